From an optimization exercise on the open Yosys and OpenROAD flow, aimed at a short achievable clock period and few clock cycles; shortcuts taken in it are not production practice.
Where RTL was checked, it was by simulation tests only, not by an equivalence proof against the original.
Order is by start time. A run may have started before the one above it ended, and the first run may already hold edits.
Not every run is shown, and edits may drop behaviour that the tests do not exercise.
No functional check of the RTL was part of run 2.
No activity file was given, so power comes from the tool's default toggle rates.

### config.mk
export PLATFORM = sky130hd
export DESIGN_NAME = PCPU
export DESIGN_NICKNAME = PCPU
export VERILOG_FILES = /design/flow/design.v
export SDC_FILE = /design/flow/constraint.sdc
export NUM_CORES = 4
export LEC_CHECK = 0
export CAP_MARGIN = 20
export CORE_MARGIN = 2
export CORE_UTILIZATION = 40
export SLEW_MARGIN = 20
### run.sh
#!/bin/bash
# synth_recipe.tcl (not shown) runs the flow's synth.tcl, then flattens the netlist and writes it again
# the make line also repeats each setting of config.mk as NAME=value (left out here)
make -C /OpenROAD-flow-scripts/flow DESIGN_CONFIG=/design/flow/config.mk WORK_HOME=/design/flow/orfs CLKGATE_MAP_FILE= SYNTH_SCRIPT=/design/flow/synth_recipe.tcl finish
### constraint.sdc
create_clock -name core_clock -period 12.0 [get_ports {clk}]
set_input_delay 2.4000 -clock core_clock [delete_from_list [all_inputs] [get_ports {clk}]]
set_output_delay 2.4000 -clock core_clock [all_outputs]
set_load 0.01 [all_outputs]
### design.v
`timescale 1ns / 1ps
module REG32(
    input clk,
    input rst,
    input CE,
    input [31:0] D,
    output reg [31:0] Q
);
    always @(posedge clk or posedge rst) begin
        if (rst) Q <= 32'b0;
        else if (CE) Q <= D;
    end
endmodule
`timescale 1ns / 1ps
module MUX2T1_32 (
    input [31:0] I0,
    input [31:0] I1,
    input S,
    output [31:0] O
);
    assign O = S ? I1 : I0;
endmodule
`timescale 1ns / 1ps
module MUX4T1_32(
    input [31:0] I0,
    input [31:0] I1,
    input [31:0] I2,
    input [31:0] I3,
    input [1:0] S,
    output [31:0] O
);
    assign O = S[1] ? (S[0] ? I3 : I2) : (S[0] ? I1 : I0);
endmodule
`timescale 1ns / 1ps
module MUX8T1_32 (
    input [31:0] I0,
    input [31:0] I1,
    input [31:0] I2,
    input [31:0] I3,
    input [31:0] I4,
    input [31:0] I5,
    input [31:0] I6,
    input [31:0] I7,
    input [2:0] S,
    output [31:0] O
);
    assign O = (S == 3'b000) ? I0 :
               (S == 3'b001) ? I1 :
               (S == 3'b010) ? I2 :
               (S == 3'b011) ? I3 :
               (S == 3'b100) ? I4 :
               (S == 3'b101) ? I5 :
               (S == 3'b110) ? I6 : I7;
endmodule
`timescale 1ns / 1ps
module add_32(
    input [31:0] A,
    input [31:0] B,
    output [31:0] O
);
    assign O = A + B;
endmodule
`timescale 1ns / 1ps
module ALU (
    input [31:0] A,
    input [31:0] B,
    input [3:0] ALU_operation,
    output reg [31:0] res,
    output reg zero
);
    always @(*) begin
        case (ALU_operation)
            4'b0000: res = A + B;  
            4'b0001: res = A - B;  
            4'b0010: res = A << B[4:0];  
            4'b0011: res = ($signed(A) < $signed(B)) ? 1 : 0;  
            4'b0100: res = (A < B) ? 1 : 0;  
            4'b0101: res = A ^ B;  
            4'b0110: res = A >> B[4:0];  
            4'b0111: res = $signed(A) >>> B[4:0];  
            4'b1000: res = A | B;  
            4'b1001: res = A & B;  
            4'b1010: res = (A == B) ? 1 : 0;  
            default: res = 32'b0;
        endcase
        zero = (res == 32'b0) ? 1 : 0;
    end
endmodule
`timescale 1ns / 1ps
module Regs(
    input clk,
    input rst,
    input [4:0] Rs1_addr,
    input [4:0] Rs2_addr,
    input [4:0] Wt_addr,
    input [31:0] Wt_data,
    input RegWrite,
    output [31:0] Rs1_data,
    output [31:0] Rs2_data,
    output [31:0] Reg00,
    output [31:0] Reg01,
    output [31:0] Reg02,
    output [31:0] Reg03,
    output [31:0] Reg04,
    output [31:0] Reg05,
    output [31:0] Reg06,
    output [31:0] Reg07,
    output [31:0] Reg08,
    output [31:0] Reg09,
    output [31:0] Reg10,
    output [31:0] Reg11,
    output [31:0] Reg12,
    output [31:0] Reg13,
    output [31:0] Reg14,
    output [31:0] Reg15,
    output [31:0] Reg16,
    output [31:0] Reg17,
    output [31:0] Reg18,
    output [31:0] Reg19,
    output [31:0] Reg20,
    output [31:0] Reg21,
    output [31:0] Reg22,
    output [31:0] Reg23,
    output [31:0] Reg24,
    output [31:0] Reg25,
    output [31:0] Reg26,
    output [31:0] Reg27,
    output [31:0] Reg28,
    output [31:0] Reg29,
    output [31:0] Reg30,
    output [31:0] Reg31
);
    wire [31:0] rf[31:0];
    assign rf[0] = 32'b0;
    genvar g;
    generate
        for (g = 1; g < 32; g = g + 1) begin : gen_reg
            reg [31:0] r;
            always @(negedge clk or posedge rst) begin
                if (rst) r <= 0;
                else if (RegWrite && Wt_addr == g) r <= Wt_data;
            end
            assign rf[g] = r;
        end
    endgenerate
    assign Reg00 = rf[0];
    assign Reg01 = rf[1];
    assign Reg02 = rf[2];
    assign Reg03 = rf[3];
    assign Reg04 = rf[4];
    assign Reg05 = rf[5];
    assign Reg06 = rf[6];
    assign Reg07 = rf[7];
    assign Reg08 = rf[8];
    assign Reg09 = rf[9];
    assign Reg10 = rf[10];
    assign Reg11 = rf[11];
    assign Reg12 = rf[12];
    assign Reg13 = rf[13];
    assign Reg14 = rf[14];
    assign Reg15 = rf[15];
    assign Reg16 = rf[16];
    assign Reg17 = rf[17];
    assign Reg18 = rf[18];
    assign Reg19 = rf[19];
    assign Reg20 = rf[20];
    assign Reg21 = rf[21];
    assign Reg22 = rf[22];
    assign Reg23 = rf[23];
    assign Reg24 = rf[24];
    assign Reg25 = rf[25];
    assign Reg26 = rf[26];
    assign Reg27 = rf[27];
    assign Reg28 = rf[28];
    assign Reg29 = rf[29];
    assign Reg30 = rf[30];
    assign Reg31 = rf[31];
    assign Rs1_data = (Rs1_addr == 0) ? 0 : rf[Rs1_addr];
    assign Rs2_data = (Rs2_addr == 0) ? 0 : rf[Rs2_addr];
endmodule
`timescale 1ns / 1ps
module ImmGen(
    input [2:0] ImmSel,
    input [31:0] inst_field,
    output reg [31:0] Imm_out
);
    always @(*) begin
        Imm_out = 32'b0;  
        case (ImmSel)
            3'b000: Imm_out = {inst_field[31:12], 12'h000};  
            3'b001: Imm_out = {{21{inst_field[31]}}, inst_field[30:20]};  
            3'b010: Imm_out = {{21{inst_field[31]}}, inst_field[30:25], inst_field[11:7]};  
            3'b011: Imm_out = {{20{inst_field[31]}}, inst_field[7], inst_field[30:25], inst_field[11:8], 1'b0};  
            3'b100: Imm_out = {{12{inst_field[31]}}, inst_field[19:12], inst_field[20], inst_field[30:21], 1'b0};  
        endcase
    end
endmodule
`timescale 1ns / 1ps
module SCPU_ctrl (
    input Fun7,
    input MIO_ready,
    input [2:0] Fun3,
    input [4:0] OPcode,
    output reg UT,
    output reg MemRW,
    output reg CPU_MIO,
    output reg RegWrite,
    output reg ALUSrc_B,
    output reg Unsigned,
    output reg [1:0] Jump,
    output reg [1:0] Branch,
    output reg [1:0] MemtoReg,
    output reg [1:0] SLType,
    output reg [2:0] ImmSel,
    output reg [3:0] ALU_Control
);
    reg [1:0] ALUOp;
    always @(*) begin
        {ALUSrc_B, MemtoReg, RegWrite, MemRW, Jump, ALUOp, Unsigned, SLType} = 12'b000000000000;  
        case (OPcode)
            5'b01100: {ALUSrc_B, MemtoReg, RegWrite, MemRW, Jump, ALUOp, Unsigned, SLType} = 12'b000100010000;  
            5'b00100: {ALUSrc_B, MemtoReg, RegWrite, MemRW, Jump, ALUOp, Unsigned, SLType} = 12'b100100011000;  
            5'b00000: begin  
                case (Fun3)
                    3'b000: {ALUSrc_B, MemtoReg, RegWrite, MemRW, Jump, ALUOp, Unsigned, SLType} = 12'b101100000010;  
                    3'b001: {ALUSrc_B, MemtoReg, RegWrite, MemRW, Jump, ALUOp, Unsigned, SLType} = 12'b101100000011;  
                    3'b010: {ALUSrc_B, MemtoReg, RegWrite, MemRW, Jump, ALUOp, Unsigned, SLType} = 12'b101100000001;  
                    3'b100: {ALUSrc_B, MemtoReg, RegWrite, MemRW, Jump, ALUOp, Unsigned, SLType} = 12'b101100000110;  
                    3'b101: {ALUSrc_B, MemtoReg, RegWrite, MemRW, Jump, ALUOp, Unsigned, SLType} = 12'b101100000111;  
                endcase
            end
            5'b01000: begin  
                case (Fun3)
                    3'b000: {ALUSrc_B, MemtoReg, RegWrite, MemRW, Jump, ALUOp, Unsigned, SLType} = 12'b100010000010;  
                    3'b001: {ALUSrc_B, MemtoReg, RegWrite, MemRW, Jump, ALUOp, Unsigned, SLType} = 12'b100010000011;  
                    3'b010: {ALUSrc_B, MemtoReg, RegWrite, MemRW, Jump, ALUOp, Unsigned, SLType} = 12'b100010000001;  
                endcase
            end
            5'b11000: {ALUSrc_B, MemtoReg, RegWrite, MemRW, Jump, ALUOp, Unsigned, SLType} = 12'b000000001000;  
            5'b11011: {ALUSrc_B, MemtoReg, RegWrite, MemRW, Jump, ALUOp, Unsigned, SLType} = 12'b110100100000;  
            5'b11001: {ALUSrc_B, MemtoReg, RegWrite, MemRW, Jump, ALUOp, Unsigned, SLType} = 12'b110101000000;  
            5'b01101: {ALUSrc_B, MemtoReg, RegWrite, MemRW, Jump, ALUOp, Unsigned, SLType} = 12'b011100000000;  
            5'b00101: {ALUSrc_B, MemtoReg, RegWrite, MemRW, Jump, ALUOp, Unsigned, SLType} = 12'b011100000000;  
        endcase
        Branch[0] = (OPcode == 5'b11000 && (Fun3 == 3'b000 || Fun3 == 3'b100 || Fun3 == 3'b110)) ? 1'b1 : 1'b0;
        Branch[1] = (OPcode == 5'b11000 && (Fun3 == 3'b001 || Fun3 == 3'b101 || Fun3 == 3'b111)) ? 1'b1 : 1'b0;
        UT = (OPcode == 5'b00101) ? 1'b1 : 1'b0;
    end
    always @(*) begin
        ImmSel = 3'b001;  
        case (OPcode)
            5'b00100: ImmSel = 3'b001;  
            5'b00000: ImmSel = 3'b001;  
            5'b01000: ImmSel = 3'b010;  
            5'b11000: ImmSel = 3'b011;  
            5'b11011: ImmSel = 3'b100;  
            5'b11001: ImmSel = 3'b001;  
            5'b01101: ImmSel = 3'b000;  
            5'b00101: ImmSel = 3'b000;  
        endcase
    end
    always @(*) begin
        ALU_Control = 4'b0000;  
        case (ALUOp)
            2'b00: ALU_Control = 4'b0000;  
            2'b01: begin  
                case (Fun3)
                    3'b000: ALU_Control = 4'b1010;  
                    3'b001: ALU_Control = 4'b1010;  
                    3'b100: ALU_Control = 4'b0011;  
                    3'b101: ALU_Control = 4'b0011;  
                    3'b110: ALU_Control = 4'b0100;  
                    3'b111: ALU_Control = 4'b0100;  
                endcase
            end
            2'b10: begin  
                case ({Fun3, Fun7})
                    4'b0000: ALU_Control = 4'b0000;  
                    4'b0001: ALU_Control = 4'b0001;  
                    4'b0010: ALU_Control = 4'b0010;  
                    4'b0100: ALU_Control = 4'b0011;  
                    4'b0110: ALU_Control = 4'b0100;  
                    4'b1000: ALU_Control = 4'b0101;  
                    4'b1010: ALU_Control = 4'b0110;  
                    4'b1011: ALU_Control = 4'b0111;  
                    4'b1100: ALU_Control = 4'b1000;  
                    4'b1110: ALU_Control = 4'b1001;  
                endcase
            end
            2'b11: begin  
                case (Fun3)
                    3'b000: ALU_Control = 4'b0000;  
                    3'b001: ALU_Control = 4'b0010;  
                    3'b010: ALU_Control = 4'b0011;  
                    3'b011: ALU_Control = 4'b0100;  
                    3'b100: ALU_Control = 4'b0101;  
                    3'b110: ALU_Control = 4'b1000;  
                    3'b111: ALU_Control = 4'b1001;  
                    3'b101: begin
                        case (Fun7)
                            1'b0: ALU_Control = 4'b0110;  
                            1'b1: ALU_Control = 4'b0111;  
                        endcase
                    end
                endcase
            end
        endcase
        CPU_MIO = 0;
    end
endmodule
`timescale 1ns / 1ps
module DataProcess(
    input Unsigned,
    input [1:0] Addr,
    input [1:0] SLType,
    input [31:0] Data_in,
    output reg [31:0] DataTMUX
);
    reg [31:0] tmp;
    always @(*) begin
        case (Addr)
            2'b00: tmp = Data_in;
            2'b01: tmp = {8'b0, Data_in[31:8]};
            2'b10: tmp = {16'b0, Data_in[31:16]};
            2'b11: tmp = {24'b0, Data_in[31:24]};
        endcase
        case (SLType)
            3'b001: DataTMUX = tmp[31:0];  
            3'b010: DataTMUX = (Unsigned) ? {{24{1'b0}}, tmp[7:0]} : {{24{tmp[7]}}, tmp[7:0]};  
            3'b011: DataTMUX = (Unsigned) ? {{16{1'b0}}, tmp[15:0]} : {{16{tmp[15]}}, tmp[15:0]};  
            default: DataTMUX = 32'b0;
        endcase
    end
endmodule
`timescale 1ns / 1ps
module MemRWProcess(
    input MemRW_in,
    input [1:0] Addr,
    input [1:0] SLType,
    input [31:0] Rs2_data,
    output reg [3:0] MemRW_out,
    output reg [31:0] Data_out
);
    always @(*) begin
        MemRW_out = 4'b0;
        Data_out = Rs2_data;
        if (MemRW_in) begin
            case (SLType)
                2'b01: {MemRW_out, Data_out} = {4'b1111, Rs2_data};  
                2'b10: begin  
                    case (Addr)
                        2'b00: {MemRW_out, Data_out} = {4'b0001, 24'b0, Rs2_data[7:0]};
                        2'b01: {MemRW_out, Data_out} = {4'b0010, 16'b0, Rs2_data[7:0], 8'b0};
                        2'b10: {MemRW_out, Data_out} = {4'b0100, 8'b0, Rs2_data[7:0], 16'b0};
                        2'b11: {MemRW_out, Data_out} = {4'b1000, Rs2_data[7:0], 24'b0};
                    endcase
                end
                2'b11: begin  
                    case (Addr)
                        2'b00: {MemRW_out, Data_out} = {4'b0011, 16'b0, Rs2_data[15:0]};
                        2'b01: {MemRW_out, Data_out} = {4'b0110, 8'b0, Rs2_data[15:0], 8'b0};
                        2'b10: {MemRW_out, Data_out} = {4'b1100, Rs2_data[15:0], 16'b0};
                    endcase
                end
            endcase
        end
    end
endmodule
`timescale 1ns / 1ps
module IF (
    input clk,
    input rst,
    input stall,
    input ALU_0,
    input [1:0] Jump,
    input [1:0] Branch,
    input [31:0] PCPI,
    input [31:0] PC_jalr,
    output [31:0] PC_out
);
    wire JB;
    wire [31:0] PC_in;
    assign PC_in = (Jump == 2'b01) ? PCPI :  
                   (Jump == 2'b10) ? PC_jalr :  
                   ((Branch[0] & ALU_0) | (Branch[1] & ~ALU_0)) ? PCPI :  
                   (Jump[0] | Jump[1] | Branch[0] | Branch[1]) ? PC_out : PC_out + 4;  
    REG32 PC (
        .clk(clk),
        .rst(rst),
        .CE(~stall),
        .D(PC_in),
        .Q(PC_out)
    );
endmodule
`timescale 1ns / 1ps
module ID (
    input clk,
    input rst,
    input RegWrite_in,
    input [4:0] Rd_addr,
    input [31:0] Wt_data,
    input [31:0] Inst_in,
    output [4:0] Rd_addr_out,
    output [31:0] Rs1_out,
    output [31:0] Rs2_out,
    output [31:0] Imm_out,
    output UT,
    output MemRW,
    output ALUSrc_B,
    output Unsigned,
    output RegWrite_out,
    output [1:0] Jump,
    output [1:0] Branch,
    output [1:0] SLType,
    output [1:0] MemtoReg,
    output [3:0] ALU_Control,
    output [31:0] x0,
    output [31:0] ra,
    output [31:0] sp,
    output [31:0] gp,
    output [31:0] tp,
    output [31:0] t0,
    output [31:0] t1,
    output [31:0] t2,
    output [31:0] s0,
    output [31:0] s1,
    output [31:0] a0,
    output [31:0] a1,
    output [31:0] a2,
    output [31:0] a3,
    output [31:0] a4,
    output [31:0] a5,
    output [31:0] a6,
    output [31:0] a7,
    output [31:0] s2,
    output [31:0] s3,
    output [31:0] s4,
    output [31:0] s5,
    output [31:0] s6,
    output [31:0] s7,
    output [31:0] s8,
    output [31:0] s9,
    output [31:0] s10,
    output [31:0] s11,
    output [31:0] t3,
    output [31:0] t4,
    output [31:0] t5,
    output [31:0] t6
);
    wire [2:0] ImmSel;
    Regs Regs (
        .clk(clk),
        .rst(rst),
        .Rs1_addr(Inst_in[19:15]),
        .Rs2_addr(Inst_in[24:20]),
        .Wt_addr(Rd_addr),
        .Wt_data(Wt_data),
        .RegWrite(RegWrite_in),
        .Rs1_data(Rs1_out),
        .Rs2_data(Rs2_out),
        .Reg00(x0),
        .Reg01(ra),
        .Reg02(sp),
        .Reg03(gp),
        .Reg04(tp),
        .Reg05(t0),
        .Reg06(t1),
        .Reg07(t2),
        .Reg08(s0),
        .Reg09(s1),
        .Reg10(a0),
        .Reg11(a1),
        .Reg12(a2),
        .Reg13(a3),
        .Reg14(a4),
        .Reg15(a5),
        .Reg16(a6),
        .Reg17(a7),
        .Reg18(s2),
        .Reg19(s3),
        .Reg20(s4),
        .Reg21(s5),
        .Reg22(s6),
        .Reg23(s7),
        .Reg24(s8),
        .Reg25(s9),
        .Reg26(s10),
        .Reg27(s11),
        .Reg28(t3),
        .Reg29(t4),
        .Reg30(t5),
        .Reg31(t6)
    );
    assign Rd_addr_out = Inst_in[11:7];
    ImmGen ImmGen (
        .ImmSel(ImmSel),
        .inst_field(Inst_in),
        .Imm_out(Imm_out)
    );
    SCPU_ctrl SCPU_ctrl (
        .Fun7(Inst_in[30]),
        .Fun3(Inst_in[14:12]),
        .OPcode(Inst_in[6:2]),
        .UT(UT),
        .MemRW(MemRW),
        .RegWrite(RegWrite_out),
        .ALUSrc_B(ALUSrc_B),
        .Unsigned(Unsigned),
        .Jump(Jump),
        .Branch(Branch),
        .MemtoReg(MemtoReg),
        .SLType(SLType),
        .ImmSel(ImmSel),
        .ALU_Control(ALU_Control)
    );
endmodule
`timescale 1ns / 1ps
module Ex (
    input [31:0] PC_in,
    input [31:0] Rs1_in,
    input [31:0] Rs2_in,
    input [31:0] Imm_in,
    input UT,
    input ALUSrc_B,
    input [3:0] ALU_control,
    output [31:0] UI_out,
    output [31:0] ALU_out,
    output [31:0] PCP4_out
);
    wire [31:0] PCPI;
    wire [31:0] M2_0_res;
    add_32 A0 (
        .A(PC_in),
        .B(32'h00000004),
        .O(PCP4_out)
    );
    add_32 A1 (
        .A(PC_in),
        .B(Imm_in),
        .O(PCPI)
    );
    MUX2T1_32 M2_0 (
        .I0(Rs2_in),
        .I1(Imm_in),
        .S(ALUSrc_B),
        .O(M2_0_res)
    );
    MUX2T1_32 M2_2 (
        .I0(Imm_in),
        .I1(PCPI),
        .S(UT),
        .O(UI_out)
    );
    ALU ALU (
        .A(Rs1_in),
        .B(M2_0_res),
        .ALU_operation(ALU_control),
        .res(ALU_out)
    );
endmodule
`timescale 1ns / 1ps
module Mem (
    input Unsigned,
    input MemRW_in,
    input [1:0] SLType,
    input [31:0] PCP4,
    input [31:0] ALU_in,
    input [31:0] Rs2_in,
    input [31:0] Data_in,
    output [3:0] MemRW_out,
    output [31:0] Data_in_Mem,
    output [31:0] Data_to_Mem
);
    MemRWProcess MP (
        .MemRW_in(MemRW_in),
        .Addr(ALU_in[1:0]),
        .SLType(SLType),
        .MemRW_out(MemRW_out),
        .Rs2_data(Rs2_in),
        .Data_out(Data_to_Mem)
    );
    DataProcess DP (
        .Unsigned(Unsigned),
        .Addr(ALU_in[1:0]),
        .SLType(SLType),
        .Data_in(Data_in),
        .DataTMUX(Data_in_Mem)
    );
endmodule
`timescale 1ns / 1ps
module WB (
    input [1:0] MemtoReg,
    input [31:0] UI,
    input [31:0] PCP4,
    input [31:0] ALU_in,
    input [31:0] Data_in,
    output [31:0] Data_out
);
    MUX4T1_32 M4_1 (
        .I0(ALU_in),
        .I1(Data_in),
        .I2(PCP4),
        .I3(UI),
        .S(MemtoReg),
        .O(Data_out)
    );
endmodule
`timescale 1ns / 1ps
module StallUnit (
    input jump,  
    input MemRead_ID_Ex,  
    input RegWrite_ID_Ex,
    input [4:0] Rd_ID_Ex,
    input [4:0] Rs1_IF_ID,
    input [4:0] Rs2_IF_ID,
    output bubble
);
    assign bubble = (MemRead_ID_Ex || (jump && RegWrite_ID_Ex && Rd_ID_Ex != 0))
                 && (Rs1_IF_ID == Rd_ID_Ex || Rs2_IF_ID == Rd_ID_Ex);
endmodule
`timescale 1ns / 1ps
module ForwardingUnit (
    input UT,
    input ALUSrc_B,
    input RegWrite_Ex_Mem,
    input RegWrite_Mem_WB,
    input [1:0] MemtoReg_Ex_Mem,
    input [1:0] MemtoReg_Mem_WB,
    input [4:0] Rs1_ID_Ex,
    input [4:0] Rs2_ID_Ex,
    input [4:0] Rd_Ex_Mem,
    input [4:0] Rd_Mem_WB,
    output reg [2:0] Forward_rs1,
    output reg [2:0] Forward_rs2,
    output reg [1:0] Forward_to_Mem
);
    always @(*) begin
        if (UT) begin
            Forward_rs1 = 3'b011;
        end else begin
            if (RegWrite_Ex_Mem && Rd_Ex_Mem != 0 && Rs1_ID_Ex == Rd_Ex_Mem) begin
                case (MemtoReg_Ex_Mem)
                    2'b10: Forward_rs1 = 3'b100;  
                    2'b11: Forward_rs1 = 3'b110;  
                    default: Forward_rs1 = 3'b001;  
                endcase
            end else if (RegWrite_Mem_WB && Rd_Mem_WB != 0 && Rs1_ID_Ex == Rd_Mem_WB) begin
                case (MemtoReg_Mem_WB)
                    2'b10: Forward_rs1 = 3'b101;  
                    2'b11: Forward_rs1 = 3'b111;  
                    default: Forward_rs1 = 3'b010;  
                endcase
            end else Forward_rs1 = 3'b000;
        end
        if (ALUSrc_B) begin
            Forward_rs2 = 3'b011;  
        end else begin
            if (RegWrite_Ex_Mem && Rd_Ex_Mem != 0 && Rs2_ID_Ex == Rd_Ex_Mem) begin
                case (MemtoReg_Ex_Mem)
                    2'b10: Forward_rs2 = 3'b100;  
                    2'b11: Forward_rs2 = 3'b110;  
                    default: Forward_rs2 = 3'b001;  
                endcase
            end else if (RegWrite_Mem_WB && Rd_Mem_WB != 0 && Rs2_ID_Ex == Rd_Mem_WB) begin
                case (MemtoReg_Mem_WB)
                    2'b10: Forward_rs2 = 3'b101;  
                    2'b11: Forward_rs2 = 3'b111;  
                    default: Forward_rs2 = 3'b010;  
                endcase
            end else Forward_rs2 = 3'b000;
        end
        if (RegWrite_Ex_Mem && Rd_Ex_Mem != 0 && Rs2_ID_Ex == Rd_Ex_Mem) begin
            if (MemtoReg_Ex_Mem == 2'b11) Forward_to_Mem = 2'b11;  
            else Forward_to_Mem = 2'b01;  
        end else if (RegWrite_Mem_WB && Rd_Mem_WB != 0 && Rs2_ID_Ex == Rd_Mem_WB) Forward_to_Mem = 2'b10;
        else Forward_to_Mem = 2'b00;
    end
endmodule
`timescale 1ns / 1ps
module Reg_IF_ID (
    input en,
    input clk,
    input rst,
    input flush,
    input stall,
    input [31:0] PC_in,
    input [31:0] inst_in,
    output reg [31:0] PC_out,
    output reg [31:0] inst_out
);
    always @(posedge clk or posedge rst) begin
        if (rst) begin
            PC_out <= 32'b0;
            inst_out <= 32'h00000013;
        end else if (en) begin
            if (stall) begin
                PC_out <= PC_out;
                inst_out <= inst_out;
            end else if (flush) begin
                PC_out <= PC_out;
                inst_out <= 32'h00000013;
            end else begin
                PC_out <= PC_in;
                inst_out <= inst_in;
            end
        end
    end
endmodule
`timescale 1ns / 1ps
module Reg_ID_Ex (
    input en,
    input clk,
    input rst,
    input flush,
    input [31:0] PC_in,
    input [4:0] Rd_addr_in,
    input [31:0] Rs1_in,
    input [31:0] Rs2_in,
    input [31:0] Imm_in,
    input [4:0] Rs1_addr_in,
    input [4:0] Rs2_addr_in,
    input UT_in,
    input MemRW_in,
    input ALUSrc_B_in,
    input Unsigned_in,
    input RegWrite_in,
    input [1:0] SLType_in,
    input [1:0] MemtoReg_in,
    input [3:0] ALU_Control_in,
    output reg [31:0] PC_out,
    output reg [4:0] Rd_addr_out,
    output reg [31:0] Rs1_out,
    output reg [31:0] Rs2_out,
    output reg [31:0] Imm_out,
    output reg [4:0] Rs1_addr_out,
    output reg [4:0] Rs2_addr_out,
    output reg UT_out,
    output reg MemRW_out,
    output reg ALUSrc_B_out,
    output reg Unsigned_out,
    output reg RegWrite_out,
    output reg [1:0] SLType_out,
    output reg [1:0] MemtoReg_out,
    output reg [3:0] ALU_Control_out
);
    always @(posedge clk or posedge rst) begin
        if (rst) begin
            PC_out <= 32'b0;
            Rd_addr_out <= 5'b0;
            Rs1_out <= 32'b0;
            Rs2_out <= 32'b0;
            Imm_out <= 32'b0;
            Rs1_addr_out <= 32'b0;
            Rs2_addr_out <= 32'b0;
            UT_out <= 1'b0;
            MemRW_out <= 1'b0;
            ALUSrc_B_out <= 1'b0;
            Unsigned_out <= 1'b0;
            RegWrite_out <= 1'b0;
            SLType_out <= 2'b0;
            MemtoReg_out <= 2'b0;
            ALU_Control_out <= 4'b0;
        end else if (en) begin
            if (flush) begin
                PC_out <= PC_in;
                Rd_addr_out <= Rd_addr_in;
                Rs1_out <= Rs1_in;
                Rs2_out <= Rs2_in;
                Imm_out <= Imm_in;
                Rs1_addr_out <= Rs1_addr_in;
                Rs2_addr_out <= Rs2_addr_in;
                UT_out <= 1'b0;
                MemRW_out <= 1'b0;
                ALUSrc_B_out <= 1'b0;
                Unsigned_out <= 1'b0;
                RegWrite_out <= 1'b0;
                SLType_out <= 2'b0;
                MemtoReg_out <= 2'b0;
                ALU_Control_out <= 4'b0;
            end else begin
                PC_out <= PC_in;
                Rd_addr_out <= Rd_addr_in;
                Rs1_out <= Rs1_in;
                Rs2_out <= Rs2_in;
                Imm_out <= Imm_in;
                Rs1_addr_out <= Rs1_addr_in;
                Rs2_addr_out <= Rs2_addr_in;
                UT_out <= UT_in;
                MemRW_out <= MemRW_in;
                ALUSrc_B_out <= ALUSrc_B_in;
                Unsigned_out <= Unsigned_in;
                RegWrite_out <= RegWrite_in;
                SLType_out <= SLType_in;
                MemtoReg_out <= MemtoReg_in;
                ALU_Control_out <= ALU_Control_in;
            end
        end
    end
endmodule
`timescale 1ns / 1ps
module Reg_Ex_Mem (
    input en,
    input clk,
    input rst,
    input MemRW_in,
    input Unsigned_in,
    input RegWrite_in,
    input [1:0] SLType_in,
    input [1:0] MemtoReg_in,
    input [4:0] Rd_addr_in,
    input [31:0] UI_in,
    input [31:0] ALU_in,
    input [31:0] PCP4_in,
    input [31:0] Data_to_Mem_in,
    output reg MemRW_out,
    output reg Unsigned_out,
    output reg RegWrite_out,
    output reg [1:0] SLType_out,
    output reg [1:0] MemtoReg_out,
    output reg [4:0] Rd_addr_out,
    output reg [31:0] UI_out,
    output reg [31:0] ALU_out,
    output reg [31:0] PCP4_out,
    output reg [31:0] Data_to_Mem_out
);
    always @(posedge clk or posedge rst) begin
        if (rst) begin
            MemRW_out <= 4'b0;
            Unsigned_out <= 1'b0;
            RegWrite_out <= 1'b0;
            SLType_out <= 2'b0;
            MemtoReg_out <= 2'b0;
            Rd_addr_out <= 5'b0;
            UI_out <= 32'b0;
            ALU_out <= 32'b0;
            PCP4_out <= 32'b0;
            Data_to_Mem_out <= 32'b0;
        end else if (en) begin
            MemRW_out <= MemRW_in;
            Unsigned_out <= Unsigned_in;
            RegWrite_out <= RegWrite_in;
            SLType_out <= SLType_in;
            MemtoReg_out <= MemtoReg_in;
            Rd_addr_out <= Rd_addr_in;
            UI_out <= UI_in;
            ALU_out <= ALU_in;
            PCP4_out <= PCP4_in;
            Data_to_Mem_out <= Data_to_Mem_in;
        end
    end
endmodule
`timescale 1ns / 1ps
module Reg_Mem_WB (
    input en,
    input clk,
    input rst,
    input Unsigned_in,
    input RegWrite_in,
    input [1:0] SLType_in,
    input [1:0] MemtoReg_in,
    input [4:0] Rd_addr_in,
    input [31:0] UI_in,
    input [31:0] ALU_in,
    input [31:0] Data_in,
    input [31:0] PCP4_in,
    output reg Unsigned_out,
    output reg RegWrite_out,
    output reg [1:0] SLType_out,
    output reg [1:0] MemtoReg_out,
    output reg [4:0] Rd_addr_out,
    output reg [31:0] UI_out,
    output reg [31:0] ALU_out,
    output reg [31:0] Data_out,
    output reg [31:0] PCP4_out
);
    always @(posedge clk or posedge rst) begin
        if (rst) begin
            Unsigned_out <= 1'b0;
            RegWrite_out <= 1'b0;
            SLType_out <= 2'b00;
            MemtoReg_out <= 2'b00;
            Rd_addr_out <= 5'b00000;
            UI_out <= 32'b0;
            ALU_out <= 32'b0;
            Data_out <= 32'b0;
            PCP4_out <= 32'b0;
        end else if (en) begin
            Unsigned_out <= Unsigned_in;
            RegWrite_out <= RegWrite_in;
            SLType_out <= SLType_in;
            MemtoReg_out <= MemtoReg_in;
            Rd_addr_out <= Rd_addr_in;
            UI_out <= UI_in;
            ALU_out <= ALU_in;
            Data_out <= Data_in;
            PCP4_out <= PCP4_in;
        end
    end
endmodule
`timescale 1ns / 1ps
module PCPU (
    input clk,
    input rst,
    input [31:0] Data_in, 
    input [31:0] inst_in,
    output [3:0] MemRW_out,  
    output [31:0] PC_out_IF,  
    output [31:0] Data_to_Mem,
    output [31:0] Addr_out
);
    wire [31:0] x0, ra, sp, gp, tp, t0, t1, t2, s0, s1, a0, a1, a2, a3, a4, a5, a6, a7, s2, s3, s4, s5, s6, s7, s8, s9, s10, s11, t3, t4, t5, t6;
    wire [31:0] PC_IF_ID;
    wire [31:0] inst_out_IF_ID;
    wire [31:0] PC_ID_Ex;
    wire [31:0] MemRW_ID_Ex;
    wire [31:0] Data_to_Reg_WB;
    wire UT_ID;
    wire MemRW_ID;
    wire ALUSrc_B_ID;
    wire Unsigned_ID;
    wire RegWrite_ID;
    wire [1:0] Jump_ID;
    wire [1:0] Branch_ID;
    wire [1:0] SLType_ID;
    wire [1:0] MemtoReg_ID;
    wire [3:0] ALU_control_ID;
    wire [4:0] Rd_addr_ID;
    wire [31:0] Rs1_out_ID;
    wire [31:0] Rs2_out_ID;
    wire [31:0] Imm_out_ID;
    wire [4:0] Rd_addr_ID_Ex;
    wire [31:0] Rs1_out_ID_Ex;
    wire [31:0] Rs2_out_ID_Ex;
    wire [31:0] Imm_out_ID_Ex;
    wire [4:0] Rs1_addr_ID_Ex;
    wire [4:0] Rs2_addr_ID_Ex;
    wire UT_ID_Ex;
    wire ALUSrc_B_ID_Ex;
    wire Unsigned_ID_Ex;
    wire RegWrite_ID_Ex;
    wire [1:0] SLType_ID_Ex;
    wire [1:0] MemtoReg_ID_Ex;
    wire [3:0] ALU_control_ID_Ex;
    wire bubble;
    wire [31:0] UI_Ex;
    wire [31:0] ALU_out_Ex;
    wire [31:0] PCP4_out_Ex;
    wire MemRW_Ex_Mem;
    wire Unsigned_Ex_Mem;
    wire RegWrite_Ex_Mem;
    wire [1:0] SLType_Ex_Mem;
    wire [1:0] MemtoReg_Ex_Mem;
    wire [4:0] Rd_addr_Ex_Mem;
    wire [31:0] UI_Ex_Mem;
    wire [31:0] ALU_out_Ex_Mem;
    wire [31:0] PCP4_Ex_Mem;
    wire [31:0] Data_out_Mem;
    wire RegWrite_Mem_WB;
    wire [1:0] MemtoReg_Mem_WB;
    wire [4:0] Rd_addr_Mem_WB;
    wire [31:0] UI_Mem_WB;
    wire [31:0] ALU_out_Mem_WB;
    wire [31:0] Dmem_data_Mem_WB;
    wire [31:0] PCP4_Mem_WB;
    wire [2:0] Forward_rs1, Forward_rs2;
    wire [1:0] Forward_to_Mem;
    wire [31:0] Rs1_M8_out, Rs2_M8_out;
    wire JB, ALU_0;
    wire [4:0] Rs1_addr_IF_ID, Rs2_addr_IF_ID;
    wire [31:0] tmp, reg1, reg2;
    wire [31:0] Data_in_Mem;
    IF Instruction_Fetch (
        .clk(clk),
        .rst(rst),
        .stall(bubble),
        .ALU_0(ALU_0),
        .Jump(Jump_ID),
        .Branch(Branch_ID),
        .PCPI(PC_IF_ID + Imm_out_ID),
        .PC_jalr(reg1 + Imm_out_ID),
        .PC_out(PC_out_IF)
    );
    Reg_IF_ID Register_IF_ID (
        .en(1'b1),
        .clk(clk),
        .rst(rst),
        .flush(JB),
        .stall(bubble),
        .PC_in(PC_out_IF),
        .inst_in(inst_in),
        .PC_out(PC_IF_ID),
        .inst_out(inst_out_IF_ID)
    );
    ID Instruction_Decoder (
        .clk(clk),
        .rst(rst),
        .RegWrite_in(RegWrite_Mem_WB),
        .Rd_addr(Rd_addr_Mem_WB),
        .Wt_data(Data_to_Reg_WB),
        .Inst_in(inst_out_IF_ID),
        .Rd_addr_out(Rd_addr_ID),
        .Rs1_out(Rs1_out_ID),
        .Rs2_out(Rs2_out_ID),
        .Imm_out(Imm_out_ID),
        .UT(UT_ID),
        .MemRW(MemRW_ID),
        .ALUSrc_B(ALUSrc_B_ID),
        .Unsigned(Unsigned_ID),
        .RegWrite_out(RegWrite_ID),
        .Jump(Jump_ID),
        .Branch(Branch_ID),
        .SLType(SLType_ID),
        .MemtoReg(MemtoReg_ID),
        .ALU_Control(ALU_control_ID),
        .x0(x0),
        .ra(ra),
        .sp(sp),
        .gp(gp),
        .tp(tp),
        .t0(t0),
        .t1(t1),
        .t2(t2),
        .s0(s0),
        .s1(s1),
        .a0(a0),
        .a1(a1),
        .a2(a2),
        .a3(a3),
        .a4(a4),
        .a5(a5),
        .a6(a6),
        .a7(a7),
        .s2(s2),
        .s3(s3),
        .s4(s4),
        .s5(s5),
        .s6(s6),
        .s7(s7),
        .s8(s8),
        .s9(s9),
        .s10(s10),
        .s11(s11),
        .t3(t3),
        .t4(t4),
        .t5(t5),
        .t6(t6)
    );
    assign JB = Jump_ID[0] | Jump_ID[1] | Branch_ID[0] | Branch_ID[1];
    assign Rs1_addr_IF_ID = inst_out_IF_ID[19:15];
    assign Rs2_addr_IF_ID = inst_out_IF_ID[24:20];
    MUX4T1_32 M4_tmp (
        .I0(ALU_out_Ex_Mem),
        .I1(Data_in_Mem),
        .I2(PCP4_Ex_Mem),
        .I3(UI_Ex_Mem),
        .S(MemtoReg_Ex_Mem),
        .O(tmp)
    );
    assign reg1 = (JB && RegWrite_Ex_Mem && (Rd_addr_Ex_Mem != 0) && Rd_addr_Ex_Mem == Rs1_addr_IF_ID) ? tmp : Rs1_out_ID;
    assign reg2 = (JB && RegWrite_Ex_Mem && (Rd_addr_Ex_Mem != 0) && Rd_addr_Ex_Mem == Rs2_addr_IF_ID) ? tmp : Rs2_out_ID;
    assign ALU_0 = (ALU_control_ID == 4'b1010) ? (reg1 == reg2) :  
                   (ALU_control_ID == 4'b0011) ? ($signed(reg1) < $signed(reg2)) :  
                   (reg1 < reg2);  
    Reg_ID_Ex Register_ID_Ex (
        .en(1'b1),
        .clk(clk),
        .rst(rst),
        .flush(bubble),
        .PC_in(PC_IF_ID),
        .Rs1_addr_in(inst_out_IF_ID[19:15]),
        .Rs2_addr_in(inst_out_IF_ID[24:20]),
        .Rd_addr_in(Rd_addr_ID),
        .Rs1_in(Rs1_out_ID),
        .Rs2_in(Rs2_out_ID),
        .Imm_in(Imm_out_ID),
        .UT_in(UT_ID),
        .MemRW_in(MemRW_ID),
        .ALUSrc_B_in(ALUSrc_B_ID),
        .Unsigned_in(Unsigned_ID),
        .RegWrite_in(RegWrite_ID),
        .SLType_in(SLType_ID),
        .MemtoReg_in(MemtoReg_ID),
        .ALU_Control_in(ALU_control_ID),
        .PC_out(PC_ID_Ex),
        .Rs1_addr_out(Rs1_addr_ID_Ex),
        .Rs2_addr_out(Rs2_addr_ID_Ex),
        .Rd_addr_out(Rd_addr_ID_Ex),
        .Rs1_out(Rs1_out_ID_Ex),
        .Rs2_out(Rs2_out_ID_Ex),
        .Imm_out(Imm_out_ID_Ex),
        .UT_out(UT_ID_Ex),
        .MemRW_out(MemRW_ID_Ex),
        .ALUSrc_B_out(ALUSrc_B_ID_Ex),
        .Unsigned_out(Unsigned_ID_Ex),
        .RegWrite_out(RegWrite_ID_Ex),
        .SLType_out(SLType_ID_Ex),
        .MemtoReg_out(MemtoReg_ID_Ex),
        .ALU_Control_out(ALU_control_ID_Ex)
    );
    StallUnit HazardDetection (
        .jump(JB),
        .MemRead_ID_Ex((SLType_ID_Ex[0] | SLType_ID_Ex[1]) & RegWrite_ID_Ex),
        .RegWrite_ID_Ex(RegWrite_ID_Ex),
        .Rd_ID_Ex(Rd_addr_ID_Ex),
        .Rs1_IF_ID(Rs1_addr_IF_ID),
        .Rs2_IF_ID(Rs2_addr_IF_ID),
        .bubble(bubble)
    );
    ForwardingUnit ForwardingUnit (
        .UT(UT_ID_Ex),
        .ALUSrc_B(ALUSrc_B_ID_Ex),
        .RegWrite_Ex_Mem(RegWrite_Ex_Mem),
        .RegWrite_Mem_WB(RegWrite_Mem_WB),
        .MemtoReg_Ex_Mem(MemtoReg_Ex_Mem),
        .MemtoReg_Mem_WB(MemtoReg_Mem_WB),
        .Rs1_ID_Ex(Rs1_addr_ID_Ex),
        .Rs2_ID_Ex(Rs2_addr_ID_Ex),
        .Rd_Ex_Mem(Rd_addr_Ex_Mem),
        .Rd_Mem_WB(Rd_addr_Mem_WB),
        .Forward_rs1(Forward_rs1),
        .Forward_rs2(Forward_rs2),
        .Forward_to_Mem(Forward_to_Mem)
    );
    MUX8T1_32 M8_rs1 (
        .I0(Rs1_out_ID_Ex),
        .I1(ALU_out_Ex_Mem),
        .I2(Data_to_Reg_WB),
        .I3(PC_ID_Ex),
        .I4(PCP4_Ex_Mem),
        .I5(PCP4_Mem_WB),
        .I6(UI_Ex_Mem),
        .I7(UI_Mem_WB),
        .S(Forward_rs1),
        .O(Rs1_M8_out)
    );
    MUX8T1_32 M8_rs2 (
        .I0(Rs2_out_ID_Ex),
        .I1(ALU_out_Ex_Mem),
        .I2(Data_to_Reg_WB),
        .I3(Imm_out_ID_Ex),
        .I4(PCP4_Ex_Mem),
        .I5(PCP4_Mem_WB),
        .I6(UI_Ex_Mem),
        .I7(UI_Mem_WB),
        .S(Forward_rs2),
        .O(Rs2_M8_out)
    );
    Ex Execute (
        .PC_in(PC_ID_Ex),
        .Rs1_in(Rs1_M8_out),
        .Rs2_in(Rs2_M8_out),
        .Imm_in(Imm_out_ID_Ex),
        .UT(UT_ID_Ex),
        .ALUSrc_B(ALUSrc_B_ID_Ex),
        .ALU_control(ALU_control_ID_Ex),
        .UI_out(UI_Ex),
        .ALU_out(ALU_out_Ex),
        .PCP4_out(PCP4_out_Ex)
    );
    wire [31:0] Data_to_Mem_M4;
    wire [31:0] Rs2_out_Ex;
    MemRWProcess MP_Ex (
        .MemRW_in(MemRW_ID_Ex),
        .Addr(ALU_out_Ex[1:0]),
        .SLType(SLType_ID_Ex),
        .Rs2_data(Rs2_out_ID_Ex),
        .Data_out(Rs2_out_Ex)
    );
    MUX4T1_32 M4_to_Mem (
        .I0(Rs2_out_ID_Ex),
        .I1(ALU_out_Ex_Mem),
        .I2(Data_to_Reg_WB),
        .I3(UI_Ex_Mem),
        .S(Forward_to_Mem),
        .O(Data_to_Mem_M4)
    );
    wire [31:0] Data_to_Mem_out;
    Reg_Ex_Mem Register_Ex_Mem (
        .en(1'b1),
        .clk(clk),
        .rst(rst),
        .MemRW_in(MemRW_ID_Ex),
        .Unsigned_in(Unsigned_ID_Ex),
        .RegWrite_in(RegWrite_ID_Ex),
        .SLType_in(SLType_ID_Ex),
        .MemtoReg_in(MemtoReg_ID_Ex),
        .Rd_addr_in(Rd_addr_ID_Ex),
        .UI_in(UI_Ex),
        .ALU_in(ALU_out_Ex),
        .PCP4_in(PCP4_out_Ex),
        .Data_to_Mem_in(Data_to_Mem_M4),
        .MemRW_out(MemRW_Ex_Mem),
        .Unsigned_out(Unsigned_Ex_Mem),
        .RegWrite_out(RegWrite_Ex_Mem),
        .SLType_out(SLType_Ex_Mem),
        .MemtoReg_out(MemtoReg_Ex_Mem),
        .Rd_addr_out(Rd_addr_Ex_Mem),
        .UI_out(UI_Ex_Mem),
        .ALU_out(ALU_out_Ex_Mem),
        .PCP4_out(PCP4_Ex_Mem),
        .Data_to_Mem_out(Data_to_Mem_out)
    );
    assign Addr_out = ALU_out_Ex_Mem;
    Mem Memory_Access (
        .Unsigned(Unsigned_Ex_Mem),
        .MemRW_in(MemRW_Ex_Mem),
        .SLType(SLType_Ex_Mem),
        .PCP4(PCP4_Ex_Mem),
        .ALU_in(Addr_out),
        .Rs2_in(Data_to_Mem_out),
        .MemRW_out(MemRW_out),
        .Data_in(Data_in),
        .Data_in_Mem(Data_in_Mem),
        .Data_to_Mem(Data_to_Mem)
    );
    Reg_Mem_WB Register_Mem_WB (
        .en(1'b1),
        .clk(clk),
        .rst(rst),
        .RegWrite_in(RegWrite_Ex_Mem),
        .MemtoReg_in(MemtoReg_Ex_Mem),
        .Rd_addr_in(Rd_addr_Ex_Mem),
        .UI_in(UI_Ex_Mem),
        .ALU_in(Addr_out),
        .Data_in(Data_in_Mem),
        .PCP4_in(PCP4_Ex_Mem),
        .RegWrite_out(RegWrite_Mem_WB),
        .MemtoReg_out(MemtoReg_Mem_WB),
        .Rd_addr_out(Rd_addr_Mem_WB),
        .UI_out(UI_Mem_WB),
        .ALU_out(ALU_out_Mem_WB),
        .Data_out(Dmem_data_Mem_WB),
        .PCP4_out(PCP4_Mem_WB)
    );
    WB Write_Back (
        .MemtoReg(MemtoReg_Mem_WB),
        .UI(UI_Mem_WB),
        .PCP4(PCP4_Mem_WB),
        .ALU_in(ALU_out_Mem_WB),
        .Data_in(Dmem_data_Mem_WB),
        .Data_out(Data_to_Reg_WB)
    );
endmodule
==> impl_metrics.json, run 1 <==
{
  "finalSetupViolations": 0,
  "row_count": 171,
  "r2r_end": "Instruction_Fetch.PC.Q[29]",
  "syn-cell-area_sq_mm": 0.0871,
  "die_w_um": 471,
  "r2r_start": "Instruction_Decoder.Regs.gen_reg[13].r[31]",
  "crit_slowest_cell": "or4_1",
  "synth.area.mux_share": 0.0449,
  "first_pass_iters": 10,
  "max-slew-margin-rel": 0.0655,
  "synth_edf_count": 0,
  "synthDistinctLibCells": 113,
  "drv_slew": 0,
  "avgSynthCellArea_sq_um": 8.86,
  "crit_type": "flop to flop",
  "synth_simple_gate_area_share": 0.148,
  "clkPwrFrac": 0.274,
  "numClockSinks": 1518,
  "finClkSkew_ns": 0.114,
  "crit_path_max_incr_delay_ns": 0.57,
  "synthArstFlopShare": 1.00,
  "p_seq_frac": 0.375,
  "max-vdd-ir-drop_uv": 181,
  "antenna_found_initial": 37,
  "ant_nets": 0,
  "num_io_pins": 166,
  "largest_reg_flops": 992,
  "p_total_mw": 21.1,
  "layout_commonest_cell": "nand2_1",
  "insertion_delay_ns": 0.90,
  "htreeDepth": 4,
  "nNetsFinal": 10000,
  "num_vias": 90300,
  "clkTransAtPathRegs_ns": 0.06,
  "synthCells": 9827,
  "top_register": "Instruction_Decoder.Regs.gen.r",
  "clk_root_buffer_cell": "clkbuf_16",
  "grt_pass1_wl_um": 656000,
  "cp-startpoint": "Instruction_Decoder.Regs.gen_reg[13].r[31]",
  "drcViolationCount": 0,
  "drive_above_1_share": 0.109,
  "drt_iter0_markers": 16300,
  "crit_top_cell": "buf_4",
  "syn_nets": 10100,
  "placed_area_sq_mm": 0.0931,
  "switching_share": 0.417,
  "run_status": "no timing/DRC/antenna violations",
  "synth-compound-area-share": 0.273,
  "cellLeakagePower_nw": 42.0,
  "routedWlPerCell_um": 37.2,
  "r2r_cells": 26,
  "dp_hpwl_um": 303000,
  "path_max_fanout": 8,
  "fin_setup_tns_ns": 0,
  "synth_xor_xnor_area_share": 0.0179,
  "timing.hold.ws_ns": 0.340,
  "vias_per_cell": 7.08,
  "critPathCapture": "Instruction_Fetch.PC.Q[29]",
  "numCtsBuffers": 169,
  "grt_pass1_vias": 84300,
  "hp-class": "flop to flop",
  "synthAdderAreaFrac": 0.0358,
  "yosys_warnings": 15,
  "powerDensity_mw_per_mm2": 212,
  "hold_violations": 0,
  "final_cell_mix": "1570 x nand2_1, 1302 x o21ai_0, 992 x dfrtn_1",
  "p_sw_mw": 8.81,
  "hold_path_startpoint": "Register_ID_Ex.MemtoReg_out[0]",
  "port_buffers": 163,
  "end_kind": "flop",
  "grt_max_degree": 116,
  "cp-start-kind": "flop",
  "synthFlopType": "dfrtn_1",
  "wl_um": 475000,
  "die_h_um": 471,
  "drv_cap": 0,
  "initial_utilization": 0.402,
  "cp_num_buf_inv": 7,
  "final_cell_area_sq_mm": 0.0995,
  "critPathRequiredTime_ns": 12.76,
  "comb_power_share": 0.351,
  "holdBufCountCts": 0,
  "crit_arrival_ns": 12.41,
  "area_growth_pct": 14.3,
  "die_area_sq_mm": 0.221,
  "cp.depth": 26,
  "overflow": 0,
  "seq_area_frac_synth": 0.436,
  "cts_buffer_depth": 3,
  "crit_family": "compound AO/OA/AOI/OAI gates",
  "core_area_sq_mm": 0.217,
  "grtUsageTotal": 0.414,
  "cts_tree": "yes",
  "place.gp.congestion": 1.07,
  "rsz0062_at_grt": "false",
  "internal-power_mw": 12.3,
  "synth_top_family_by_area": "compound AO/OA/AOI/OAI gates",
  "ys_seq_elements": 1518,
  "worst_pin_slew_ns": 1.40,
  "rrSetupSlack_ns": 0.35
}
[metal layers]
metal	track usage	vias to the layer above	routed length, um
li1	-	36100	-
met1	0.537	44000	179000
met2	0.545	8081	180000
met3	0.208	2096	80200
met4	0.241	32	35600
met5	0.0231	-	437
[cells by family (layout without fill, tap and decap cells)]
family / after synthesis / after routing
DFF: 1518 / 1518
AOI/OAI and AO/OA: 3620 / 3620
xor gates and xnor gates: 178 / 178
adders and majority gates: 246 / 246
buffers and inverters: 988 / 1026
and+or+nand+nor: 2937 / 2937
muxes: 340 / 340
other: 0 / 40
[power by group through the flow]
stage	sequential (mW)	clock (mW)	combinational (mW)
3_3_place_gp	7.85	0	6.94
6_report	7.91	5.79	7.41
4_1_cts	7.81	5.78	7.05
2_1_floorplan	7.30	0	4.29
5_1_grt	8.00	5.99	7.80
3_5_place_dp	7.89	0	7.01
[through the flow]
stage / util / setup slack [ns] / instances
6_report: 0.459 / 0.347 / 12800
5_1_grt: 0.459 / 0.0259 / 12700
4_1_cts: 0.458 / 0.0647 / 12700
3_5_place_dp: 0.430 / 0.0423 / 12400
3_3_place_gp: 0.430 / 0.174 / 12400
2_1_floorplan: - / -16.89 / 9827
[synthesized netlist by cell type, types with 16 or more instances]
master / number / share of area
nand2_1: 1594 / 0.069
o21ai_0: 1303 / 0.075
dfrtn_1: 992 / 0.29
clkbuf_1: 710 / 0.031
dfrtp_1: 525 / 0.15
nor2_1: 477 / 0.021
a21oi_1: 462 / 0.027
a22oi_1: 444 / 0.038
a221oi_1: 276 / 0.028
a22o_1: 248 / 0.025
ha_1: 241 / 0.035
nand3_1: 208 / 0.012
nor3_1: 181 / 0.010
mux2i_1: 173 / 0.020
nand4_1: 165 / 0.012
inv_1: 156 / 0.0067
mux2_2: 139 / 0.018
xnor2_1: 115 / 0.012
a211oi_1: 114 / 0.0098
o22ai_1: 88 / 0.0063
a31oi_1: 77 / 0.0055
a222oi_1: 74 / 0.0085
o211ai_1: 73 / 0.0063
a21o_1: 67 / 0.0058
xor2_1: 63 / 0.0063
nand2b_1: 62 / 0.0045
and3_1: 55 / 0.0040
buf_1: 54 / 0.0023
buf_2: 52 / 0.0030
nor2b_1: 41 / 0.0029
o21a_1: 41 / 0.0035
o21ai_1: 39 / 0.0022
and2_1: 37 / 0.0027
o221ai_1: 34 / 0.0034
mux4_2: 26 / 0.0067
o31ai_1: 26 / 0.0022
a221o_1: 25 / 0.0029
o21bai_1: 23 / 0.0020
nor4_1: 22 / 0.0016
or3_1: 20 / 0.0014
a21boi_0: 16 / 0.0014
o41ai_1: 16 / 0.0016
[worst min path at each step]
stage / end / slack (ns) / depth (start not counted)
floorplan: Register_Ex_Mem.MemRW_out / 0.33 / 0
detailed placement: Register_Ex_Mem.MemtoReg_out[0] / 0.34 / 0
global placement: Register_Ex_Mem.MemtoReg_out[1] / 0.34 / 0
global route: Register_Ex_Mem.MemtoReg_out[0] / 0.36 / 0
CTS: Register_Ex_Mem.MemtoReg_out[0] / 0.35 / 0
finish: Register_Ex_Mem.MemtoReg_out[0] / 0.34 / 0
[worst register-to-register path: stages (launching register included)]
cell	delay (ns)
dfrtn_1	0.36
inv_1	0.06
nor3_1	0.04
a2111o_1	0.43
or4_1	0.57
o31ai_1	0.34
buf_4	0.25
nor2_1	0.06
a21oi_1	0.20
inv_1	0.07
ha_1	0.29
nand4_1	0.14
nor2_1	0.08
buf_4	0.14
a21oi_1	0.12
o211ai_1	0.19
a2111oi_2	0.42
o21ai_1	0.24
buf_4	0.20
xnor2_1	0.20
o21a_2	0.30
buf_4	0.21
nand2_1	0.10
buf_4	0.17
o21ai_0	0.14
o21ai_0	0.10
o22a_1	0.19
[repair_timing]
| item | CTS | global route |
|---|---|---|
| endpoints found under the setup margin | 0 | 30 |
| endpoints found under the hold margin | 0 | 0 |
| buffers inserted | 0 | 0 |
| gates resized for setup | 0 | 4 |
[cell type report]
| type | count | area (sq um) |
|---|---|---|
| timing repair buffer | 552 | 4810 |
| inverter | 162 | 612 |
| multi-input combinational | 7321 | 46300 |
| tap | 2854 | 3570 |
| fill | 20700 | 117000 |
| clock inverter | 75 | 1240 |
| sequential | 1518 | 38000 |
| clock buffer | 237 | 4870 |
| antenna | 40 | 100 |
Testbench counts, summed over its fixed seeds: cycles 34,588.
==> run 2: changes to the inputs <==
==> design.v (replaced) <==
`timescale 1ns / 1ps
module PCPU (
    input clk,
    input rst,
    input [31:0] Data_in,
    input [31:0] inst_in,
    output [3:0] MemRW_out,
    output [31:0] PC_out_IF,
    output [31:0] Data_to_Mem,
    output [31:0] Addr_out
);
    reg [31:0] pc;
    reg [31:0] e_a, e_b, e_imm, e_pc, e_pc4;
    reg [4:0]  e_rd;
    reg        e_lb, e_lh, e_lbu, e_lhu;
    reg        e_wen, e_load, e_sb, e_sh, e_sw, e_jal, e_jalr;
    reg        e_beq, e_bne, e_blt, e_bge, e_bltu, e_bgeu;
    reg        fa_rf, fa_m, fa_w, fa_w2;           
    reg        fb_rf, fb_m, fb_w, fb_w2, fb_imm;   
    reg        fs_rf, fs_m, fs_w, fs_w2;           
    reg        s_add, s_sub, s_sll, s_slt, s_sltu, s_xor, s_srl, s_sra;
    reg        s_or, s_and, s_lui, s_auipc, s_link;
    reg [31:0] m_res, m_sd;
    reg [3:0]  m_be;
    reg [4:0]  m_rd;
    reg        m_wen, m_load, m_lb, m_lh, m_lbu, m_lhu;
    reg [31:0] w_val, w2_val;
    reg [4:0]  w_rd, w2_rd;
    reg        w_wen, w2_wen;
    wire [31:0] rf [0:31];
    assign rf[0] = 32'b0;
    genvar g;
    generate
        for (g = 1; g < 32; g = g + 1) begin : gen_reg
            reg [31:0] r;
            always @(posedge clk or posedge rst) begin
                if (rst) r <= 32'b0;
                else if (w_wen && w_rd == g) r <= w_val;
            end
            assign rf[g] = r;
        end
    endgenerate
    assign PC_out_IF = pc;
    wire [31:0] ins = inst_in;
    wire [4:0]  opc = ins[6:2];
    wire [2:0]  f3  = ins[14:12];
    wire [4:0]  rd  = ins[11:7];
    wire [4:0]  rs1 = ins[19:15];
    wire [4:0]  rs2 = ins[24:20];
    wire d_lui   = opc == 5'b01101;
    wire d_auipc = opc == 5'b00101;
    wire d_jal   = opc == 5'b11011;
    wire d_jalr  = opc == 5'b11001;
    wire d_br    = opc == 5'b11000;
    wire d_load  = opc == 5'b00000;
    wire d_store = opc == 5'b01000;
    wire d_opimm = opc == 5'b00100;
    wire d_op    = opc == 5'b01100;
    wire d_alu   = d_op | d_opimm;
    wire d_wen  = (d_lui | d_auipc | d_jal | d_jalr | d_load | d_alu) && rd != 5'd0;
    wire d_use1 = d_jalr | d_br | d_load | d_store | d_alu;
    wire d_use2 = d_br | d_store | d_op;
    wire d_bimm = d_opimm | d_load | d_store | d_jalr;
    wire [31:0] imm_i = {{21{ins[31]}}, ins[30:20]};
    wire [31:0] imm_s = {{21{ins[31]}}, ins[30:25], ins[11:7]};
    wire [31:0] imm_b = {{20{ins[31]}}, ins[7], ins[30:25], ins[11:8], 1'b0};
    wire [31:0] imm_u = {ins[31:12], 12'b0};
    wire [31:0] imm_j = {{12{ins[31]}}, ins[19:12], ins[20], ins[30:21], 1'b0};
    wire [31:0] d_imm = d_store ? imm_s :
                        d_br ? imm_b :
                        (d_lui | d_auipc) ? imm_u :
                        d_jal ? imm_j : imm_i;
    wire a_hit_e = e_wen && e_rd == rs1;
    wire a_hit_m = m_wen && m_rd == rs1;
    wire a_hit_w = w_wen && w_rd == rs1;
    wire b_hit_e = e_wen && e_rd == rs2;
    wire b_hit_m = m_wen && m_rd == rs2;
    wire b_hit_w = w_wen && w_rd == rs2;
    wire stall = e_load && ((d_use1 && a_hit_e) || (d_use2 && b_hit_e));
    wire [31:0] A = ({32{fa_rf}} & e_a) | ({32{fa_m}} & m_res) |
                    ({32{fa_w}} & w_val) | ({32{fa_w2}} & w2_val);
    wire [31:0] B = ({32{fb_rf}} & e_b) | ({32{fb_m}} & m_res) |
                    ({32{fb_w}} & w_val) | ({32{fb_w2}} & w2_val) |
                    ({32{fb_imm}} & e_imm);
    wire [31:0] S = ({32{fs_rf}} & e_b) | ({32{fs_m}} & m_res) |
                    ({32{fs_w}} & w_val) | ({32{fs_w2}} & w2_val);
    wire [31:0] sum  = A + B;
    wire [31:0] diff = A - B;
    wire        eq   = A == B;
    wire        lt   = $signed(A) < $signed(B);
    wire        ltu  = A < B;
    wire [31:0] shl  = A << B[4:0];
    wire [31:0] shr  = A >> B[4:0];
    wire [31:0] sha  = $signed(A) >>> B[4:0];
    wire [31:0] tgt  = e_pc + e_imm;
    wire [31:0] res = ({32{s_add}} & sum) | ({32{s_sub}} & diff) |
                      ({32{s_sll}} & shl) | ({32{s_srl}} & shr) | ({32{s_sra}} & sha) |
                      {31'b0, (s_slt & lt) | (s_sltu & ltu)} |
                      ({32{s_xor}} & (A ^ B)) | ({32{s_or}} & (A | B)) | ({32{s_and}} & (A & B)) |
                      ({32{s_lui}} & e_imm) | ({32{s_auipc}} & tgt) | ({32{s_link}} & e_pc4);
    wire taken = e_jal | e_jalr | (e_beq & eq) | (e_bne & ~eq) | (e_blt & lt) |
                 (e_bge & ~lt) | (e_bltu & ltu) | (e_bgeu & ~ltu);
    wire [31:0] npc = e_jalr ? sum : tgt;
    wire [3:0] x_be = e_sw ? 4'b1111 :
                      e_sh ? (sum[1] ? 4'b1100 : 4'b0011) :
                      e_sb ? (4'b0001 << sum[1:0]) : 4'b0000;
    wire [31:0] x_sd = e_sb ? {4{S[7:0]}} : e_sh ? {2{S[15:0]}} : S;
    assign Addr_out = m_res;
    assign MemRW_out = m_be;
    assign Data_to_Mem = m_sd;
    wire [31:0] dsh = Data_in >> {m_res[1:0], 3'b000};
    wire [31:0] ld = m_lb  ? {{24{dsh[7]}}, dsh[7:0]} :
                     m_lbu ? {24'b0, dsh[7:0]} :
                     m_lh  ? {{16{dsh[15]}}, dsh[15:0]} :
                     m_lhu ? {16'b0, dsh[15:0]} : Data_in;
    wire [31:0] m_val = m_load ? ld : m_res;
    always @(posedge clk or posedge rst) begin
        if (rst) begin
            pc <= 32'b0;
        end else if (taken) begin
            pc <= npc;
        end else if (!stall) begin
            pc <= pc + 32'd4;
        end
    end
    wire kill = taken | stall;
    always @(posedge clk or posedge rst) begin
        if (rst) begin
            e_a <= 0; e_b <= 0; e_imm <= 0; e_pc <= 0; e_pc4 <= 0; e_rd <= 0;
            e_lb <= 0; e_lh <= 0; e_lbu <= 0; e_lhu <= 0;
            e_wen <= 0; e_load <= 0; e_sb <= 0; e_sh <= 0; e_sw <= 0; e_jal <= 0; e_jalr <= 0;
            e_beq <= 0; e_bne <= 0; e_blt <= 0; e_bge <= 0; e_bltu <= 0; e_bgeu <= 0;
            fa_rf <= 0; fa_m <= 0; fa_w <= 0; fa_w2 <= 0;
            fb_rf <= 0; fb_m <= 0; fb_w <= 0; fb_w2 <= 0; fb_imm <= 0;
            fs_rf <= 0; fs_m <= 0; fs_w <= 0; fs_w2 <= 0;
            s_add <= 0; s_sub <= 0; s_sll <= 0; s_slt <= 0; s_sltu <= 0; s_xor <= 0;
            s_srl <= 0; s_sra <= 0; s_or <= 0; s_and <= 0; s_lui <= 0; s_auipc <= 0; s_link <= 0;
        end else begin
            e_a <= rf[rs1];
            e_b <= rf[rs2];
            e_imm <= d_imm;
            e_pc <= pc;
            e_pc4 <= pc + 32'd4;
            e_rd <= rd;
            e_lb  <= f3 == 3'd0;
            e_lh  <= f3 == 3'd1;
            e_lbu <= f3 == 3'd4;
            e_lhu <= f3 == 3'd5;
            fa_m  <= a_hit_e;
            fa_w  <= ~a_hit_e & a_hit_m;
            fa_w2 <= ~a_hit_e & ~a_hit_m & a_hit_w;
            fa_rf <= ~a_hit_e & ~a_hit_m & ~a_hit_w;
            fb_imm <= d_bimm;
            fb_m  <= ~d_bimm & b_hit_e;
            fb_w  <= ~d_bimm & ~b_hit_e & b_hit_m;
            fb_w2 <= ~d_bimm & ~b_hit_e & ~b_hit_m & b_hit_w;
            fb_rf <= ~d_bimm & ~b_hit_e & ~b_hit_m & ~b_hit_w;
            fs_m  <= b_hit_e;
            fs_w  <= ~b_hit_e & b_hit_m;
            fs_w2 <= ~b_hit_e & ~b_hit_m & b_hit_w;
            fs_rf <= ~b_hit_e & ~b_hit_m & ~b_hit_w;
            s_add  <= (d_op & f3 == 3'd0 & ~ins[30]) | (d_opimm & f3 == 3'd0) | d_load | d_store;
            s_sub  <= d_op & f3 == 3'd0 & ins[30];
            s_sll  <= d_alu & f3 == 3'd1;
            s_slt  <= d_alu & f3 == 3'd2;
            s_sltu <= d_alu & f3 == 3'd3;
            s_xor  <= d_alu & f3 == 3'd4;
            s_srl  <= d_alu & f3 == 3'd5 & ~ins[30];
            s_sra  <= d_alu & f3 == 3'd5 & ins[30];
            s_or   <= d_alu & f3 == 3'd6;
            s_and  <= d_alu & f3 == 3'd7;
            s_lui  <= d_lui;
            s_auipc <= d_auipc;
            s_link <= d_jal | d_jalr;
            if (kill) begin
                e_wen <= 0; e_load <= 0; e_sb <= 0; e_sh <= 0; e_sw <= 0; e_jal <= 0; e_jalr <= 0;
                e_beq <= 0; e_bne <= 0; e_blt <= 0; e_bge <= 0; e_bltu <= 0; e_bgeu <= 0;
            end else begin
                e_wen  <= d_wen;
                e_load <= d_load;
                e_sb   <= d_store & f3 == 3'd0;
                e_sh   <= d_store & f3 == 3'd1;
                e_sw   <= d_store & f3 == 3'd2;
                e_jal  <= d_jal;
                e_jalr <= d_jalr;
                e_beq  <= d_br & f3 == 3'd0;
                e_bne  <= d_br & f3 == 3'd1;
                e_blt  <= d_br & f3 == 3'd4;
                e_bge  <= d_br & f3 == 3'd5;
                e_bltu <= d_br & f3 == 3'd6;
                e_bgeu <= d_br & f3 == 3'd7;
            end
        end
    end
    always @(posedge clk or posedge rst) begin
        if (rst) begin
            m_res <= 0; m_sd <= 0; m_be <= 0; m_rd <= 0;
            m_wen <= 0; m_load <= 0; m_lb <= 0; m_lh <= 0; m_lbu <= 0; m_lhu <= 0;
            w_val <= 0; w_rd <= 0; w_wen <= 0;
            w2_val <= 0; w2_rd <= 0; w2_wen <= 0;
        end else begin
            m_res  <= res;
            m_sd   <= x_sd;
            m_be   <= x_be;
            m_rd   <= e_rd;
            m_wen  <= e_wen;
            m_load <= e_load;
            m_lb   <= e_load & e_lb;
            m_lh   <= e_load & e_lh;
            m_lbu  <= e_load & e_lbu;
            m_lhu  <= e_load & e_lhu;
            w_val  <= m_val;
            w_rd   <= m_rd;
            w_wen  <= m_wen;
            w2_val <= w_val;
            w2_rd  <= w_rd;
            w2_wen <= w_wen;
        end
    end
endmodule
==> impl_metrics.json, run 2 <==
{
  "min_period_ns": 6.46,
  "overflow": 0,
  "cellLeakagePower_nw": 38.4,
  "ant_nets": 0,
  "fin_setup_tns_ns": 0,
  "synth_edf_count": 0,
  "max_clock_freq_ghz": 0.155,
  "p_sw_mw": 4.56,
  "end_kind": "flop",
  "initial_utilization": 0.403,
  "drt_iter0_markers": 11900,
  "clkPwrFrac": 0.376,
  "hp-class": "flop to flop",
  "layout_commonest_cell": "dfrtp_1",
  "area_growth_pct": 13.5,
  "powerDensity_mw_per_mm2": 162,
  "die_area_sq_mm": 0.190,
  "final_cell_count_no_fill": 9471,
  "path_max_fanout": 51,
  "clkTransAtPathRegs_ns": 0.06,
  "rsz0062_at_grt": "false",
  "routedWlPerCell_um": 39.7,
  "cts_setup_buffers": 0,
  "port_buffers": 163,
  "syn-cell-area_sq_mm": 0.0747,
  "synthCells": 6941,
  "synth_most_common_cell": "dfrtp_1",
  "numClockSinks": 1379,
  "drv_cap": 0,
  "run_status": "no timing/DRC/antenna violations",
  "cp-start-kind": "flop",
  "cts_resized": 0,
  "crit_type": "flop to flop",
  "cts_buffer_depth": 3,
  "post-route-period-util": 0.538,
  "synthDistinctLibCells": 95,
  "holdBufCountCts": 0,
  "num_io_pins": 166,
  "comb_power_share": 0.205,
  "synth_area_leaders": "dfrtp_1 46%, mux2_2 15%, a22oi_1 8.0%",
  "dpl_worst_slack_ns": 5.71,
  "finalSetupViolations": 0,
  "place.gp.congestion": 1.03,
  "r2r_start": "w_val[4]",
  "wl_um": 376000,
  "largest_reg_flops": 992,
  "max-slew-margin-rel": 0.178,
  "nFillCells": 17200,
  "grt_pass1_vias": 65000,
  "drive_above_1_share": 0.234,
  "grtUsageTotal": 0.383,
  "drv_slew": 0,
  "core_area_sq_mm": 0.186,
  "num_vias": 68300,
  "critPathRequiredTime_ns": 12.68,
  "worst_pin_slew_ns": 1.23,
  "drcViolationCount": 0,
  "hold-path-cell-count": 0,
  "row_count": 158,
  "antenna_found_initial": 30,
  "synthArstFlopShare": 1.00,
  "internal-power_mw": 9.19,
  "grt_max_degree": 174,
  "p_seq_frac": 0.418,
  "ys_top_cells_by_count": "1379 x dfrtp_1, 1021 x mux2_2, 795 x a22oi_1",
  "die_w_um": 436,
  "first_pass_iters": 12,
  "ys_seq_elements": 1379,
  "hold_path_startpoint": "m_wen",
  "numCtsBuffers": 153,
  "final_cell_mix": "1369 x dfrtp_1, 1021 x mux2_2, 795 x a22oi_1",
  "hold_end": "w_wen",
  "r2r_end": "e_sb",
  "rrSetupSlack_ns": 5.54,
  "dp_hpwl_um": 222000,
  "htreeDepth": 4,
  "setup_ws_ns": 5.54,
  "seq_area_frac_synth": 0.462,
  "placed_cells": 9166,
  "insertion_delay_ns": 0.87,
  "cts_tree": "yes",
  "max-vdd-ir-drop_uv": 152,
  "crit_arrival_ns": 7.14,
  "synth_top_area_share": 0.462,
  "die_h_um": 436,
  "synthDominantAreaCellType": "dfrtp_1",
  "synthFlopType": "dfrtp_1",
  "clk_root_buffer_cell": "clkbuf_16",
  "top_register": "gen.r",
  "avgSynthCellArea_sq_um": 10.8,
  "vias_per_cell": 7.21,
  "nNetsFinal": 7041,
  "yosys_warnings": 1,
  "syn_nets": 7140,
  "r2r_cells": 13,
  "finClkSkew_ns": 0.107,
  "switching_share": 0.332,
  "grt_pass1_wl_um": 516000,
  "hold_violations": 0
}
run 2: worst max-delay path by stage:
stage             end  startpoint  cells after the start  slack, ns
5_1_grt          e_sb    w_val[4]                     13       5.25
3_5_place_dp     e_sb    w_val[4]                     13       5.71
3_3_place_gp     e_sb    w_val[4]                     13       5.71
2_1_floorplan  e_a[0]         rst                      1      -9.48
6_report         e_sb    w_val[4]                     13       5.54
4_1_cts          e_sb    w_val[4]                     13       5.69
run 2: logic make-up (layout without fill, tap and decap cells):
| kind of cell | after synthesis | in the layout | share of synthesized area |
|---|---|---|---|
| AOI/OAI and AO/OA | 1934 | 1934 | 0.194 |
| and+or+nand+nor | 1435 | 1435 | 0.0929 |
| DFF | 1379 | 1379 | 0.462 |
| muxes | 1157 | 1157 | 0.172 |
| buffers and inverters | 752 | 778 | 0.0390 |
| xor gates and xnor gates | 151 | 151 | 0.0177 |
| adders and majority gates | 133 | 133 | 0.0226 |
| other | 0 | 24 | 0 |
run 2: final cells by class:
class / count / area, sq um / area share
multi-input combinational: 4810 / 37900 / 0.447
sequential: 1379 / 34500 / 0.407
clock inverter: 58 / 1030 / 0.0121
tap: 2480 / 3100 / 0.0366
clock buffer: 222 / 4500 / 0.0530
antenna: 24 / 60.1 / 0.000708
timing repair buffer: 359 / 3170 / 0.0373
inverter: 139 / 526 / 0.00619
run 2: stage by stage:
stage | area [sq um] | hold WS, ns | power, mW | utilization
floorplan | 74700 | 0.352 | 7.30 | -
global placement | 79200 | 0.383 | 8.48 | 0.427
detailed placement | 79200 | 0.398 | 8.53 | 0.427
CTS | 84800 | 0.371 | 13.6 | 0.457
global route | 84800 | 0.386 | 14.1 | 0.457
finish | 84900 | 0.374 | 13.7 | 0.457
run 2: power groups by stage:
stage	logic [mW]	registers, mW	clock network (mW)
6_report	2.82	5.75	5.17
3_3_place_gp	2.70	5.78	0
5_1_grt	2.98	5.78	5.37
4_1_cts	2.75	5.71	5.18
3_5_place_dp	2.73	5.79	0
2_1_floorplan	1.75	5.56	0
run 2: layer usage:
| layer | track usage | vias up | wire [um] |
|---|---|---|---|
| met5 | 0.0103 | - | 638 |
| met1 | 0.460 | 34100 | 131000 |
| met2 | 0.540 | 6099 | 155000 |
| li1 | - | 26300 | - |
| met3 | 0.166 | 1813 | 55500 |
| met4 | 0.283 | 28 | 34000 |
run 2: critical path, cell delays in order (launching register included):
cell	delay, ns
dfrtp_1	1.07
a22oi_1	0.21
and2_1	0.24
buf_4	0.27
ha_1	0.57
or4b_1	0.53
or4_1	0.67
nor4_2	0.38
mux2i_1	0.25
nand2_1	0.08
a2111oi_0	0.53
mux2_4	0.72
nand4b_4	0.21
nor2_1	0.47
==> run 3: changes to the inputs <==
--- a/design.v
+++ b/design.v
@@ -11,3 +11,6 @@
 );
-    reg [31:0] pc;
+    reg [31:0] pc;           
+    reg        e_sq;         
+    reg        e_pt;         
+    reg        e_auipc;      
     reg [31:0] e_a, e_b, e_imm, e_pc, e_pc4;
@@ -16,3 +19,3 @@
     reg        e_wen, e_load, e_sb, e_sh, e_sw, e_jal, e_jalr;
-    reg        e_beq, e_bne, e_blt, e_bge, e_bltu, e_bgeu;
+    reg        r_j, r_eq, r_ne, r_lt, r_ge, r_ltu, r_geu;
     reg        fa_rf, fa_m, fa_w, fa_w2;           
@@ -42,3 +45,5 @@
     endgenerate
-    assign PC_out_IF = pc;
+    wire [31:0] fpc = pc;
+    wire [31:0] fpc4 = fpc + 32'd4;
+    assign PC_out_IF = fpc;
     wire [31:0] ins = inst_in;
@@ -72,9 +77,23 @@
                         d_jal ? imm_j : imm_i;
-    wire a_hit_e = e_wen && e_rd == rs1;
+    wire e_v = ~e_sq;
+    wire a_hit_e = e_wen && e_v && e_rd == rs1;
     wire a_hit_m = m_wen && m_rd == rs1;
     wire a_hit_w = w_wen && w_rd == rs1;
-    wire b_hit_e = e_wen && e_rd == rs2;
+    wire b_hit_e = e_wen && e_v && e_rd == rs2;
     wire b_hit_m = m_wen && m_rd == rs2;
     wire b_hit_w = w_wen && w_rd == rs2;
-    wire stall = e_load && ((d_use1 && a_hit_e) || (d_use2 && b_hit_e));
+    wire stall = e_load && e_v && ((d_use1 && a_hit_e) || (d_use2 && b_hit_e));
+    wire [31:0] tgt  = e_pc + e_imm;    
+    wire [10:0] j_lo = {1'b0, fpc[9:0]} + {1'b0, imm_j[9:0]};
+    wire [10:0] b_lo = {1'b0, fpc[9:0]} + {1'b0, imm_b[9:0]};
+    wire [10:0] r_lo = {1'b0, tgt[9:0]} + {1'b0, imm_i[9:0]};
+    wire j_ok = (imm_j[31:10] == {22{imm_j[31]}}) & (j_lo[10] == imm_j[31]);
+    wire b_ok = (imm_b[31:10] == {22{1'b1}}) & b_lo[10];
+    wire r_ok = (imm_i[31:10] == {22{imm_i[31]}}) & (r_lo[10] == imm_i[31]);
+    wire p_jal = d_jal & j_ok;
+    wire p_br  = d_br & b_ok;
+    wire p_jr  = d_jalr & e_auipc & a_hit_e & r_ok;
+    wire ptaken = p_jal | p_br | p_jr;
+    wire [31:0] ptgt = d_jalr ? {tgt[31:10], r_lo[9:0]} :
+                       d_jal  ? {fpc[31:10], j_lo[9:0]} : {fpc[31:10], b_lo[9:0]};
     wire [31:0] A = ({32{fa_rf}} & e_a) | ({32{fa_m}} & m_res) |
@@ -94,3 +113,2 @@
     wire [31:0] sha  = $signed(A) >>> B[4:0];
-    wire [31:0] tgt  = e_pc + e_imm;
     wire [31:0] res = ({32{s_add}} & sum) | ({32{s_sub}} & diff) |
@@ -100,6 +118,7 @@
                       ({32{s_lui}} & e_imm) | ({32{s_auipc}} & tgt) | ({32{s_link}} & e_pc4);
-    wire taken = e_jal | e_jalr | (e_beq & eq) | (e_bne & ~eq) | (e_blt & lt) |
-                 (e_bge & ~lt) | (e_bltu & ltu) | (e_bgeu & ~ltu);
-    wire [31:0] npc = e_jalr ? sum : tgt;
-    wire [3:0] x_be = e_sw ? 4'b1111 :
+    wire taken = e_v & (r_j | (r_eq & eq) | (r_ne & ~eq) | (r_lt & lt) | (r_ge & ~lt) |
+                        (r_ltu & ltu) | (r_geu & ~ltu));
+    wire [31:0] npc = e_jalr ? sum : e_pt ? e_pc4 : tgt;
+    wire [3:0] x_be = e_sq ? 4'b0000 :
+                      e_sw ? 4'b1111 :
                       e_sh ? (sum[1] ? 4'b1100 : 4'b0011) :
@@ -116,2 +135,3 @@
     wire [31:0] m_val = m_load ? ld : m_res;
+    wire [31:0] fd_next = stall ? pc : ptaken ? ptgt : fpc4;
     always @(posedge clk or posedge rst) begin
@@ -119,15 +139,14 @@
             pc <= 32'b0;
-        end else if (taken) begin
-            pc <= npc;
-        end else if (!stall) begin
-            pc <= pc + 32'd4;
+            e_sq <= 1'b1;
+        end else begin
+            pc <= taken ? npc : fd_next;
+            e_sq <= taken | stall;
         end
     end
-    wire kill = taken | stall;
     always @(posedge clk or posedge rst) begin
         if (rst) begin
-            e_a <= 0; e_b <= 0; e_imm <= 0; e_pc <= 0; e_pc4 <= 0; e_rd <= 0;
+            e_a <= 0; e_b <= 0; e_imm <= 0; e_pc <= 0; e_pc4 <= 0; e_rd <= 0; e_pt <= 0; e_auipc <= 0;
             e_lb <= 0; e_lh <= 0; e_lbu <= 0; e_lhu <= 0;
             e_wen <= 0; e_load <= 0; e_sb <= 0; e_sh <= 0; e_sw <= 0; e_jal <= 0; e_jalr <= 0;
-            e_beq <= 0; e_bne <= 0; e_blt <= 0; e_bge <= 0; e_bltu <= 0; e_bgeu <= 0;
+            r_j <= 0; r_eq <= 0; r_ne <= 0; r_lt <= 0; r_ge <= 0; r_ltu <= 0; r_geu <= 0;
             fa_rf <= 0; fa_m <= 0; fa_w <= 0; fa_w2 <= 0;
@@ -141,5 +160,7 @@
             e_imm <= d_imm;
-            e_pc <= pc;
-            e_pc4 <= pc + 32'd4;
+            e_pc <= fpc;
+            e_pc4 <= fpc4;
             e_rd <= rd;
+            e_pt <= ptaken;
+            e_auipc <= d_auipc & d_wen;
             e_lb  <= f3 == 3'd0;
@@ -174,20 +195,16 @@
             s_link <= d_jal | d_jalr;
-            if (kill) begin
-                e_wen <= 0; e_load <= 0; e_sb <= 0; e_sh <= 0; e_sw <= 0; e_jal <= 0; e_jalr <= 0;
-                e_beq <= 0; e_bne <= 0; e_blt <= 0; e_bge <= 0; e_bltu <= 0; e_bgeu <= 0;
-            end else begin
-                e_wen  <= d_wen;
-                e_load <= d_load;
-                e_sb   <= d_store & f3 == 3'd0;
-                e_sh   <= d_store & f3 == 3'd1;
-                e_sw   <= d_store & f3 == 3'd2;
-                e_jal  <= d_jal;
-                e_jalr <= d_jalr;
-                e_beq  <= d_br & f3 == 3'd0;
-                e_bne  <= d_br & f3 == 3'd1;
-                e_blt  <= d_br & f3 == 3'd4;
-                e_bge  <= d_br & f3 == 3'd5;
-                e_bltu <= d_br & f3 == 3'd6;
-                e_bgeu <= d_br & f3 == 3'd7;
-            end
+            e_wen  <= d_wen;
+            e_load <= d_load;
+            e_sb   <= d_store & f3 == 3'd0;
+            e_sh   <= d_store & f3 == 3'd1;
+            e_sw   <= d_store & f3 == 3'd2;
+            e_jal  <= d_jal;
+            e_jalr <= d_jalr;
+            r_j   <= (d_jal | d_jalr) & ~ptaken;
+            r_eq  <= d_br & (ptaken ? f3 == 3'd1 : f3 == 3'd0);
+            r_ne  <= d_br & (ptaken ? f3 == 3'd0 : f3 == 3'd1);
+            r_lt  <= d_br & (ptaken ? f3 == 3'd5 : f3 == 3'd4);
+            r_ge  <= d_br & (ptaken ? f3 == 3'd4 : f3 == 3'd5);
+            r_ltu <= d_br & (ptaken ? f3 == 3'd7 : f3 == 3'd6);
+            r_geu <= d_br & (ptaken ? f3 == 3'd6 : f3 == 3'd7);
         end
@@ -205,4 +222,4 @@
             m_rd   <= e_rd;
-            m_wen  <= e_wen;
-            m_load <= e_load;
+            m_wen  <= e_wen & e_v;
+            m_load <= e_load & e_v;
             m_lb   <= e_load & e_lb;
==> flow/run.sh (new file) <==
#!/bin/bash
set -uo pipefail
bash standard.sh SETUP_SLACK_MARGIN=8 finish > standard_make.log 2>&1
==> standard.sh (new file) <==
#!/bin/bash
# synth_recipe.tcl (not shown) runs the flow's synth.tcl, then flattens the netlist and writes it again
# the make line also repeats each setting of config.mk as NAME=value (left out here)
make -C /OpenROAD-flow-scripts/flow DESIGN_CONFIG=/design/flow/config.mk WORK_HOME=/design/flow/orfs CLKGATE_MAP_FILE= SYNTH_SCRIPT=/design/flow/synth_recipe.tcl "${@:-finish}"
--- a/config.mk
+++ b/config.mk
@@ -9,3 +9,3 @@
 export CORE_MARGIN = 2
-export CORE_UTILIZATION = 40
+export CORE_UTILIZATION = 35
 export SLEW_MARGIN = 20
removed: run.sh
==> impl_metrics.json, run 3 <==
{
  "cp_num_buf_inv": 4,
  "p_sw_mw": 5.31,
  "r2r_start": "fa_m",
  "powerDensity_mw_per_mm2": 161,
  "clk_root_buffer_cell": "clkbuf_16",
  "clkTransAtPathRegs_ns": 0.06,
  "crit_type": "input pin to flop",
  "synthArstFlopShare": 1.00,
  "top_register": "gen.r",
  "internal-power_mw": 9.74,
  "cp_cell_sequence": "buf_6, buf_12, ha_4, inv_2, fa_2, nor2b_4, o2111ai_4, and3_4, o31ai_4, mux2i_1, nand4_1, and2_4, buf_12, or3_1, a31oi_1, nand2_1, nand2_1",
  "numClockSinks": 1382,
  "hp-class": "flop to flop",
  "drive_above_1_share": 0.320,
  "htreeDepth": 4,
  "vias_per_cell": 7.04,
  "area_growth_pct": 23.3,
  "synth_area_leaders": "dfrtp_1 46%, mux2_2 15%, a22oi_1 7.7%",
  "nFillCells": 19900,
  "place.gp.congestion": 1.04,
  "drv_slew": 0,
  "port_buffers": 163,
  "holdBufCountCts": 0,
  "dp_hpwl_um": 230000,
  "avgSynthCellArea_sq_um": 10.6,
  "p_seq_frac": 0.378,
  "grtUsageTotal": 0.355,
  "synthCells": 7164,
  "cellLeakagePower_nw": 42.1,
  "fin_setup_tns_ns": 0,
  "multi_input_area_sq_mm": 0.0411,
  "post-route-period-util": 0.387,
  "path_max_fanout": 6,
  "finClkSkew_ns": 0.0525,
  "routedWlPerCell_um": 39.6,
  "min_period_ns": 4.64,
  "synth_most_common_cell": "dfrtp_1",
  "die_area_sq_mm": 0.220,
  "initial_utilization": 0.353,
  "end_kind": "flop",
  "yosys_warnings": 1,
  "rsz0062_at_grt": "true",
  "setup_ws_ns": 7.36,
  "max_clock_freq_ghz": 0.215,
  "max-slew-margin-rel": 0.163,
  "cp-start-kind": "input pin",
  "grt_pass1_vias": 68700,
  "die_h_um": 470,
  "seq_area_frac_synth": 0.456,
  "numCtsBuffers": 152,
  "synthFlopType": "dfrtp_1",
  "ant_nets": 0,
  "syn-cell-area_sq_mm": 0.0758,
  "num_vias": 73300,
  "max-vdd-ir-drop_uv": 161,
  "hold_path_startpoint": "m_wen",
  "final_cell_mix": "1290 x dfrtp_1, 1011 x mux2_2, 772 x a22oi_1",
  "grt_pass1_wl_um": 555000,
  "critPathRequiredTime_ns": 12.78,
  "crit_path_max_incr_delay_ns": 0.38,
  "crit_slowest_cell": "fa_2",
  "timing.hold.ws_ns": 0.409,
  "cp-startpoint": "inst_in[20]",
  "worst_pin_slew_ns": 1.25,
  "ys_top_cells_by_count": "1381 x dfrtp_1, 1013 x mux2_2, 780 x a22oi_1",
  "drv_cap": 0,
  "first_pass_iters": 14,
  "crit_arrival_ns": 5.42,
  "ys_seq_elements": 1382,
  "wl_um": 413000,
  "grt_max_degree": 180,
  "synth_edf_count": 0,
  "dpl_worst_slack_ns": 5.11,
  "layout_commonest_cell": "dfrtp_1",
  "final-seq-area_sq_mm": 0.0347,
  "synthDominantAreaCellType": "dfrtp_1",
  "nNetsFinal": 7662,
  "synth_top_area_share": 0.456,
  "synthDistinctLibCells": 98,
  "drcViolationCount": 0,
  "die_w_um": 470,
  "utilization": 0.435,
  "num_io_pins": 166,
  "row_count": 170,
  "largest_reg_flops": 992,
  "switching_share": 0.353,
  "overflow": 0,
  "cts_tree": "yes",
  "run_status": "no timing/DRC/antenna violations",
  "core_area_sq_mm": 0.215,
  "drt_iter0_markers": 13200,
  "clkPwrFrac": 0.342,
  "finalSetupViolations": 0,
  "antenna_found_initial": 42,
  "cts_buffer_depth": 3,
  "hold_violations": 0,
  "syn_nets": 7389,
  "comb_power_share": 0.280,
  "crit_family": "simple AND/OR/NAND/NOR gates",
  "insertion_delay_ns": 0.86
}
## run 3: cell count changes after synthesis, moves of 11 or more
| cell | delta |
|---|---|
| a221oi_1 | +17 |
| a21o_1 | +11 |
| a21oi_1 | +69 |
| a2bb2oi_1 | -12 |
| a22o_1 | -11 |
| o21ai_0 | +59 |
| a22oi_1 | -15 |
| a31oi_1 | -16 |
| ha_1 | +23 |
| nor2_1 | +12 |
| nand2_1 | +88 |
## run 3: area by class of cell
type	instances	share of cell area
flip-flops and latches	1382	0.371
diodes	30	0.000803
inverters	136	0.00586
clock inverters	58	0.0107
repair buffers	736	0.0865
well taps	2838	0.0380
multi-input cells	5029	0.439
clock buffers	215	0.0474
## run 3: final timing paths
| path | slack (ns) | end | cells past startpoint |
|---|---|---|---|
| max in group asynchronous | 8.25 | gen_reg[31].r[7] | 4 |
| min in group asynchronous | 2.16 | e_wen | 3 |
| worst min register to register | 0.41 | w_wen | 0 |
| worst max-delay path | 7.36 | pc[16] | 17 |
| worst max register to register | 7.38 | pc[28] | 15 |
| worst min-delay path | 0.41 | w_wen | 0 |
## run 3: cell families after synthesis
kind of cell | count (synthesis) | synth area share
AO/OA/AOI/OAI | 2038 | 0.197
XOR/XNOR | 145 | 0.0167
adder cells (fa/ha/maj) | 159 | 0.0268
buffers and inverters | 755 | 0.0388
flip-flops | 1382 | 0.456
multiplexers | 1150 | 0.168
AND/OR/NAND/NOR | 1535 | 0.0966
## run 3: through the flow
| stage | total power [mW] | cell area (sq um) | instances |
|---|---|---|---|
| 6_report | 15.0 | 93500 | 10400 |
| 5_1_grt | 15.4 | 93500 | 10400 |
| 4_1_cts | 14.6 | 91200 | 10300 |
| 3_5_place_dp | 9.05 | 80800 | 9745 |
| 3_3_place_gp | 9.03 | 80800 | 9745 |
| 2_1_floorplan | 7.57 | 75900 | 7164 |
## run 3: power groups by stage
| stage | Sequential (mW) | Combinational (mW) | Clock (mW) |
|---|---|---|---|
| floorplan | 5.52 | 2.05 | 0 |
| global placement | 5.82 | 3.21 | 0 |
| detailed placement | 5.83 | 3.22 | 0 |
| CTS | 5.65 | 3.81 | 5.15 |
| global route | 5.70 | 4.37 | 5.34 |
| finish | 5.69 | 4.21 | 5.15 |
## run 3: metal layers
metal,vias up,routed length (um),global-route usage
li1,27800,-,-
met1,36300,141000,0.419
met2,6792,165000,0.499
met3,2387,61400,0.149
met4,36,45300,0.291
met5,-,424,0.00735
## run 3: what timing repair did
action,CTS,global route
endpoints found under the setup margin,259,307
gates cloned,33,8
gates resized for setup,838,255
pin swaps,101,135
hold endpoints to repair,0,0
setup buffers,237,98
Testbench counts for the RTL of run 3, summed over its fixed seeds: cycles 27,341.
==> run 4: changes to the inputs <==
--- a/design.v
+++ b/design.v
@@ -14,4 +14,6 @@
     reg        e_pt;         
-    reg        e_auipc;      
-    reg [31:0] e_a, e_b, e_imm, e_pc, e_pc4;
+    reg        e_rf;         
+    reg        np;           
+    reg        e_auipc0;     
+    reg [31:0] e_a, e_b, e_s, e_imm, e_pc, e_pc4;    
     reg [4:0]  e_rd;
@@ -20,5 +22,4 @@
     reg        r_j, r_eq, r_ne, r_lt, r_ge, r_ltu, r_geu;
-    reg        fa_rf, fa_m, fa_w, fa_w2;           
-    reg        fb_rf, fb_m, fb_w, fb_w2, fb_imm;   
-    reg        fs_rf, fs_m, fs_w, fs_w2;           
+    reg        fa_m, fb_m, fs_m;    
+    reg        c_ab, c_mb, c_am, c_mm;  
     reg        s_add, s_sub, s_sll, s_slt, s_sltu, s_xor, s_srl, s_sra;
@@ -26,2 +27,3 @@
     reg [31:0] m_res, m_sd;
+    reg [31:0] m_addr;    
     reg [3:0]  m_be;
@@ -29,5 +31,5 @@
     reg        m_wen, m_load, m_lb, m_lh, m_lbu, m_lhu;
-    reg [31:0] w_val, w2_val;
-    reg [4:0]  w_rd, w2_rd;
-    reg        w_wen, w2_wen;
+    reg [31:0] w_val;
+    reg [4:0]  w_rd;
+    reg        w_wen;
     wire [31:0] rf [0:31];
@@ -88,24 +90,33 @@
     wire [10:0] b_lo = {1'b0, fpc[9:0]} + {1'b0, imm_b[9:0]};
-    wire [10:0] r_lo = {1'b0, tgt[9:0]} + {1'b0, imm_i[9:0]};
-    wire j_ok = (imm_j[31:10] == {22{imm_j[31]}}) & (j_lo[10] == imm_j[31]);
-    wire b_ok = (imm_b[31:10] == {22{1'b1}}) & b_lo[10];
-    wire r_ok = (imm_i[31:10] == {22{imm_i[31]}}) & (r_lo[10] == imm_i[31]);
-    wire p_jal = d_jal & j_ok;
-    wire p_br  = d_br & b_ok;
-    wire p_jr  = d_jalr & e_auipc & a_hit_e & r_ok;
-    wire ptaken = p_jal | p_br | p_jr;
-    wire [31:0] ptgt = d_jalr ? {tgt[31:10], r_lo[9:0]} :
-                       d_jal  ? {fpc[31:10], j_lo[9:0]} : {fpc[31:10], b_lo[9:0]};
-    wire [31:0] A = ({32{fa_rf}} & e_a) | ({32{fa_m}} & m_res) |
-                    ({32{fa_w}} & w_val) | ({32{fa_w2}} & w2_val);
-    wire [31:0] B = ({32{fb_rf}} & e_b) | ({32{fb_m}} & m_res) |
-                    ({32{fb_w}} & w_val) | ({32{fb_w2}} & w2_val) |
-                    ({32{fb_imm}} & e_imm);
-    wire [31:0] S = ({32{fs_rf}} & e_b) | ({32{fs_m}} & m_res) |
-                    ({32{fs_w}} & w_val) | ({32{fs_w2}} & w2_val);
-    wire [31:0] sum  = A + B;
-    wire [31:0] diff = A - B;
-    wire        eq   = A == B;
-    wire        lt   = $signed(A) < $signed(B);
-    wire        ltu  = A < B;
+    wire [10:0] r_lo = {1'b0, e_pc[9:0]} + {1'b0, imm_i[9:0]};
+    wire j_small = imm_j[31:10] == {22{imm_j[31]}};
+    wire b_small = imm_b[31:10] == {22{1'b1}};
+    wire r_small = imm_i[31:10] == {22{imm_i[31]}};
+    wire nowrap = ~&fpc[9:2];
+    wire p_jal = d_jal & j_small;
+    wire p_br  = d_br & b_small;
+    wire p_jr  = d_jalr & e_auipc0 & ~&e_pc[9:2] & a_hit_e & r_small;
+    wire ptaken = (p_jal | p_br | p_jr) & nowrap & ~np;
+    wire t_bad = d_jalr ? r_lo[10] != imm_i[31] :
+                 d_jal  ? j_lo[10] != imm_j[31] : ~b_lo[10];
+    wire [9:0] ptgt = d_jalr ? r_lo[9:0] : d_jal ? j_lo[9:0] : b_lo[9:0];
+    wire [31:0] A = fa_m ? m_res : e_a;
+    wire [31:0] B = fb_m ? m_res : e_b;
+    wire [31:0] S = fs_m ? m_res : e_s;
+    wire [31:0] sum_ab = e_a + e_b;
+    wire [31:0] sum_mb = m_res + e_b;
+    wire [31:0] sum_am = e_a + m_res;
+    wire [31:0] sum_mm = {m_res[30:0], 1'b0};
+    wire [31:0] dif_ab = e_a - e_b;
+    wire [31:0] dif_mb = m_res - e_b;
+    wire [31:0] dif_am = e_a - m_res;
+    wire [31:0] sum  = ({32{c_ab}} & sum_ab) | ({32{c_mb}} & sum_mb) |
+                       ({32{c_am}} & sum_am) | ({32{c_mm}} & sum_mm);
+    wire [31:0] diff = ({32{c_ab}} & dif_ab) | ({32{c_mb}} & dif_mb) |
+                       ({32{c_am}} & dif_am);
+    wire eq  = (c_ab & (e_a == e_b)) | (c_mb & (m_res == e_b)) |
+               (c_am & (e_a == m_res)) | c_mm;
+    wire lt  = (c_ab & ($signed(e_a) < $signed(e_b))) | (c_mb & ($signed(m_res) < $signed(e_b))) |
+               (c_am & ($signed(e_a) < $signed(m_res)));
+    wire ltu = (c_ab & (e_a < e_b)) | (c_mb & (m_res < e_b)) | (c_am & (e_a < m_res));
     wire [31:0] shl  = A << B[4:0];
@@ -118,5 +129,5 @@
                       ({32{s_lui}} & e_imm) | ({32{s_auipc}} & tgt) | ({32{s_link}} & e_pc4);
-    wire taken = e_v & (r_j | (r_eq & eq) | (r_ne & ~eq) | (r_lt & lt) | (r_ge & ~lt) |
+    wire taken = e_v & (e_rf | r_j | (r_eq & eq) | (r_ne & ~eq) | (r_lt & lt) | (r_ge & ~lt) |
                         (r_ltu & ltu) | (r_geu & ~ltu));
-    wire [31:0] npc = e_jalr ? sum : e_pt ? e_pc4 : tgt;
+    wire [31:0] npc = e_rf ? e_pc : e_jalr ? sum : e_pt ? e_pc4 : tgt;
     wire [3:0] x_be = e_sq ? 4'b0000 :
@@ -126,3 +137,3 @@
     wire [31:0] x_sd = e_sb ? {4{S[7:0]}} : e_sh ? {2{S[15:0]}} : S;
-    assign Addr_out = m_res;
+    assign Addr_out = m_addr;
     assign MemRW_out = m_be;
@@ -135,3 +146,5 @@
     wire [31:0] m_val = m_load ? ld : m_res;
-    wire [31:0] fd_next = stall ? pc : ptaken ? ptgt : fpc4;
+    wire [31:0] fd_next = stall ? pc : {fpc4[31:10], ptaken ? ptgt : fpc4[9:0]};
+    wire [31:0] rs1v = a_hit_m ? m_val : a_hit_w ? w_val : rf[rs1];
+    wire [31:0] rs2v = b_hit_m ? m_val : b_hit_w ? w_val : rf[rs2];
     always @(posedge clk or posedge rst) begin
@@ -140,3 +153,5 @@
             e_sq <= 1'b1;
+            np <= 1'b0;
         end else begin
+            np <= stall ? np : e_v & e_rf;
             pc <= taken ? npc : fd_next;
@@ -147,3 +162,3 @@
         if (rst) begin
-            e_a <= 0; e_b <= 0; e_imm <= 0; e_pc <= 0; e_pc4 <= 0; e_rd <= 0; e_pt <= 0; e_auipc <= 0;
+            e_a <= 0; e_b <= 0; e_imm <= 0; e_pc <= 0; e_pc4 <= 0; e_rd <= 0; e_pt <= 0; e_rf <= 0; e_auipc0 <= 0;
             e_lb <= 0; e_lh <= 0; e_lbu <= 0; e_lhu <= 0;
@@ -151,5 +166,4 @@
             r_j <= 0; r_eq <= 0; r_ne <= 0; r_lt <= 0; r_ge <= 0; r_ltu <= 0; r_geu <= 0;
-            fa_rf <= 0; fa_m <= 0; fa_w <= 0; fa_w2 <= 0;
-            fb_rf <= 0; fb_m <= 0; fb_w <= 0; fb_w2 <= 0; fb_imm <= 0;
-            fs_rf <= 0; fs_m <= 0; fs_w <= 0; fs_w2 <= 0;
+            fa_m <= 0; fb_m <= 0; fs_m <= 0; e_s <= 0;
+            c_ab <= 0; c_mb <= 0; c_am <= 0; c_mm <= 0;
             s_add <= 0; s_sub <= 0; s_sll <= 0; s_slt <= 0; s_sltu <= 0; s_xor <= 0;
@@ -157,4 +171,5 @@
         end else begin
-            e_a <= rf[rs1];
-            e_b <= rf[rs2];
+            e_a <= rs1v;
+            e_b <= d_bimm ? d_imm : rs2v;
+            e_s <= rs2v;
             e_imm <= d_imm;
@@ -164,3 +179,4 @@
             e_pt <= ptaken;
-            e_auipc <= d_auipc & d_wen;
+            e_rf <= ptaken & t_bad;
+            e_auipc0 <= d_auipc & d_wen & (ins[31:12] == 20'b0);
             e_lb  <= f3 == 3'd0;
@@ -169,15 +185,9 @@
             e_lhu <= f3 == 3'd5;
-            fa_m  <= a_hit_e;
-            fa_w  <= ~a_hit_e & a_hit_m;
-            fa_w2 <= ~a_hit_e & ~a_hit_m & a_hit_w;
-            fa_rf <= ~a_hit_e & ~a_hit_m & ~a_hit_w;
-            fb_imm <= d_bimm;
-            fb_m  <= ~d_bimm & b_hit_e;
-            fb_w  <= ~d_bimm & ~b_hit_e & b_hit_m;
-            fb_w2 <= ~d_bimm & ~b_hit_e & ~b_hit_m & b_hit_w;
-            fb_rf <= ~d_bimm & ~b_hit_e & ~b_hit_m & ~b_hit_w;
-            fs_m  <= b_hit_e;
-            fs_w  <= ~b_hit_e & b_hit_m;
-            fs_w2 <= ~b_hit_e & ~b_hit_m & b_hit_w;
-            fs_rf <= ~b_hit_e & ~b_hit_m & ~b_hit_w;
+            fa_m <= a_hit_e;
+            fb_m <= ~d_bimm & b_hit_e;
+            fs_m <= b_hit_e;
+            c_ab <= ~a_hit_e & ~(~d_bimm & b_hit_e);
+            c_mb <=  a_hit_e & ~(~d_bimm & b_hit_e);
+            c_am <= ~a_hit_e &  (~d_bimm & b_hit_e);
+            c_mm <=  a_hit_e &  (~d_bimm & b_hit_e);
             s_add  <= (d_op & f3 == 3'd0 & ~ins[30]) | (d_opimm & f3 == 3'd0) | d_load | d_store;
@@ -213,8 +223,8 @@
         if (rst) begin
-            m_res <= 0; m_sd <= 0; m_be <= 0; m_rd <= 0;
+            m_res <= 0; m_addr <= 0; m_sd <= 0; m_be <= 0; m_rd <= 0;
             m_wen <= 0; m_load <= 0; m_lb <= 0; m_lh <= 0; m_lbu <= 0; m_lhu <= 0;
             w_val <= 0; w_rd <= 0; w_wen <= 0;
-            w2_val <= 0; w2_rd <= 0; w2_wen <= 0;
         end else begin
             m_res  <= res;
+            m_addr <= sum;
             m_sd   <= x_sd;
@@ -222,3 +232,3 @@
             m_rd   <= e_rd;
-            m_wen  <= e_wen & e_v;
+            m_wen  <= e_wen & e_v & ~e_rf;
             m_load <= e_load & e_v;
@@ -231,5 +241,2 @@
             w_wen  <= m_wen;
-            w2_val <= w_val;
-            w2_rd  <= w_rd;
-            w2_wen <= w_wen;
         end
==> impl_metrics.json, run 4 <==
{
  "run_status": "no timing/DRC/antenna violations",
  "critPathCapture": "e_b[12]",
  "synthDominantAreaCellType": "dfrtp_1",
  "hold_violations": 0,
  "wl_um": 474000,
  "max-slew-margin-rel": 0.118,
  "r2r_end": "pc[7]",
  "htreeDepth": 4,
  "top_register": "gen.r",
  "num_vias": 85900,
  "ys_top_cells_by_count": "1409 x dfrtp_1, 1045 x mux2_2, 607 x nand2_1",
  "wl_met1_um": 158000,
  "synth_top_area_share": 0.413,
  "placed_cells": 11400,
  "grtUsageTotal": 0.354,
  "crit_arrival_ns": 5.42,
  "holdBufCountCts": 0,
  "post-route-period-util": 0.388,
  "wl_met3_um": 70200,
  "finClkSkew_ns": 0.0669,
  "crit_type": "input pin to flop",
  "die_area_sq_mm": 0.248,
  "cts_buffer_depth": 3,
  "worst_pin_slew_ns": 1.32,
  "drv_slew": 0,
  "drive_above_1_share": 0.346,
  "fin_setup_tns_ns": 0,
  "ant_nets": 0,
  "synth_edf_count": 0,
  "area_growth_pct": 29.0,
  "yosys_warnings": 1,
  "cellLeakagePower_nw": 50.0,
  "min_period_ns": 4.65,
  "seq_area_frac_synth": 0.413,
  "r2r_start": "e_a[31]",
  "drv_cap": 0,
  "drcViolationCount": 0,
  "cts_tree": "yes",
  "p_total_mw": 16.3,
  "placed_area_sq_mm": 0.0908,
  "antenna_found_initial": 50,
  "finalSetupViolations": 0,
  "nFillCells": 22200,
  "synthArstFlopShare": 1.00,
  "path_max_fanout": 11,
  "final_cell_mix": "1290 x dfrtp_1, 1015 x mux2_2, 580 x nand2_1",
  "max_clock_freq_ghz": 0.215,
  "num_io_pins": 166,
  "max-vdd-ir-drop_uv": 150,
  "clkTransAtPathRegs_ns": 0.06,
  "layout_commonest_cell": "dfrtp_1",
  "port_buffers": 163,
  "row_count": 181,
  "first_pass_iters": 11,
  "ys_seq_elements": 1410,
  "die_w_um": 498,
  "rrSetupSlack_ns": 7.87,
  "syn_nets": 8874,
  "timing.hold.ws_ns": 0.418,
  "route.met2.wl_um": 191000,
  "overflow": 0,
  "synthCells": 8488,
  "syn-cell-area_sq_mm": 0.0853,
  "routedWlPerCell_um": 38.3,
  "vias_per_cell": 6.94,
  "dp_hpwl_um": 272000,
  "rsz0062_at_grt": "true",
  "synth_most_common_cell": "dfrtp_1",
  "final_cell_count_no_fill": 12400,
  "critPathRequiredTime_ns": 12.77,
  "cp-startpoint": "inst_in[24]",
  "cp-start-kind": "input pin",
  "nNetsFinal": 9382,
  "synth_area_leaders": "dfrtp_1 41%, mux2_2 14%, ha_1 4.5%",
  "end_kind": "flop",
  "numClockSinks": 1410,
  "core_area_sq_mm": 0.243,
  "r2r_cells": 16,
  "numCtsBuffers": 153,
  "final_cell_area_sq_mm": 0.110,
  "place.gp.congestion": 1.01,
  "clk_root_buffer_cell": "clkbuf_16",
  "grt_pass1_vias": 79600,
  "powerDensity_mw_per_mm2": 148,
  "grt_pass1_wl_um": 626000,
  "drt_iter0_markers": 14600,
  "insertion_delay_ns": 0.88,
  "routed.top_layer": "met5",
  "largest_reg_flops": 992,
  "initial_utilization": 0.352,
  "avgSynthCellArea_sq_um": 10.1,
  "synthDistinctLibCells": 103,
  "hp-class": "flop to flop",
  "grt_max_degree": 167,
  "die_h_um": 498,
  "synthFlopType": "dfrtp_1"
}
## run 4: cell count changes after synthesis, sizes merged, moves of 129 or more
cell / change
a22oi: -284
a21oi: +194
ha: +157
nor2: +153
inv: +140
o21ai: +129
## run 4: logic make-up (layout without fill, tap and decap cells)
| kind of cell | after synthesis | in the layout | synth area share |
|---|---|---|---|
| adders and majority gates | 320 | 320 | 0.0478 |
| muxes | 1202 | 1202 | 0.156 |
| xor gates and xnor gates | 262 | 262 | 0.0269 |
| AOI/OAI and AO/OA | 2520 | 2520 | 0.214 |
| other | 0 | 55 | 0 |
| buffers and inverters | 976 | 1608 | 0.0440 |
| DFF | 1410 | 1410 | 0.413 |
| and+or+nand+nor | 1798 | 1800 | 0.0975 |
## run 4: final cells by class
type                            count  area [sq um]  area share
Sequential cell                  1410         35500       0.322
Multi-Input combinational cell   6104         51500       0.468
Tap cell                         3202          4010      0.0364
Inverter                          278          1130      0.0102
Clock buffer                      221          4490      0.0408
Timing Repair inverter              1          11.3    0.000102
Antenna cell                       55           138     0.00125
Timing Repair Buffer             1048         12300       0.112
Clock inverter                     60          1020     0.00928
## run 4: metal layers
layer / GRT usage / vias to the layer above
met4: 0.296 / 39
met1: 0.404 / 42100
met5: 0.0129 / -
met2: 0.509 / 7775
met3: 0.150 / 2955
li1: - / 33000
## run 4: through the flow
| stage | utilization | setup slack, ns |
|---|---|---|
| global placement | 0.374 | 4.44 |
| finish | 0.453 | 7.35 |
| detailed placement | 0.374 | 4.64 |
| floorplan | - | -9.91 |
| global route | 0.453 | 7.45 |
| CTS | 0.431 | 7.75 |
## run 4: power by group
part | switching (mW) | internal, mW
logic | 3.08 | 2.13
registers | 0.657 | 5.19
clock network | 2.23 | 2.99
total | 5.97 | 10.3
## run 4: how the worst min path moves through the flow
stage	cells past startpoint	start	to
2_1_floorplan	0	m_wen	w_wen
3_3_place_gp	0	m_wen	w_wen
3_5_place_dp	0	m_wen	w_wen
4_1_cts	0	m_wen	w_wen
5_1_grt	0	m_wen	w_wen
6_report	0	m_wen	w_wen
## run 4: critical path: stages
cell and delay, ns:
buf_6 0.09, buf_12 0.14, or2_4 0.33, buf_4 0.18, nor2_4 0.56, bufbuf_16 0.50, a22oi_1 0.10, nand2_1 0.13
nor4_4 0.06, a21oi_4 0.37, a21oi_2 0.06, o21ai_2 0.27, mux2_4 0.19
## run 4: repair_timing
action,in CTS,in global routing
endpoints found under the setup margin,854,643
cloned,35,35
resized for setup,1322,526
setup buffers,341,250
pin swaps,274,326
Testbench counts for the RTL of run 4, summed over its fixed seeds: cycles 27,405.
==> run 5: changes to the inputs <==
--- a/design.v
+++ b/design.v
@@ -147,4 +147,10 @@
     wire [31:0] fd_next = stall ? pc : {fpc4[31:10], ptaken ? ptgt : fpc4[9:0]};
-    wire [31:0] rs1v = a_hit_m ? m_val : a_hit_w ? w_val : rf[rs1];
-    wire [31:0] rs2v = b_hit_m ? m_val : b_hit_w ? w_val : rf[rs2];
+    wire        a_rf  = ~a_hit_m & ~a_hit_w;
+    wire        s_rf  = ~b_hit_m & ~b_hit_w;
+    wire        b_rf  = ~d_bimm & s_rf;
+    wire [31:0] a_byp = a_hit_m ? m_val : w_val;
+    wire [31:0] s_byp = b_hit_m ? m_val : w_val;
+    wire [31:0] b_byp = d_bimm ? d_imm : s_byp;
+    wire [31:0] rf1 = rf[rs1];
+    wire [31:0] rf2 = rf[rs2];
     always @(posedge clk or posedge rst) begin
@@ -171,5 +177,5 @@
         end else begin
-            e_a <= rs1v;
-            e_b <= d_bimm ? d_imm : rs2v;
-            e_s <= rs2v;
+            e_a <= a_rf ? rf1 : a_byp;
+            e_b <= b_rf ? rf2 : b_byp;
+            e_s <= s_rf ? rf2 : s_byp;
             e_imm <= d_imm;
==> impl_metrics.json, run 5 <==
{
  "run_status": "no timing/DRC/antenna violations",
  "synthDominantAreaCellType": "dfrtp_1",
  "drt_iter0_markers": 15800,
  "crit_top_cell": "buf_12",
  "numCtsBuffers": 156,
  "crit_type": "input pin to flop",
  "first_pass_iters": 19,
  "die_w_um": 497,
  "synth_top_area_share": 0.414,
  "overflow": 0,
  "num_io_pins": 166,
  "r2r_end": "pc[21]",
  "crit_arrival_ns": 5.30,
  "area_growth_pct": 30.4,
  "htreeDepth": 4,
  "drive_above_1_share": 0.359,
  "cp_num_buf_inv": 7,
  "cts_tree": "yes",
  "drcViolationCount": 0,
  "insertion_delay_ns": 0.88,
  "cellLeakagePower_nw": 50.2,
  "timing.hold.ws_ns": 0.441,
  "nNetsFinal": 9361,
  "num_vias": 86500,
  "row_count": 181,
  "max-vdd-ir-drop_uv": 118,
  "syn_nets": 8769,
  "hold_end": "m_rd[4]",
  "grt_max_degree": 164,
  "dp_hpwl_um": 280000,
  "crit_family": "buffers and inverters",
  "largest_reg_flops": 992,
  "avgSynthCellArea_sq_um": 10.2,
  "die_area_sq_mm": 0.247,
  "synth_area_leaders": "dfrtp_1 41%, mux2_2 14%, ha_1 4.6%",
  "numClockSinks": 1410,
  "crit_slowest_cell": "or4_4",
  "powerDensity_mw_per_mm2": 144,
  "synth_edf_count": 0,
  "seq_area_frac_synth": 0.415,
  "synth_most_common_cell": "dfrtp_1",
  "layout_commonest_cell": "dfrtp_1",
  "ant_nets": 0,
  "nFillCells": 21900,
  "hold_violations": 0,
  "synthFlopType": "dfrtp_1",
  "end_kind": "flop",
  "worst_pin_slew_ns": 1.37,
  "cp-start-kind": "input pin",
  "clk_root_buffer_cell": "clkbuf_16",
  "antenna_found_initial": 55,
  "vias_per_cell": 7.01,
  "ys_top_cells_by_count": "1409 x dfrtp_1, 1048 x mux2_2, 541 x clkbuf_1",
  "synthDistinctLibCells": 105,
  "r2r_start": "e_b[26]",
  "cp_cell_sequence": "buf_12, buf_16, nand3b_1, buf_6, nor2_4, buf_6, buf_12, buf_12, a222oi_1, nand3_1, or4_4, a222oi_1, inv_1, mux2_4",
  "final-seq-area_sq_mm": 0.0354,
  "core_area_sq_mm": 0.243,
  "grt_pass1_vias": 80600,
  "wl_um": 486000,
  "crit_path_max_incr_delay_ns": 0.55,
  "drv_slew": 0,
  "post-route-period-util": 0.386,
  "grtUsageTotal": 0.371,
  "port_buffers": 163,
  "critPathRequiredTime_ns": 12.68,
  "holdBufCountCts": 0,
  "synthArstFlopShare": 1.00,
  "finalSetupViolations": 0,
  "routedWlPerCell_um": 39.4,
  "initial_utilization": 0.351,
  "place.gp.congestion": 1.03,
  "final_cell_mix": "1304 x dfrtp_1, 1018 x mux2_2, 553 x buf_4",
  "r2r_cells": 18,
  "max_clock_freq_ghz": 0.216,
  "fin_setup_tns_ns": 0,
  "synthCells": 8383,
  "path_max_fanout": 5,
  "hold_path_startpoint": "e_rd[4]",
  "hp-class": "flop to flop",
  "grt_pass1_wl_um": 651000,
  "rrSetupSlack_ns": 7.82,
  "cts_buffer_depth": 3,
  "ys_seq_elements": 1410,
  "die_h_um": 497,
  "top_register": "gen.r",
  "max-slew-margin-rel": 0.0783,
  "min_period_ns": 4.63,
  "rsz0062_at_grt": "true",
  "syn-cell-area_sq_mm": 0.0851,
  "clkTransAtPathRegs_ns": 0.06,
  "multi_input_area_sq_mm": 0.0517,
  "hold-path-cell-count": 0,
  "yosys_warnings": 1,
  "finClkSkew_ns": 0.0949,
  "drv_cap": 0
}
[run 5: routing by layer]
layer  vias up  global-route usage  routed length, um
met5         -              0.0249               1290
met4        56               0.319              55800
met3      3120               0.175              72900
met2      8013               0.525             195000
met1     42300               0.418             161000
li1      33000                   -                  -
[run 5: area by class of cell]
| class | instances | area share |
|---|---|---|
| antenna | 41 | 0.000924 |
| timing repair buffer | 1129 | 0.121 |
| inverter | 266 | 0.00946 |
| multi-input combinational | 6012 | 0.466 |
| clock inverter | 74 | 0.00849 |
| clock buffer | 210 | 0.0390 |
| tap | 3202 | 0.0361 |
| sequential | 1410 | 0.319 |
[run 5: how the worst max path moves through the flow]
stage / cells after the start / end / from / slack (ns)
global placement: 12 / e_b[19] / inst_in[22] / 4.75
finish: 14 / e_b[0] / inst_in[23] / 7.37
detailed placement: 12 / e_b[19] / inst_in[22] / 4.73
floorplan: 1 / c_ab / rst / -9.91
CTS: 13 / e_b[13] / inst_in[24] / 7.66
global route: 15 / e_b[14] / inst_in[23] / 7.39
[run 5: repair_timing]
action                      CTS  global route
gates resized for setup    1398           511
gates cloned                 51            12
setup endpoints to repair   901           670
buffers inserted            437           224
pin swaps                   317           382
[run 5: stage by stage]
stage	setup slack [ns]	utilization	area [sq um]	total power, mW	std cells
after floorplan	-9.91	-	85100	8.29	8383
after global placement	4.75	0.373	90600	9.98	11300
after detailed placement	4.73	0.373	90600	10.0	11300
after CTS	7.66	0.438	106000	15.5	12100
after global routing	7.39	0.457	111000	16.5	12300
final	7.37	0.458	111000	16.0	12300
[run 5: logic make-up (layout without fill, tap and decap cells)]
kind of cell / after synthesis / count (layout) / share of synthesized area
simple gates: 1783 / 1788 / 0.0989
fa+ha+maj: 320 / 320 / 0.0479
other cells: 0 / 41 / 0
buf+inv: 966 / 1679 / 0.0438
compound gates: 2449 / 2449 / 0.212
flops: 1410 / 1410 / 0.415
mux: 1200 / 1200 / 0.157
xor+xnor: 255 / 255 / 0.0262
[run 5: report_power, final]
| group | internal (mW) | switching, mW | total [mW] |
|---|---|---|---|
| logic | 2.07 | 3.05 | 5.13 |
| registers | 5.20 | 0.666 | 5.87 |
| clock network | 2.79 | 2.24 | 5.03 |
| total | 10.1 | 5.96 | 16.0 |
Testbench counts for the RTL of run 5, summed over its fixed seeds: cycles 27,405.
==> run 6: changes to the inputs <==
--- a/design.v
+++ b/design.v
@@ -17,3 +17,5 @@
     reg        e_auipc0;     
-    reg [31:0] e_a, e_b, e_s, e_imm, e_pc, e_pc4;    
+    reg [31:0] e_a, e_imm, e_pc, e_pc4;
+    reg [31:0] e_r2, e_b2, e_s2;
+    reg        b_rf_q, s_rf_q;
     reg [4:0]  e_rd;
@@ -103,2 +105,4 @@
     wire [31:0] A = fa_m ? m_res : e_a;
+    wire [31:0] e_b = b_rf_q ? e_r2 : e_b2;
+    wire [31:0] e_s = s_rf_q ? e_r2 : e_s2;
     wire [31:0] B = fb_m ? m_res : e_b;
@@ -168,3 +172,3 @@
         if (rst) begin
-            e_a <= 0; e_b <= 0; e_imm <= 0; e_pc <= 0; e_pc4 <= 0; e_rd <= 0; e_pt <= 0; e_rf <= 0; e_auipc0 <= 0;
+            e_a <= 0; e_r2 <= 0; e_b2 <= 0; e_s2 <= 0; b_rf_q <= 0; s_rf_q <= 0; e_imm <= 0; e_pc <= 0; e_pc4 <= 0; e_rd <= 0; e_pt <= 0; e_rf <= 0; e_auipc0 <= 0;
             e_lb <= 0; e_lh <= 0; e_lbu <= 0; e_lhu <= 0;
@@ -172,3 +176,3 @@
             r_j <= 0; r_eq <= 0; r_ne <= 0; r_lt <= 0; r_ge <= 0; r_ltu <= 0; r_geu <= 0;
-            fa_m <= 0; fb_m <= 0; fs_m <= 0; e_s <= 0;
+            fa_m <= 0; fb_m <= 0; fs_m <= 0;
             c_ab <= 0; c_mb <= 0; c_am <= 0; c_mm <= 0;
@@ -178,4 +182,7 @@
             e_a <= a_rf ? rf1 : a_byp;
-            e_b <= b_rf ? rf2 : b_byp;
-            e_s <= s_rf ? rf2 : s_byp;
+            e_r2 <= rf2;
+            e_b2 <= b_byp;
+            e_s2 <= s_byp;
+            b_rf_q <= b_rf;
+            s_rf_q <= s_rf;
             e_imm <= d_imm;
--- a/config.mk
+++ b/config.mk
@@ -9,3 +9,3 @@
 export CORE_MARGIN = 2
-export CORE_UTILIZATION = 35
+export CORE_UTILIZATION = 45
 export SLEW_MARGIN = 20
==> impl_metrics.json, run 6 <==
{
  "placed_cells": 10800,
  "numCtsBuffers": 160,
  "place.gp.congestion": 1.04,
  "core_area_sq_mm": 0.193,
  "area_growth_pct": 23.5,
  "min_period_ns": 4.67,
  "cp_num_buf_inv": 11,
  "setup_ws_ns": 7.33,
  "finClkSkew_ns": 0.0470,
  "cp_cell_sequence": "buf_6, buf_6, buf_12, buf_16, buf_12, mux2_4, inv_4, ha_4, buf_6, nand4_1, nor2_4, o31ai_4, buf_6, a21oi_4, nor4b_4, a31oi_2, nand3_4, mux2_4, buf_12, nor3_4, buf_12, buf_12, nor2_1, o31ai_1",
  "grt_max_degree": 170,
  "nFillCells": 16500,
  "synthFlopType": "dfrtp_1",
  "vias_per_cell": 7.28,
  "hold_path_startpoint": "m_rd[0]",
  "finalSetupViolations": 0,
  "synth_most_common_cell": "dfrtp_1",
  "run_status": "complete, but fails checks",
  "antenna_found_initial": 30,
  "num_vias": 84200,
  "ant_nets": 1,
  "synthCells": 8563,
  "multi_input_area_sq_mm": 0.0523,
  "drt_iter0_markers": 12900,
  "crit_family": "buffers and inverters",
  "utilization": 0.560,
  "r2r_end": "pc[27]",
  "cp-start-kind": "flop",
  "overflow": 0,
  "powerDensity_mw_per_mm2": 154,
  "timing.hold.ws_ns": 0.443,
  "r2r_start": "b_rf_q",
  "hold-path-cell-count": 0,
  "cellLeakagePower_nw": 49.8,
  "hold_end": "w_rd[0]",
  "rsz0062_at_grt": "true",
  "grt_pass1_wl_um": 636000,
  "max-vdd-ir-drop_uv": 121,
  "largest_reg_flops": 992,
  "row_count": 161,
  "synth_edf_count": 0,
  "yosys_warnings": 1,
  "drv_slew": 0,
  "final_cell_area_sq_mm": 0.108,
  "clkTransAtPathRegs_ns": 0.06,
  "die_h_um": 444,
  "post-route-period-util": 0.389,
  "final-seq-area_sq_mm": 0.0362,
  "drv_cap": 0,
  "initial_utilization": 0.453,
  "synthDominantAreaCellType": "dfrtp_1",
  "crit_path_max_incr_delay_ns": 0.43,
  "crit_type": "flop to flop",
  "synth_area_leaders": "dfrtp_1 41%, mux2_2 15%, a22oi_1 4.8%",
  "synth_top_area_share": 0.414,
  "end_kind": "flop",
  "fin_setup_tns_ns": 0,
  "first_pass_iters": 10,
  "top_register": "gen.r",
  "port_buffers": 163,
  "insertion_delay_ns": 0.85,
  "die_w_um": 444,
  "htreeDepth": 4,
  "crit_slowest_cell": "dfrtp_2",
  "path_max_fanout": 7,
  "placed_area_sq_mm": 0.0918,
  "seq_area_frac_synth": 0.414,
  "grt_pass1_vias": 80000,
  "crit_top_cell": "buf_12",
  "final_cell_mix": "1379 x dfrtp_1, 1100 x mux2_2, 547 x a22oi_1",
  "max-slew-margin-rel": 0.144,
  "grtUsageTotal": 0.456,
  "worst_pin_slew_ns": 1.27,
  "cts_tree": "yes",
  "die_area_sq_mm": 0.198,
  "dp_hpwl_um": 284000,
  "hold_violations": 0,
  "r2r_cells": 24,
  "final_cell_count_no_fill": 11600,
  "syn_nets": 8965,
  "layout_commonest_cell": "dfrtp_1",
  "wl_um": 470000,
  "drcViolationCount": 0,
  "crit_arrival_ns": 5.41,
  "dpl_worst_slack_ns": 5.10,
  "num_io_pins": 166,
  "rrSetupSlack_ns": 7.33,
  "avgSynthCellArea_sq_um": 10.2,
  "clk_root_buffer_cell": "clkbuf_16",
  "drive_above_1_share": 0.320,
  "ys_top_cells_by_count": "1443 x dfrtp_1, 1136 x mux2_2, 555 x a22oi_1",
  "ys_seq_elements": 1444,
  "hp-class": "flop to flop",
  "violations": "antenna rules",
  "synthArstFlopShare": 1.00,
  "critPathRequiredTime_ns": 12.74,
  "numClockSinks": 1444,
  "cts_buffer_depth": 3,
  "syn-cell-area_sq_mm": 0.0873,
  "p_total_mw": 16.6,
  "nNetsFinal": 9276,
  "synthDistinctLibCells": 94,
  "routedWlPerCell_um": 40.7,
  "max_clock_freq_ghz": 0.214
}
==> run 6: cell count changes after synthesis, moves of 22 or more <==
| cell | before | now |
|---|---|---|
| a21o_1 | 65 | 110 |
| a222oi_1 | 148 | 76 |
| a22o_1 | 272 | 220 |
| a22oi_1 | 452 | 555 |
| dfrtp_1 | 1409 | 1443 |
| mux2_2 | 1048 | 1136 |
| nand2_1 | 461 | 486 |
| nand3_1 | 214 | 181 |
| nand4_1 | 134 | 162 |
| nor2_1 | 521 | 483 |
| o21ai_0 | 278 | 300 |
==> run 6: cell type report <==
type	instances	share of cell area
inverters	278	0.0103
flip-flops and latches	1444	0.336
well taps	2526	0.0293
multi-input cells	6139	0.485
clock buffers	223	0.0427
diodes	30	0.000696
clock inverters	67	0.00916
repair buffers	851	0.0870
==> run 6: timing repair <==
item,CTS,global route
buffers inserted,308,120
resized for setup,1170,372
hold endpoints to repair,0,0
pin swaps,192,183
endpoints found under the setup margin,821,708
cloned,14,14
hold buffers,0,0
==> run 6: worst max-delay path by stage <==
stage,cells past startpoint,start,slack (ns),to
global placement,10,inst_in[16],5.09,e_a[23]
detailed placement,11,inst_in[15],5.10,e_a[23]
CTS,16,b_rf_q,7.35,pc[25]
finish,24,b_rf_q,7.33,pc[27]
floorplan,1,rst,-10.39,b_rf_q
global route,23,b_rf_q,7.26,pc[27]
==> run 6: worst register-to-register path, stage by stage, from the launching register on <==
cell and delay [ns]:
dfrtp_2 0.43, buf_6 0.12, buf_6 0.11, buf_12 0.13, buf_16 0.16, buf_12 0.14, mux2_4 0.32, inv_4 0.08
ha_4 0.34, buf_6 0.12, nand4_1 0.13, nor2_4 0.17, o31ai_4 0.12, buf_6 0.15, a21oi_4 0.20, nor4b_4 0.08
a31oi_2 0.18, nand3_4 0.22, mux2_4 0.45, buf_12 0.15, nor3_4 0.22, buf_12 0.16, buf_12 0.13, nor2_1 0.06
o31ai_1 0.20
==> run 6: routing by layer <==
metal,vias to the layer above,GRT usage,wire length [um]
met1,41800,0.534,161000
met2,6890,0.654,193000
met3,2481,0.160,60500
met5,-,0.00635,366
li1,33000,-,-
met4,16,0.412,55800
==> run 6: cell families (layout without fill, tap and decap cells) <==
| logic type | Yosys count | count (layout) | share of synthesized area |
|---|---|---|---|
| and+or+nand+nor | 1759 | 1761 | 0.0956 |
| buffers and inverters | 982 | 1419 | 0.0433 |
| other | 0 | 30 | 0 |
| adders and majority gates | 336 | 336 | 0.0490 |
| xor gates and xnor gates | 243 | 243 | 0.0244 |
| muxes | 1300 | 1300 | 0.166 |
| DFF | 1444 | 1444 | 0.414 |
| AOI/OAI and AO/OA | 2499 | 2499 | 0.208 |
==> run 6: report_power, final <==
group          internal [mW]  switching, mW  total, mW
Clock                   3.07           2.24       5.31
Combinational           2.12           3.25       5.38
Sequential              5.30          0.598       5.90
Testbench counts for the RTL of run 6, summed over its fixed seeds: cycles 27,405.
==> run 7: changes to the inputs <==
--- a/design.v
+++ b/design.v
@@ -25,3 +25,3 @@
     reg        fa_m, fb_m, fs_m;    
-    reg        c_ab, c_mb, c_am, c_mm;  
+    reg        c_ar, c_ab, c_mr, c_mb, c_am, c_mm;  
     reg        s_add, s_sub, s_sll, s_slt, s_sltu, s_xor, s_srl, s_sra;
@@ -109,18 +109,27 @@
     wire [31:0] S = fs_m ? m_res : e_s;
-    wire [31:0] sum_ab = e_a + e_b;
-    wire [31:0] sum_mb = m_res + e_b;
+    wire [31:0] sum_ar = e_a + e_r2;
+    wire [31:0] sum_ab = e_a + e_b2;
+    wire [31:0] sum_mr = m_res + e_r2;
+    wire [31:0] sum_mb = m_res + e_b2;
     wire [31:0] sum_am = e_a + m_res;
     wire [31:0] sum_mm = {m_res[30:0], 1'b0};
-    wire [31:0] dif_ab = e_a - e_b;
-    wire [31:0] dif_mb = m_res - e_b;
+    wire [31:0] dif_ar = e_a - e_r2;
+    wire [31:0] dif_ab = e_a - e_b2;
+    wire [31:0] dif_mr = m_res - e_r2;
+    wire [31:0] dif_mb = m_res - e_b2;
     wire [31:0] dif_am = e_a - m_res;
-    wire [31:0] sum  = ({32{c_ab}} & sum_ab) | ({32{c_mb}} & sum_mb) |
+    wire [31:0] sum  = ({32{c_ar}} & sum_ar) | ({32{c_ab}} & sum_ab) |
+                       ({32{c_mr}} & sum_mr) | ({32{c_mb}} & sum_mb) |
                        ({32{c_am}} & sum_am) | ({32{c_mm}} & sum_mm);
-    wire [31:0] diff = ({32{c_ab}} & dif_ab) | ({32{c_mb}} & dif_mb) |
+    wire [31:0] diff = ({32{c_ar}} & dif_ar) | ({32{c_ab}} & dif_ab) |
+                       ({32{c_mr}} & dif_mr) | ({32{c_mb}} & dif_mb) |
                        ({32{c_am}} & dif_am);
-    wire eq  = (c_ab & (e_a == e_b)) | (c_mb & (m_res == e_b)) |
+    wire eq  = (c_ar & (e_a == e_r2)) | (c_ab & (e_a == e_b2)) |
+               (c_mr & (m_res == e_r2)) | (c_mb & (m_res == e_b2)) |
                (c_am & (e_a == m_res)) | c_mm;
-    wire lt  = (c_ab & ($signed(e_a) < $signed(e_b))) | (c_mb & ($signed(m_res) < $signed(e_b))) |
+    wire lt  = (c_ar & ($signed(e_a) < $signed(e_r2))) | (c_ab & ($signed(e_a) < $signed(e_b2))) |
+               (c_mr & ($signed(m_res) < $signed(e_r2))) | (c_mb & ($signed(m_res) < $signed(e_b2))) |
                (c_am & ($signed(e_a) < $signed(m_res)));
-    wire ltu = (c_ab & (e_a < e_b)) | (c_mb & (m_res < e_b)) | (c_am & (e_a < m_res));
+    wire ltu = (c_ar & (e_a < e_r2)) | (c_ab & (e_a < e_b2)) |
+               (c_mr & (m_res < e_r2)) | (c_mb & (m_res < e_b2)) | (c_am & (e_a < m_res));
     wire [31:0] shl  = A << B[4:0];
@@ -177,3 +186,3 @@
             fa_m <= 0; fb_m <= 0; fs_m <= 0;
-            c_ab <= 0; c_mb <= 0; c_am <= 0; c_mm <= 0;
+            c_ar <= 0; c_ab <= 0; c_mr <= 0; c_mb <= 0; c_am <= 0; c_mm <= 0;
             s_add <= 0; s_sub <= 0; s_sll <= 0; s_slt <= 0; s_sltu <= 0; s_xor <= 0;
@@ -201,4 +210,6 @@
             fs_m <= b_hit_e;
-            c_ab <= ~a_hit_e & ~(~d_bimm & b_hit_e);
-            c_mb <=  a_hit_e & ~(~d_bimm & b_hit_e);
+            c_ar <= ~a_hit_e & ~(~d_bimm & b_hit_e) & b_rf;
+            c_ab <= ~a_hit_e & ~(~d_bimm & b_hit_e) & ~b_rf;
+            c_mr <=  a_hit_e & ~(~d_bimm & b_hit_e) & b_rf;
+            c_mb <=  a_hit_e & ~(~d_bimm & b_hit_e) & ~b_rf;
             c_am <= ~a_hit_e &  (~d_bimm & b_hit_e);
--- a/config.mk
+++ b/config.mk
@@ -9,3 +9,3 @@
 export CORE_MARGIN = 2
-export CORE_UTILIZATION = 45
+export CORE_UTILIZATION = 40
 export SLEW_MARGIN = 20
==> impl_metrics.json, run 7 <==
{
  "path_max_fanout": 14,
  "htreeDepth": 4,
  "fin_setup_tns_ns": 0,
  "port_buffers": 163,
  "synth_xor_xnor_area_share": 0.0302,
  "yosys_warnings": 1,
  "cp_num_buf_inv": 3,
  "rsz0062_at_grt": "true",
  "p_total_mw": 18.1,
  "powerDensity_mw_per_mm2": 156,
  "initial_utilization": 0.403,
  "nFillCells": 21600,
  "vias_per_cell": 7.02,
  "layout_commonest_cell": "dfrtp_1",
  "synthFlopType": "dfrtp_1",
  "hold_violations": 0,
  "crit_top_cell": "nand4_1",
  "setup_ws_ns": 7.55,
  "grtUsageTotal": 0.424,
  "utilization": 0.493,
  "numClockSinks": 1446,
  "die_w_um": 491,
  "dpl_worst_slack_ns": 4.95,
  "antenna_found_initial": 47,
  "seq_area_frac_synth": 0.381,
  "crit_type": "flop to flop",
  "synth_edf_count": 0,
  "dp_hpwl_um": 342000,
  "hold-path-cell-count": 0,
  "avgSynthCellArea_sq_um": 9.74,
  "num_io_pins": 166,
  "crit_arrival_ns": 5.25,
  "cellLeakagePower_nw": 53.1,
  "cts_tree": "yes",
  "placed_cells": 12600,
  "drcViolationCount": 0,
  "hold_path_startpoint": "pc[20]",
  "ys_seq_elements": 1446,
  "holdBufCountCts": 0,
  "largest_reg_flops": 992,
  "drt_iter0_markers": 13500,
  "cts_buffer_depth": 3,
  "drv_cap": 0,
  "synthCells": 9741,
  "synth_most_common_cell": "dfrtp_1",
  "grt_pass1_wl_um": 724000,
  "crit_path_max_incr_delay_ns": 0.58,
  "wl_um": 537000,
  "row_count": 178,
  "clk_root_buffer_cell": "clkbuf_16",
  "num_vias": 93500,
  "synth.area.mux_share": 0.157,
  "rrSetupSlack_ns": 7.55,
  "grt_max_degree": 187,
  "placed_area_sq_mm": 0.100,
  "critPathRequiredTime_ns": 12.80,
  "final_cell_count_no_fill": 13300,
  "finClkSkew_ns": 0.100,
  "finalSetupViolations": 0,
  "hold_end": "e_pc[20]",
  "r2r_end": "pc[9]",
  "final_cell_mix": "1310 x dfrtp_1, 1078 x mux2_2, 582 x a22oi_1",
  "hp-class": "flop to flop",
  "drive_above_1_share": 0.292,
  "syn_nets": 10300,
  "clkTransAtPathRegs_ns": 0.06,
  "post-route-period-util": 0.371,
  "top_register": "gen.r",
  "synthDominantAreaCellType": "dfrtp_1",
  "nNetsFinal": 10500,
  "synth_simple_gate_area_share": 0.109,
  "die_h_um": 491,
  "core_area_sq_mm": 0.236,
  "r2r_start": "e_r2[22]",
  "crit_slowest_cell": "or4_1",
  "synthAdderAreaFrac": 0.0604,
  "numCtsBuffers": 159,
  "grt_pass1_vias": 89500,
  "synth_top_family_by_area": "compound AO/OA/AOI/OAI gates",
  "drv_slew": 0,
  "ys_top_cells_by_count": "1445 x dfrtp_1, 1079 x mux2_2, 619 x nor2_1",
  "min_period_ns": 4.45,
  "timing.hold.ws_ns": 0.450,
  "synth_top_area_share": 0.381,
  "r2r_cells": 15,
  "overflow": 0,
  "final_cell_area_sq_mm": 0.116,
  "end_kind": "flop",
  "run_status": "no timing/DRC/antenna violations",
  "synth_area_leaders": "dfrtp_1 38%, mux2_2 13%, ha_1 5.7%",
  "max-slew-margin-rel": 0.144,
  "synthArstFlopShare": 1.00,
  "cp-start-kind": "flop",
  "insertion_delay_ns": 0.90,
  "ant_nets": 0,
  "synthDistinctLibCells": 100,
  "worst_pin_slew_ns": 1.28,
  "synth-compound-area-share": 0.217,
  "crit_family": "simple AND/OR/NAND/NOR gates",
  "place.gp.congestion": 1.07,
  "max-vdd-ir-drop_uv": 151,
  "die_area_sq_mm": 0.241,
  "syn-cell-area_sq_mm": 0.0949,
  "first_pass_iters": 12,
  "area_growth_pct": 22.3,
  "cp_cell_sequence": "buf_4, inv_1, ha_4, and4_1, nand4_1, or4_1, nand4_1, nor3_4, mux2i_2, nand2_1, o41a_1, nor2_4, inv_4, a211o_1, nand3_1",
  "max_clock_freq_ghz": 0.225,
  "routedWlPerCell_um": 40.3
}
-- run 7: changes by cell type after synthesis, moves of 85 or more --
cell,before,now
inv_1,264,349
nor2_1,483,619
ha_1,326,436
o21ai_0,300,397
mux2i_1,162,272
a21oi_1,393,530
-- run 7: worst max-delay path by stage --
stage | startpoint | to | slack, ns | cells after the start
6_report | e_r2[22] | pc[9] | 7.55 | 15
5_1_grt | e_a[8] | m_res[29] | 7.52 | 15
4_1_cts | inst_in[8] | pc[9] | 7.51 | 15
3_5_place_dp | inst_in[16] | pc[5] | 4.95 | 10
3_3_place_gp | m_res[0] | pc[9] | 5.02 | 18
2_1_floorplan | rst | b_rf_q | -10.42 | 1
-- run 7: metal layers --
metal | GRT usage | routed length [um] | share of wire | vias to the layer above
li1 | - | - | - | 37100
met1 | 0.508 | 188000 | 0.35 | 46400
met2 | 0.614 | 223000 | 0.41 | 7499
met3 | 0.136 | 67900 | 0.13 | 2475
met4 | 0.364 | 58200 | 0.11 | 21
met5 | 0.00873 | 284 | 0.00053 | -
-- run 7: cell type report --
| cell class | instances | area [sq um] | area share |
|---|---|---|---|
| multi-input combinational | 7187 | 59700 | 0.514 |
| sequential | 1446 | 36400 | 0.313 |
| timing repair buffer | 827 | 8670 | 0.0747 |
| clock buffer | 216 | 4470 | 0.0385 |
| tap | 3150 | 3940 | 0.0340 |
| inverter | 358 | 1420 | 0.0122 |
| clock inverter | 76 | 1380 | 0.0119 |
| antenna | 61 | 153 | 0.00131 |
| timing repair inverter | 1 | 5.00 | 0.0000431 |
-- run 7: repair_timing --
action                                  CTS  global route
setup endpoints to repair              1462           854
pin swaps                               161           160
gates cloned                             20            10
gates resized for setup                1136           457
buffers inserted                        212           136
endpoints found under the hold margin     0             0
-- run 7: where the power goes --
part | internal, mW | switching, mW | total (mW)
clock network | 3.16 | 2.29 | 5.45
registers | 5.31 | 0.616 | 5.92
logic | 2.51 | 4.17 | 6.68
-- run 7: cell families after synthesis --
group | Yosys count
buffers and inverters | 1110
xor gates and xnor gates | 327
AOI/OAI and AO/OA | 2887
adders and majority gates | 450
DFF | 1446
and+or+nand+nor | 2168
muxes | 1353
Testbench counts for the RTL of run 7, summed over its fixed seeds: cycles 27,405.
==> run 8: changes to the inputs <==
--- a/design.v
+++ b/design.v
@@ -26,2 +26,3 @@
     reg        c_ar, c_ab, c_mr, c_mb, c_am, c_mm;  
+    reg        ka_ar, ka_ab, ka_mr, ka_mb, ka_am, ka_mm, kd_ar, kd_ab, kd_mr, kd_mb, kd_am;
     reg        s_add, s_sub, s_sll, s_slt, s_sltu, s_xor, s_srl, s_sra;
@@ -137,3 +138,6 @@
     wire [31:0] sha  = $signed(A) >>> B[4:0];
-    wire [31:0] res = ({32{s_add}} & sum) | ({32{s_sub}} & diff) |
+    wire [31:0] res = ({32{ka_ar}} & sum_ar) | ({32{ka_ab}} & sum_ab) | ({32{ka_mr}} & sum_mr) |
+                      ({32{ka_mb}} & sum_mb) | ({32{ka_am}} & sum_am) | ({32{ka_mm}} & sum_mm) |
+                      ({32{kd_ar}} & dif_ar) | ({32{kd_ab}} & dif_ab) | ({32{kd_mr}} & dif_mr) |
+                      ({32{kd_mb}} & dif_mb) | ({32{kd_am}} & dif_am) |
                       ({32{s_sll}} & shl) | ({32{s_srl}} & shr) | ({32{s_sra}} & sha) |
@@ -168,2 +172,11 @@
     wire [31:0] rf2 = rf[rs2];
+    wire d_add = (d_op & f3 == 3'd0 & ~ins[30]) | (d_opimm & f3 == 3'd0) | d_load | d_store;
+    wire d_sub = d_op & f3 == 3'd0 & ins[30];
+    wire n_bm = ~d_bimm & b_hit_e;
+    wire n_ar = ~a_hit_e & ~n_bm & b_rf;
+    wire n_ab = ~a_hit_e & ~n_bm & ~b_rf;
+    wire n_mr =  a_hit_e & ~n_bm & b_rf;
+    wire n_mb =  a_hit_e & ~n_bm & ~b_rf;
+    wire n_am = ~a_hit_e &  n_bm;
+    wire n_mm =  a_hit_e &  n_bm;
     always @(posedge clk or posedge rst) begin
@@ -187,2 +200,4 @@
             c_ar <= 0; c_ab <= 0; c_mr <= 0; c_mb <= 0; c_am <= 0; c_mm <= 0;
+            ka_ar <= 0; ka_ab <= 0; ka_mr <= 0; ka_mb <= 0; ka_am <= 0; ka_mm <= 0;
+            kd_ar <= 0; kd_ab <= 0; kd_mr <= 0; kd_mb <= 0; kd_am <= 0;
             s_add <= 0; s_sub <= 0; s_sll <= 0; s_slt <= 0; s_sltu <= 0; s_xor <= 0;
@@ -210,10 +225,10 @@
             fs_m <= b_hit_e;
-            c_ar <= ~a_hit_e & ~(~d_bimm & b_hit_e) & b_rf;
-            c_ab <= ~a_hit_e & ~(~d_bimm & b_hit_e) & ~b_rf;
-            c_mr <=  a_hit_e & ~(~d_bimm & b_hit_e) & b_rf;
-            c_mb <=  a_hit_e & ~(~d_bimm & b_hit_e) & ~b_rf;
-            c_am <= ~a_hit_e &  (~d_bimm & b_hit_e);
-            c_mm <=  a_hit_e &  (~d_bimm & b_hit_e);
-            s_add  <= (d_op & f3 == 3'd0 & ~ins[30]) | (d_opimm & f3 == 3'd0) | d_load | d_store;
-            s_sub  <= d_op & f3 == 3'd0 & ins[30];
+            c_ar <= n_ar; c_ab <= n_ab; c_mr <= n_mr;
+            c_mb <= n_mb; c_am <= n_am; c_mm <= n_mm;
+            s_add  <= d_add;
+            s_sub  <= d_sub;
+            ka_ar <= d_add & n_ar; ka_ab <= d_add & n_ab; ka_mr <= d_add & n_mr;
+            ka_mb <= d_add & n_mb; ka_am <= d_add & n_am; ka_mm <= d_add & n_mm;
+            kd_ar <= d_sub & n_ar; kd_ab <= d_sub & n_ab; kd_mr <= d_sub & n_mr;
+            kd_mb <= d_sub & n_mb; kd_am <= d_sub & n_am;
             s_sll  <= d_alu & f3 == 3'd1;
==> impl_metrics.json, run 8 <==
{
  "cp-start-kind": "flop",
  "top_register": "gen.r",
  "cts_tree": "yes",
  "numClockSinks": 1455,
  "seq_area_frac_synth": 0.380,
  "drcViolationCount": 0,
  "crit_arrival_ns": 5.46,
  "hp-class": "flop to flop",
  "powerDensity_mw_per_mm2": 189,
  "numCtsBuffers": 162,
  "critPathRequiredTime_ns": 12.78,
  "syn_nets": 10400,
  "p_total_mw": 22.4,
  "num_vias": 96800,
  "grt_pass1_vias": 90900,
  "initial_utilization": 0.402,
  "synthCells": 9877,
  "ys_top_cells_by_count": "1454 x dfrtp_1, 1061 x mux2_2, 621 x nor2_1",
  "die_h_um": 493,
  "dp_hpwl_um": 348000,
  "dpl_worst_slack_ns": 4.95,
  "drv_cap": 0,
  "setup_ws_ns": 7.32,
  "port_buffers": 163,
  "finClkSkew_ns": 0.102,
  "hold_path_startpoint": "m_wen",
  "largest_reg_flops": 992,
  "hold-path-cell-count": 0,
  "num_io_pins": 166,
  "run_status": "no timing/DRC/antenna violations",
  "overflow": 0,
  "drv_slew": 0,
  "first_pass_iters": 11,
  "path_max_fanout": 5,
  "worst_pin_slew_ns": 1.31,
  "cellLeakagePower_nw": 53.0,
  "vias_per_cell": 7.17,
  "area_growth_pct": 23.2,
  "r2r_cells": 21,
  "hold_end": "w_wen",
  "r2r_end": "pc[11]",
  "cts_buffer_depth": 3,
  "holdBufCountCts": 0,
  "core_area_sq_mm": 0.238,
  "row_count": 179,
  "r2r_start": "e_a[0]",
  "synthFlopType": "dfrtp_1",
  "synthDominantAreaCellType": "dfrtp_1",
  "grt_pass1_wl_um": 740000,
  "clk_root_buffer_cell": "clkbuf_16",
  "synthArstFlopShare": 1.00,
  "layout_commonest_cell": "dfrtp_1",
  "ys_seq_elements": 1455,
  "fin_setup_tns_ns": 0,
  "htreeDepth": 4,
  "rsz0062_at_grt": "true",
  "die_w_um": 493,
  "placed_cells": 12700,
  "nNetsFinal": 10700,
  "synth_edf_count": 0,
  "synthDistinctLibCells": 108,
  "antenna_found_initial": 50,
  "grt_max_degree": 135,
  "drt_iter0_markers": 15800,
  "grtUsageTotal": 0.433,
  "rrSetupSlack_ns": 7.32,
  "nFillCells": 21600,
  "crit_type": "flop to flop",
  "end_kind": "flop",
  "finalSetupViolations": 0,
  "synth_most_common_cell": "dfrtp_1",
  "drive_above_1_share": 0.301,
  "wl_um": 552000,
  "clkTransAtPathRegs_ns": 0.06,
  "final_cell_count_no_fill": 13500,
  "post-route-period-util": 0.390,
  "die_area_sq_mm": 0.243,
  "synth_area_leaders": "dfrtp_1 38%, mux2_2 12%, ha_1 5.7%",
  "routedWlPerCell_um": 40.9,
  "avgSynthCellArea_sq_um": 9.70,
  "max_clock_freq_ghz": 0.214,
  "max-vdd-ir-drop_uv": 129,
  "yosys_warnings": 1,
  "max-slew-margin-rel": 0.122,
  "place.gp.congestion": 1.11,
  "hold_violations": 0,
  "insertion_delay_ns": 0.87,
  "syn-cell-area_sq_mm": 0.0958,
  "final_cell_mix": "1333 x dfrtp_1, 1060 x mux2_2, 599 x a22oi_1",
  "ant_nets": 0,
  "synth_top_area_share": 0.380,
  "min_period_ns": 4.68
}
==> run 8: per-layer routing <==
metal,global-route usage,vias up,part of all wire
li1,-,37700,-
met1,0.510,47800,0.34
met2,0.606,8348,0.40
met3,0.167,2866,0.14
met4,0.389,49,0.12
met5,0.00333,-,0.0013
==> run 8: worst max-delay path by stage <==
stage                            from      to  cells past startpoint  slack, ns
after floorplan                   rst  b_rf_q                      1     -10.54
after global placement    inst_in[15]   pc[0]                     10       4.99
after detailed placement  inst_in[15]   pc[1]                     10       4.95
after CTS                      e_a[0]  pc[30]                     17       7.35
after global routing           e_a[0]  pc[28]                     21       7.29
final                          e_a[0]  pc[11]                     21       7.32
==> run 8: worst max-delay path, cell delays in order (launching register included) <==
cell and delay (ns):
dfrtp_2 0.50, inv_4 0.11, buf_6 0.10, ha_4 0.12, inv_2 0.03, fa_2 0.38, a21oi_4 0.21, nor2_4 0.07
o311ai_4 0.38, nand4b_1 0.16, buf_6 0.17, a311oi_4 0.37, a311oi_2 0.10, nand2_4 0.24, mux2_4 0.34, a2111oi_4 0.34
buf_6 0.18, buf_12 0.12, a21o_4 0.18, inv_6 0.06, or3_1 0.35, o211ai_2 0.07
==> run 8: repair_timing <==
item,CTS,global route
cloned,23,12
buffers inserted,277,140
gates resized for setup,1205,540
endpoints found under the setup margin,1354,173
pin swaps,195,197
==> run 8: stage by stage <==
step	hold WS, ns	util	area (sq um)
floorplan	0.359	-	95800
global placement	0.399	0.425	101000
detailed placement	0.384	0.425	101000
CTS	0.429	0.479	114000
global route	0.446	0.496	118000
finish	0.444	0.496	118000
==> run 8: logic make-up (layout without fill, tap and decap cells) <==
kind of cell / count (synthesis) / in the layout / share of synthesized area
multiplexers: 1330 / 1330 / 0.153
adder cells (fa/ha/maj): 450 / 450 / 0.0599
AO/OA/AOI/OAI: 2992 / 2993 / 0.223
other: 0 / 38 / 0
flip-flops: 1455 / 1455 / 0.380
XOR/XNOR: 334 / 334 / 0.0305
buffers and inverters: 1195 / 1603 / 0.0484
AND/OR/NAND/NOR: 2121 / 2126 / 0.105
==> run 8: cell type report <==
class / count / area, sq um / share of cell area
Multi-Input combinational cell: 7233 / 60700 / 0.514
Sequential cell: 1455 / 36600 / 0.310
Timing Repair Buffer: 884 / 9400 / 0.0796
Clock buffer: 224 / 4640 / 0.0393
Tap cell: 3167 / 3960 / 0.0336
Inverter: 422 / 1680 / 0.0142
Clock inverter: 73 / 1040 / 0.00878
Antenna cell: 38 / 95.1 / 0.000805
==> run 8: report_power, final <==
part | internal (mW) | switching [mW]
clock network | 3.06 | 2.32
logic | 3.78 | 6.38
registers | 5.64 | 1.17
total | 12.5 | 9.87
Testbench counts for the RTL of run 8, summed over its fixed seeds: cycles 27,405.

[separate check: timing with driven ports]
Ports are ideal in the flow. The routed layouts listed here were re-timed in OpenROAD. Step 1, drivers: a clkbuf_16 drives clk and a buf_2 each remaining input, both assumed. Step 2 also shifts input and output timing later by t, the mid clock arrival at the registers, as if the neighbouring blocks saw the same clock. a / b / c = ideal / step 1 / step 2; a / b = the first two.
| run | t (ns) | setup WS [ns] | worst setup path after step 2 |
|---|---|---|---|
| run 2 | 0.914 | 5.543 / 5.543 / 5.319 | input to register |
| run 3 | 0.943 | 7.359 / 7.383 / 6.454 | input to register |
| run 4 | 0.947 | 7.350 / 7.414 / 6.468 | input to register |
| run 5 | 0.921 | 7.370 / 7.402 / 6.481 | input to register |
| run 6 | 0.919 | 7.327 / 7.327 / 6.724 | input to register |
| run 7 | 0.931 | 7.551 / 7.551 / 6.718 | input to register |
| run 8 | 0.906 | 7.322 / 7.322 / 6.547 | input to register |
For run 3, which loses most, drivers alone change the setup slack by +0.024 ns; drivers and shift together by -0.905 ns.
